Context: an optimization exercise on an open-source flow, tuned for small area, a short achievable clock period and few clock cycles. The choices shown serve that exercise and are no tape-out recipe.
RTL that was checked went through simulation tests only; none was proved equivalent to the original.
The runs stand in the order in which they began. Some may have run side by side, so a run need not build on the results above it, and the first need not be the original design.
The series may have gaps, and a smaller design here may also do less where the tests do not look.
Function not checked in runs 2 to 7: the RTL went through the layout flow alone.
Power is estimated from default activity; no workload was simulated.

==> design/flow/design.v <==
module rv_core (
    input         clk,
    input         rst,
    output [31:0] imem_addr,
    input  [31:0] imem_rdata,
    output [31:0] dmem_addr,
    output [31:0] dmem_wdata,
    output        dmem_we,
    input  [31:0] dmem_rdata
);
top_module core (
    .clk        (clk),
    .reset_F    (rst),
    .reset_D    (rst),
    .reset_E    (rst),
    .reset_M    (rst),
    .reset_W    (rst),
    .pc_sel     (1'b1),
    .en_F       (1'b1),
    .en_D       (1'b1),
    .instr      (imem_rdata),
    .read_data  (dmem_rdata),
    .pc_out     (imem_addr),
    .write_en   (dmem_we),
    .write_data (dmem_wdata),
    .alu_result (dmem_addr)
);
endmodule
module top_module (clk,reset_F,reset_D,reset_E,reset_M,reset_W,pc_sel
					,en_F,en_D,instr,read_data,pc_out,write_en
					,write_data,alu_result);
input clk,reset_F,reset_D,reset_E,reset_M,reset_W,pc_sel,en_F,en_D;
input [31:0] instr,read_data;
output [31:0] pc_out,write_data,alu_result;
output write_en;
wire alu_sel,reg_write,jalr_sel,bne_beq_sel,jump,branch,mem_write;
wire [1:0] result_sel,imm_sel;
wire [2:0] alu_control;
wire [31:0] instrD;
control_unit c1(.instr(instrD),
				.result_sel(result_sel),
				.mem_write(mem_write),
				.alu_sel(alu_sel),
				.imm_sel(imm_sel),
				.reg_write(reg_write),
				.alu_control(alu_control),
				.jalr_sel(jalr_sel),
				.bne_beq_sel(bne_beq_sel),
				.jump(jump),
				.branch(branch));
datapath d1(.instr(instr),
			.instrD(instrD),
			.read_data(read_data),
			.clk(clk),
			.reset_F(reset_F),
			.reset_D(reset_D),
			.reset_E(reset_E),
			.reset_M(reset_M),
			.reset_W(reset_W),
			.pc_sel(pc_sel),
			.en_F(en_F),
			.en_D(en_D),
			.reg_write(reg_write),
			.alu_sel(alu_sel),
			.alu_control(alu_control),
			.result_sel(result_sel),
			.imm_sel(imm_sel),
			.pc_out(pc_out),
			.alu_result_out(alu_result),
			.write_dataM(write_data),
			.jalr_sel(jalr_sel),
			.bne_beq_sel(bne_beq_sel),
			.jump(jump),
			.branch(branch),
			.mem_write(mem_write),
			.mem_writeM(write_en));
endmodule
module datapath (instr,instrD,read_data,clk,reset_F,reset_D,reset_E,reset_M,reset_W,pc_sel,en_F,en_D,reg_write,alu_sel,alu_control,result_sel,imm_sel,pc_out
				,alu_result_out,write_dataM,jalr_sel,bne_beq_sel,jump,branch,mem_write,mem_writeM);
input [31:0] instr;
input [31:0] read_data;
input clk,reset_F,reset_D,reset_E,reset_M,reset_W,pc_sel,en_F,en_D;
input reg_write,alu_sel,jalr_sel,bne_beq_sel,jump,branch,mem_write;
input [2:0] alu_control;
input [1:0] result_sel,imm_sel;
output mem_writeM;
output [31:0] pc_out;
output [31:0] alu_result_out;
output [31:0] write_dataM;
output [31:0] instrD;
wire [31:0] pcF;
wire [31:0] pcD,pc_plus4D,rd1,rd2,immexD;
wire [4:0] rs1D,rs2D,rdD;
assign rs1D = instrD [19:15];
assign rs2D = instrD [24:20];
assign rdD = instrD [11:7];
wire reg_writeE,alu_selE,jalr_selE,bne_beq_selE,mem_writeE,jumpE,branchE;
wire [2:0] alu_controlE;
wire [1:0] result_selE;
wire [31:0] pcE,pc_plus4E,rd1E,rd2E,immexE;
wire [4:0] rs1E,rs2E,rdE;
wire [31:0] write_dataE;
wire reg_writeM;
wire [1:0] result_selM;
wire [31:0] pc_plus4M,alu_resultM;
wire [4:0] rdM;
wire reg_writeW;
wire [1:0] result_selW;
wire [31:0] pc_plus4W,alu_resultW,read_dataW;
wire [4:0] rdW;
wire [1:0] forwardAE,forwardBE;
wire stallF,stallD,flushD,flushE;
wire [31:0] sourceB,sourceA;
wire zero,zero_flag;
wire pc_sel_real;
wire [31:0] pc_next,pc_target,pc_plus4;
wire [31:0] pc_or_reg;     
mux2 pc_mux(.mux_out (pc_next),
			.in0 (pc_plus4),
			.in1 (pc_or_reg),
			.sel (pc_sel_real));
full_adder_behave add_plus_4(.f_sum (pc_plus4),
					         .a (32'd4),
							 .b (pcF));		 
wire [31:0] result;
reg_file reg_file1(.a1 (instrD[19:15]),
				   .a2 (instrD[24:20]),
				   .a3 (rdW),
				   .wd3 (result),
				   .rd1 (rd1),
				   .rd2 (rd2),
				   .clk (clk),
				   .we3 (reg_writeW));
sign_extend extend(.in (instrD[31:7]),
				   .out (immexD),
				   .sel (imm_sel));
mux3 source_forwardingA(.mux_out (sourceA),
						.in0 (rd1E),
						.in1 (result),
						.in2 (alu_resultM),
						.sel (forwardAE));
mux3 source_forwardingB(.mux_out (write_dataE),
						.in0 (rd2E),
						.in1 (result),
						.in2 (alu_resultM),
						.sel (forwardBE));
full_adder_behave add_imm(.f_sum (pc_target),
						  .a (immexE),
					      .b (pcE));						   			   
mux2 reg_out_mux(.mux_out (sourceB),
				 .in0 (write_dataE),
				 .in1 (immexE),
				 .sel (alu_selE));
wire [31:0] alu_res;
ALU alu1(.zero (zero),
		 .ALUout (alu_res),
		 .a (sourceA),
		 .b (sourceB),
		 .ALUControl (alu_controlE));
assign zero_flag = bne_beq_selE ? zero : ~zero;
assign pc_sel_real = pc_sel ? (jumpE | (zero_flag & branchE)) : 1'b0;
mux2 jalr_mux(.mux_out (pc_or_reg),
			  .in0 (pc_target),
			  .in1 (alu_res),
			  .sel (jalr_selE));
mux3 result_mux(.mux_out (result),
				.in0 (alu_resultW),
				.in1 (read_dataW),
				.in2 (pc_plus4W),
				.sel (result_selW));
wire en_F_real = en_F ? stallF : 1'b0;
d_flip_flop #(32) featch(.in(pc_next),
						 .out(pcF),
						 .clk(clk),
						 .reset(reset_F),
						 .en(en_F_real));
wire reset_D_real = reset_D ? 1'b1 : flushD;
wire en_D_real = en_D ? stallD : 1'b0;
wire [95:0] decode_in = {instr,pcF,pc_plus4};
wire [95:0] decode_out;
assign {instrD,pcD,pc_plus4D} = decode_out;
d_flip_flop #(96) decode(.in(decode_in),
						 .out(decode_out),
						 .clk(clk),
						 .reset(reset_D_real),
						 .en(en_D_real));
wire reset_E_real = reset_E ? 1'b1 : flushE;
wire [186:0] excute_in = {reg_write,alu_sel,jalr_sel,bne_beq_sel,alu_control,result_sel,mem_write,rd1,rd2,pcD,rs1D,rs2D,rdD,immexD,pc_plus4D,jump,branch};
wire [186:0] excute_out;
assign {reg_writeE,alu_selE,jalr_selE,bne_beq_selE,alu_controlE,result_selE,mem_writeE,rd1E,rd2E,pcE,rs1E,rs2E,rdE,immexE,pc_plus4E,jumpE,branchE} = excute_out;
d_flip_flop #(187) excute(.in(excute_in),
						  .out(excute_out),
						  .clk(clk),
						  .reset(reset_E_real),
						  .en(1'b0));
wire [104:0] mem_in = {reg_writeE,result_selE,mem_writeE,alu_res,write_dataE,rdE,pc_plus4E};
wire [104:0] mem_out;
assign {reg_writeM,result_selM,mem_writeM,alu_resultM,write_dataM,rdM,pc_plus4M} = mem_out;
d_flip_flop #(105) memory(.in(mem_in),
						  .out(mem_out),
						  .clk(clk),
						  .reset(reset_M),
						  .en(1'b0));
wire [103:0] write_back_in = {reg_writeM,result_selM,alu_resultM,read_data,rdM,pc_plus4M};
wire [103:0] write_back_out;
assign {reg_writeW,result_selW,alu_resultW,read_dataW,rdW,pc_plus4W} = write_back_out;
d_flip_flop #(104) write_back(.in(write_back_in),
							  .out(write_back_out),
							  .clk(clk),
							  .reset(reset_W),
							  .en(1'b0));
hazerd_unit u0(.rs1D(rs1D),
			   .rs2D(rs2D),
			   .rdE(rdE),
			   .rs1E(rs1E),
			   .rs2E(rs2E),
			   .pc_sel(pc_sel_real),
			   .result_selE(result_selE[0]),
			   .rdM(rdM),
			   .reg_writeM(reg_writeM),
			   .rdW(rdW),
			   .reg_writeW(reg_writeW),
			   .forwardAE(forwardAE),
			   .forwardBE(forwardBE),
			   .stallF(stallF),
			   .stallD(stallD),
			   .flushD(flushD),
			   .flushE(flushE));
assign pc_out = pcF;
assign alu_result_out = alu_resultM;
endmodule
module control_unit (instr,result_sel,mem_write,alu_sel,imm_sel,reg_write,alu_control,jalr_sel,bne_beq_sel,jump,branch);
localparam lw 	  = 7'b0000011;
localparam sw 	  = 7'b0100011;
localparam R_type = 7'b0110011;
localparam I_type = 7'b0010011;
localparam jal    = 7'b1101111;
localparam beq    = 7'b1100011;
localparam jalr   = 7'b1100111;
input [31:0] instr;
output reg_write,alu_sel,mem_write,jalr_sel,branch,jump;
output reg bne_beq_sel;
output reg [2:0] alu_control;
output [1:0] result_sel,imm_sel;
wire [6:0] op_code = instr [6:0];
wire [2:0] func3 = instr [14:12];
wire func7_5 = instr [30];
wire [1:0] alu_operation;
reg [11:0] op;
assign reg_write = op [11];
assign imm_sel = op [10:9];
assign alu_sel = op [8];
assign mem_write = op [7];
assign result_sel = op [6:5];
assign branch = op [4];
assign jump = op [3];
assign alu_operation = op [2:1];
assign jalr_sel = op [0];
always@(op_code)    
begin
	case (op_code)
	lw: op = 	 {1'b1,     2'b00,    1'b1,     1'b0,      2'b01,      1'b0,   1'b0,      2'b00,		1'b0};
	sw: op = 	 {1'b0,     2'b01,    1'b1,     1'b1,      2'b00,      1'b0,   1'b0,      2'b00,	    1'b0};
	beq: op =    {1'b0,     2'b10,    1'b0,     1'b0,      2'b00,      1'b1,   1'b0,      2'b01,		1'b0};
	jal: op = 	 {1'b1,     2'b11,    1'b0,     1'b0,      2'b10,      1'b0,   1'b1,      2'b00,		1'b0};
	I_type: op = {1'b1,     2'b00,    1'b1,     1'b0,      2'b00,      1'b0,   1'b0,      2'b10,		1'b0};
	R_type: op = {1'b1,     2'b00,    1'b0,     1'b0,      2'b00,      1'b0,   1'b0,      2'b10,		1'b0};
	jalr: op =   {1'b1,     2'b00,    1'b1,     1'b0,      2'b10,      1'b0,   1'b1,      2'b00,		1'b1};
	default : op = 0;
	endcase
end
always@(*)    
begin
	if (func3 == 3'b001)
		bne_beq_sel = 1'b0;
	else 
		bne_beq_sel = 1'b1;
	if (alu_operation == 2'b0)
		alu_control = 3'b000;    
	else if (alu_operation == 2'b01)
		alu_control = 3'b001;    
	else      
	begin
		case (func3)
		3'b000: 
			begin 
				if ({op_code[5],func7_5} == 2'b11)
					alu_control = 3'b001;      
				else
					alu_control = 3'b000;      
			end
		3'b010: alu_control = 3'b101;        
		3'b110: alu_control = 3'b011;        
		3'b111: alu_control = 3'b010;        
		default : 	alu_control = 3'b000;
		endcase
	end
end
endmodule
module hazerd_unit (rs1D,rs2D,rdE,rs1E,rs2E,pc_sel,result_selE,rdM,reg_writeM,rdW
					,reg_writeW,forwardAE,forwardBE,stallF,stallD,flushD,flushE);
input pc_sel,result_selE,reg_writeM,reg_writeW;
input [4:0] rdE,rdM,rdW,rs1D,rs2D,rs1E,rs2E;
output reg stallF,stallD,flushD,flushE;
output reg [1:0] forwardAE,forwardBE;
always@(*)
begin
	if (((rs1E == rdM) & reg_writeM) & (rs1E != 0)) 
		forwardAE = 2'b10;
	else if (((rs1E == rdW) & reg_writeW) & (rs1E != 0))
		forwardAE = 2'b01;
	else 
		forwardAE = 2'b00;
	if (((rs2E == rdM) & reg_writeM) & (rs2E != 0)) 
		forwardBE = 2'b10;
	else if (((rs2E == rdW) & reg_writeW) & (rs2E != 0))
		forwardBE = 2'b01;
	else 
		forwardBE = 2'b00;
end
wire lwStall;
assign lwStall = result_selE  & ((rs1D == rdE) | (rs2D == rdE));
always@(lwStall or pc_sel)
begin
	stallF = 1'b0;
	stallD = 1'b0;
	flushE = 1'b0;
	flushD = 1'b0;
	if (lwStall == 1'b1)
		begin
			stallF = lwStall;
			stallD = lwStall;
		end	
	if ((lwStall | pc_sel)== 1'b1)
	begin
		flushD = pc_sel;
		flushE = lwStall | pc_sel;
	end
end
endmodule
module ALU (zero,ALUout,a,b,ALUControl);
	output reg zero;
	output reg signed [31:0] ALUout;
	input [2:0] ALUControl;
	input [31:0] a,b;
	always @(*) 
	begin
		case (ALUControl)
		3'b010 : ALUout = a & b;    
		3'b011 : ALUout = a | b;    
		3'b000 : ALUout = a + b;    
		3'b001 : ALUout = a - b;    
		3'b101 : ALUout = ($signed(a)<$signed(b))? 1:0;    
		default : ALUout = 0;
		endcase
		if (ALUout == 0)
			zero = 1;
		else 
			zero = 0;
	end
endmodule
module reg_file (a1,a2,a3,wd3,rd1,rd2,clk,we3);
input clk,we3;
input [4:0] a1,a2,a3;
input [31:0] wd3;
output [31:0] rd1,rd2;
reg [31:0] mem [31:1];
assign rd1 = (a1 == 5'd0) ? 32'd0 : mem [a1];
assign rd2 = (a2 == 5'd0) ? 32'd0 : mem [a2];
always@(negedge clk)
	if (we3 && (a3 != 5'd0))
		mem [a3] <= wd3;
	else
		mem [a3] <= mem [a3];
endmodule
module sign_extend (in,out,sel);
input [31:7] in;
input [1:0] sel;
output reg [31:0] out;
always@(*)
	if (sel == 2'b00)    
		out = {{20{in[31]}}, in[31:20]};
	else if (sel == 2'b01)   
		out = {{20{in[31]}}, in[31:25], in[11:7]};
	else if (sel == 2'b10)		 
		out = {{20{in[31]}}, in[7], in[30:25], in[11:8], 1'b0};
	else       
		out = {{12{in[31]}}, in[19:12], in[20], in[30:21], 1'b0};
endmodule
module mux2 (mux_out,in0,in1,sel);
	output [31:0] mux_out;
	input [31:0] in0,in1;
	input sel;
	assign mux_out = sel ? in1 : in0;
endmodule
module mux3 (mux_out,in0,in1,in2,sel);
	output reg [31:0] mux_out;
	input [31:0] in0,in1,in2;
	input [1:0] sel;
	always@(*)
		case (sel)
		2'b00:	mux_out = in0;
		2'b01:	mux_out = in1;
		2'b10:	mux_out = in2;
		2'b11:	mux_out = 32'd0;
		endcase
endmodule
module full_adder_behave (f_sum,a,b);
	output reg [31:0] f_sum;
	input [31:0] a,b;
	always @ (*)
		f_sum = a + b ;
endmodule
module d_flip_flop #(parameter n = 32)(in,out,clk,reset,en);
input [n-1:0] in;
input clk,reset,en;
output reg [n-1:0] out;
always@(posedge clk)
	if (!en)
	begin
		if (reset)
			out <= 32'd0;
		else
			out <= in;
	end
	else
		out <= out;
endmodule
==> design/flow/run.sh <==
#!/bin/bash
# synth_recipe.tcl (not shown) runs the flow's synth.tcl, then flattens the netlist and writes it again
# the make line also repeats each setting of config.mk as NAME=value (left out here)
make -C /OpenROAD-flow-scripts/flow DESIGN_CONFIG=/design/flow/config.mk WORK_HOME=/design/flow/orfs CLKGATE_MAP_FILE= SYNTH_SCRIPT=/design/flow/synth_recipe.tcl finish
==> design/flow/config.mk <==
export PLATFORM = sky130hd
export DESIGN_NAME = rv_core
export DESIGN_NICKNAME = rv_core
export VERILOG_FILES = /design/flow/design.v
export SDC_FILE = /design/flow/constraint.sdc
export NUM_CORES = 8
export LEC_CHECK = 0
export CAP_MARGIN = 20
export CORE_MARGIN = 2
export CORE_UTILIZATION = 40
export SLEW_MARGIN = 20
==> design/flow/constraint.sdc <==
create_clock -name core_clock -period 8.0 [get_ports {clk}]
set_input_delay 1.6000 -clock core_clock [delete_from_list [all_inputs] [get_ports {clk}]]
set_output_delay 1.6000 -clock core_clock [all_outputs]
set_load 0.01 [all_outputs]
==> notes.md, run 1 <==
----------------------------------------------------
[Status]
  Result of the run ... finished clean

[Layout]
  Total number of nets in the final design ... 6,125
  Area Overhead vs Synth ... 19.8%
  Fraction of final layout cells with drive strength greater than 1 ... 18.9%
  Leading cell types in the layout, fill and taps excluded ... sky130_fd_sc_hd__inv_1 (1,135), sky130_fd_sc_hd__edfxtp_1 (1,118), sky130_fd_sc_hd__mux4_2 (577)
  Most common cell after layout, fill and taps aside ... sky130_fd_sc_hd__inv_1

[Logic synthesis]
  Flip-flop cell with the highest count after synthesis ... sky130_fd_sc_hd__edfxtp_1
  Count of unique library cells instantiated by Yosys ... 89
  Syn Inst Count ... 4,837
  Number of enable-type register cells in the synthesized netlist ... 1,118
  Portion of the post-synthesis area used by sequential elements ... 57.9%
  Yosys reg bits ... 1,500
  Post-synthesis instance area ... 0.0712 mm²
  Yosys warnings ... 12
  Async SR Flop Fraction ... 0%
  Per-instance average area after synthesis ... 14.7 µm²

[Floorplanning]
  Effective utilization at floorplan ... 40.4%
  I/O Pins ... 163
  Width of the die ... 426 µm
  Floorplan row count ... 154
  Vertical die dimension ... 426 µm
  Floorplan core area ... 0.176 mm²
  Die ar. ... 0.182 mm²

[Clocking]
  Number of H-tree levels ... 4
  Clock tree from TritonCTS ... built
  Setup repair bufs after CTS ... 0
  Clk Latency, worst-skew pair ... 0.83 ns
  Buffer cell driving the clock tree root ... sky130_fd_sc_hd__clkbuf_16
  Register clock-pin slew on the reported worst setup and hold paths ... 0.06 ns
  Buffers from clock root to sink, at most ... 3
  Sinks on Clock Net ... 1,500
  Number of buffers created by CTS ... 163

[Setup path]
  Category of the most critical setup path ... register to register
  Max Fanout on Critical Path ... 147
  Data arrival, critical path ... 8.19 ns
  Required time at the worst-slack endpoint ... 8.58 ns
  Type of origin of the critical path ... register
  Crit path capture type ... register

[Pwr]
  Internal power ... 14.6 mW
  Part of the total power dissipated in combinational logic ... 9.9%
  Post-layout total power ... 20.5 mW
  Share of total power consumed by net switching ... 28.9%
  Power density relative to cell area ... 241 mW/mm²
  Clock Power Share ... 47.9%
  Total leakage power ... 32.9 nW
  Part of the power in registers ... 42.2%
  Maximum VDD drop ... 0.209 mV
  Net switching power of the design ... 5.93 mW

[STA]
  Final setup violation count ... 0
  Final TNS setup ... 0 ns
  Top achievable clock speed ... 131 MHz
  Pin slew with the least headroom to its limit ... 1.20 ns
  Slew Limit Fails ... 0
  Normalized max-slew margin ... 19.4%
  Post-route clock period utilization ... 95.2%
  Hold Vio Cnt, Final ... 0
  Shortest period the worst path allows ... 7.62 ns
  RSZ-0062 raised after global routing ... no
  Setup skew after layout ... 0.0654 ns

[Global routing]
  Total overflow reported by the global router ... 0
  Maximum number of pins on one net before global-route repair ... 186
  Global router's overall resource usage ... 25.1%
  Initial antenna violation count ... 8
  Global-route wire length before repair ... 331,000 µm
  Via count of the first global-routing pass ... 50,300

[Min path]
  Worst hold-check path type ... register to register

[Route]
  DRT Wirelength ... 228,000 µm
  Number of antenna-violating nets in the routed design ... 0
  Routed wire length per instance ... 27.1 µm
  Via density per instance ... 5.71
  Remaining routing DRC violations ... 0
  Count of vias placed by the detailed router ... 48,000
  DR pass1 iterations ... 6
  Iter 0 DRT Violations ... 4,923

[Place]
  Final HPWL from detailed placement ... 142,000 µm
  Quantity of I/O buffers inserted on ports ... 162
  Routability congestion estimate ... 0.964

[Run]
  Max_cap viols ... 0

----------------------------------------------------
## routing by layer
| metal | track usage (%) | part of all wire, % |
|---|---|---|
| met1 | 31.6 | 39 |
| met2 | 40.6 | 49 |
| met3 | 5.67 | 7.3 |
| met4 | 13.1 | 4.6 |
| met5 | 0 | 0.018 |
## power groups by stage
stage	clock (mW)	combinational [mW]	sequential, mW
after global placement	0.733	2.01	8.79
after global routing	10.8	2.16	8.66
after detailed placement	0.733	2.01	8.79
after floorplan	0.733	1.30	8.71
final	9.83	2.03	8.67
after CTS	10.1	2.02	8.67
## logic make-up after synthesis
kind of cell | count (synthesis) | synth area share [%]
multiplexers | 783 | 21.2
flip-flops | 1500 | 57.9
AO/OA/AOI/OAI | 674 | 6.04
XOR/XNOR | 98 | 1.20
adder cells (fa/ha/maj) | 133 | 2.37
buffers and inverters | 517 | 3.30
AND/OR/NAND/NOR | 1132 | 8.05
## what timing repair did
action                     in CTS  in global routing
setup endpoints to repair       0                 56
hold buffers                    0                  0
resized for setup               0                  1
## worst paths after layout
| check | startpoint | to | slack (ns) | cells past startpoint |
|---|---|---|---|---|
| worst max register to register | core.d1.write_back.out[35] | core.d1.decode.out[50] | 0.38 | 22 |
| worst max-delay path | core.d1.write_back.out[35] | core.d1.decode.out[50] | 0.38 | 22 |
| worst min-delay path | core.d1.memory.out[0] | core.d1.write_back.out[0] | 0.43 | 1 |
| worst min register to register | core.d1.memory.out[0] | core.d1.write_back.out[0] | 0.43 | 1 |
## final cells by class
type | count | area (µm²)
Antenna cell | 1 | 2.50
Clock buffer | 184 | 4300
Clock inverter | 1110 | 5100
Fill cell | 15600 | 91100
Inverter | 117 | 444
Multi-Input combinational cell | 2820 | 28100
Sequential cell | 1500 | 41200
Tap cell | 2340 | 2930
Timing Repair Buffer | 332 | 3250
## registers in the layout, summed over array words and instances (netlist names)
name                    cells
core.d1.decode.out         94
core.d1.write_back.out    104
core.d1.featch.out         32
core.d1.reg_file1.mem     992
core.d1.memory.out        105
core.d1.excute.out        173
## synthesized netlist by cell type (52+ instances only)
cell,number,area share [%]
sky130_fd_sc_hd__edfxtp_1,1118,47
sky130_fd_sc_hd__mux4_2,577,18
sky130_fd_sc_hd__dfxtp_1,382,11
sky130_fd_sc_hd__nor2_1,353,1.9
sky130_fd_sc_hd__clkbuf_1,243,1.3
sky130_fd_sc_hd__nor2b_1,205,1.8
sky130_fd_sc_hd__a21oi_1,193,1.4
sky130_fd_sc_hd__mux2i_1,181,2.5
sky130_fd_sc_hd__nand2_1,181,0.95
sky130_fd_sc_hd__o21ai_0,154,1.1
sky130_fd_sc_hd__ha_1,130,2.3
sky130_fd_sc_hd__inv_1,114,0.60
sky130_fd_sc_hd__and3_1,96,0.84
sky130_fd_sc_hd__buf_4,75,0.79
sky130_fd_sc_hd__and2_1,69,0.61
sky130_fd_sc_hd__xnor2_1,63,0.77
sky130_fd_sc_hd__nand2b_1,52,0.46
sky130_fd_sc_hd__o211ai_1,52,0.55
## per-stage QoR
stage / utilization, % / instance area [µm²] / setup WS, ns / hold slack (ns) / instances
6_report: 48.4 / 85400 / 0.384 / 0.432 / 8404
5_1_grt: 48.4 / 85400 / 0.00786 / 0.447 / 8403
4_1_cts: 48.4 / 85400 / 0.429 / 0.437 / 8402
3_5_place_dp: 43.0 / 76000 / 0.464 / 0.423 / 7109
3_3_place_gp: 43.0 / 76000 / 0.523 / 0.421 / 7109
2_1_floorplan: - / 71200 / 0.685 / 0.414 / 4837
## critical path, stage by stage (launching register included)
cell and delay, ns:
sky130_fd_sc_hd__dfxtp_1 0.50, sky130_fd_sc_hd__xnor2_1 0.16, sky130_fd_sc_hd__nand4_1 0.13, sky130_fd_sc_hd__nor4_2 0.48, sky130_fd_sc_hd__buf_4 0.29, sky130_fd_sc_hd__buf_4 0.32
sky130_fd_sc_hd__mux2i_1 0.33, sky130_fd_sc_hd__o21ai_0 0.20, sky130_fd_sc_hd__mux2_2 0.32, sky130_fd_sc_hd__ha_1 0.47, sky130_fd_sc_hd__inv_2 0.14, sky130_fd_sc_hd__or4_1 0.58
sky130_fd_sc_hd__o211ai_1 0.42, sky130_fd_sc_hd__a31oi_1 0.29, sky130_fd_sc_hd__o41ai_2 0.35, sky130_fd_sc_hd__mux2i_1 0.12, sky130_fd_sc_hd__a211o_1 0.41, sky130_fd_sc_hd__nor4_1 0.26
sky130_fd_sc_hd__nand3_1 0.17, sky130_fd_sc_hd__or4_4 0.63, sky130_fd_sc_hd__o211a_4 0.18, sky130_fd_sc_hd__buf_12 0.23, sky130_fd_sc_hd__and2_1 0.26
Testbench counts, summed over its fixed seeds: cycles 125,688.
==> run 2, diff against run 1 <==
==> design/flow/design.v (replaced) <==
module rv_core (
    input         clk,
    input         rst,
    output [31:0] imem_addr,
    input  [31:0] imem_rdata,
    output [31:0] dmem_addr,
    output [31:0] dmem_wdata,
    output        dmem_we,
    input  [31:0] dmem_rdata
);
integer k;
genvar  i;
reg  [31:2] pcF;
reg  [31:0] irD;
reg  [31:2] pcD;
reg         validD;
reg  [31:0] aE, bE, sdE;
reg         cinE;
reg         selSumE, selSltE, selOrE, selAndE, selSdE;
reg         brE, bneE, predE, jalrE, ldE, stE, wenE;
reg  [4:0]  rdE;
reg  [31:0] aluM, sdM;
reg         stM, wenM, ldM;
reg  [4:0]  rdM;
wire [31:0] resM = ldM ? dmem_rdata : aluM;
wire [31:0] rfq [0:31];
assign rfq[0] = 32'd0;
generate
    for (i = 1; i < 32; i = i + 1) begin : g_rf
        reg [31:0] q;
        always @(posedge clk)
            if (wenM && rdM == i)
                q <= resM;
        assign rfq[i] = q;
    end
endgenerate
wire [6:0] op  = irD[6:0];
wire [2:0] f3  = irD[14:12];
wire [4:0] rs1 = irD[19:15];
wire [4:0] rs2 = irD[24:20];
wire [4:0] rd  = irD[11:7];
wire isJal   = op[6] & op[3];
wire isJalr  = op[6] & ~op[3] & op[2];
wire isBr    = op[6] & ~op[2];
wire isAlu   = ~op[6] & op[4];
wire isLoad  = ~op[6] & ~op[4] & ~op[5];
wire isStore = ~op[6] & ~op[4] & op[5];
wire usesRs1 = ~isJal;
wire usesRs2 = op[5] & ~op[2];
wire writes  = ~op[5] | op[4] | op[2];
wire wenD    = writes & (rd != 5'd0);
wire [31:0] immI = {{20{irD[31]}}, irD[31:20]};
wire [31:0] immS = {{20{irD[31]}}, irD[31:25], irD[11:7]};
wire [31:0] immB = {{20{irD[31]}}, irD[7], irD[30:25], irD[11:8], 1'b0};
wire [31:0] immJ = {{12{irD[31]}}, irD[19:12], irD[20], irD[30:21], 1'b0};
wire [31:0] dec1 = 32'd1 << rs1;
wire [31:0] dec2 = 32'd1 << rs2;
reg  [31:0] rfA, rfB;
always @* begin
    rfA = 32'd0;
    rfB = 32'd0;
    for (k = 1; k < 32; k = k + 1) begin
        rfA = rfA | (rfq[k] & {32{dec1[k]}});
        rfB = rfB | (rfq[k] & {32{dec2[k]}});
    end
end
wire [31:0] aluOut;
wire bAE = wenE & (rdE == rs1);
wire bAM = wenM & (rdM == rs1);
wire bBE = wenE & (rdE == rs2);
wire bBM = wenM & (rdM == rs2);
wire [31:0] valA = bAE ? aluOut : bAM ? resM : rfA;
wire [31:0] valB = bBE ? aluOut : bBM ? resM : rfB;
wire stall = validD & ldE & ((bAE & usesRs1) | (bBE & usesRs2));
wire x1busy = (wenE & (rdE == 5'd1)) | (wenM & (rdM == 5'd1));
wire predD  = isJal | (isBr & irD[31]) | (isJalr & (rs1 == 5'd1) & ~x1busy);
wire [31:0] tbase = isJalr ? rfq[1] : {pcD, 2'b00};
wire [31:0] timm  = isJal ? immJ : isBr ? immB : immI;
wire [31:0] tgtD  = tbase + timm;
wire redirE;
wire redirD = validD & predD & ~stall;
wire goE    = validD & ~stall & ~redirE;
wire invB    = isAlu & ~f3[2] & (f3[1] | (op[5] & irD[30]));
wire useImm  = ~op[6] & ~(op[5] & op[4]) | isJalr;
wire [31:0] immIS = isStore ? immS : immI;
wire [31:0] bSel  = useImm ? immIS : valB;
wire [31:0] sum = aE + bE + {31'd0, cinE};
wire lt = (aE[31] == bE[31]) ? aE[31] : sum[31];
assign aluOut = ({32{selSumE}} & sum)
              | {31'd0, selSltE & lt}
              | ({32{selOrE}}  & (aE | bE))
              | ({32{selAndE}} & (aE & bE))
              | ({32{selSdE}}  & sdE);
wire eq    = (aE == bE);
wire taken = eq ^ bneE;
assign redirE = (brE & (taken ^ predE)) | jalrE;
wire [31:2] tgtE = brE ? sdE[31:2] : sum[31:2];
always @(posedge clk) begin
    if (rst)
        pcF <= 30'd0;
    else if (redirE)
        pcF <= tgtE;
    else if (stall)
        pcF <= pcF;
    else if (redirD)
        pcF <= tgtD[31:2];
    else
        pcF <= pcF + 30'd1;
    if (!stall) begin
        irD <= imem_rdata;
        pcD <= pcF;
    end
    validD <= ~rst & ~redirE & (stall | ~redirD);
    aE      <= valA;
    bE      <= bSel ^ {32{invB}};
    cinE    <= invB;
    sdE     <= isStore ? valB : (isBr & ~predD) ? tgtD : {pcF, 2'b00};
    selSumE <= ~op[6] & ~op[4] | isAlu & ~f3[2] & ~f3[1];
    selSltE <= isAlu & ~f3[2] & f3[1];
    selOrE  <= isAlu & f3[2] & ~f3[0];
    selAndE <= isAlu & f3[2] & f3[0];
    selSdE  <= op[6];
    bneE    <= f3[0];
    predE   <= predD;
    rdE     <= rd;
    if (rst) begin
        brE <= 1'b0; jalrE <= 1'b0; ldE <= 1'b0; stE <= 1'b0; wenE <= 1'b0;
    end else begin
        brE   <= goE & isBr;
        jalrE <= goE & isJalr & ~predD;
        ldE   <= goE & isLoad & wenD;
        stE   <= goE & isStore;
        wenE  <= goE & wenD;
    end
    aluM <= aluOut;
    sdM  <= sdE;
    rdM  <= rdE;
    ldM  <= ldE;
    if (rst) begin
        stM <= 1'b0; wenM <= 1'b0;
    end else begin
        stM  <= stE;
        wenM <= wenE;
    end
end
assign imem_addr  = {pcF, 2'b00};
assign dmem_addr  = aluM;
assign dmem_wdata = sdM;
assign dmem_we    = stM;
endmodule
==> run 2 against run 1 <==
  * Worst setup slack improved by 1.9 ns
  * Combinational power rose by about 40%
  * Synthesized area fell by 18%
  * Global-route usage rose by 12 points
  * Critical path depth fell by 6
  * Total power fell by 16%
  * Critical path type unchanged
  * Highest routed layer unchanged
==> notes.md, run 2 <==
----------------------------------------------------
[Min path]
  Worst hold-check path type ... register to register

[Status]
  Result of the run ... finished clean

[Setup path]
  Required time at the worst-slack endpoint ... 8.67 ns (+0.09 ns)
  Crit path capture type ... register
  Type of origin of the critical path ... register
  Data arrival, critical path ... 6.41 ns (-1.78 ns)
  Category of the most critical setup path ... register to register
  Max Fanout on Critical Path ... 31 (-79%)

[Clocking]
  Resized cells post-CTS ... 0 (unchanged)
  Setup repair bufs after CTS ... 0 (unchanged)
  Sinks on Clock Net ... 1,269 (-15%)
  Buffers from clock root to sink, at most ... 3 (unchanged)
  Register clock-pin slew on the reported worst setup and hold paths ... 0.06 ns (about the same)
  Hold bufs inserted after CTS ... 0 (unchanged)
  Number of H-tree levels ... 4 (unchanged)
  Clk Latency, worst-skew pair ... 0.81 ns (-0.02 ns)
  Clock tree from TritonCTS ... built
  Buffer cell driving the clock tree root ... sky130_fd_sc_hd__clkbuf_16
  Number of buffers created by CTS ... 136 (-17%)

[Floorplanning]
  I/O Pins ... 163 (unchanged)
  Effective utilization at floorplan ... 40.4% (about the same)
  Floorplan core area ... 0.144 mm² (-19%)
  Width of the die ... 385 µm (-9.6%)
  Vertical die dimension ... 385 µm (-9.6%)
  Floorplan row count ... 139 (-9.7%)
  Die ar. ... 0.148 mm² (-18%)

[Logic synthesis]
  Most common cell in the synthesized netlist ... sky130_fd_sc_hd__edfxtp_1
  Yosys warnings ... 1 (-11)
  Cell types with the highest counts after synthesis ... sky130_fd_sc_hd__edfxtp_1 (1,052), sky130_fd_sc_hd__a22oi_1 (648), sky130_fd_sc_hd__nand2_1 (436)
  Syn Inst Count ... 4,770 (-1.4%)
  Synth top area share ... 54.4% (+7.3 points)
  Yosys reg bits ... 1,269 (-15%)
  Cell accounting for the most synthesized area ... sky130_fd_sc_hd__edfxtp_1
  Portion of the post-synthesis area used by sequential elements ... 61.9% (+4.0 points)
  Ranking of synthesized cells by area ... sky130_fd_sc_hd__edfxtp_1 (54%), sky130_fd_sc_hd__a22oi_1 (8.4%), sky130_fd_sc_hd__dfxtp_1 (7.5%), sky130_fd_sc_hd__nand2_1 (2.8%), sky130_fd_sc_hd__ha_1 (2.1%)
  Per-instance average area after synthesis ... 12.2 µm² (-17%)
  Flip-flop cell with the highest count after synthesis ... sky130_fd_sc_hd__edfxtp_1
  Async SR Flop Fraction ... 0% (unchanged)
  Count of unique library cells instantiated by Yosys ... 95 (+6.7%)
  Number of enable-type register cells in the synthesized netlist ... 1,052 (-5.9%)
  Post-synthesis instance area ... 0.0581 mm² (-18%)

[Layout]
  Post-route cell area ... 0.0670 mm² (-22%)
  Fraction of final layout cells with drive strength greater than 1 ... 10.7% (-8.1 points)
  Number of cells in the finished layout apart from fillers ... 6,891 (-18%)
  Total number of nets in the final design ... 5,042 (-18%)
  Max FFs per register ... 992 (unchanged)
  Utilization after layout ... 46.6% (-1.8 points)
  Reg with most FFs ... g_rf.q
  Leading cell types in the layout, fill and taps excluded ... sky130_fd_sc_hd__edfxtp_1 (1,052), sky130_fd_sc_hd__a22oi_1 (648), sky130_fd_sc_hd__nand2_1 (436)
  Area Overhead vs Synth ... 15.3%
  Most common cell after layout, fill and taps aside ... sky130_fd_sc_hd__edfxtp_1

[STA]
  RSZ-0062 raised after global routing ... no
  Slew Limit Fails ... 0 (unchanged)
  Hold Vio Cnt, Final ... 0 (unchanged)
  Final TNS setup ... 0 ns (unchanged)
  Top achievable clock speed ... 174 MHz (+33%)
  Final setup violation count ... 0 (unchanged)
  Post-route clock period utilization ... 71.7% (-23 points)
  Pin slew with the least headroom to its limit ... 1.31 ns (+0.112 ns)
  Setup skew after layout ... 0.0395 ns (-0.0259 ns)
  Shortest period the worst path allows ... 5.74 ns (-1.88 ns)
  Normalized max-slew margin ... 12.5% (-6.8 points)
  Worst hold margin ... 0.378 ns (-0.0535 ns)

[Place]
  Routability congestion estimate ... 0.971 (+0.78%)
  Number of placed instances with taps included ... 6,641 (-6.6%)
  Final HPWL from detailed placement ... 166,000 µm (+17%)
  Quantity of I/O buffers inserted on ports ... 158 (-2.5%)
  Placed cell areas ... 0.0625 mm² (-18%)

[Run]
  Max_cap viols ... 0 (unchanged)

[Global routing]
  Global-route wire length before repair ... 383,000 µm (+16%)
  Total overflow reported by the global router ... 0 (unchanged)
  Via count of the first global-routing pass ... 46,800 (-7.1%)
  Global router's overall resource usage ... 37.6% (+12 points)
  Maximum number of pins on one net before global-route repair ... 53 (-72%)
  Initial antenna violation count ... 18 (+10)

[Pwr]
  Part of the power in registers ... 46.2% (+4.0 points)
  Share of total power consumed by net switching ... 28.7% (-0.21 points)
  Part of the total power dissipated in combinational logic ... 16.4% (+6.5 points)
  Power density relative to cell area ... 259 mW/mm² (+7.6%)
  Net switching power of the design ... 4.97 mW (-16%)
  Clock Power Share ... 37.4% (-10 points)
  Internal power ... 12.4 mW (-15%)
  Total leakage power ... 23.4 nW (-29%)
  Maximum VDD drop ... 0.214 mV (+2.6%)

[Route]
  DR pass1 iterations ... 8 (+2)
  Number of antenna-violating nets in the routed design ... 0 (unchanged)
  Routed wire length per instance ... 41.5 µm (+53%)
  Count of vias placed by the detailed router ... 50,200 (+4.5%)
  Via density per instance ... 7.28 (+27%)
  DRT Wirelength ... 286,000 µm (+25%)
  Iter 0 DRT Violations ... 10,800 (+120%)
  Remaining routing DRC violations ... 0 (unchanged)

----------------------------------------------------
==> run 2: cell count changes in the layout (fill, tap and decap cells not counted), moves of 118 or more <==
cell,delta
sky130_fd_sc_hd__a221oi_1,+127
sky130_fd_sc_hd__a22o_1,+118
sky130_fd_sc_hd__a22oi_1,+609
sky130_fd_sc_hd__dfxtp_1,-164
sky130_fd_sc_hd__inv_1,-1024
sky130_fd_sc_hd__mux2i_1,-139
sky130_fd_sc_hd__mux4_2,-577
sky130_fd_sc_hd__nand2_1,+256
sky130_fd_sc_hd__nor2_1,-172
sky130_fd_sc_hd__nor2b_1,-188
==> run 2: critical path: stages, from the launching register on <==
cell and delay, ns:
sky130_fd_sc_hd__edfxtp_1 0.80, sky130_fd_sc_hd__inv_1 0.31, sky130_fd_sc_hd__nor2_4 0.69, sky130_fd_sc_hd__nand2_1 0.19, sky130_fd_sc_hd__inv_1 0.10, sky130_fd_sc_hd__ha_1 0.24
sky130_fd_sc_hd__a211oi_1 0.87, sky130_fd_sc_hd__o211ai_1 0.29, sky130_fd_sc_hd__nand4_1 0.27, sky130_fd_sc_hd__o31ai_1 0.11, sky130_fd_sc_hd__buf_4 0.16, sky130_fd_sc_hd__a22oi_1 0.45
sky130_fd_sc_hd__a21boi_1 0.16, sky130_fd_sc_hd__o21ai_0 0.44, sky130_fd_sc_hd__nor2b_1 0.23, sky130_fd_sc_hd__mux2i_1 0.22, sky130_fd_sc_hd__nor3_1 0.08
==> run 2: final timing paths <==
path	from	end	slack [ns]	depth (start not counted)
setup / recovery	irD[6]	pcF[25]	2.26	16
setup reg to reg	irD[6]	pcF[25]	2.26	16
hold / removal	ldE	ldM	0.38	0
hold reg to reg	ldE	ldM	0.38	0
==> run 2: area by class of cell <==
type	count	area, µm²
flip-flops and latches	1269	35900
multi-input cells	3046	21000
inverters	113	425
diodes	7	17.5
repair buffers	311	2800
well taps	1903	2380
clock inverters	70	713
clock buffers	172	3760
fillers	12800	76800
==> run 2: logic make-up (layout without fill, tap and decap cells) <==
kind of cell	after synthesis	after routing	share of synthesized area, %
AOI/OAI and AO/OA	1551	1551	19.8
DFF	1269	1269	61.9
and+or+nand+nor	1197	1197	9.73
buffers and inverters	456	666	3.16
xor gates and xnor gates	111	111	1.67
adders and majority gates	99	99	2.17
muxes	86	86	1.60
other	1	9	0.00645
==> run 2: per-layer routing <==
metal  track usage, %  up-vias  share of wire (%)
met5            0.877        -               0.11
met4             25.5       25                9.3
met3             16.9     1575                 17
met2             53.6     5240                 40
met1             45.4    24100                 33
li1                 -    19200                  -
==> run 2: stage by stage <==
stage	worst slack, ns	power, mW
after floorplan	3.92	9.57
after global placement	2.27	10.8
after detailed placement	2.31	10.8
after CTS	2.29	17.2
after global routing	1.87	17.7
final	2.26	17.3
==> run 2: power groups by stage <==
stage / Sequential (mW) / Clock, mW / Combinational, mW
after floorplan: 8.08 / 0 / 1.50
after global placement: 8.15 / 0 / 2.68
after detailed placement: 8.15 / 0 / 2.70
after CTS: 8.01 / 6.45 / 2.71
after global routing: 8.03 / 6.71 / 2.95
final: 8.02 / 6.47 / 2.84
==> run 3, diff against run 2 <==
--- a/design/flow/config.mk
+++ b/design/flow/config.mk
@@ -6,6 +6,8 @@
 export NUM_CORES = 8
 export LEC_CHECK = 0
+export ABC_CLOCK_PERIOD_IN_PS = 3000
 export CAP_MARGIN = 20
 export CORE_MARGIN = 2
 export CORE_UTILIZATION = 40
+export SETUP_SLACK_MARGIN = 5
 export SLEW_MARGIN = 20
==> run 3 against run 2 <==
  * Still clean on timing, DRC and antenna
  * Register-to-register slack improved by 1.9 ns
  * Total power increased by 5.5%
  * Count of clock-buffer cells in the layout decreased by 3
  * Flip-flop and latch count unchanged
  * Utilization increased by 6.3 points
  * Synthesized area unchanged
  * Clock skew increased by 0.0048 ns
  * Maximum frequency increased by 48%
  * Global-route usage increased by 3.6 points
  * Die area unchanged
  * Critical path type unchanged
==> notes.md, run 3 <==
----------------------------------------------------
[Floorplanning]
  I/O Pins ... 163 (unchanged)
  Floorplan row count ... 139 (unchanged)
  Width of the die ... 385 µm (unchanged)
  Die ar. ... 0.148 mm² (unchanged)
  Effective utilization at floorplan ... 40.4% (unchanged)
  Vertical die dimension ... 385 µm (unchanged)
  Floorplan core area ... 0.144 mm² (unchanged)

[STA]
  Slew Limit Fails ... 0 (unchanged)
  Setup skew after layout ... 0.0443 ns (+0.00482 ns)
  Hold Vio Cnt, Final ... 0 (unchanged)
  Pin slew with the least headroom to its limit ... 1.23 ns (-0.0821 ns)
  Normalized max-slew margin ... 18.2% (+5.7 points)
  Final TNS setup ... 0 ns (unchanged)
  Worst hold margin ... 0.359 ns (-0.0194 ns)
  RSZ-0062 raised after global routing ... yes
  Post-route clock period utilization ... 48.4% (-23 points)
  Shortest period the worst path allows ... 3.87 ns (-1.86 ns)
  Final setup violation count ... 0 (unchanged)
  Top achievable clock speed ... 258 MHz (+48%)

[Global routing]
  Global router's overall resource usage ... 41.2% (+3.6 points)
  Total overflow reported by the global router ... 0 (unchanged)
  Maximum number of pins on one net before global-route repair ... 50 (-5.7%)
  Via count of the first global-routing pass ... 49,700 (+6.3%)
  Initial antenna violation count ... 17 (-1)
  Global-route wire length before repair ... 416,000 µm (+8.5%)

[Layout]
  Total number of nets in the final design ... 5,505 (+9.2%)
  Leading cell types in the layout, fill and taps excluded ... sky130_fd_sc_hd__edfxtp_1 (1,052), sky130_fd_sc_hd__a22oi_1 (601), sky130_fd_sc_hd__nand2_1 (410)
  Area Overhead vs Synth ... 31.0%
  Fraction of final layout cells with drive strength greater than 1 ... 28.7% (+18 points)
  Most common cell after layout, fill and taps aside ... sky130_fd_sc_hd__edfxtp_1
  Max FFs per register ... 992 (unchanged)
  Reg with most FFs ... g_rf.q
  Filler cells ... 11,900 (-7.4%)
  Utilization after layout ... 52.9% (+6.3 points)

[Clocking]
  Clock tree from TritonCTS ... built
  Buffers from clock root to sink, at most ... 3 (unchanged)
  Register clock-pin slew on the reported worst setup and hold paths ... 0.06 ns (about the same)
  Sinks on Clock Net ... 1,269 (unchanged)
  Number of H-tree levels ... 4 (unchanged)
  Number of buffers created by CTS ... 136 (unchanged)
  Clk Latency, worst-skew pair ... 0.83 ns (+0.02 ns)
  Buffer cell driving the clock tree root ... sky130_fd_sc_hd__clkbuf_16

[Pwr]
  Power density relative to cell area ... 240 mW/mm² (-7.1%)
  Maximum VDD drop ... 0.189 mV (-12%)
  Total leakage power ... 27.3 nW (+17%)
  Post-layout total power ... 18.3 mW (+5.5%)

[Run]
  Max_cap viols ... 0 (unchanged)

[Place]
  Final HPWL from detailed placement ... 168,000 µm (+1.6%)
  Routability congestion estimate ... 0.997 (+2.6%)
  Quantity of I/O buffers inserted on ports ... 158 (unchanged)

[Route]
  Remaining routing DRC violations ... 0 (unchanged)
  Via density per instance ... 7.40 (+1.7%)
  Iter 0 DRT Violations ... 11,600 (+7.6%)
  DRT Wirelength ... 318,000 µm (+11%)
  Count of vias placed by the detailed router ... 54,500 (+8.6%)
  Number of antenna-violating nets in the routed design ... 0 (unchanged)
  DR pass1 iterations ... 13 (+5)
  Routed wire length per instance ... 43.2 µm (+4.3%)

[Setup path]
  Cell with the largest stage delay on the worst path ... sky130_fd_sc_hd__edfxtp_1
  Required time at the worst-slack endpoint ... 8.69 ns (+0.02 ns)
  Data arrival, critical path ... 4.56 ns (-1.85 ns)
  Critical-path cell list ... buf_6 -> nand2b_4 -> nor2_4 -> mux2_4 -> ha_4 -> a211oi_4 -> o211ai_1 -> buf_4 -> nand4_1 -> o31ai_4 -> a22oi_2 -> buf_4 -> a21boi_4 -> o21ai_4 -> nor2b_4 -> mux2i_1 -> nor3_1
  Category of the most critical setup path ... register to register
  Worst reg-to-reg path cell count ... 17 (+1)
  Worst R2R Setup Slack ... 4.13 ns (+1.86 ns)
  CP most frequent cell ... sky130_fd_sc_hd__buf_4
  Top delay family on crit path ... compound AO/OA/AOI/OAI gates
  Type of origin of the critical path ... register
  Critical register-to-register path endpoint ... pcF[25]
  Number of buffers and inverters on the critical path ... 3 (unchanged)
  Crit path capture type ... register
  Maximum single-stage delay on the critical path ... 0.43 ns (-0.44 ns)
  RR Startpoint ... irD[6]
  Max Fanout on Critical Path ... 11 (-65%)

[Min path]
  Hold Crit Start ... ldE
  Hold Crit Endpoint ... ldM
  Worst hold-check path type ... register to register
  Instance count along the most critical hold path ... 0 (unchanged)

[Logic synthesis]
  Ranking of synthesized cells by area ... sky130_fd_sc_hd__edfxtp_1 (54%), sky130_fd_sc_hd__a22oi_1 (8.4%), sky130_fd_sc_hd__dfxtp_1 (7.5%), sky130_fd_sc_hd__nand2_1 (2.8%), sky130_fd_sc_hd__ha_1 (2.1%)
  Async SR Flop Fraction ... 0% (unchanged)
  Syn Inst Count ... 4,770 (unchanged)
  Count of unique library cells instantiated by Yosys ... 95 (unchanged)
  Most common cell in the synthesized netlist ... sky130_fd_sc_hd__edfxtp_1
  Flip-flop cell with the highest count after synthesis ... sky130_fd_sc_hd__edfxtp_1
  Cell accounting for the most synthesized area ... sky130_fd_sc_hd__edfxtp_1
  Number of enable-type register cells in the synthesized netlist ... 1,052 (unchanged)
  Portion of the post-synthesis area used by sequential elements ... 61.9% (unchanged)
  Yosys warnings ... 1 (unchanged)
  Yosys reg bits ... 1,269 (unchanged)
  Cell types with the highest counts after synthesis ... sky130_fd_sc_hd__edfxtp_1 (1,052), sky130_fd_sc_hd__a22oi_1 (648), sky130_fd_sc_hd__nand2_1 (436)
  Synth top area share ... 54.4% (unchanged)
  Post-synthesis instance area ... 0.0581 mm² (unchanged)
  Per-instance average area after synthesis ... 12.2 µm² (unchanged)

[Status]
  Result of the run ... finished clean

----------------------------------------------------
## run 3: cell counts after synthesis
Identical to the previous run, type by type.
## run 3: layout make-up
| cell class | instances | area, µm² | area share [%] |
|---|---|---|---|
| Clock buffer | 169 | 3760 | 4.94 |
| Clock inverter | 72 | 717 | 0.942 |
| Inverter | 113 | 437 | 0.574 |
| Sequential cell | 1269 | 36100 | 47.4 |
| Tap cell | 1903 | 2380 | 3.13 |
| Antenna cell | 12 | 30.0 | 0.0395 |
| Timing Repair Buffer | 764 | 8290 | 10.9 |
| Timing Repair inverter | 1 | 8.76 | 0.0115 |
| Multi-Input combinational cell | 3055 | 24400 | 32.0 |
## run 3: logic make-up (layout without fill, tap and decap cells)
kind of cell	Yosys count	after routing	synth area share (%)
muxes	86	86	1.60
xor gates and xnor gates	111	111	1.67
and+or+nand+nor	1197	1206	9.73
adders and majority gates	99	99	2.17
DFF	1269	1269	61.9
AOI/OAI and AO/OA	1551	1551	19.8
buffers and inverters	456	1119	3.16
other	1	14	0.00645
## run 3: worst reg2reg max path, stage by stage (launching register included)
cell and delay [ns]:
sky130_fd_sc_hd__edfxtp_1 0.43, sky130_fd_sc_hd__buf_6 0.20, sky130_fd_sc_hd__nand2b_4 0.08, sky130_fd_sc_hd__nor2_4 0.20, sky130_fd_sc_hd__mux2_4 0.37, sky130_fd_sc_hd__ha_4 0.24, sky130_fd_sc_hd__a211oi_4 0.34, sky130_fd_sc_hd__o211ai_1 0.12
sky130_fd_sc_hd__buf_4 0.19, sky130_fd_sc_hd__nand4_1 0.20, sky130_fd_sc_hd__o31ai_4 0.12, sky130_fd_sc_hd__a22oi_2 0.34, sky130_fd_sc_hd__buf_4 0.19, sky130_fd_sc_hd__a21boi_4 0.06, sky130_fd_sc_hd__o21ai_4 0.26, sky130_fd_sc_hd__nor2b_4 0.20
sky130_fd_sc_hd__mux2i_1 0.19, sky130_fd_sc_hd__nor3_1 0.06
## run 3: report_power, final
part	internal [mW]	switching, mW
Clock	3.65	2.82
Combinational	1.35	2.47
Sequential	7.82	0.188
## run 3: metrics by stage
| step | instances | setup slack, ns | cell area (µm²) |
|---|---|---|---|
| after floorplan | 4771 | 4.55 | 58300 |
| final | 7358 | 4.13 | 76100 |
| after global routing | 7347 | 4.03 | 76100 |
| after CTS | 7232 | 4.23 | 73400 |
| after global placement | 6637 | 2.78 | 62600 |
| after detailed placement | 6637 | 2.80 | 62600 |
## run 3: per-layer routing
metal  vias up  global-route usage, %  routed length, µm
met2      6153                   57.7             125000
li1      20100                      -                  -
met3      2062                   21.2              58100
met1     26100                   46.7              98600
met4        44                   33.2              35500
met5         -                   1.30                718
## run 3: how the worst max path moves through the flow
| stage | start | endpoint | cells past startpoint |
|---|---|---|---|
| global route | irD[2] | pcF[29] | 16 |
| finish | irD[6] | pcF[25] | 17 |
| detailed placement | irD[6] | pcF[22] | 17 |
| global placement | irD[6] | sdE[31] | 16 |
| floorplan | irD[3] | pcF[26] | 17 |
| CTS | irD[2] | sdE[31] | 15 |
## run 3: timing repair
action                                  in CTS  in global routing
gates resized for setup                    971                356
pin swaps                                  222                224
gates cloned                                20                  6
hold buffers                                 0                  0
setup buffers                              334                108
endpoints found under the setup margin     352                204
==> run 4, diff against run 3 <==
--- a/design/flow/config.mk
+++ b/design/flow/config.mk
@@ -6,5 +6,4 @@
 export NUM_CORES = 8
 export LEC_CHECK = 0
-export ABC_CLOCK_PERIOD_IN_PS = 3000
 export CAP_MARGIN = 20
 export CORE_MARGIN = 2
==> run 4 against run 3 <==
  * Total power unchanged
  * Still clean on timing, DRC and antenna
  * Global-route usage is the same
  * Sequential power barely moved
  * Worst setup slack is the same
  * Highest routed layer unchanged
  * Critical endpoint unchanged
  * Synthesized cell count did not move
==> notes.md, run 4 <==
----------------------------------------------------
[Status]
  Result of the run ... finished clean

[Layout]
  Filler cells ... 11,900 (unchanged)
  Max FFs per register ... 992 (unchanged)
  Total number of nets in the final design ... 5,505 (unchanged)
  Reg with most FFs ... g_rf.q
  Most common cell after layout, fill and taps aside ... sky130_fd_sc_hd__edfxtp_1
  Leading cell types in the layout, fill and taps excluded ... sky130_fd_sc_hd__edfxtp_1 (1,052), sky130_fd_sc_hd__a22oi_1 (601), sky130_fd_sc_hd__nand2_1 (410)
  Fraction of final layout cells with drive strength greater than 1 ... 28.7% (unchanged)
  Area Overhead vs Synth ... 31.0% (unchanged)

[Floorplanning]
  Floorplan core area ... 0.144 mm² (unchanged)
  Floorplan row count ... 139 (unchanged)
  Width of the die ... 385 µm (unchanged)
  Die ar. ... 0.148 mm² (unchanged)
  I/O Pins ... 163 (unchanged)
  Vertical die dimension ... 385 µm (unchanged)
  Effective utilization at floorplan ... 40.4% (unchanged)

[Pwr]
  Total leakage power ... 27.3 nW (unchanged)
  Power density relative to cell area ... 240 mW/mm² (unchanged)
  Post-layout total power ... 18.3 mW (unchanged)
  Maximum VDD drop ... 0.189 mV (unchanged)

[Setup path]
  Critical register-to-register path endpoint ... pcF[25]
  RR Startpoint ... irD[6]
  Category of the most critical setup path ... register to register
  Data arrival, critical path ... 4.56 ns (about the same)
  Max Fanout on Critical Path ... 11 (unchanged)
  Number of buffers and inverters on the critical path ... 3 (unchanged)
  Maximum single-stage delay on the critical path ... 0.43 ns (about the same)
  Type of origin of the critical path ... register
  Worst R2R Setup Slack ... 4.13 ns (about the same)
  Worst reg-to-reg path cell count ... 17 (unchanged)
  Top delay family on crit path ... compound AO/OA/AOI/OAI gates
  Critical-path cell list ... buf_6 -> nand2b_4 -> nor2_4 -> mux2_4 -> ha_4 -> a211oi_4 -> o211ai_1 -> buf_4 -> nand4_1 -> o31ai_4 -> a22oi_2 -> buf_4 -> a21boi_4 -> o21ai_4 -> nor2b_4 -> mux2i_1 -> nor3_1
  CP most frequent cell ... sky130_fd_sc_hd__buf_4
  Crit path capture type ... register
  Required time at the worst-slack endpoint ... 8.69 ns (about the same)
  Cell with the largest stage delay on the worst path ... sky130_fd_sc_hd__edfxtp_1

[Min path]
  Hold Crit Endpoint ... ldM
  Worst hold-check path type ... register to register
  Instance count along the most critical hold path ... 0 (unchanged)
  Hold Crit Start ... ldE

[Clocking]
  Buffers from clock root to sink, at most ... 3 (unchanged)
  Number of buffers created by CTS ... 136 (unchanged)
  Sinks on Clock Net ... 1,269 (unchanged)
  Buffer cell driving the clock tree root ... sky130_fd_sc_hd__clkbuf_16
  Clock tree from TritonCTS ... built
  Register clock-pin slew on the reported worst setup and hold paths ... 0.06 ns (about the same)
  Clk Latency, worst-skew pair ... 0.83 ns (about the same)
  Number of H-tree levels ... 4 (unchanged)

[Place]
  Quantity of I/O buffers inserted on ports ... 158 (unchanged)
  Final HPWL from detailed placement ... 168,000 µm (unchanged)
  Routability congestion estimate ... 0.997 (unchanged)

[STA]
  Shortest period the worst path allows ... 3.87 ns (unchanged)
  Slew Limit Fails ... 0 (unchanged)
  Normalized max-slew margin ... 18.2% (unchanged)
  Hold Vio Cnt, Final ... 0 (unchanged)
  Final TNS setup ... 0 ns (unchanged)
  RSZ-0062 raised after global routing ... yes
  Final setup violation count ... 0 (unchanged)
  Pin slew with the least headroom to its limit ... 1.23 ns (unchanged)
  Post-route clock period utilization ... 48.4% (unchanged)
  Top achievable clock speed ... 258 MHz (unchanged)
  Setup skew after layout ... 0.0443 ns (unchanged)

[Global routing]
  Maximum number of pins on one net before global-route repair ... 50 (unchanged)
  Via count of the first global-routing pass ... 49,700 (unchanged)
  Total overflow reported by the global router ... 0 (unchanged)
  Initial antenna violation count ... 17 (unchanged)
  Global-route wire length before repair ... 416,000 µm (unchanged)
  Global router's overall resource usage ... 41.2% (unchanged)

[Route]
  Remaining routing DRC violations ... 0 (unchanged)
  Count of vias placed by the detailed router ... 54,500 (unchanged)
  Number of antenna-violating nets in the routed design ... 0 (unchanged)
  Via density per instance ... 7.40 (unchanged)
  Iter 0 DRT Violations ... 11,600 (unchanged)
  DR pass1 iterations ... 13 (unchanged)
  Routed wire length per instance ... 43.2 µm (unchanged)
  DRT Wirelength ... 318,000 µm (unchanged)

[Logic synthesis]
  Per-instance average area after synthesis ... 12.2 µm² (unchanged)
  Async SR Flop Fraction ... 0% (unchanged)
  Cell accounting for the most synthesized area ... sky130_fd_sc_hd__edfxtp_1
  Number of enable-type register cells in the synthesized netlist ... 1,052 (unchanged)
  Cell types with the highest counts after synthesis ... sky130_fd_sc_hd__edfxtp_1 (1,052), sky130_fd_sc_hd__a22oi_1 (648), sky130_fd_sc_hd__nand2_1 (436)
  Syn Inst Count ... 4,770 (unchanged)
  Synth top area share ... 54.4% (unchanged)
  Portion of the post-synthesis area used by sequential elements ... 61.9% (unchanged)
  Count of unique library cells instantiated by Yosys ... 95 (unchanged)
  Ranking of synthesized cells by area ... sky130_fd_sc_hd__edfxtp_1 (54%), sky130_fd_sc_hd__a22oi_1 (8.4%), sky130_fd_sc_hd__dfxtp_1 (7.5%), sky130_fd_sc_hd__nand2_1 (2.8%), sky130_fd_sc_hd__ha_1 (2.1%)
  Yosys reg bits ... 1,269 (unchanged)
  Most common cell in the synthesized netlist ... sky130_fd_sc_hd__edfxtp_1
  Flip-flop cell with the highest count after synthesis ... sky130_fd_sc_hd__edfxtp_1
  Post-synthesis instance area ... 0.0581 mm² (unchanged)
  Yosys warnings ... 1 (unchanged)

[Run]
  Max_cap viols ... 0 (unchanged)

----------------------------------------------------
run 4: cell counts after synthesis:
No cell type changed its count.
run 4: cell families after synthesis:
family          after synthesis  share of synthesized area (%)
compound gates             1551                           19.8
xor+xnor                    111                           1.67
fa+ha+maj                    99                           2.17
buf+inv                     456                           3.16
flops                      1269                           61.9
mux                          86                           1.60
other cells                   1                        0.00645
simple gates               1197                           9.73
run 4: layer usage:
| metal | part of all wire [%] | global-route usage (%) |
|---|---|---|
| met4 | 11 | 33.2 |
| met3 | 18 | 21.2 |
| met2 | 39 | 57.7 |
| met5 | 0.23 | 1.30 |
| met1 | 31 | 46.7 |
run 4: how the worst max path moves through the flow:
stage | from | to | slack, ns | cells after the start
finish | irD[6] | pcF[25] | 4.13 | 17
detailed placement | irD[6] | pcF[22] | 2.80 | 17
floorplan | irD[3] | pcF[26] | 4.55 | 17
CTS | irD[2] | sdE[31] | 4.23 | 15
global placement | irD[6] | sdE[31] | 2.78 | 16
global route | irD[2] | pcF[29] | 4.03 | 16
run 4: repair_timing:
action,4_1_cts,5_1_grt
setup buffers,334,108
cloned,20,6
pin swaps,222,224
gates resized for setup,971,356
setup endpoints to repair,352,204
hold buffers,0,0
run 4: cell type report:
class                      instances  area (µm²)  share of cell area (%)
sequential                      1269       36100                    47.4
clock buffer                     169        3760                    4.94
clock inverter                    72         717                   0.942
timing repair inverter             1        8.76                  0.0115
inverter                         113         437                   0.574
timing repair buffer             764        8290                    10.9
multi-input combinational       3055       24400                    32.0
antenna                           12        30.0                  0.0395
tap                             1903        2380                    3.13
run 4: power breakdown:
part / internal (mW) / switching, mW
Clock: 3.65 / 2.82
Combinational: 1.35 / 2.47
Sequential: 7.82 / 0.188
run 4: through the flow:
step,instance area (µm²),utilization (%),setup slack [ns],std cells,hold WS [ns]
2_1_floorplan,58300,-,4.55,4771,0.331
3_3_place_gp,62600,43.5,2.78,6637,0.339
3_5_place_dp,62600,43.5,2.80,6637,0.337
4_1_cts,73400,51.0,4.23,7232,0.357
5_1_grt,76100,52.9,4.03,7347,0.378
6_report,76100,52.9,4.13,7358,0.359
==> run 5, diff against run 4 <==
==> design/flow/design.v (replaced) <==
module rv_core (
    input         clk,
    input         rst,
    output [31:0] imem_addr,
    input  [31:0] imem_rdata,
    output [31:0] dmem_addr,
    output [31:0] dmem_wdata,
    output        dmem_we,
    input  [31:0] dmem_rdata
);
integer k;
genvar  i;
reg  [31:2] pcF;
reg  [31:0] aX, bX, sdX;
reg         cinX;
reg         selSumX, selSltX, selOrX, selAndX, selSdX;
reg         brX, bneX, predX, jalrX, ldX, stX, wenX;
reg  [4:0]  rdX;
reg  [31:0] aluM, sdM;
reg         stM, wenM, ldM;
reg  [4:0]  rdM;
wire [31:0] resM = ldM ? dmem_rdata : aluM;
wire [31:0] rfq [0:31];
assign rfq[0] = 32'd0;
generate
    for (i = 1; i < 32; i = i + 1) begin : g_rf
        reg [31:0] q;
        always @(posedge clk)
            if (wenM && rdM == i)
                q <= resM;
        assign rfq[i] = q;
    end
endgenerate
wire [31:0] ir  = imem_rdata;
wire [6:0]  op  = ir[6:0];
wire [2:0]  f3  = ir[14:12];
wire [4:0]  rs1 = ir[19:15];
wire [4:0]  rs2 = ir[24:20];
wire [4:0]  rd  = ir[11:7];
wire isJal   = op[6] & op[3];
wire isJalr  = op[6] & ~op[3] & op[2];
wire isBr    = op[6] & ~op[2];
wire isAlu   = ~op[6] & op[4];
wire isLoad  = ~op[6] & ~op[4] & ~op[5];
wire isStore = ~op[6] & ~op[4] & op[5];
wire usesRs1 = ~isJal;
wire usesRs2 = op[5] & ~op[2];
wire writes  = ~op[5] | op[4] | op[2];
wire wenF    = writes & (rd != 5'd0);
wire [31:0] immI = {{20{ir[31]}}, ir[31:20]};
wire [31:0] immS = {{20{ir[31]}}, ir[31:25], ir[11:7]};
wire [31:2] immB = {{20{ir[31]}}, ir[7], ir[30:25], ir[11:9]};
wire [31:2] immJ = {{12{ir[31]}}, ir[19:12], ir[20], ir[30:22]};
wire [31:0] dec1 = 32'd1 << rs1;
wire [31:0] dec2 = 32'd1 << rs2;
reg  [31:0] rfA, rfB;
always @* begin
    rfA = 32'd0;
    rfB = 32'd0;
    for (k = 1; k < 32; k = k + 1) begin
        rfA = rfA | (rfq[k] & {32{dec1[k]}});
        rfB = rfB | (rfq[k] & {32{dec2[k]}});
    end
end
wire [31:0] aluOut;
wire bAX = wenX & (rdX == rs1);
wire bAM = wenM & (rdM == rs1);
wire bBX = wenX & (rdX == rs2);
wire bBM = wenM & (rdM == rs2);
wire [31:0] valA = bAX ? aluOut : bAM ? resM : rfA;
wire [31:0] valB = bBX ? aluOut : bBM ? resM : rfB;
wire stall = ldX & ((bAX & usesRs1) | (bBX & usesRs2));
wire x1busy = (wenX & (rdX == 5'd1)) | (wenM & (rdM == 5'd1));
wire isRet  = isJalr & (rs1 == 5'd1) & (ir[31:20] == 12'd0) & ~x1busy;
wire predF  = isJal | (isBr & ir[31]) | isRet;
wire [31:2] pcInc = pcF + 30'd1;
wire [31:2] tgtF  = pcF + (isJal ? immJ : immB);
wire redirX;
wire goX = ~stall & ~redirX;
wire invB    = isAlu & ~f3[2] & (f3[1] | (op[5] & ir[30]));
wire useImm  = ~op[6] & ~(op[5] & op[4]) | isJalr;
wire [31:0] immIS = isStore ? immS : immI;
wire [31:0] bSel  = useImm ? immIS : valB;
wire [31:0] sum = aX + bX + {31'd0, cinX};
wire lt = (aX[31] == bX[31]) ? aX[31] : sum[31];
assign aluOut = ({32{selSumX}} & sum)
              | {31'd0, selSltX & lt}
              | ({32{selOrX}}  & (aX | bX))
              | ({32{selAndX}} & (aX & bX))
              | ({32{selSdX}}  & sdX);
wire eq    = (aX == bX);
wire taken = eq ^ bneX;
assign redirX = (brX & (taken ^ predX)) | jalrX;
wire [31:2] tgtX = brX ? sdX[31:2] : sum[31:2];
always @(posedge clk) begin
    if (rst)
        pcF <= 30'd0;
    else if (redirX)
        pcF <= tgtX;
    else if (stall)
        pcF <= pcF;
    else if (predF)
        pcF <= isRet ? rfq[1][31:2] : tgtF;
    else
        pcF <= pcInc;
    aX      <= valA;
    bX      <= bSel ^ {32{invB}};
    cinX    <= invB;
    sdX     <= isStore ? valB : (isBr & ~predF) ? {tgtF, 2'b00} : {pcInc, 2'b00};
    selSumX <= ~op[6] & ~op[4] | isAlu & ~f3[2] & ~f3[1];
    selSltX <= isAlu & ~f3[2] & f3[1];
    selOrX  <= isAlu & f3[2] & ~f3[0];
    selAndX <= isAlu & f3[2] & f3[0];
    selSdX  <= op[6];
    bneX    <= f3[0];
    predX   <= predF;
    rdX     <= rd;
    if (rst) begin
        brX <= 1'b0; jalrX <= 1'b0; ldX <= 1'b0; stX <= 1'b0; wenX <= 1'b0;
    end else begin
        brX   <= goX & isBr;
        jalrX <= goX & isJalr & ~isRet;
        ldX   <= goX & isLoad & wenF;
        stX   <= goX & isStore;
        wenX  <= goX & wenF;
    end
    aluM <= aluOut;
    sdM  <= sdX;
    rdM  <= rdX;
    ldM  <= ldX;
    if (rst) begin
        stM <= 1'b0; wenM <= 1'b0;
    end else begin
        stM  <= stX;
        wenM <= wenX;
    end
end
assign imem_addr  = {pcF, 2'b00};
assign dmem_addr  = aluM;
assign dmem_wdata = sdM;
assign dmem_we    = stM;
endmodule
==> run 5 against run 4 <==
  * Synthesized area decreased by 2.8%
  * Utilization rose by 4.3 points
  * Largest power group unchanged
  * Die area decreased by 2.8%
  * Hold slack better by 0.018 ns
  * Wire length is 14% higher
  * Sequential power is 3.5% lower
  * Clock skew decreased by 0.0047 ns
  * Critical path depth down 2
  * Design area is 5.2% higher
  * Non-clock buffer count rose by 282
  * Critical path type is now input pin to register
==> notes.md, run 5 <==
----------------------------------------------------
[Floorplanning]
  I/O Pins ... 163 (unchanged)
  Width of the die ... 380 µm (-1.4%)
  Effective utilization at floorplan ... 40.4% (about the same)
  Floorplan row count ... 137 (-1.4%)
  Vertical die dimension ... 380 µm (-1.4%)
  Floorplan core area ... 0.140 mm² (-2.7%)
  Die ar. ... 0.144 mm² (-2.8%)

[STA]
  Top achievable clock speed ... 241 MHz (-6.8%)
  Post-route clock period utilization ... 52.0% (+3.6 points)
  Normalized max-slew margin ... 12.3% (-5.9 points)
  Pin slew with the least headroom to its limit ... 1.32 ns (+0.0891 ns)
  Final setup violation count ... 0 (unchanged)
  Setup skew after layout ... 0.0396 ns (-0.00473 ns)
  Final TNS setup ... 0 ns (unchanged)
  Hold Vio Cnt, Final ... 0 (unchanged)
  PnR worst setup slack ... 3.84 ns (-0.284 ns)
  RSZ-0062 raised after global routing ... yes
  Shortest period the worst path allows ... 4.16 ns (+0.284 ns)
  Slew Limit Fails ... 0 (unchanged)

[Route]
  Routed wire length per instance ... 47.5 µm (+9.9%)
  Count of vias placed by the detailed router ... 58,500 (+7.5%)
  DR pass1 iterations ... 22 (+9)
  Via density per instance ... 7.63 (+3.1%)
  Number of antenna-violating nets in the routed design ... 0 (unchanged)
  DRT Wirelength ... 364,000 µm (+14%)
  Iter 0 DRT Violations ... 14,300 (+23%)
  Remaining routing DRC violations ... 0 (unchanged)

[Setup path]
  Worst R2R Setup Slack ... 4.09 ns (-0.04 ns)
  Critical-path cell list ... buf_6 -> buf_6 -> and2_4 -> mux2_4 -> ha_4 -> a21o_1 -> a221o_1 -> a41oi_4 -> o21a_1 -> o211a_1 -> o31a_1 -> buf_6 -> o211ai_1 -> a41oi_4 -> mux2i_1
  Crit path capture type ... register
  Number of gates on the worst path with buffers counted ... 15 (-2)
  Category of the most critical setup path ... input pin to register
  Number of buffers and inverters on the critical path ... 3 (unchanged)
  Required time at the worst-slack endpoint ... 8.68 ns (about the same)
  Top delay family on crit path ... compound AO/OA/AOI/OAI gates
  CP most frequent cell ... sky130_fd_sc_hd__buf_6
  Type of origin of the critical path ... input pin
  Data arrival, critical path ... 4.84 ns (+0.28 ns)
  Worst reg-to-reg path cell count ... 11 (-6)
  Cell with the largest stage delay on the worst path ... sky130_fd_sc_hd__a221o_1
  Maximum single-stage delay on the critical path ... 0.41 ns (-0.02 ns)
  Max Fanout on Critical Path ... 7 (-4)

[Clocking]
  Clk Latency, worst-skew pair ... 0.81 ns (-0.02 ns)
  Sinks on Clock Net ... 1,208 (-4.8%)
  Buffer cell driving the clock tree root ... sky130_fd_sc_hd__clkbuf_16
  Buffers from clock root to sink, at most ... 3 (unchanged)
  Clock tree from TritonCTS ... built
  Number of buffers created by CTS ... 133 (-2.2%)
  Number of H-tree levels ... 4 (unchanged)
  Register clock-pin slew on the reported worst setup and hold paths ... 0.06 ns (about the same)

[Layout]
  Reg with most FFs ... g_rf.q
  Register cell area after layout ... 0.0343 mm² (-5.0%)
  Most common cell after layout, fill and taps aside ... sky130_fd_sc_hd__edfxtp_1
  Leading cell types in the layout, fill and taps excluded ... sky130_fd_sc_hd__edfxtp_1 (992), sky130_fd_sc_hd__a22oi_1 (563), sky130_fd_sc_hd__buf_4 (510)
  Area Overhead vs Synth ... 41.8%
  Filler cells ... 11,000 (-7.0%)
  Max FFs per register ... 992 (unchanged)
  Total area of multi-input combinational cells ... 0.0265 mm² (+8.7%)
  Fraction of final layout cells with drive strength greater than 1 ... 37.3% (+8.7 points)
  Total number of nets in the final design ... 5,820 (+5.7%)

[Place]
  Final HPWL from detailed placement ... 175,000 µm (+3.9%)
  Quantity of I/O buffers inserted on ports ... 158 (unchanged)
  Routability congestion estimate ... 0.984 (-1.3%)
  Pre-CTS setup slack ... 1.66 ns (-1.13 ns)

[Logic synthesis]
  Count of unique library cells instantiated by Yosys ... 91 (-4.2%)
  Async SR Flop Fraction ... 0% (unchanged)
  Flip-flop cell with the highest count after synthesis ... sky130_fd_sc_hd__edfxtp_1
  Yosys warnings ... 1 (unchanged)
  Synth top area share ... 52.7% (-1.6 points)
  Number of enable-type register cells in the synthesized netlist ... 992 (-5.7%)
  Syn Inst Count ... 4,776 (+0.13%)
  Yosys reg bits ... 1,208 (-4.8%)
  Cell accounting for the most synthesized area ... sky130_fd_sc_hd__edfxtp_1
  Ranking of synthesized cells by area ... sky130_fd_sc_hd__edfxtp_1 (53%), sky130_fd_sc_hd__a22oi_1 (10%), sky130_fd_sc_hd__dfxtp_1 (7.7%), sky130_fd_sc_hd__nand2_1 (3.1%), sky130_fd_sc_hd__ha_1 (2.1%)
  Cell types with the highest counts after synthesis ... sky130_fd_sc_hd__edfxtp_1 (992), sky130_fd_sc_hd__a22oi_1 (780), sky130_fd_sc_hd__nand2_1 (464)
  Per-instance average area after synthesis ... 11.8 µm² (-2.9%)
  Post-synthesis instance area ... 0.0565 mm² (-2.8%)
  Most common cell in the synthesized netlist ... sky130_fd_sc_hd__edfxtp_1
  Portion of the post-synthesis area used by sequential elements ... 60.4% (-1.5 points)

[Global routing]
  Via count of the first global-routing pass ... 51,500 (+3.5%)
  Total overflow reported by the global router ... 0 (unchanged)
  Global router's overall resource usage ... 47.0% (+5.8 points)
  Global-route wire length before repair ... 458,000 µm (+10%)
  Maximum number of pins on one net before global-route repair ... 52 (+4.0%)
  Initial antenna violation count ... 34 (+17)

[Pwr]
  Power density relative to cell area ... 232 mW/mm² (-3.4%)
  Total leakage power ... 29.6 nW (+8.4%)
  Maximum VDD drop ... 0.250 mV (+32%)

[Status]
  Result of the run ... finished clean

[Min path]
  Worst hold-check path type ... register to register
  Instance count along the most critical hold path ... 0 (unchanged)

[Run]
  Max_cap viols ... 0 (unchanged)

----------------------------------------------------
## run 5: power by group
part | total, mW | internal [mW] | switching, mW
clock network | 6.54 | 3.79 | 2.75
registers | 7.72 | 7.50 | 0.221
logic | 4.35 | 1.43 | 2.92
total | 18.6 | 12.7 | 5.90
## run 5: stage by stage
step | hold slack, ns | utilization, % | cell area (µm²) | power (mW) | instances
finish | 0.377 | 57.2 | 80100 | 18.6 | 7666
global route | 0.381 | 57.2 | 80000 | 18.8 | 7651
CTS | 0.374 | 54.1 | 75700 | 17.9 | 7427
detailed placement | 0.363 | 44.3 | 61900 | 11.0 | 6626
global placement | 0.362 | 44.3 | 61900 | 11.0 | 6626
floorplan | 0.332 | - | 59200 | 9.47 | 4777
## run 5: worst paths after layout
kind,from,end
max,imem_rdata[6],sdX[31]
min,sdX[1],sdM[1]
max reg2reg,aX[21],pcF[26]
min reg2reg,sdX[1],sdM[1]
## run 5: area by class of cell
class / instances / share of cell area (%)
diodes: 30 / 0.0938
clock buffers: 166 / 4.49
clock inverters: 72 / 1.12
inverters: 121 / 0.581
multi-input cells: 3146 / 33.1
flip-flops and latches: 1208 / 42.8
well taps: 1876 / 2.93
repair buffers: 1046 / 14.9
repair inverters: 1 / 0.00625
## run 5: routing by layer
metal  global-route usage, %  share of wire (%)
met5                    9.19               0.80
met4                    42.3                 13
met3                    30.2                 19
met2                    63.2                 37
met1                    49.3                 29
## run 5: logic make-up after synthesis
group,after synthesis,synth area share (%)
AND/OR/NAND/NOR,1282,10.9
multiplexers,79,1.49
XOR/XNOR,118,1.83
buffers and inverters,457,3.34
AO/OA/AOI/OAI,1534,19.9
other,1,0.00664
flip-flops,1208,60.4
adder cells (fa/ha/maj),97,2.19
## run 5: timing repair
| action | CTS | global route |
|---|---|---|
| cloned | 47 | 14 |
| resized for setup | 1136 | 472 |
| endpoints found under the setup margin | 242 | 182 |
| hold buffers | 0 | 0 |
| pin swaps | 333 | 317 |
| buffers inserted | 516 | 194 |
## run 5: worst register-to-register path: stages, from the launching register on
cell and delay [ns]:
sky130_fd_sc_hd__dfxtp_1 0.42, sky130_fd_sc_hd__inv_1 0.07, sky130_fd_sc_hd__ha_1 0.40, sky130_fd_sc_hd__nor4_1 0.30
sky130_fd_sc_hd__nand4_1 0.18, sky130_fd_sc_hd__nor2_1 0.41, sky130_fd_sc_hd__xnor2_1 0.20, sky130_fd_sc_hd__a21o_2 0.39
sky130_fd_sc_hd__buf_4 0.47, sky130_fd_sc_hd__nand2_1 0.15, sky130_fd_sc_hd__a21oi_2 0.56, sky130_fd_sc_hd__o32ai_1 0.18
==> run 6, diff against run 5 <==
--- a/design/flow/config.mk
+++ b/design/flow/config.mk
@@ -9,4 +9,4 @@
 export CORE_MARGIN = 2
 export CORE_UTILIZATION = 40
-export SETUP_SLACK_MARGIN = 5
+export SETUP_SLACK_MARGIN = 3.5
 export SLEW_MARGIN = 20
==> run 6 against run 5 <==
  * Synthesized area is the same
  * Largest power group unchanged
  * Count of clock-buffer cells in the layout is 4 lower
  * Highest routed layer unchanged
  * Via count shrank 11%
  * Sequential share of layout area grew 8.0 points
  * Cell count shrank 7.9%
  * First-iteration DRC count decreased by 15%
  * Synthesized cell count unchanged
  * Global-route usage down 6.6 points
  * Still clean on timing, DRC and antenna
  * Die area unchanged
  * Clock power fell by 3.7%
  * Critical path type unchanged
==> notes.md, run 6 <==
----------------------------------------------------
[Clocking]
  Buffers from clock root to sink, at most ... 3 (unchanged)
  Number of H-tree levels ... 4 (unchanged)
  Sinks on Clock Net ... 1,208 (unchanged)
  Clock tree from TritonCTS ... built
  Clk Latency, worst-skew pair ... 0.78 ns (-0.03 ns)
  Register clock-pin slew on the reported worst setup and hold paths ... 0.06 ns (about the same)
  Buffer cell driving the clock tree root ... sky130_fd_sc_hd__clkbuf_16
  Number of buffers created by CTS ... 131 (-1.5%)

[Min path]
  Hold Crit Start ... sdX[13]
  Hold Crit Endpoint ... sdM[13]
  Instance count along the most critical hold path ... 0 (unchanged)
  Worst hold-check path type ... register to register

[Floorplanning]
  Width of the die ... 380 µm (unchanged)
  Floorplan core area ... 0.140 mm² (unchanged)
  Floorplan row count ... 137 (unchanged)
  Vertical die dimension ... 380 µm (unchanged)
  I/O Pins ... 163 (unchanged)
  Die ar. ... 0.144 mm² (unchanged)
  Effective utilization at floorplan ... 40.4% (unchanged)

[Pwr]
  Total leakage power ... 24.1 nW (-18%)
  Power density relative to cell area ... 259 mW/mm² (+12%)
  Maximum VDD drop ... 0.220 mV (-12%)

[Route]
  DRT Wirelength ... 306,000 µm (-16%)
  Routed wire length per instance ... 43.3 µm (-8.9%)
  Remaining routing DRC violations ... 0 (unchanged)
  Number of antenna-violating nets in the routed design ... 0 (unchanged)
  Iter 0 DRT Violations ... 12,100 (-15%)
  Via density per instance ... 7.41 (-2.9%)
  Count of vias placed by the detailed router ... 52,300 (-11%)
  DR pass1 iterations ... 13 (-41%)

[Logic synthesis]
  Synth top area share ... 52.7% (unchanged)
  Flip-flop cell with the highest count after synthesis ... sky130_fd_sc_hd__edfxtp_1
  Ranking of synthesized cells by area ... sky130_fd_sc_hd__edfxtp_1 (53%), sky130_fd_sc_hd__a22oi_1 (10%), sky130_fd_sc_hd__dfxtp_1 (7.7%), sky130_fd_sc_hd__nand2_1 (3.1%), sky130_fd_sc_hd__ha_1 (2.1%)
  Count of unique library cells instantiated by Yosys ... 91 (unchanged)
  Syn Inst Count ... 4,776 (unchanged)
  Most common cell in the synthesized netlist ... sky130_fd_sc_hd__edfxtp_1
  Async SR Flop Fraction ... 0% (unchanged)
  Yosys warnings ... 1 (unchanged)
  Cell accounting for the most synthesized area ... sky130_fd_sc_hd__edfxtp_1
  Per-instance average area after synthesis ... 11.8 µm² (unchanged)
  Post-synthesis instance area ... 0.0565 mm² (unchanged)
  Portion of the post-synthesis area used by sequential elements ... 60.4% (unchanged)
  Number of enable-type register cells in the synthesized netlist ... 992 (unchanged)
  Yosys reg bits ... 1,208 (unchanged)
  Cell types with the highest counts after synthesis ... sky130_fd_sc_hd__edfxtp_1 (992), sky130_fd_sc_hd__a22oi_1 (780), sky130_fd_sc_hd__nand2_1 (464)

[Layout]
  Total number of nets in the final design ... 5,215 (-10%)
  Filler cells ... 12,500 (+13%)
  Area Overhead vs Synth ... 18.9%
  Max FFs per register ... 992 (unchanged)
  Post-route cell area ... 0.0672 mm² (-16%)
  Leading cell types in the layout, fill and taps excluded ... sky130_fd_sc_hd__edfxtp_1 (992), sky130_fd_sc_hd__a22oi_1 (780), sky130_fd_sc_hd__nand2_1 (463)
  Fraction of final layout cells with drive strength greater than 1 ... 14.6% (-23 points)
  Reg with most FFs ... g_rf.q
  Most common cell after layout, fill and taps aside ... sky130_fd_sc_hd__edfxtp_1

[Setup path]
  Worst reg-to-reg path cell count ... 12 (+1)
  Worst R2R Setup Slack ... 3.62 ns (-0.47 ns)
  Crit path capture type ... register
  Required time at the worst-slack endpoint ... 8.65 ns (-0.03 ns)
  Type of origin of the critical path ... input pin
  Category of the most critical setup path ... input pin to register
  RR Startpoint ... aX[0]
  Data arrival, critical path ... 5.37 ns (+0.53 ns)
  Critical register-to-register path endpoint ... pcF[26]
  Max Fanout on Critical Path ... 14 (+7)

[Global routing]
  Global router's overall resource usage ... 40.4% (-6.6 points)
  Initial antenna violation count ... 28 (-18%)
  Total overflow reported by the global router ... 0 (unchanged)
  Global-route wire length before repair ... 403,000 µm (-12%)
  Maximum number of pins on one net before global-route repair ... 51 (-1.9%)
  Via count of the first global-routing pass ... 47,800 (-7.2%)

[STA]
  Hold Vio Cnt, Final ... 0 (unchanged)
  Slew Limit Fails ... 0 (unchanged)
  Post-route clock period utilization ... 59.0% (+7.0 points)
  RSZ-0062 raised after global routing ... yes
  Shortest period the worst path allows ... 4.72 ns (+0.560 ns)
  Pin slew with the least headroom to its limit ... 1.44 ns (+0.121 ns)
  Top achievable clock speed ... 212 MHz (-12%)
  Normalized max-slew margin ... 3.23% (-9.1 points)
  Final TNS setup ... 0 ns (unchanged)
  Final setup violation count ... 0 (unchanged)
  Setup skew after layout ... 0.0384 ns (-0.00114 ns)

[Place]
  Final HPWL from detailed placement ... 182,000 µm (+4.0%)
  Routability congestion estimate ... 1.02 (+3.5%)
  Quantity of I/O buffers inserted on ports ... 158 (unchanged)
  Placed cell areas ... 0.0611 mm² (-1.3%)

[Status]
  Result of the run ... finished clean

[Run]
  Max_cap viols ... 0 (unchanged)

----------------------------------------------------
==> run 6: cell counts after synthesis <==
No cell type changed its count.
==> run 6: layout make-up <==
cell class | count | area (µm²) | area share, %
multi-input cells | 3119 | 21500 | 31.9
inverters | 121 | 455 | 0.678
well taps | 1876 | 2350 | 3.49
flip-flops and latches | 1208 | 34100 | 50.8
clock inverters | 78 | 815 | 1.21
diodes | 23 | 57.6 | 0.0857
clock buffers | 162 | 3550 | 5.29
repair buffers | 471 | 4370 | 6.50
==> run 6: what timing repair did <==
action / 4_1_cts / 5_1_grt
pin swaps: 20 / 26
setup buffers: 63 / 53
gates resized for setup: 69 / 68
gates cloned: 2 / 5
hold buffers: 0 / 0
endpoints found under the setup margin: 121 / 88
==> run 6: cell families after synthesis <==
kind of cell             count (synthesis)  share of synthesized area (%)
XOR/XNOR                               118                           1.83
other                                    1                        0.00664
AO/OA/AOI/OAI                         1534                           19.9
multiplexers                            79                           1.49
AND/OR/NAND/NOR                       1282                           10.9
flip-flops                            1208                           60.4
adder cells (fa/ha/maj)                 97                           2.19
buffers and inverters                  457                           3.34
==> run 6: worst max path at each step <==
stage                     cells past startpoint            from  endpoint
after floorplan                              14   imem_rdata[6]   sdX[31]
after global placement                       14   imem_rdata[6]   sdX[23]
after detailed placement                     14   imem_rdata[6]   sdX[23]
after CTS                                    14  imem_rdata[31]   sdX[23]
after global routing                         12  imem_rdata[18]    pcF[8]
final                                        13  imem_rdata[20]    bX[27]
==> run 6: per-stage QoR <==
stage                     hold WS, ns  utilization, %  setup slack (ns)  std cells  power (mW)
after global placement          0.363            43.7              1.37       6671        10.9
after detailed placement        0.368            43.7              1.43       6671        11.0
final                           0.370            48.0              3.28       7058        17.4
after floorplan                 0.332               -              3.49       4777        9.38
after CTS                       0.372            47.4              3.43       6976        17.1
after global routing            0.380            48.0              3.47       7036        17.7
==> run 6: power by group <==
| part | switching, mW | leakage [nW] | internal, mW |
|---|---|---|---|
| Clock | 2.67 | 2.13 | 3.63 |
| Combinational | 2.42 | 11.2 | 0.995 |
| Sequential | 0.233 | 10.8 | 7.48 |
==> run 6: layer usage <==
layer  share of wire [%]  up-vias  GRT usage [%]
li1                    -    19400              -
met1                  31    24800           46.0
met2                  39     5969           56.4
met3                  18     2039           19.9
met4                  12       38           34.7
met5                0.11        -          0.132
==> run 6: worst max-delay path: stages <==
cell and delay (ns):
sky130_fd_sc_hd__clkdlybuf4s50_1 0.45, sky130_fd_sc_hd__buf_4 0.23, sky130_fd_sc_hd__nor2b_4 0.46, sky130_fd_sc_hd__buf_4 0.24, sky130_fd_sc_hd__and2_4 0.42, sky130_fd_sc_hd__buf_4 0.38, sky130_fd_sc_hd__a22oi_1 0.17, sky130_fd_sc_hd__nand2_1 0.12
sky130_fd_sc_hd__nor4_1 0.05, sky130_fd_sc_hd__nand3_1 0.31, sky130_fd_sc_hd__o211ai_1 0.29, sky130_fd_sc_hd__and3_1 0.25, sky130_fd_sc_hd__a2111o_1 0.33
==> run 7, diff against run 6 <==
==> design/flow/design.v (replaced) <==
module rv_core (
    input         clk,
    input         rst,
    output [31:0] imem_addr,
    input  [31:0] imem_rdata,
    output [31:0] dmem_addr,
    output [31:0] dmem_wdata,
    output        dmem_we,
    input  [31:0] dmem_rdata
);
genvar i;
function [32:0] ks32;
    input [31:0] a;
    input [31:0] b;
    input        cin;
    reg   [31:0] g, p, gn, pn;
    integer l, j;
    begin
        g = a & b;
        p = a ^ b;
        g[0] = g[0] | (p[0] & cin);
        for (l = 0; l < 5; l = l + 1) begin
            for (j = 0; j < 32; j = j + 1) begin
                if (j >= (1 << l)) begin
                    gn[j] = g[j] | (p[j] & g[j - (1 << l)]);
                    pn[j] = p[j] & p[j - (1 << l)];
                end else begin
                    gn[j] = g[j];
                    pn[j] = p[j];
                end
            end
            g = gn;
            p = pn;
        end
        ks32 = {g[31], (a ^ b) ^ {g[30:0], cin}};
    end
endfunction
function [29:0] inc30;
    input [29:0] a;
    reg   [29:0] c, cn;
    integer l, j;
    begin
        c = a;
        for (l = 0; l < 5; l = l + 1) begin
            for (j = 0; j < 30; j = j + 1)
                cn[j] = (j >= (1 << l)) ? (c[j] & c[j - (1 << l)]) : c[j];
            c = cn;
        end
        inc30 = a ^ {c[28:0], 1'b1};
    end
endfunction
reg  [31:2] pcF;
reg  [31:0] irD;
reg  [31:2] pcD;
reg  [11:2] tLoD;        
reg         cLoD;        
reg         predTD;      
reg         predRD;      
reg         validD;
reg  [31:1] sel1D, sel2D;        
reg         bAXD, bAMD, bBXD, bBMD;   
reg  [31:0] aX, bX, sdX;
reg         cinX;
reg         selSumX, selSltX, selOrX, selAndX, selSdX;
reg         brX, bneX, predX, jmpX, ldX, stX, wenX;
reg  [4:0]  rdX;
reg  [31:0] aluM, sdM;
reg         stM, wenM, ldM;
reg  [4:0]  rdM;
wire [31:0] resM = ldM ? dmem_rdata : aluM;
wire [32*32-1:0] rfv;
assign rfv[31:0] = 32'd0;
generate
    for (i = 1; i < 32; i = i + 1) begin : g_rf
        reg [31:0] q;
        always @(posedge clk)
            if (wenM && rdM == i)
                q <= resM;
        assign rfv[32*i +: 32] = q;
    end
endgenerate
wire [31:0] x1 = rfv[63:32];
wire [6:0]  op  = irD[6:0];
wire [2:0]  f3  = irD[14:12];
wire [4:0]  rdD = irD[11:7];
wire isJal   = op[6] & op[3];
wire isJalr  = op[6] & ~op[3] & op[2];
wire isBr    = op[6] & ~op[2];
wire isAlu   = ~op[6] & op[4];
wire isLoad  = ~op[6] & ~op[4] & ~op[5];
wire isStore = ~op[6] & ~op[4] & op[5];
wire usesRs1 = ~isJal;
wire usesRs2 = op[5] & ~op[2];
wire dWrites = ~op[5] | op[4] | op[2];
wire wenD    = validD & dWrites & (rdD != 5'd0);
wire [31:0] ir = imem_rdata;
wire [4:0] rs1F = ir[19:15];
wire [4:0] rs2F = ir[24:20];
wire fJal  = ir[6] & ir[3];
wire fJalr = ir[6] & ~ir[3] & ir[2];
wire fBr   = ir[6] & ~ir[2];
wire fUse1 = ~fJal;
wire fUse2 = ir[5] & ~ir[2];
wire sgn   = ir[31];
wire [11:2] offLo = {ir[3] ? ir[20] : ir[7], ir[30:25], ir[3] ? ir[24:22] : ir[11:9]};
wire x1busy = (wenD & (rdD == 5'd1)) | (wenX & (rdX == 5'd1)) | (wenM & (rdM == 5'd1));
wire ffF    = &pcF[11:2];           
wire [31:2] pcInc = inc30(pcF);
wire [32:0] tgfSum = ks32({22'd0, pcF[11:2]}, {22'd0, offLo}, 1'b0);
wire [11:2] tLo = tgfSum[9:0];
wire        cLo = tgfSum[10];
wire [31:0] dec1F, dec2F;
dec5 u_d1 (.a(rs1F), .y(dec1F));
dec5 u_d2 (.a(rs2F), .y(dec2F));
wire [31:0] immI  = {{20{irD[31]}}, irD[31:20]};
wire [31:0] immS  = {{20{irD[31]}}, irD[31:25], irD[11:7]};
wire [31:0] immJ  = {{12{irD[31]}}, irD[19:12], irD[20], irD[30:21], 1'b0};
wire [31:2] linkD = inc30(pcD);
wire [29:0] hiInc = inc30({10'd0, pcD[31:12]});
wire [29:0] hiDec = ~inc30({10'd0, ~pcD[31:12]});
wire [31:12] pcDHiInc = hiInc[19:0];
wire [31:12] pcDHiDec = hiDec[19:0];
wire crossD = cLoD ^ irD[31];
wire fitsJD = (irD[19:12] == {8{irD[31]}});
wire longJD = isJal & ~fitsJD;
wire [31:12] tHiD = ~crossD ? pcD[31:12] : irD[31] ? pcDHiDec : pcDHiInc;
wire [31:2] tgtD = {tHiD, tLoD};
wire [31:0] rfA, rfB;
rf_read u_r1 (.q(rfv), .sel({sel1D, 1'b0}), .y(rfA));
rf_read u_r2 (.q(rfv), .sel({sel2D, 1'b0}), .y(rfB));
wire [31:0] aluOut;
wire sAld = bAMD & ldM;
wire sAal = bAMD & ~ldM;
wire sApc = ~bAMD & isJal;
wire sArf = ~bAMD & ~isJal;
wire [31:0] slowA = ({32{sAld}} & dmem_rdata) | ({32{sAal}} & aluM)
                  | ({32{sApc}} & {pcD, 2'b00}) | ({32{sArf}} & rfA);
wire [31:0] slowB = ({32{bBMD & ldM}} & dmem_rdata) | ({32{bBMD & ~ldM}} & aluM)
                  | ({32{~bBMD}} & rfB);
wire [31:0] valA, valB;
late_mux #(32) u_ba (.d(slowA), .f(aluOut), .s(bAXD), .y(valA));
late_mux #(32) u_bb (.d(slowB), .f(aluOut), .s(bBXD), .y(valB));
wire stall = validD & ldX & (bAXD | bBXD);
wire redirX;
wire redirD = validD & predTD & crossD & ~longJD & ~stall & ~redirX;
wire goX = validD & ~stall & ~redirX;
wire invB    = isAlu & ~f3[2] & (f3[1] | (op[5] & irD[30]));
wire useImm  = ~op[6] & ~(op[5] & op[4]) | op[2];
wire [31:0] immISJ = isStore ? immS : op[3] ? immJ : immI;
wire sBld = bBMD & ldM & ~useImm;
wire sBal = bBMD & ~ldM & ~useImm;
wire sBrf = ~bBMD & ~useImm;
wire [31:0] bPre  = ({32{sBld}} & dmem_rdata) | ({32{sBal}} & aluM)
                  | ({32{sBrf}} & rfB) | ({32{useImm}} & immISJ);
wire [31:0] bSlow = bPre ^ {32{invB}};
wire [31:0] bFast = aluOut ^ {32{invB}};
wire [31:0] bNext;
late_mux #(32) u_bn (.d(bSlow), .f(bFast), .s(bBXD & ~useImm), .y(bNext));
wire [32:0] aluSum = ks32(aX, bX, cinX);
wire [31:0] sum = aluSum[31:0];
wire lt = (aX[31] == bX[31]) ? aX[31] : sum[31];
wire [31:0] aluSlow = {31'd0, selSltX & lt}
                    | ({32{selOrX}}  & (aX | bX))
                    | ({32{selAndX}} & (aX & bX))
                    | ({32{selSdX}}  & sdX);
late_mux #(32) u_res (.d(aluSlow), .f(sum), .s(selSumX), .y(aluOut));
wire eq    = (aX == bX);
wire taken = eq ^ bneX;
assign redirX = (brX & (taken ^ predX)) | jmpX;
wire [31:2] tgtX = brX ? sdX[31:2] : sum[31:2];
wire        slowSel = redirX | stall | redirD;
wire [31:2] pcSlow  = redirX ? tgtX : stall ? pcF : redirD ? tgtD : pcInc;
wire        predT, isRet, retSel, takeT;
fpred u_fp (.op({ir[6], ir[3], ir[2]}), .sgn(sgn), .rs1(rs1F), .x1busy(x1busy),
            .ff(ffF), .slow(slowSel), .predT(predT), .isRet(isRet),
            .takeT(takeT), .retSel(retSel));
wire [31:2] pcRet;
late_mux #(30) u_pcr (.d(pcSlow), .f(x1[31:2]), .s(retSel), .y(pcRet));
wire [11:2] pcLo;
late_mux #(10) u_pc (.d(pcRet[11:2]), .f(tLo), .s(takeT), .y(pcLo));
wire [31:2] pcNext = {pcRet[31:12], pcLo};
wire nAX1 = wenD & (rdD == rs1F) & fUse1;
wire nAM1 = wenX & (rdX == rs1F) & fUse1;
wire nAX2 = wenD & (rdD == rs2F) & fUse2;
wire nAM2 = wenX & (rdX == rs2F) & fUse2;
always @(posedge clk) begin
    if (rst)
        pcF <= 30'd0;
    else
        pcF <= pcNext;
    if (stall) begin
        bAXD <= 1'b0;
        bBXD <= 1'b0;
        bAMD <= bAXD;
        bBMD <= bBXD;
    end else begin
        irD    <= ir;
        pcD    <= pcF;
        tLoD   <= tLo;
        cLoD   <= cLo;
        predTD <= predT;
        predRD <= isRet;
        sel1D  <= dec1F[31:1];
        sel2D  <= dec2F[31:1];
        bAXD   <= nAX1;
        bAMD   <= nAM1;
        bBXD   <= nAX2;
        bBMD   <= nAM2;
    end
    validD <= ~rst & ~redirX & ~redirD;
    aX      <= valA;
    bX      <= bNext;
    cinX    <= invB;
    sdX     <= isStore ? valB : (isBr & ~predTD) ? {tgtD, 2'b00} : {linkD, 2'b00};
    selSumX <= ~op[6] & ~op[4] | isAlu & ~f3[2] & ~f3[1];
    selSltX <= isAlu & ~f3[2] & f3[1];
    selOrX  <= isAlu & f3[2] & ~f3[0];
    selAndX <= isAlu & f3[2] & f3[0];
    selSdX  <= op[6];
    bneX    <= f3[0];
    predX   <= predTD;
    rdX     <= rdD;
    if (rst) begin
        brX <= 1'b0; jmpX <= 1'b0; ldX <= 1'b0; stX <= 1'b0; wenX <= 1'b0;
    end else begin
        brX  <= goX & isBr;
        jmpX <= goX & ((isJalr & ~(predRD & (irD[31:20] == 12'd0))) | (isJal & (~predTD | longJD)));
        ldX  <= goX & isLoad & wenD;
        stX  <= goX & isStore;
        wenX <= goX & wenD;
    end
    aluM <= aluOut;
    sdM  <= sdX;
    rdM  <= rdX;
    ldM  <= ldX;
    if (rst) begin
        stM <= 1'b0; wenM <= 1'b0;
    end else begin
        stM  <= stX;
        wenM <= wenX;
    end
end
assign imem_addr  = {pcF, 2'b00};
assign dmem_addr  = aluM;
assign dmem_wdata = sdM;
assign dmem_we    = stM;
endmodule
module dec5 (
    input  [4:0]  a,
    output [31:0] y
);
wire [3:0] lo = 4'b0001 << a[1:0];
wire [7:0] hi = 8'b00000001 << a[4:2];
genvar i;
generate
    for (i = 0; i < 32; i = i + 1) begin : g_y
        assign y[i] = lo[i % 4] & hi[i / 4];
    end
endgenerate
endmodule
module rf_read (
    input  [32*32-1:0] q,
    input  [31:0]      sel,
    output [31:0]      y
);
reg [31:0] acc;
integer k;
always @* begin
    acc = 32'd0;
    for (k = 1; k < 32; k = k + 1)
        acc = acc | (q[32*k +: 32] & {32{sel[k]}});
end
assign y = acc;
endmodule
module late_mux #(parameter N = 32) (
    input  [N-1:0] d,
    input  [N-1:0] f,
    input          s,
    output [N-1:0] y
);
assign y = s ? f : d;
endmodule
module fpred (
    input  [2:0] op,         
    input        sgn,        
    input  [4:0] rs1,
    input        x1busy,
    input        ff,
    input        slow,
    output       predT,
    output       isRet,
    output       takeT,
    output       retSel
);
assign predT  = op[2] & (op[1] | (~op[0] & sgn)) & ~ff;
assign isRet  = op[2] & ~op[1] & op[0] & (rs1 == 5'd1) & ~x1busy;
assign takeT  = predT & ~slow;
assign retSel = isRet & ~slow;
endmodule
module ks_add #(parameter N = 32) (
    input  [N-1:0] a,
    input  [N-1:0] b,
    input          cin,
    output [N-1:0] s,
    output         cout
);
localparam L = $clog2(N);
wire [N-1:0] p0 = a ^ b;
wire [N-1:0] g0 = a & b;
wire [N-1:0] gl [0:L];
wire [N-1:0] pl [0:L];
assign gl[0] = {g0[N-1:1], g0[0] | (p0[0] & cin)};
assign pl[0] = p0;
genvar l, j;
generate
    for (l = 0; l < L; l = l + 1) begin : g_lvl
        for (j = 0; j < N; j = j + 1) begin : g_bit
            if (j >= (1 << l)) begin : g_op
                assign gl[l+1][j] = gl[l][j] | (pl[l][j] & gl[l][j - (1 << l)]);
                assign pl[l+1][j] = pl[l][j] & pl[l][j - (1 << l)];
            end else begin : g_pass
                assign gl[l+1][j] = gl[l][j];
                assign pl[l+1][j] = pl[l][j];
            end
        end
    end
endgenerate
assign s    = p0 ^ {gl[L][N-2:0], cin};
assign cout = gl[L][N-1];
endmodule
module inc_pp #(parameter N = 30) (
    input  [N-1:0] a,
    output [N-1:0] s
);
localparam L = $clog2(N);
wire [N-1:0] al [0:L];
assign al[0] = a;
genvar l, j;
generate
    for (l = 0; l < L; l = l + 1) begin : g_lvl
        for (j = 0; j < N; j = j + 1) begin : g_bit
            if (j >= (1 << l)) begin : g_op
                assign al[l+1][j] = al[l][j] & al[l][j - (1 << l)];
            end else begin : g_pass
                assign al[l+1][j] = al[l][j];
            end
        end
    end
endgenerate
assign s = a ^ {al[L][N-2:0], 1'b1};
endmodule
module dec_pp #(parameter N = 12) (
    input  [N-1:0] a,
    output [N-1:0] s
);
wire [N-1:0] t;
inc_pp #(N) u (.a(~a), .s(t));
assign s = ~t;
endmodule
--- a/design/flow/config.mk
+++ b/design/flow/config.mk
@@ -9,4 +9,4 @@
 export CORE_MARGIN = 2
 export CORE_UTILIZATION = 40
-export SETUP_SLACK_MARGIN = 3.5
+export SETUP_SLACK_MARGIN = 5
 export SLEW_MARGIN = 20
==> run 7 against run 6 <==
  * Wire length shrank 1.2%
  * Clock skew rose by 0.00061 ns
  * Hold slack lost 0.0018 ns
  * Flip-flop and latch count grew 140
  * Critical path type is now register to register
==> notes.md, run 7 <==
----------------------------------------------------
[Status]
  Result of the run ... finished clean

[Clocking]
  Buffers from clock root to sink, at most ... 3 (unchanged)
  Register clock-pin slew on the reported worst setup and hold paths ... 0.06 ns (about the same)
  Number of H-tree levels ... 4 (unchanged)
  Clk Latency, worst-skew pair ... 0.81 ns (+0.03 ns)
  Clock tree from TritonCTS ... built
  Sinks on Clock Net ... 1,348 (+12%)
  Number of buffers created by CTS ... 140 (+6.9%)
  Buffer cell driving the clock tree root ... sky130_fd_sc_hd__clkbuf_16

[STA]
  Normalized max-slew margin ... 22.2% (+19 points)
  Shortest period the worst path allows ... 3.30 ns (-1.42 ns)
  Pin slew with the least headroom to its limit ... 1.16 ns (-0.274 ns)
  Worst hold margin ... 0.369 ns (-0.00184 ns)
  Hold Vio Cnt, Final ... 0 (unchanged)
  Top achievable clock speed ... 303 MHz (+43%)
  Post-route clock period utilization ... 41.2% (-18 points)
  Final setup violation count ... 0 (unchanged)
  Slew Limit Fails ... 0 (unchanged)
  RSZ-0062 raised after global routing ... yes
  Final TNS setup ... 0 ns (unchanged)
  Setup skew after layout ... 0.0390 ns (+0.000610 ns)

[Logic synthesis]
  Yosys warnings ... 2 (+1)
  Synth top area share ... 56.0% (+3.3 points)
  Yosys reg bits ... 1,348 (+12%)
  Flip-flop cell with the highest count after synthesis ... sky130_fd_sc_hd__edfxtp_1
  Post-synthesis instance area ... 0.0604 mm² (+6.9%)
  Cell types with the highest counts after synthesis ... sky130_fd_sc_hd__edfxtp_1 (1,127), sky130_fd_sc_hd__a22oi_1 (422), sky130_fd_sc_hd__clkbuf_1 (263)
  Syn Inst Count ... 4,744 (-0.67%)
  Most common cell in the synthesized netlist ... sky130_fd_sc_hd__edfxtp_1
  Per-instance average area after synthesis ... 12.7 µm² (+7.7%)
  Count of unique library cells instantiated by Yosys ... 98 (+7.7%)
  Cell accounting for the most synthesized area ... sky130_fd_sc_hd__edfxtp_1
  Portion of the post-synthesis area used by sequential elements ... 63.4% (+3.0 points)
  Ranking of synthesized cells by area ... sky130_fd_sc_hd__edfxtp_1 (56%), sky130_fd_sc_hd__dfxtp_1 (7.3%), sky130_fd_sc_hd__a22oi_1 (5.2%), sky130_fd_sc_hd__a221oi_1 (3.8%), sky130_fd_sc_hd__a22o_1 (3.7%)
  Number of enable-type register cells in the synthesized netlist ... 1,127 (+14%)
  Async SR Flop Fraction ... 0% (unchanged)

[Route]
  Count of vias placed by the detailed router ... 53,200 (+1.7%)
  Routed wire length per instance ... 41.6 µm (-3.9%)
  Remaining routing DRC violations ... 0 (unchanged)
  DR pass1 iterations ... 10 (-3)
  Via density per instance ... 7.33 (-1.1%)
  Iter 0 DRT Violations ... 11,500 (-4.9%)
  Top metal layer carrying routed signals ... met5
  Met1 WL ... 98,500 µm (+2.9%)
  Number of antenna-violating nets in the routed design ... 0 (unchanged)
  Amount of wire on met3 after detailed routing ... 51,200 µm (-4.9%)
  Routed length on met2 ... 124,000 µm (+3.5%)
  DRT Wirelength ... 302,000 µm (-1.2%)

[Setup path]
  Worst reg-to-reg path cell count ... 13 (+1)
  Critical-path cell list ... fa_2 -> inv_2 -> fa_2 -> nor2b_4 -> o2111ai_4 -> a21oi_4 -> or3_4 -> o21ai_4 -> nor3b_4 -> o31ai_2 -> buf_4 -> a211oi_1 -> a21oi_1
  Required time at the worst-slack endpoint ... 8.66 ns (about the same)
  CP Launch Point ... cinX
  Data arrival, critical path ... 3.96 ns (-1.41 ns)
  Category of the most critical setup path ... register to register
  Top delay family on crit path ... compound AO/OA/AOI/OAI gates
  Maximum single-stage delay on the critical path ... 0.47 ns (about the same)
  Number of buffers and inverters on the critical path ... 2 (-2)
  Crit path capture type ... register
  Cell with the largest stage delay on the worst path ... sky130_fd_sc_hd__or3_4
  CP most frequent cell ... sky130_fd_sc_hd__fa_2
  Critical register-to-register path endpoint ... sdX[24]
  RR Startpoint ... cinX
  Worst R2R Setup Slack ... 4.70 ns (+1.08 ns)
  Number of gates on the worst path with buffers counted ... 13 (unchanged)
  Max Fanout on Critical Path ... 4 (-10)
  Type of origin of the critical path ... register

[Pwr]
  Post-layout total power ... 19.0 mW (+9.0%)
  Maximum VDD drop ... 0.209 mV (-5.3%)
  Total leakage power ... 25.4 nW (+5.1%)
  Power density relative to cell area ... 255 mW/mm² (-1.6%)

[Layout]
  Leading cell types in the layout, fill and taps excluded ... sky130_fd_sc_hd__edfxtp_1 (1,127), sky130_fd_sc_hd__a22oi_1 (417), sky130_fd_sc_hd__buf_4 (326)
  Area Overhead vs Synth ... 23.2%
  Utilization after layout ... 49.6% (+1.6 points)
  Post-route cell area ... 0.0744 mm² (+11%)
  Reg with most FFs ... g_rf.q
  Max FFs per register ... 992 (unchanged)
  Most common cell after layout, fill and taps aside ... sky130_fd_sc_hd__edfxtp_1
  Fraction of final layout cells with drive strength greater than 1 ... 23.3% (+8.7 points)
  Total number of nets in the final design ... 5,261 (+0.88%)

[Place]
  Final HPWL from detailed placement ... 169,000 µm (-6.9%)
  Quantity of I/O buffers inserted on ports ... 158 (unchanged)
  Routability congestion estimate ... 0.968 (-5.0%)
  Placed cell areas ... 0.0648 mm² (+6.0%)

[Global routing]
  Initial antenna violation count ... 12 (-57%)
  Global router's overall resource usage ... 37.8% (-2.6 points)
  Via count of the first global-routing pass ... 49,000 (+2.7%)
  Total overflow reported by the global router ... 0 (unchanged)
  Maximum number of pins on one net before global-route repair ... 77 (+51%)
  Global-route wire length before repair ... 401,000 µm (-0.52%)

[Floorplanning]
  I/O Pins ... 163 (unchanged)
  Floorplan core area ... 0.150 mm² (+7.2%)
  Die ar. ... 0.154 mm² (+6.9%)
  Width of the die ... 393 µm (+3.4%)
  Floorplan row count ... 142 (+3.6%)
  Vertical die dimension ... 393 µm (+3.4%)
  Effective utilization at floorplan ... 40.3% (-0.098 points)

[Min path]
  Hold Crit Start ... ldX
  Instance count along the most critical hold path ... 0 (unchanged)
  Worst hold-check path type ... register to register
  Hold Crit Endpoint ... ldM

[Run]
  Max_cap viols ... 0 (unchanged)

----------------------------------------------------
## run 7: cell types whose count changed after synthesis, sizes merged, moves of 41 or more
cell,previous run,this run
a21oi,126,192
a221oi,62,264
a22o,41,258
a22oi,780,422
and3,105,25
buf,127,86
clkbuf,209,263
edfxtp,992,1127
nand2,464,204
nand4,45,156
nor3,28,106
## run 7: timing repair
action,in CTS,in global routing
gates resized for setup,715,324
hold buffers,0,0
pin swaps,84,155
gates cloned,3,1
buffers inserted,130,117
setup endpoints to repair,320,191
## run 7: cells by family after synthesis
family / Yosys count / synth area share (%)
buffers and inverters: 444 / 2.92
DFF: 1348 / 63.4
muxes: 63 / 1.12
and+or+nand+nor: 1079 / 9.02
adders and majority gates: 81 / 1.72
xor gates and xnor gates: 148 / 2.15
AOI/OAI and AO/OA: 1580 / 19.7
other: 1 / 0.00621
## run 7: layer usage
layer  vias up  track usage (%)
met5         -            0.606
met4        15             26.0
met3      1717             16.2
met2      5744             54.5
met1     25700             45.7
li1      20000                -
## run 7: area by class of cell
| type | instances | area (µm²) |
|---|---|---|
| antenna | 11 | 27.5 |
| clock buffer | 183 | 3910 |
| clock inverter | 73 | 812 |
| fill | 12900 | 75500 |
| inverter | 95 | 373 |
| multi-input combinational | 2955 | 23200 |
| sequential | 1348 | 38500 |
| tap | 2016 | 2520 |
| timing repair buffer | 574 | 5090 |
## run 7: metrics by stage
stage	setup slack, ns	cells
global placement	2.47	6737
floorplan	4.30	4745
global route	4.66	7246
detailed placement	2.44	6737
finish	4.70	7255
CTS	4.72	7126
## run 7: worst max-delay path by stage
stage | to | slack [ns]
after floorplan | cLoD | 4.30
after CTS | pcF[26] | 4.72
after detailed placement | pcF[29] | 2.44
final | sdX[24] | 4.70
after global placement | pcF[29] | 2.47
after global routing | pcF[26] | 4.66
## run 7: power breakdown
part	switching, mW	internal [mW]
clock network	2.89	3.97
logic	2.32	1.29
registers	0.268	8.24
==> run 8, diff against run 7 <==
--- a/design/flow/design.v
+++ b/design/flow/design.v
@@ -298,62 +298,2 @@
 assign retSel = isRet & ~slow;
 endmodule
-module ks_add #(parameter N = 32) (
-    input  [N-1:0] a,
-    input  [N-1:0] b,
-    input          cin,
-    output [N-1:0] s,
-    output         cout
-);
-localparam L = $clog2(N);
-wire [N-1:0] p0 = a ^ b;
-wire [N-1:0] g0 = a & b;
-wire [N-1:0] gl [0:L];
-wire [N-1:0] pl [0:L];
-assign gl[0] = {g0[N-1:1], g0[0] | (p0[0] & cin)};
-assign pl[0] = p0;
-genvar l, j;
-generate
-    for (l = 0; l < L; l = l + 1) begin : g_lvl
-        for (j = 0; j < N; j = j + 1) begin : g_bit
-            if (j >= (1 << l)) begin : g_op
-                assign gl[l+1][j] = gl[l][j] | (pl[l][j] & gl[l][j - (1 << l)]);
-                assign pl[l+1][j] = pl[l][j] & pl[l][j - (1 << l)];
-            end else begin : g_pass
-                assign gl[l+1][j] = gl[l][j];
-                assign pl[l+1][j] = pl[l][j];
-            end
-        end
-    end
-endgenerate
-assign s    = p0 ^ {gl[L][N-2:0], cin};
-assign cout = gl[L][N-1];
-endmodule
-module inc_pp #(parameter N = 30) (
-    input  [N-1:0] a,
-    output [N-1:0] s
-);
-localparam L = $clog2(N);
-wire [N-1:0] al [0:L];
-assign al[0] = a;
-genvar l, j;
-generate
-    for (l = 0; l < L; l = l + 1) begin : g_lvl
-        for (j = 0; j < N; j = j + 1) begin : g_bit
-            if (j >= (1 << l)) begin : g_op
-                assign al[l+1][j] = al[l][j] & al[l][j - (1 << l)];
-            end else begin : g_pass
-                assign al[l+1][j] = al[l][j];
-            end
-        end
-    end
-endgenerate
-assign s = a ^ {al[L][N-2:0], 1'b1};
-endmodule
-module dec_pp #(parameter N = 12) (
-    input  [N-1:0] a,
-    output [N-1:0] s
-);
-wire [N-1:0] t;
-inc_pp #(N) u (.a(~a), .s(t));
-assign s = ~t;
-endmodule
==> run 8 against run 7 <==
  * First-iteration DRC count unchanged
  * Critical path depth unchanged
  * Register-to-register slack barely moved
  * Sequential power about the same
  * Wire length unchanged
  * Non-clock buffer count is the same
  * Critical path type unchanged
==> notes.md, run 8 <==
----------------------------------------------------
[Layout]
  Fraction of final layout cells with drive strength greater than 1 ... 23.3% (unchanged)
  Area Overhead vs Synth ... 23.2% (unchanged)
  Max FFs per register ... 992 (unchanged)
  Leading cell types in the layout, fill and taps excluded ... sky130_fd_sc_hd__edfxtp_1 (1,127), sky130_fd_sc_hd__a22oi_1 (417), sky130_fd_sc_hd__buf_4 (326)
  Total number of nets in the final design ... 5,261 (unchanged)
  Reg with most FFs ... g_rf.q
  Utilization after layout ... 49.6% (unchanged)
  Post-route cell area ... 0.0744 mm² (unchanged)
  Most common cell after layout, fill and taps aside ... sky130_fd_sc_hd__edfxtp_1

[Setup path]
  Category of the most critical setup path ... register to register
  Max Fanout on Critical Path ... 4 (unchanged)
  CP most frequent cell ... sky130_fd_sc_hd__fa_2
  Cell with the largest stage delay on the worst path ... sky130_fd_sc_hd__or3_4
  Type of origin of the critical path ... register
  Required time at the worst-slack endpoint ... 8.66 ns (about the same)
  Worst R2R Setup Slack ... 4.70 ns (about the same)
  Number of buffers and inverters on the critical path ... 2 (unchanged)
  Top delay family on crit path ... compound AO/OA/AOI/OAI gates
  Worst reg-to-reg path cell count ... 13 (unchanged)
  Crit path capture type ... register
  RR Startpoint ... cinX
  Data arrival, critical path ... 3.96 ns (about the same)
  Critical register-to-register path endpoint ... sdX[24]
  Maximum single-stage delay on the critical path ... 0.47 ns (about the same)
  Critical-path cell list ... fa_2 -> inv_2 -> fa_2 -> nor2b_4 -> o2111ai_4 -> a21oi_4 -> or3_4 -> o21ai_4 -> nor3b_4 -> o31ai_2 -> buf_4 -> a211oi_1 -> a21oi_1

[Logic synthesis]
  Count of unique library cells instantiated by Yosys ... 98 (unchanged)
  Yosys reg bits ... 1,348 (unchanged)
  Number of enable-type register cells in the synthesized netlist ... 1,127 (unchanged)
  Synth top area share ... 56.0% (unchanged)
  Async SR Flop Fraction ... 0% (unchanged)
  Cell types with the highest counts after synthesis ... sky130_fd_sc_hd__edfxtp_1 (1,127), sky130_fd_sc_hd__a22oi_1 (422), sky130_fd_sc_hd__clkbuf_1 (263)
  Post-synthesis instance area ... 0.0604 mm² (unchanged)
  Per-instance average area after synthesis ... 12.7 µm² (unchanged)
  Flip-flop cell with the highest count after synthesis ... sky130_fd_sc_hd__edfxtp_1
  Yosys warnings ... 2 (unchanged)
  Syn Inst Count ... 4,744 (unchanged)
  Cell accounting for the most synthesized area ... sky130_fd_sc_hd__edfxtp_1
  Portion of the post-synthesis area used by sequential elements ... 63.4% (unchanged)
  Most common cell in the synthesized netlist ... sky130_fd_sc_hd__edfxtp_1
  Ranking of synthesized cells by area ... sky130_fd_sc_hd__edfxtp_1 (56%), sky130_fd_sc_hd__dfxtp_1 (7.3%), sky130_fd_sc_hd__a22oi_1 (5.2%), sky130_fd_sc_hd__a221oi_1 (3.8%), sky130_fd_sc_hd__a22o_1 (3.7%)

[Clocking]
  Number of buffers created by CTS ... 140 (unchanged)
  Sinks on Clock Net ... 1,348 (unchanged)
  Clock tree from TritonCTS ... built
  Clk Latency, worst-skew pair ... 0.81 ns (about the same)
  Register clock-pin slew on the reported worst setup and hold paths ... 0.06 ns (about the same)
  Number of H-tree levels ... 4 (unchanged)
  Buffers from clock root to sink, at most ... 3 (unchanged)
  Buffer cell driving the clock tree root ... sky130_fd_sc_hd__clkbuf_16

[Min path]
  Hold Crit Endpoint ... ldM
  Hold Crit Start ... ldX
  Instance count along the most critical hold path ... 0 (unchanged)
  Worst hold-check path type ... register to register

[STA]
  Normalized max-slew margin ... 22.2% (unchanged)
  Hold Vio Cnt, Final ... 0 (unchanged)
  Setup skew after layout ... 0.0390 ns (unchanged)
  Shortest period the worst path allows ... 3.30 ns (unchanged)
  Slew Limit Fails ... 0 (unchanged)
  Worst hold margin ... 0.369 ns (unchanged)
  Final TNS setup ... 0 ns (unchanged)
  Top achievable clock speed ... 303 MHz (unchanged)
  Final setup violation count ... 0 (unchanged)
  Post-route clock period utilization ... 41.2% (unchanged)
  RSZ-0062 raised after global routing ... yes
  Pin slew with the least headroom to its limit ... 1.16 ns (unchanged)

[Global routing]
  Global router's overall resource usage ... 37.8% (unchanged)
  Total overflow reported by the global router ... 0 (unchanged)
  Global-route wire length before repair ... 401,000 µm (unchanged)
  Initial antenna violation count ... 12 (unchanged)
  Maximum number of pins on one net before global-route repair ... 77 (unchanged)
  Met2 Use GR ... 54.5% (unchanged)
  Met3 routing resource usage after global routing ... 16.2% (unchanged)
  Busiest metal layer after global routing ... met2
  Via count of the first global-routing pass ... 49,000 (unchanged)
  Met1 track utilization from global routing ... 45.7% (unchanged)

[Route]
  Remaining routing DRC violations ... 0 (unchanged)
  Number of antenna-violating nets in the routed design ... 0 (unchanged)
  Count of vias placed by the detailed router ... 53,200 (unchanged)
  DR pass1 iterations ... 10 (unchanged)
  DRT Wirelength ... 302,000 µm (unchanged)
  Iter 0 DRT Violations ... 11,500 (unchanged)
  Via density per instance ... 7.33 (unchanged)
  Routed wire length per instance ... 41.6 µm (unchanged)

[Floorplanning]
  Floorplan row count ... 142 (unchanged)
  Die ar. ... 0.154 mm² (unchanged)
  Width of the die ... 393 µm (unchanged)
  Vertical die dimension ... 393 µm (unchanged)
  Effective utilization at floorplan ... 40.3% (unchanged)
  Floorplan core area ... 0.150 mm² (unchanged)
  I/O Pins ... 163 (unchanged)

[Place]
  Placed cell areas ... 0.0648 mm² (unchanged)
  Quantity of I/O buffers inserted on ports ... 158 (unchanged)
  Final HPWL from detailed placement ... 169,000 µm (unchanged)
  Routability congestion estimate ... 0.968 (unchanged)

[Pwr]
  Total leakage power ... 25.4 nW (unchanged)
  Power density relative to cell area ... 255 mW/mm² (unchanged)
  Maximum VDD drop ... 0.209 mV (unchanged)
  Post-layout total power ... 19.0 mW (unchanged)

[Run]
  Max_cap viols ... 0 (unchanged)

[Status]
  Result of the run ... finished clean

----------------------------------------------------
[run 8: final cells by class]
cell class	count	area [µm²]
fillers	12900	75500
flip-flops and latches	1348	38500
multi-input cells	2955	23200
repair buffers	574	5090
clock buffers	183	3910
well taps	2016	2520
clock inverters	73	812
inverters	95	373
diodes	11	27.5
[run 8: metal layers]
metal | vias up | part of all wire [%]
li1 | 20000 | -
met1 | 25700 | 33
met2 | 5744 | 41
met3 | 1717 | 17
met4 | 15 | 9.1
met5 | - | 0.11
[run 8: worst max path at each step]
stage                    from  endpoint  slack, ns  depth (start not counted)
2_1_floorplan   imem_rdata[3]      cLoD       4.30                         13
3_3_place_gp   imem_rdata[17]   pcF[29]       2.47                         10
3_5_place_dp   imem_rdata[17]   pcF[29]       2.44                         10
4_1_cts                  cinX   pcF[26]       4.72                         13
5_1_grt                  cinX   pcF[26]       4.66                         13
6_report                 cinX   sdX[24]       4.70                         13
[run 8: repair_timing]
item | in CTS | in global routing
hold buffers | 0 | 0
gates cloned | 3 | 1
resized for setup | 715 | 324
endpoints found under the hold margin | 0 | 0
pin swaps | 84 | 155
buffers inserted | 130 | 117
setup endpoints to repair | 320 | 191
[run 8: where the power goes]
group          switching, mW  total (mW)  internal (mW)
clock                   2.89        6.86           3.97
sequential             0.268        8.51           8.24
combinational           2.32        3.62           1.29
total                   5.48        19.0           13.5
[run 8: kinds of logic after synthesis]
kind of cell | count (synthesis) | synth area share [%]
AOI/OAI and AO/OA | 1580 | 19.7
DFF | 1348 | 63.4
and+or+nand+nor | 1079 | 9.02
buffers and inverters | 444 | 2.92
xor gates and xnor gates | 148 | 2.15
adders and majority gates | 81 | 1.72
muxes | 63 | 1.12
other | 1 | 0.00621
[run 8: per-stage QoR]
| step | setup slack (ns) | std cells |
|---|---|---|
| global placement | 2.47 | 6737 |
| floorplan | 4.30 | 4745 |
| CTS | 4.72 | 7126 |
| global route | 4.66 | 7246 |
| detailed placement | 2.44 | 6737 |
| finish | 4.70 | 7255 |
Testbench counts for the RTL of run 8, summed over its fixed seeds: cycles 104,436.
==> run 9, diff against run 8 <==
--- a/design/flow/design.v
+++ b/design/flow/design.v
@@ -103,11 +103,11 @@
 wire fUse2 = ir[5] & ~ir[2];
 wire sgn   = ir[31];
-wire [11:2] offLo = {ir[3] ? ir[20] : ir[7], ir[30:25], ir[3] ? ir[24:22] : ir[11:9]};
 wire x1busy = (wenD & (rdD == 5'd1)) | (wenX & (rdX == 5'd1)) | (wenM & (rdM == 5'd1));
 wire ffF    = &pcF[11:2];           
 wire [31:2] pcInc = inc30(pcF);
-wire [32:0] tgfSum = ks32({22'd0, pcF[11:2]}, {22'd0, offLo}, 1'b0);
-wire [11:2] tLo = tgfSum[9:0];
-wire        cLo = tgfSum[10];
+wire [32:0] tgfJ = ks32({22'd0, pcF[11:2]}, {22'd0, ir[20], ir[30:25], ir[24:22]}, 1'b0);
+wire [32:0] tgfB = ks32({22'd0, pcF[11:2]}, {22'd0, ir[7],  ir[30:25], ir[11:9]},  1'b0);
+wire [11:2] tLo = ir[3] ? tgfJ[9:0] : tgfB[9:0];
+wire        cLo = ir[3] ? tgfJ[10]  : tgfB[10];
 wire [31:0] dec1F, dec2F;
 dec5 u_d1 (.a(rs1F), .y(dec1F));
==> design/flow/flow/run.sh (new file) <==
#!/bin/bash
# Layout flow: the standard layout (standard.sh), with one change: the
# buffers that buffer_ports puts on every input and output port are
# sky130_fd_sc_hd__buf_4 instead of the cell OpenROAD picks by default (a
# clock-delay buffer, clkdlybuf4s50_1, which adds about 0.4 ns to every path
# from an input or to an output).  make's full output goes to flow.log.
set -euo pipefail
bash standard.sh "BUFFER_PORTS_ARGS=-buffer_cell sky130_fd_sc_hd__buf_4" finish > flow.log 2>&1
==> design/flow/standard.sh (new file) <==
#!/bin/bash
# synth_recipe.tcl (not shown) runs the flow's synth.tcl, then flattens the netlist and writes it again
# the make line also repeats each setting of config.mk as NAME=value (left out here)
make -C /OpenROAD-flow-scripts/flow DESIGN_CONFIG=/design/flow/config.mk WORK_HOME=/design/flow/orfs CLKGATE_MAP_FILE= SYNTH_SCRIPT=/design/flow/synth_recipe.tcl "${@:-finish}"
--- a/design/flow/config.mk
+++ b/design/flow/config.mk
@@ -6,4 +6,5 @@
 export NUM_CORES = 8
 export LEC_CHECK = 0
+export ABC_AREA = 1
 export CAP_MARGIN = 20
 export CORE_MARGIN = 2
removed: design/flow/run.sh
==> run 9 against run 8 <==
  * Cell count up 27%
  * Sequential share of layout area about the same
  * Register-to-register slack better by 0.18 ns
  * Clock power up 2%
  * Flip-flop and latch count unchanged
  * Still clean on timing, DRC and antenna
  * Count of clock-buffer cells in the layout down 2
  * Critical path depth down 4
  * Non-clock buffer count down 166
  * Via count up 11%
  * Total power down 3.7%
  * Design area down 0.15%
  * Largest power group unchanged
==> notes.md, run 9 <==
----------------------------------------------------
[Status]
  Result of the run ... finished clean

[Logic synthesis]
  Adder-cell share of the synthesized area ... 1.73% (+0.012 points)
  Post-synthesis instance area ... 0.0640 mm² (+6.0%)
  Flip-flop cell with the highest count after synthesis ... sky130_fd_sc_hd__edfxtp_1
  Portion of the post-synthesis area used by sequential elements ... 59.8% (-3.6 points)
  Syn Inst Count ... 6,751 (+42%)
  Yosys reg bits ... 1,348 (unchanged)
  Post-synthesis compound-gate area fraction ... 9.38% (-10 points)
  Yosys warnings ... 2 (unchanged)
  Number of enable-type register cells in the synthesized netlist ... 1,127 (unchanged)
  Per-instance average area after synthesis ... 9.49 µm² (-25%)
  Dominant combinational cell family by area after synthesis ... simple AND/OR/NAND/NOR gates
  Count of unique library cells instantiated by Yosys ... 67 (-32%)
  Multiplexer fraction of the synthesized cell area ... 0.0156% (-1.1 points)
  Most common cell in the synthesized netlist ... sky130_fd_sc_hd__nand2_1
  Synth top area share ... 52.8% (-3.2 points)
  Async SR Flop Fraction ... 0% (unchanged)
  Ranking of synthesized cells by area ... sky130_fd_sc_hd__edfxtp_1 (53%), sky130_fd_sc_hd__nand2_1 (14%), sky130_fd_sc_hd__dfxtp_1 (6.9%), sky130_fd_sc_hd__nand4_1 (3.0%), sky130_fd_sc_hd__nand3_1 (2.7%)
  Xor and xnor area share after synthesis ... 1.37% (-0.78 points)
  Simple logic cell fraction of the synthesized area ... 23.4% (+14 points)
  Cell types with the highest counts after synthesis ... sky130_fd_sc_hd__nand2_1 (2,417), sky130_fd_sc_hd__edfxtp_1 (1,127), sky130_fd_sc_hd__inv_1 (382)
  Cell accounting for the most synthesized area ... sky130_fd_sc_hd__edfxtp_1

[STA]
  Shortest period the worst path allows ... 3.12 ns (-0.177 ns)
  RSZ-0062 raised after global routing ... yes
  Slew Limit Fails ... 0 (unchanged)
  Normalized max-slew margin ... 22.8% (+0.56 points)
  Setup skew after layout ... 0.0351 ns (-0.00391 ns)
  Final setup violation count ... 0 (unchanged)
  Worst hold margin ... 0.350 ns (-0.0181 ns)
  PnR worst setup slack ... 4.88 ns (+0.177 ns)
  Pin slew with the least headroom to its limit ... 1.15 ns (-0.0163 ns)
  Hold Vio Cnt, Final ... 0 (unchanged)
  Top achievable clock speed ... 320 MHz (+5.7%)
  Final TNS setup ... 0 ns (unchanged)
  Post-route clock period utilization ... 39.0% (-2.2 points)

[Setup path]
  Critical-path cell list ... buf_6 -> nand2_1 -> nand4_1 -> nor4_1 -> nand4_1 -> nand2_1 -> o2111ai_1 -> nand3_1 -> nand2_1
  Required time at the worst-slack endpoint ... 8.70 ns (+0.04 ns)
  Max Fanout on Critical Path ... 26 (+22)
  Type of origin of the critical path ... register
  Crit path capture type ... register
  Category of the most critical setup path ... register to register
  Maximum single-stage delay on the critical path ... 0.71 ns (+0.24 ns)
  Data arrival, critical path ... 3.82 ns (-0.14 ns)
  CP most frequent cell ... sky130_fd_sc_hd__nand2_1
  Number of buffers and inverters on the critical path ... 1 (-1)
  Cell with the largest stage delay on the worst path ... sky130_fd_sc_hd__edfxtp_1
  Top delay family on crit path ... simple AND/OR/NAND/NOR gates

[Layout]
  Max FFs per register ... 992 (unchanged)
  Leading cell types in the layout, fill and taps excluded ... sky130_fd_sc_hd__nand2_1 (2,390), sky130_fd_sc_hd__edfxtp_1 (1,127), sky130_fd_sc_hd__buf_4 (389)
  Number of cells in the finished layout apart from fillers ... 9,194 (+27%)
  Reg with most FFs ... g_rf.q
  Area Overhead vs Synth ... 16.0%
  Total number of nets in the final design ... 7,142 (+36%)
  Most common cell after layout, fill and taps aside ... sky130_fd_sc_hd__nand2_1
  Fraction of final layout cells with drive strength greater than 1 ... 11.9% (-11 points)

[Floorplanning]
  Floorplan row count ... 146 (+2.8%)
  Die ar. ... 0.163 mm² (+6.0%)
  Width of the die ... 404 µm (+2.9%)
  Floorplan core area ... 0.159 mm² (+5.9%)
  Vertical die dimension ... 404 µm (+2.9%)
  I/O Pins ... 163 (unchanged)
  Effective utilization at floorplan ... 40.3% (+0.062 points)

[Clocking]
  Number of H-tree levels ... 4 (unchanged)
  Clk Latency, worst-skew pair ... 0.83 ns (+0.02 ns)
  Hold bufs inserted after CTS ... 0 (unchanged)
  Number of buffers created by CTS ... 147 (+5.0%)
  Register clock-pin slew on the reported worst setup and hold paths ... 0.06 ns (about the same)
  Buffer cell driving the clock tree root ... sky130_fd_sc_hd__clkbuf_16
  Buffers from clock root to sink, at most ... 3 (unchanged)
  Clock tree from TritonCTS ... built
  Sinks on Clock Net ... 1,348 (unchanged)

[Place]
  Quantity of I/O buffers inserted on ports ... 158 (unchanged)
  Number of placed instances with taps included ... 8,842 (+31%)
  Pre-CTS setup slack ... 3.67 ns (+1.24 ns)
  Routability congestion estimate ... 1.04 (+7.7%)
  Final HPWL from detailed placement ... 196,000 µm (+16%)

[Min path]
  Worst hold-check path type ... register to register

[Route]
  Number of antenna-violating nets in the routed design ... 0 (unchanged)
  DRT Wirelength ... 322,000 µm (+6.7%)
  Remaining routing DRC violations ... 0 (unchanged)
  Iter 0 DRT Violations ... 9,744 (-16%)
  Count of vias placed by the detailed router ... 58,800 (+11%)
  Routed wire length per instance ... 35.0 µm (-16%)
  Via density per instance ... 6.40 (-13%)
  DR pass1 iterations ... 11 (+1)

[Global routing]
  Total overflow reported by the global router ... 0 (unchanged)
  Maximum number of pins on one net before global-route repair ... 78 (+1.3%)
  Global router's overall resource usage ... 38.5% (+0.66 points)
  Initial antenna violation count ... 22 (+10)
  Global-route wire length before repair ... 433,000 µm (+8.0%)
  Via count of the first global-routing pass ... 54,700 (+12%)

[Pwr]
  Total leakage power ... 28.0 nW (+10%)
  Power density relative to cell area ... 246 mW/mm² (-3.6%)
  Maximum VDD drop ... 0.214 mV (+2.8%)

[Run]
  Max_cap viols ... 0 (unchanged)

----------------------------------------------------
run 9: changes by cell type after synthesis, sizes merged, moves of 43 or more:
cell,change
a221oi,-151
nand2,+2218
xnor2,-43
a22o,-180
a222oi,-50
nor3,-51
o21ai,+69
nand3,+209
inv,+297
a21oi,+108
a22oi,-398
nand4,+155
nor2,+94
run 9: metrics by stage:
stage / power [mW] / instance area, µm² / utilization [%]
after floorplan: 9.85 / 64200 / -
after global placement: 11.2 / 68300 / 43.0
after detailed placement: 11.2 / 68300 / 43.0
after CTS: 18.1 / 73900 / 46.5
after global routing: 18.7 / 74300 / 46.8
final: 18.3 / 74300 / 46.8
run 9: final timing paths:
check / from / end / slack [ns] / cells after the start
worst min-delay path: sdX[20] / sdM[20] / 0.35 / 0
worst min register to register: sdX[20] / sdM[20] / 0.35 / 0
worst max register to register: sel2D[18] / bX[27] / 4.88 / 9
worst max-delay path: sel2D[18] / bX[27] / 4.88 / 9
run 9: what timing repair did:
item / in CTS / in global routing
pin swaps: 8 / 10
setup buffers: 50 / 17
setup endpoints to repair: 214 / 79
resized for setup: 124 / 67
cloned: 4 / 0
run 9: final cells by class:
cell class / instances / area, µm²
multi-input cells: 4691 / 23700
clock buffers: 181 / 3930
flip-flops and latches: 1348 / 38400
inverters: 394 / 1530
clock inverters: 88 / 877
repair buffers: 408 / 3240
diodes: 12 / 30.0
fillers: 14800 / 84400
well taps: 2072 / 2590
run 9: cells by family after synthesis:
kind of cell,after synthesis
xor gates and xnor gates,99
AOI/OAI and AO/OA,940
muxes,1
DFF,1348
other,1
adders and majority gates,86
and+or+nand+nor,3559
buffers and inverters,717
run 9: per-layer routing:
metal  vias to the layer above  global-route usage, %  wire, µm
li1                      24100                      -         -
met1                     28000                   44.5    107000
met2                      5120                   57.9    137000
met3                      1572                   14.1     46400
met4                        22                   29.9     31800
met5                         -                 0.0595       157
run 9: power breakdown:
| group | total [mW] | internal (mW) | switching [mW] | leakage [nW] |
|---|---|---|---|---|
| Clock | 6.97 | 3.96 | 3.01 | 2.34 |
| Sequential | 8.40 | 8.14 | 0.256 | 12.5 |
| Combinational | 2.92 | 0.768 | 2.15 | 13.2 |
| Total | 18.3 | 12.9 | 5.41 | 28.0 |
Testbench counts for the RTL of run 9, summed over its fixed seeds: cycles 104,436.
==> run 10, diff against run 9 <==
--- a/design/flow/config.mk
+++ b/design/flow/config.mk
@@ -10,4 +10,6 @@
 export CORE_MARGIN = 2
 export CORE_UTILIZATION = 40
+export CTS_CLUSTER_DIAMETER = 100
+export CTS_CLUSTER_SIZE = 20
 export SETUP_SLACK_MARGIN = 5
 export SLEW_MARGIN = 20
==> run 10 against run 9 <==
  * Clock power fell by 37%
  * Cell count is 1.8% lower
  * Hold slack improved by 0.0052 ns
  * Count of clock-buffer cells in the layout decreased by 68
  * Synthesized cell count is the same
  * Critical endpoint is now bX[2]
  * Global-route usage fell by 0.53 points
  * Largest power group unchanged
  * Utilization decreased by 1.7 points
==> notes.md, run 10 <==
----------------------------------------------------
[Logic synthesis]
  Per-instance average area after synthesis ... 9.49 µm² (unchanged)
  Async SR Flop Fraction ... 0% (unchanged)
  Portion of the post-synthesis area used by sequential elements ... 59.8% (unchanged)
  Number of enable-type register cells in the synthesized netlist ... 1,127 (unchanged)
  Cell accounting for the most synthesized area ... sky130_fd_sc_hd__edfxtp_1
  Yosys reg bits ... 1,348 (unchanged)
  Cell types with the highest counts after synthesis ... sky130_fd_sc_hd__nand2_1 (2,417), sky130_fd_sc_hd__edfxtp_1 (1,127), sky130_fd_sc_hd__inv_1 (382)
  Ranking of synthesized cells by area ... sky130_fd_sc_hd__edfxtp_1 (53%), sky130_fd_sc_hd__nand2_1 (14%), sky130_fd_sc_hd__dfxtp_1 (6.9%), sky130_fd_sc_hd__nand4_1 (3.0%), sky130_fd_sc_hd__nand3_1 (2.7%)
  Synth top area share ... 52.8% (unchanged)
  Flip-flop cell with the highest count after synthesis ... sky130_fd_sc_hd__edfxtp_1
  Count of unique library cells instantiated by Yosys ... 67 (unchanged)
  Most common cell in the synthesized netlist ... sky130_fd_sc_hd__nand2_1
  Post-synthesis instance area ... 0.0640 mm² (unchanged)
  Syn Inst Count ... 6,751 (unchanged)
  Yosys warnings ... 2 (unchanged)

[STA]
  Slew Limit Fails ... 0 (unchanged)
  Shortest period the worst path allows ... 3.05 ns (-0.0711 ns)
  Top achievable clock speed ... 328 MHz (+2.3%)
  RSZ-0062 raised after global routing ... yes
  Hold Vio Cnt, Final ... 0 (unchanged)
  Pin slew with the least headroom to its limit ... 1.14 ns (-0.0101 ns)
  Final TNS setup ... 0 ns (unchanged)
  Post-route clock period utilization ... 38.1% (-0.89 points)
  Final setup violation count ... 0 (unchanged)
  Normalized max-slew margin ... 24.0% (+1.2 points)
  PnR worst setup slack ... 4.95 ns (+0.0711 ns)
  Worst hold margin ... 0.356 ns (+0.00519 ns)
  Setup skew after layout ... 0.0459 ns (+0.0108 ns)

[Route]
  DRT Wirelength ... 319,000 µm (-1.1%)
  Amount of wire on met3 after detailed routing ... 45,000 µm (-3.1%)
  Routed wire length per instance ... 35.3 µm (+0.69%)
  Met1 WL ... 106,000 µm (-0.57%)
  Top metal layer carrying routed signals ... met5
  Iter 0 DRT Violations ... 9,859 (+1.2%)
  Count of vias placed by the detailed router ... 58,100 (-1.2%)
  Remaining routing DRC violations ... 0 (unchanged)
  Routed length on met2 ... 136,000 µm (-0.88%)
  Number of antenna-violating nets in the routed design ... 0 (unchanged)
  DR pass1 iterations ... 8 (-3)
  Via density per instance ... 6.43 (+0.54%)

[Run]
  Max_cap viols ... 0 (unchanged)

[Setup path]
  Worst reg-to-reg path cell count ... 10 (+1)
  CP most frequent cell ... sky130_fd_sc_hd__buf_4
  Worst R2R Setup Slack ... 4.95 ns (+0.07 ns)
  Required time at the worst-slack endpoint ... 8.60 ns (-0.10 ns)
  Number of gates on the worst path with buffers counted ... 10 (+1)
  Maximum single-stage delay on the critical path ... 0.58 ns (-0.13 ns)
  Max Fanout on Critical Path ... 39 (+50%)
  Number of buffers and inverters on the critical path ... 5 (+4)
  Critical register-to-register path endpoint ... bX[2]
  Data arrival, critical path ... 3.65 ns (-0.17 ns)
  Crit path capture type ... register
  Critical-path cell list ... nor2_1 -> inv_1 -> nor2_4 -> buf_8 -> clkinvlp_4 -> buf_4 -> buf_4 -> o211ai_1 -> nand2_1 -> xor2_1
  RR Startpoint ... irD[6]
  Category of the most critical setup path ... register to register
  Cell with the largest stage delay on the worst path ... sky130_fd_sc_hd__o211ai_1
  Top delay family on crit path ... buffers and inverters
  Type of origin of the critical path ... register

[Min path]
  Instance count along the most critical hold path ... 0 (unchanged)
  Worst hold-check path type ... register to register
  Hold Crit Endpoint ... sdM[20]
  Hold Crit Start ... sdX[20]

[Global routing]
  Initial antenna violation count ... 26 (+18%)
  Via count of the first global-routing pass ... 53,800 (-1.7%)
  Total overflow reported by the global router ... 0 (unchanged)
  Maximum number of pins on one net before global-route repair ... 78 (unchanged)
  Global router's overall resource usage ... 38.0% (-0.53 points)
  Global-route wire length before repair ... 428,000 µm (-1.3%)

[Place]
  Quantity of I/O buffers inserted on ports ... 158 (unchanged)
  Pre-CTS setup slack ... 3.67 ns (unchanged)
  Routability congestion estimate ... 1.04 (unchanged)
  Final HPWL from detailed placement ... 196,000 µm (unchanged)

[Clocking]
  Sinks on Clock Net ... 1,348 (unchanged)
  Hold bufs inserted after CTS ... 0 (unchanged)
  Buffer cell driving the clock tree root ... sky130_fd_sc_hd__clkbuf_16
  Number of H-tree levels ... 3 (-1)
  Clk Latency, worst-skew pair ... 0.74 ns (-0.09 ns)
  Clock tree from TritonCTS ... built
  Register clock-pin slew on the reported worst setup and hold paths ... 0.10 ns (+0.04 ns)
  Buffers from clock root to sink, at most ... 3 (unchanged)
  Number of buffers created by CTS ... 79 (-46%)

[Pwr]
  Power density relative to cell area ... 219 mW/mm² (-11%)
  Total leakage power ... 26.6 nW (-4.8%)
  Maximum VDD drop ... 0.150 mV (-30%)

[Floorplanning]
  Width of the die ... 404 µm (unchanged)
  Floorplan row count ... 146 (unchanged)
  I/O Pins ... 163 (unchanged)
  Floorplan core area ... 0.159 mm² (unchanged)
  Die ar. ... 0.163 mm² (unchanged)
  Vertical die dimension ... 404 µm (unchanged)
  Effective utilization at floorplan ... 40.3% (unchanged)

[Layout]
  Max FFs per register ... 992 (unchanged)
  Leading cell types in the layout, fill and taps excluded ... sky130_fd_sc_hd__nand2_1 (2,389), sky130_fd_sc_hd__edfxtp_1 (1,127), sky130_fd_sc_hd__inv_1 (374)
  Area Overhead vs Synth ... 11.8%
  Utilization after layout ... 45.1% (-1.7 points)
  Total number of nets in the final design ... 7,058 (-1.2%)
  Fraction of final layout cells with drive strength greater than 1 ... 10.3% (-1.6 points)
  Reg with most FFs ... g_rf.q
  Most common cell after layout, fill and taps aside ... sky130_fd_sc_hd__nand2_1

[Status]
  Result of the run ... finished clean

----------------------------------------------------
[run 10: cell counts after synthesis]
No cell type changed its count.
[run 10: layer usage]
| metal | vias up | global-route usage [%] |
|---|---|---|
| met5 | - | 0.119 |
| met4 | 20 | 29.3 |
| met3 | 1473 | 12.5 |
| met2 | 4929 | 57.6 |
| met1 | 27800 | 44.5 |
| li1 | 23900 | - |
[run 10: where the power goes]
group	internal (mW)	total, mW	switching [mW]
sequential	8.13	8.41	0.283
clock	1.91	4.38	2.47
combinational	0.762	2.86	2.10
[run 10: worst max path at each step]
| stage | from | end | slack (ns) |
|---|---|---|---|
| after floorplan | bAXD | pcF[18] | 4.45 |
| after global placement | imem_rdata[16] | pcF[20] | 3.71 |
| after detailed placement | imem_rdata[16] | pcF[20] | 3.67 |
| after CTS | pcD[2] | sdX[30] | 5.00 |
| after global routing | aX[12] | pcF[20] | 4.95 |
| final | irD[6] | bX[2] | 4.95 |
[run 10: what timing repair did]
action                                  CTS  global route
cloned                                    4             0
endpoints found under the hold margin     0             0
pin swaps                                 7            12
gates resized for setup                 105            77
endpoints found under the setup margin  217            82
setup buffers                            33            18
[run 10: cell type report]
cell class,instances,area (µm²)
Fill cell,15100,87100
Sequential cell,1348,38300
Multi-Input combinational cell,4691,23700
Timing Repair Buffer,392,3130
Tap cell,2072,2590
Clock buffer,113,2170
Inverter,394,1520
Clock inverter,10,97.6
Antenna cell,11,27.5
[run 10: cell families (layout without fill, tap and decap cells)]
| kind of cell | count (synthesis) | in the layout | synth area share (%) |
|---|---|---|---|
| other | 1 | 13 | 0.00586 |
| flip-flops | 1348 | 1348 | 59.8 |
| multiplexers | 1 | 1 | 0.0156 |
| XOR/XNOR | 99 | 99 | 1.37 |
| AND/OR/NAND/NOR | 3559 | 3563 | 23.4 |
| adder cells (fa/ha/maj) | 86 | 86 | 1.73 |
| buffers and inverters | 717 | 909 | 4.35 |
| AO/OA/AOI/OAI | 940 | 940 | 9.38 |
[run 10: stage by stage]
step / power (mW) / std cells / cell area (µm²)
after floorplan: 9.85 / 6752 / 64200
after global placement: 11.2 / 8840 / 68300
after detailed placement: 11.2 / 8842 / 68300
after CTS: 15.4 / 9002 / 71200
after global routing: 16.0 / 9020 / 71600
final: 15.7 / 9031 / 71600
[run 10: worst register-to-register path, cell delays in order (launching register included)]
cell and delay, ns:
sky130_fd_sc_hd__edfxtp_1 0.49, sky130_fd_sc_hd__nor2_1 0.14, sky130_fd_sc_hd__inv_1 0.11, sky130_fd_sc_hd__nor2_4 0.11, sky130_fd_sc_hd__buf_8 0.39, sky130_fd_sc_hd__clkinvlp_4 0.23, sky130_fd_sc_hd__buf_4 0.21, sky130_fd_sc_hd__buf_4 0.28
sky130_fd_sc_hd__o211ai_1 0.67, sky130_fd_sc_hd__nand2_1 0.14, sky130_fd_sc_hd__xor2_1 0.16
==> run 11, diff against run 10 <==
--- a/design/flow/design.v
+++ b/design/flow/design.v
@@ -63,5 +63,5 @@
 reg         cinX;
 reg         selSumX, selSltX, selOrX, selAndX, selSdX;
-reg         brX, bneX, predX, jmpX, ldX, stX, wenX;
+reg         brX, bneX, predX, jmpX, ldX, stX, wenX, off8X;
 reg  [4:0]  rdX;
 reg  [31:0] aluM, sdM;
@@ -103,5 +103,4 @@
 wire fUse2 = ir[5] & ~ir[2];
 wire sgn   = ir[31];
-wire x1busy = (wenD & (rdD == 5'd1)) | (wenX & (rdX == 5'd1)) | (wenM & (rdM == 5'd1));
 wire ffF    = &pcF[11:2];           
 wire [31:2] pcInc = inc30(pcF);
@@ -142,7 +141,7 @@
 late_mux #(32) u_bb (.d(slowB), .f(aluOut), .s(bBXD), .y(valB));
 wire stall = validD & ldX & (bAXD | bBXD);
-wire redirX;
+wire redirX, skipX;
 wire redirD = validD & predTD & crossD & ~longJD & ~stall & ~redirX;
-wire goX = validD & ~stall & ~redirX;
+wire goX = validD & ~stall & ~redirX & ~skipX;
 wire invB    = isAlu & ~f3[2] & (f3[1] | (op[5] & irD[30]));
 wire useImm  = ~op[6] & ~(op[5] & op[4]) | op[2];
@@ -167,6 +166,12 @@
 wire eq    = (aX == bX);
 wire taken = eq ^ bneX;
-assign redirX = (brX & (taken ^ predX)) | jmpX;
+assign skipX  = brX & ~predX & taken & off8X & validD & ~op[6];
+assign redirX = (brX & (taken ^ predX) & ~skipX) | jmpX;
 wire [31:2] tgtX = brX ? sdX[31:2] : sum[31:2];
+wire dX1 = wenD & (rdD == 5'd1);
+wire xX1 = wenX & (rdX == 5'd1);
+wire mX1 = wenM & (rdM == 5'd1);
+wire x1busy = dX1 ? ~(op[6] & op[2]) : xX1 ? ~selSdX : (mX1 & ldM);
+wire [31:2] x1p = dX1 ? linkD : xX1 ? sdX[31:2] : mX1 ? aluM[31:2] : x1[31:2];
 wire        slowSel = redirX | stall | redirD;
 wire [31:2] pcSlow  = redirX ? tgtX : stall ? pcF : redirD ? tgtD : pcInc;
@@ -176,11 +181,11 @@
             .takeT(takeT), .retSel(retSel));
 wire [31:2] pcRet;
-late_mux #(30) u_pcr (.d(pcSlow), .f(x1[31:2]), .s(retSel), .y(pcRet));
+late_mux #(30) u_pcr (.d(pcSlow), .f(x1p), .s(retSel), .y(pcRet));
 wire [11:2] pcLo;
 late_mux #(10) u_pc (.d(pcRet[11:2]), .f(tLo), .s(takeT), .y(pcLo));
 wire [31:2] pcNext = {pcRet[31:12], pcLo};
-wire nAX1 = wenD & (rdD == rs1F) & fUse1;
+wire nAX1 = wenD & ~skipX & (rdD == rs1F) & fUse1;
 wire nAM1 = wenX & (rdX == rs1F) & fUse1;
-wire nAX2 = wenD & (rdD == rs2F) & fUse2;
+wire nAX2 = wenD & ~skipX & (rdD == rs2F) & fUse2;
 wire nAM2 = wenX & (rdX == rs2F) & fUse2;
 always @(posedge clk) begin
@@ -220,4 +225,5 @@
     bneX    <= f3[0];
     predX   <= predTD;
+    off8X   <= (irD[31:25] == 7'd0) & (irD[11:7] == 5'b01000);
     rdX     <= rdD;
     if (rst) begin
==> run 11 against run 10 <==
  * Still clean on timing, DRC and antenna
  * Cell count rose by 0.78%
  * Hold slack worse by 0.011 ns
  * Clock power decreased by 2%
  * First-iteration DRC count rose by 1.3%
  * Largest power group unchanged
  * Highest routed layer unchanged
==> notes.md, run 11 <==
----------------------------------------------------
[Status]
  Result of the run ... finished clean

[Place]
  Final HPWL from detailed placement ... 195,000 µm (-0.52%)
  Routability congestion estimate ... 1.07 (+3.0%)
  Quantity of I/O buffers inserted on ports ... 158 (unchanged)

[STA]
  Shortest period the worst path allows ... 3.06 ns (+0.0124 ns)
  Pin slew with the least headroom to its limit ... 1.12 ns (-0.0189 ns)
  RSZ-0062 raised after global routing ... yes
  Slew Limit Fails ... 0 (unchanged)
  Hold Vio Cnt, Final ... 0 (unchanged)
  Setup skew after layout ... 0.0407 ns (-0.00527 ns)
  Post-route clock period utilization ... 38.3% (+0.16 points)
  Top achievable clock speed ... 327 MHz (-0.41%)
  Normalized max-slew margin ... 24.7% (+0.76 points)
  Final TNS setup ... 0 ns (unchanged)
  Final setup violation count ... 0 (unchanged)

[Logic synthesis]
  Async SR Flop Fraction ... 0% (unchanged)
  Most common cell in the synthesized netlist ... sky130_fd_sc_hd__nand2_1
  Post-synthesis instance area ... 0.0644 mm² (+0.58%)
  Post-synthesis compound-gate area fraction ... 10.8% (+1.4 points)
  Ranking of synthesized cells by area ... sky130_fd_sc_hd__edfxtp_1 (53%), sky130_fd_sc_hd__nand2_1 (13%), sky130_fd_sc_hd__dfxtp_1 (6.9%), sky130_fd_sc_hd__nand4_1 (2.9%), sky130_fd_sc_hd__o21ai_0 (2.7%)
  Yosys warnings ... 2 (unchanged)
  Dominant combinational cell family by area after synthesis ... simple AND/OR/NAND/NOR gates
  Per-instance average area after synthesis ... 9.58 µm² (+1.0%)
  Cell types with the highest counts after synthesis ... sky130_fd_sc_hd__nand2_1 (2,233), sky130_fd_sc_hd__edfxtp_1 (1,127), sky130_fd_sc_hd__nor2_1 (374)
  Synth top area share ... 52.5% (-0.30 points)
  Syn Inst Count ... 6,723 (-0.41%)
  Simple logic cell fraction of the synthesized area ... 21.8% (-1.6 points)
  Cell accounting for the most synthesized area ... sky130_fd_sc_hd__edfxtp_1
  Flip-flop cell with the highest count after synthesis ... sky130_fd_sc_hd__edfxtp_1
  Portion of the post-synthesis area used by sequential elements ... 59.4% (-0.31 points)
  Number of enable-type register cells in the synthesized netlist ... 1,127 (unchanged)
  Yosys reg bits ... 1,349 (+0.074%)
  Multiplexer fraction of the synthesized cell area ... 0.0622% (+0.047 points)
  Adder-cell share of the synthesized area ... 1.72% (-0.0099 points)
  Count of unique library cells instantiated by Yosys ... 70 (+4.5%)
  Xor and xnor area share after synthesis ... 1.86% (+0.49 points)

[Layout]
  Reg with most FFs ... g_rf.q
  Register cell area after layout ... 0.0384 mm² (about the same)
  Filler cells ... 15,100 (+0.38%)
  Total area of multi-input combinational cells ... 0.0247 mm² (+4.2%)
  Total number of nets in the final design ... 7,054 (-0.057%)
  Leading cell types in the layout, fill and taps excluded ... sky130_fd_sc_hd__nand2_1 (2,211), sky130_fd_sc_hd__edfxtp_1 (1,127), sky130_fd_sc_hd__buf_4 (393)
  Most common cell after layout, fill and taps aside ... sky130_fd_sc_hd__nand2_1
  Max FFs per register ... 992 (unchanged)
  Area Overhead vs Synth ... 13.4%
  Fraction of final layout cells with drive strength greater than 1 ... 12.0% (+1.7 points)

[Floorplanning]
  Vertical die dimension ... 405 µm (+0.28%)
  I/O Pins ... 163 (unchanged)
  Floorplan core area ... 0.160 mm² (+0.92%)
  Floorplan row count ... 147 (+0.68%)
  Width of the die ... 405 µm (+0.28%)
  Die ar. ... 0.164 mm² (+0.57%)
  Effective utilization at floorplan ... 40.2% (-0.14 points)

[Clocking]
  Sinks on Clock Net ... 1,349 (+0.074%)
  Number of buffers created by CTS ... 78 (-1.3%)
  Number of H-tree levels ... 3 (unchanged)
  Register clock-pin slew on the reported worst setup and hold paths ... 0.09 ns (about the same)
  Buffers from clock root to sink, at most ... 3 (unchanged)
  Clock tree from TritonCTS ... built
  Hold bufs inserted after CTS ... 0 (unchanged)
  Clk Latency, worst-skew pair ... 0.75 ns (about the same)
  Buffer cell driving the clock tree root ... sky130_fd_sc_hd__clkbuf_16

[Global routing]
  Via count of the first global-routing pass ... 55,200 (+2.7%)
  Global router's overall resource usage ... 37.8% (-0.21 points)
  Initial antenna violation count ... 13 (-50%)
  Global-route wire length before repair ... 430,000 µm (+0.64%)
  Maximum number of pins on one net before global-route repair ... 83 (+6.4%)
  Total overflow reported by the global router ... 0 (unchanged)

[Pwr]
  Power density relative to cell area ... 215 mW/mm² (-1.8%)
  Maximum VDD drop ... 0.176 mV (+17%)
  Post-layout total power ... 15.7 mW (+0.24%)
  Total leakage power ... 26.7 nW (+0.32%)

[Setup path]
  Required time at the worst-slack endpoint ... 8.58 ns (-0.02 ns)
  Type of origin of the critical path ... register
  Max Fanout on Critical Path ... 19 (-51%)
  Category of the most critical setup path ... register to register
  Crit path capture type ... register
  Data arrival, critical path ... 3.65 ns (about the same)

[Route]
  Top metal layer carrying routed signals ... met5
  Remaining routing DRC violations ... 0 (unchanged)
  Routed wire length per instance ... 35.1 µm (-0.60%)
  Iter 0 DRT Violations ... 9,983 (+1.3%)
  Amount of wire on met3 after detailed routing ... 48,800 µm (+8.5%)
  Count of vias placed by the detailed router ... 59,300 (+2.1%)
  Via density per instance ... 6.52 (+1.4%)
  DRT Wirelength ... 319,000 µm (+0.17%)
  Number of antenna-violating nets in the routed design ... 0 (unchanged)
  Routed length on met2 ... 134,000 µm (-1.6%)
  Met1 WL ... 105,000 µm (-1.2%)
  DR pass1 iterations ... 9 (+1)

[Run]
  Max_cap viols ... 0 (unchanged)

[Min path]
  Worst hold-check path type ... register to register

----------------------------------------------------
==> run 11: cell types whose count changed in the layout (fill, tap and decap cells not counted), sizes merged, moves of 12 or more <==
cell    delta
a31oi     +15
o22ai     +12
a21oi     -30
o21ai    +124
xor2      +23
nor3      -14
o41ai     +14
a221oi    -14
nor2      +33
nand2    -183
o211ai    +34
nand3     -81
buf       +37
==> run 11: worst paths after layout <==
| path | cells after the start | from | to | slack (ns) |
|---|---|---|---|---|
| max reg2reg | 10 | sel2D[9] | bX[15] | 4.94 |
| max | 10 | sel2D[9] | bX[15] | 4.94 |
| min | 0 | ldX | ldM | 0.34 |
| min reg2reg | 0 | ldX | ldM | 0.34 |
==> run 11: layout make-up <==
| class | instances | area share [%] |
|---|---|---|
| Timing Repair Buffer | 430 | 4.87 |
| Tap cell | 2160 | 3.70 |
| Clock inverter | 7 | 0.106 |
| Inverter | 388 | 2.09 |
| Timing Repair inverter | 1 | 0.0120 |
| Sequential cell | 1349 | 52.5 |
| Antenna cell | 6 | 0.0206 |
| Multi-Input combinational cell | 4654 | 33.8 |
| Clock buffer | 106 | 2.87 |
==> run 11: what timing repair did <==
| action | 4_1_cts | 5_1_grt |
|---|---|---|
| buffers inserted | 40 | 22 |
| cloned | 6 | 2 |
| gates resized for setup | 141 | 156 |
| pin swaps | 16 | 18 |
| setup endpoints to repair | 138 | 88 |
==> run 11: cell families after synthesis <==
logic type,after synthesis
other cells,1
xor+xnor,134
fa+ha+maj,86
buf+inv,727
compound gates,1098
simple gates,3324
flops,1349
mux,4
==> run 11: power by group <==
group          internal [mW]  switching, mW  total, mW  leakage, nW
registers               8.13          0.306       8.43         12.5
logic                  0.878           2.10       2.98         13.2
clock network           1.85           2.43       4.28         1.05
==> run 11: worst max-delay path, stage by stage, from the launching register on <==
cell	delay (ns)
sky130_fd_sc_hd__edfxtp_1	0.72
sky130_fd_sc_hd__buf_4	0.32
sky130_fd_sc_hd__buf_4	0.48
sky130_fd_sc_hd__nand2_1	0.17
sky130_fd_sc_hd__nand3_1	0.12
sky130_fd_sc_hd__nor4_1	0.05
sky130_fd_sc_hd__nand2_1	0.22
sky130_fd_sc_hd__o21ai_0	0.22
sky130_fd_sc_hd__o211ai_1	0.29
sky130_fd_sc_hd__o21ai_0	0.15
sky130_fd_sc_hd__xor2_1	0.16
==> run 11: per-layer routing <==
layer  up-vias  global-route usage [%]
met5         -                       0
met4         8                    29.5
met3      1669                    12.4
met2      5461                    56.2
met1     28300                    45.0
li1      23900                       -
==> run 11: stage by stage <==
stage               cells  utilization [%]  instance area (µm²)  hold slack [ns]  worst slack (ns)
finish               9101             45.6                73100            0.345              4.94
global route         9096             45.6                73000            0.358              4.91
CTS                  9070             45.0                72100            0.345              4.95
detailed placement   8911             43.1                69000            0.332              3.20
global placement     8909             43.0                68900            0.333              3.20
floorplan            6724                -                64600            0.331              4.82
Testbench counts for the RTL of run 11, summed over its fixed seeds: cycles 102,727.
==> run 12, diff against run 11 <==
--- a/design/flow/design.v
+++ b/design/flow/design.v
@@ -57,4 +57,5 @@
 reg         predTD;      
 reg         predRD;      
+reg         predLD;      
 reg         validD;
 reg  [31:1] sel1D, sel2D;        
@@ -174,4 +175,8 @@
 wire x1busy = dX1 ? ~(op[6] & op[2]) : xX1 ? ~selSdX : (mX1 & ldM);
 wire [31:2] x1p = dX1 ? linkD : xX1 ? sdX[31:2] : mX1 ? aluM[31:2] : x1[31:2];
+wire liD   = wenD & isAlu & ~op[5] & (f3 == 3'b000) & (irD[19:15] == 5'd0);
+wire liHit = fJalr & liD & (rs1F == rdD) & ~skipX;
+wire [12:0] liSum = {irD[31], irD[31:20]} + {ir[31], ir[31:20]};
+wire [31:2] tgtL  = {{19{liSum[12]}}, liSum[12:2]};
 wire        slowSel = redirX | stall | redirD;
 wire [31:2] pcSlow  = redirX ? tgtX : stall ? pcF : redirD ? tgtD : pcInc;
@@ -181,5 +186,5 @@
             .takeT(takeT), .retSel(retSel));
 wire [31:2] pcRet;
-late_mux #(30) u_pcr (.d(pcSlow), .f(x1p), .s(retSel), .y(pcRet));
+late_mux #(30) u_pcr (.d(pcSlow), .f(liHit ? tgtL : x1p), .s(retSel | (liHit & ~slowSel)), .y(pcRet));
 wire [11:2] pcLo;
 late_mux #(10) u_pc (.d(pcRet[11:2]), .f(tLo), .s(takeT), .y(pcLo));
@@ -206,4 +211,5 @@
         predTD <= predT;
         predRD <= isRet;
+        predLD <= liHit;
         sel1D  <= dec1F[31:1];
         sel2D  <= dec2F[31:1];
@@ -231,5 +237,5 @@
     end else begin
         brX  <= goX & isBr;
-        jmpX <= goX & ((isJalr & ~(predRD & (irD[31:20] == 12'd0))) | (isJal & (~predTD | longJD)));
+        jmpX <= goX & ((isJalr & ~(predRD & (irD[31:20] == 12'd0)) & ~predLD) | (isJal & (~predTD | longJD)));
         ldX  <= goX & isLoad & wenD;
         stX  <= goX & isStore;
==> run 12 against run 11 <==
  * Still clean on timing, DRC and antenna
  * Design area up 1.2%
  * Flip-flop and latch count grew 1
  * Synthesized area increased by 0.84%
  * Sequential share of layout area decreased by 0.56 points
  * Critical path type unchanged
  * Largest power group unchanged
  * Highest routed layer unchanged
==> notes.md, run 12 <==
----------------------------------------------------
[Status]
  Result of the run ... finished clean

[Logic synthesis]
  Cell accounting for the most synthesized area ... sky130_fd_sc_hd__edfxtp_1
  Async SR Flop Fraction ... 0% (unchanged)
  Flip-flop cell with the highest count after synthesis ... sky130_fd_sc_hd__edfxtp_1
  Ranking of synthesized cells by area ... sky130_fd_sc_hd__edfxtp_1 (52%), sky130_fd_sc_hd__nand2_1 (13%), sky130_fd_sc_hd__dfxtp_1 (6.8%), sky130_fd_sc_hd__nand4_1 (2.7%), sky130_fd_sc_hd__nand3_1 (2.6%)
  Syn Inst Count ... 6,780 (+0.85%)
  Synth top area share ... 52.1% (-0.39 points)
  Count of unique library cells instantiated by Yosys ... 73 (+4.3%)
  Most common cell in the synthesized netlist ... sky130_fd_sc_hd__nand2_1
  Yosys reg bits ... 1,350 (+0.074%)
  Number of enable-type register cells in the synthesized netlist ... 1,128 (+0.089%)
  Yosys warnings ... 2 (unchanged)
  Post-synthesis instance area ... 0.0650 mm² (+0.84%)
  Cell types with the highest counts after synthesis ... sky130_fd_sc_hd__nand2_1 (2,271), sky130_fd_sc_hd__edfxtp_1 (1,128), sky130_fd_sc_hd__inv_1 (370)
  Portion of the post-synthesis area used by sequential elements ... 59.0% (-0.45 points)
  Per-instance average area after synthesis ... 9.58 µm² (about the same)

[Layout]
  Most common cell after layout, fill and taps aside ... sky130_fd_sc_hd__nand2_1
  Total area of multi-input combinational cells ... 0.0254 mm² (+2.9%)
  Leading cell types in the layout, fill and taps excluded ... sky130_fd_sc_hd__nand2_1 (2,241), sky130_fd_sc_hd__edfxtp_1 (1,128), sky130_fd_sc_hd__buf_4 (409)
  Filler cells ... 15,200 (+0.58%)
  Register cell area after layout ... 0.0384 mm² (+0.13%)
  Total number of nets in the final design ... 7,153 (+1.4%)
  Number of cells in the finished layout apart from fillers ... 9,203 (+1.1%)
  Area Overhead vs Synth ... 13.8%
  Utilization after layout ... 45.9% (+0.34 points)
  Fraction of final layout cells with drive strength greater than 1 ... 12.8% (+0.78 points)
  Reg with most FFs ... g_rf.q
  Max FFs per register ... 992 (unchanged)
  Post-route cell area ... 0.0739 mm² (+1.2%)

[Floorplanning]
  Effective utilization at floorplan ... 40.4% (+0.15 points)
  Die ar. ... 0.166 mm² (+0.83%)
  Width of the die ... 407 µm (+0.42%)
  Floorplan row count ... 147 (unchanged)
  Vertical die dimension ... 407 µm (+0.42%)
  Floorplan core area ... 0.161 mm² (+0.46%)
  I/O Pins ... 163 (unchanged)

[Place]
  Routability congestion estimate ... 1.02 (-4.8%)
  Number of placed instances with taps included ... 8,979 (+0.76%)
  Pre-CTS setup slack ... 3.79 ns (+0.588 ns)
  Quantity of I/O buffers inserted on ports ... 158 (unchanged)
  Final HPWL from detailed placement ... 204,000 µm (+4.2%)
  Placed cell areas ... 0.0696 mm² (+0.87%)

[Clocking]
  Clk Latency, worst-skew pair ... 0.76 ns (about the same)
  Number of H-tree levels ... 3 (unchanged)
  Buffers from clock root to sink, at most ... 3 (unchanged)
  Register clock-pin slew on the reported worst setup and hold paths ... 0.09 ns (about the same)
  Buffer cell driving the clock tree root ... sky130_fd_sc_hd__clkbuf_16
  Hold bufs inserted after CTS ... 0 (unchanged)
  Sinks on Clock Net ... 1,350 (+0.074%)
  Clock tree from TritonCTS ... built
  Number of buffers created by CTS ... 78 (unchanged)

[Global routing]
  Total overflow reported by the global router ... 0 (unchanged)
  Maximum number of pins on one net before global-route repair ... 76 (-8.4%)
  Global router's overall resource usage ... 37.7% (about the same)
  Via count of the first global-routing pass ... 54,900 (-0.51%)
  Initial antenna violation count ... 15 (+2)
  Global-route wire length before repair ... 431,000 µm (about the same)

[Setup path]
  Maximum single-stage delay on the critical path ... 0.52 ns (-0.20 ns)
  Required time at the worst-slack endpoint ... 8.68 ns (+0.10 ns)
  Crit path capture type ... register
  Category of the most critical setup path ... register to register
  Type of origin of the critical path ... register
  Max Fanout on Critical Path ... 23 (+4)
  Cell with the largest stage delay on the worst path ... sky130_fd_sc_hd__dfxtp_1
  Data arrival, critical path ... 3.76 ns (+0.11 ns)
  Critical-path cell list ... buf_4 -> inv_4 -> a21oi_2 -> buf_6 -> nor2_4 -> buf_12 -> inv_2 -> nand3_4 -> inv_2 -> nand2_1 -> o211ai_1 -> nand2_1 -> nand3_1 -> nand3_1 -> inv_1

[STA]
  Final setup violation count ... 0 (unchanged)
  Post-route clock period utilization ... 38.5% (+0.22 points)
  Shortest period the worst path allows ... 3.08 ns (+0.0180 ns)
  PnR worst setup slack ... 4.92 ns (-0.0180 ns)
  Hold Vio Cnt, Final ... 0 (unchanged)
  Slew Limit Fails ... 0 (unchanged)
  Worst hold margin ... 0.399 ns (+0.0547 ns)
  RSZ-0062 raised after global routing ... yes
  Final TNS setup ... 0 ns (unchanged)
  Top achievable clock speed ... 325 MHz (-0.58%)
  Pin slew with the least headroom to its limit ... 1.19 ns (+0.0727 ns)
  Normalized max-slew margin ... 20.5% (-4.2 points)
  Setup skew after layout ... 0.0683 ns (+0.0277 ns)

[Pwr]
  Maximum VDD drop ... 0.182 mV (+3.5%)
  Power density relative to cell area ... 214 mW/mm² (-0.35%)
  Total leakage power ... 27.3 nW (+2.2%)
  Post-layout total power ... 15.8 mW (+0.85%)

[Route]
  Iter 0 DRT Violations ... 10,400 (+4.3%)
  Routed wire length per instance ... 34.9 µm (-0.40%)
  Remaining routing DRC violations ... 0 (unchanged)
  DR pass1 iterations ... 9 (unchanged)
  Count of vias placed by the detailed router ... 60,000 (+1.1%)
  Number of antenna-violating nets in the routed design ... 0 (unchanged)
  DRT Wirelength ... 322,000 µm (+0.72%)
  Via density per instance ... 6.52 (about the same)

[Min path]
  Worst hold-check path type ... register to register

[Run]
  Max_cap viols ... 0 (unchanged)

----------------------------------------------------
## run 12: changes by cell type in the layout (fill, tap and decap cells not counted), moves of 19 or more
cell,change
sky130_fd_sc_hd__nand3_1,+81
sky130_fd_sc_hd__nor2_1,-47
sky130_fd_sc_hd__nand2_1,+30
sky130_fd_sc_hd__a22o_1,+20
sky130_fd_sc_hd__nand4_1,-19
sky130_fd_sc_hd__nor4_1,-19
## run 12: final cells by class
class | instances | area share, %
antenna | 16 | 0.0542
clock buffer | 107 | 2.79
clock inverter | 10 | 0.252
inverter | 386 | 2.07
multi-input combinational | 4727 | 34.4
sequential | 1350 | 52.0
tap | 2160 | 3.66
timing repair buffer | 444 | 4.78
timing repair inverter | 3 | 0.0372
## run 12: worst paths after layout
path                            start  endpoint  slack (ns)  cells after the start
worst min register to register    ldX       ldM        0.40                      0
worst max-delay path             bBXD   pcF[15]        4.92                     15
worst min-delay path              ldX       ldM        0.40                      0
worst max register to register   bBXD   pcF[15]        4.92                     15
## run 12: what timing repair did
action	CTS	global route
pin swaps	18	48
gates resized for setup	188	174
cloned	6	4
hold endpoints to repair	0	0
endpoints found under the setup margin	362	112
buffers inserted	42	38
## run 12: metal layers
metal	global-route usage [%]	routed length (µm)	up-vias
li1	-	-	24200
met5	0.595	228	-
met4	24.4	25600	16
met3	13.5	52500	1173
met2	51.3	126000	5460
met1	50.3	117000	29100
## run 12: cells by family after synthesis
logic type / after synthesis / share of synthesized area, %
other cells: 1 / 0.00577
buf+inv: 711 / 4.24
mux: 4 / 0.0616
xor+xnor: 143 / 1.95
simple gates: 3379 / 22.0
flops: 1350 / 59.0
compound gates: 1095 / 10.9
fa+ha+maj: 97 / 1.91
## run 12: power breakdown
group | internal, mW | switching (mW)
Clock | 1.89 | 2.51
Combinational | 0.873 | 2.06
Sequential | 8.16 | 0.334
Total | 10.9 | 4.91
## run 12: critical path: cells and delay by family, from the launching register on
kind / cells / cell delay, ns
buffers and inverters: 7 / 1.56
and+or+nand+nor: 6 / 0.63
AOI/OAI and AO/OA: 2 / 0.28
DFF: 1 / 0.52
Testbench counts for the RTL of run 12, summed over its fixed seeds: cycles 99,749.
==> run 13, diff against run 12 <==
--- a/design/flow/design.v
+++ b/design/flow/design.v
@@ -182,5 +182,5 @@
 wire [31:2] pcSlow  = redirX ? tgtX : stall ? pcF : redirD ? tgtD : pcInc;
 wire        predT, isRet, retSel, takeT;
-fpred u_fp (.op({ir[6], ir[3], ir[2]}), .sgn(sgn), .rs1(rs1F), .x1busy(x1busy),
+fpred u_fp (.op({ir[6], ir[3], ir[2]}), .sgn(sgn), .f30(ir[12]), .rs1(rs1F), .rs2(rs2F), .x1busy(x1busy),
             .ff(ffF), .slow(slowSel), .predT(predT), .isRet(isRet),
             .takeT(takeT), .retSel(retSel));
@@ -296,5 +296,7 @@
     input  [2:0] op,         
     input        sgn,        
+    input        f30,        
     input  [4:0] rs1,
+    input  [4:0] rs2,
     input        x1busy,
     input        ff,
@@ -305,5 +307,5 @@
     output       retSel
 );
-assign predT  = op[2] & (op[1] | (~op[0] & sgn)) & ~ff;
+assign predT  = op[2] & (op[1] | (~op[0] & ((rs1 == rs2) ? ~f30 : sgn))) & ~ff;
 assign isRet  = op[2] & ~op[1] & op[0] & (rs1 == 5'd1) & ~x1busy;
 assign takeT  = predT & ~slow;
==> run 13 against run 12 <==
  * Still clean on timing, DRC and antenna
  * Hold slack worse by 0.037 ns
  * Non-clock buffer count is 47 higher
  * Flip-flop and latch count stayed put
  * Global-route usage is 1.4 points higher
  * Maximum frequency is 0.15% lower
  * Sequential power hardly changed
  * Wire length is 5.2% higher
  * Synthesized cell count is 1.6% higher
  * Sequential share of layout area is 0.66 points lower
  * Critical path depth stayed put
  * Cell count is 1.6% higher
  * Critical path type unchanged
  * Largest cell class unchanged
  * Largest power group unchanged
  * Highest routed layer unchanged
==> notes.md, run 13 <==
----------------------------------------------------
[Layout]
  Total number of nets in the final design ... 7,297 (+2.0%)
  Fraction of final layout cells with drive strength greater than 1 ... 13.3% (+0.56 points)
  Max FFs per register ... 992 (unchanged)
  Most common cell after layout, fill and taps aside ... sky130_fd_sc_hd__nand2_1
  Leading cell types in the layout, fill and taps excluded ... sky130_fd_sc_hd__nand2_1 (2,283), sky130_fd_sc_hd__edfxtp_1 (1,128), sky130_fd_sc_hd__buf_4 (448)
  Area Overhead vs Synth ... 14.8%
  Number of cells in the finished layout apart from fillers ... 9,346 (+1.6%)
  Utilization after layout ... 46.1% (+0.21 points)
  Reg with most FFs ... g_rf.q

[Logic synthesis]
  Simple logic cell fraction of the synthesized area ... 22.2% (+0.27 points)
  Yosys warnings ... 2 (unchanged)
  Most common cell in the synthesized netlist ... sky130_fd_sc_hd__nand2_1
  Count of unique library cells instantiated by Yosys ... 68 (-6.8%)
  Portion of the post-synthesis area used by sequential elements ... 58.7% (-0.30 points)
  Adder-cell share of the synthesized area ... 1.90% (-0.0099 points)
  Ranking of synthesized cells by area ... sky130_fd_sc_hd__edfxtp_1 (52%), sky130_fd_sc_hd__nand2_1 (13%), sky130_fd_sc_hd__dfxtp_1 (6.8%), sky130_fd_sc_hd__nand4_1 (2.9%), sky130_fd_sc_hd__nand3_1 (2.7%)
  Xor and xnor area share after synthesis ... 1.89% (-0.066 points)
  Number of enable-type register cells in the synthesized netlist ... 1,128 (unchanged)
  Multiplexer fraction of the synthesized cell area ... 0.0460% (-0.016 points)
  Cell types with the highest counts after synthesis ... sky130_fd_sc_hd__nand2_1 (2,307), sky130_fd_sc_hd__edfxtp_1 (1,128), sky130_fd_sc_hd__inv_1 (388)
  Syn Inst Count ... 6,887 (+1.6%)
  Yosys reg bits ... 1,350 (unchanged)
  Async SR Flop Fraction ... 0% (unchanged)
  Per-instance average area after synthesis ... 9.48 µm² (-1.0%)
  Dominant combinational cell family by area after synthesis ... simple AND/OR/NAND/NOR gates
  Cell accounting for the most synthesized area ... sky130_fd_sc_hd__edfxtp_1
  Post-synthesis compound-gate area fraction ... 10.8% (-0.031 points)
  Synth top area share ... 51.9% (-0.27 points)
  Flip-flop cell with the highest count after synthesis ... sky130_fd_sc_hd__edfxtp_1
  Post-synthesis instance area ... 0.0653 mm² (+0.52%)

[STA]
  Setup skew after layout ... 0.0426 ns (-0.0257 ns)
  Final setup violation count ... 0 (unchanged)
  Final TNS setup ... 0 ns (unchanged)
  RSZ-0062 raised after global routing ... yes
  Post-route clock period utilization ... 38.6% (+0.059 points)
  Slew Limit Fails ... 0 (unchanged)
  Normalized max-slew margin ... 17.2% (-3.3 points)
  Top achievable clock speed ... 324 MHz (-0.15%)
  Worst hold margin ... 0.362 ns (-0.0374 ns)
  Pin slew with the least headroom to its limit ... 1.24 ns (+0.0487 ns)
  Hold Vio Cnt, Final ... 0 (unchanged)
  Shortest period the worst path allows ... 3.08 ns (+0.00476 ns)

[Min path]
  Instance count along the most critical hold path ... 0 (unchanged)
  Hold Crit Endpoint ... sdM[28]
  Hold Crit Start ... sdX[28]
  Worst hold-check path type ... register to register

[Setup path]
  Required time at the worst-slack endpoint ... 8.64 ns (-0.04 ns)
  Maximum single-stage delay on the critical path ... 0.40 ns (-0.12 ns)
  Worst R2R Setup Slack ... 4.92 ns (about the same)
  Data arrival, critical path ... 3.72 ns (-0.04 ns)
  Category of the most critical setup path ... register to register
  Type of origin of the critical path ... register
  Crit path capture type ... register
  Top delay family on crit path ... simple AND/OR/NAND/NOR gates
  Critical register-to-register path endpoint ... pcF[25]
  Max Fanout on Critical Path ... 6 (-74%)
  Cell with the largest stage delay on the worst path ... sky130_fd_sc_hd__o211ai_1
  Critical-path cell list ... inv_1 -> ha_1 -> nor2_1 -> nand2_1 -> nor2_2 -> nand2_4 -> nor2_4 -> xnor3_2 -> nand2_8 -> nand2_8 -> buf_4 -> o211ai_1 -> nand3_1 -> nand2_1 -> a21oi_1
  RR Startpoint ... aX[0]
  Worst reg-to-reg path cell count ... 15 (unchanged)
  Number of buffers and inverters on the critical path ... 2 (-5)

[Global routing]
  Initial antenna violation count ... 19 (+4)
  Global router's overall resource usage ... 39.2% (+1.4 points)
  Via count of the first global-routing pass ... 56,000 (+2.0%)
  Maximum number of pins on one net before global-route repair ... 61 (-20%)
  Global-route wire length before repair ... 453,000 µm (+5.1%)
  Total overflow reported by the global router ... 0 (unchanged)

[Floorplanning]
  Vertical die dimension ... 408 µm (+0.26%)
  Width of the die ... 408 µm (+0.26%)
  Die ar. ... 0.166 mm² (+0.51%)
  I/O Pins ... 163 (unchanged)
  Floorplan row count ... 148 (+0.68%)
  Effective utilization at floorplan ... 40.2% (-0.16 points)
  Floorplan core area ... 0.162 mm² (+0.91%)

[Pwr]
  Maximum VDD drop ... 0.171 mV (-5.7%)
  Power density relative to cell area ... 216 mW/mm² (+0.89%)
  Total leakage power ... 27.6 nW (+1.1%)
  Post-layout total power ... 16.2 mW (+2.3%)

[Route]
  Remaining routing DRC violations ... 0 (unchanged)
  Routed length on met2 ... 141,000 µm (+12%)
  Met1 WL ... 114,000 µm (-3.0%)
  Top metal layer carrying routed signals ... met5
  Number of antenna-violating nets in the routed design ... 0 (unchanged)
  DRT Wirelength ... 338,000 µm (+5.2%)
  Count of vias placed by the detailed router ... 60,800 (+1.3%)
  Routed wire length per instance ... 36.2 µm (+3.6%)
  Iter 0 DRT Violations ... 10,600 (+1.3%)
  Via density per instance ... 6.50 (-0.25%)
  DR pass1 iterations ... 6 (-3)
  Amount of wire on met3 after detailed routing ... 49,700 µm (-5.3%)

[Clocking]
  Clk Latency, worst-skew pair ... 0.78 ns (+0.02 ns)
  Register clock-pin slew on the reported worst setup and hold paths ... 0.09 ns (about the same)
  Sinks on Clock Net ... 1,350 (unchanged)
  Buffer cell driving the clock tree root ... sky130_fd_sc_hd__clkbuf_16
  Clock tree from TritonCTS ... built
  Number of buffers created by CTS ... 81 (+3.8%)
  Hold bufs inserted after CTS ... 0 (unchanged)
  Buffers from clock root to sink, at most ... 3 (unchanged)
  Number of H-tree levels ... 3 (unchanged)

[Place]
  Final HPWL from detailed placement ... 209,000 µm (+2.7%)
  Quantity of I/O buffers inserted on ports ... 158 (unchanged)
  Number of placed instances with taps included ... 9,090 (+1.2%)
  Routability congestion estimate ... 1.05 (+3.2%)

[Run]
  Max_cap viols ... 0 (unchanged)

[Status]
  Result of the run ... finished clean

----------------------------------------------------
[run 13: cell types whose count changed in the layout (fill, tap and decap cells not counted), sizes merged, moves of 11 or more]
cell	previous run	this run
buf	444	488
nand2	2279	2317
inv	378	396
a21oi	259	279
a221oi	111	122
a22o	105	90
nand4	282	303
[run 13: through the flow]
step | worst slack, ns | instance area (µm²)
6_report | 4.92 | 74900
5_1_grt | 4.81 | 74900
4_1_cts | 4.97 | 73700
3_5_place_dp | 2.77 | 69900
3_3_place_gp | 2.81 | 69900
2_1_floorplan | 4.01 | 65400
[run 13: how the worst max path moves through the flow]
stage / startpoint / to / slack, ns / depth (start not counted)
6_report: aX[0] / pcF[25] / 4.92 / 15
4_1_cts: aX[7] / pcF[20] / 4.97 / 13
2_1_floorplan: bAXD / pcF[20] / 4.01 / 10
5_1_grt: aX[0] / pcF[25] / 4.81 / 15
3_3_place_gp: imem_rdata[3] / pcF[8] / 2.81 / 12
3_5_place_dp: imem_rdata[3] / pcF[8] / 2.77 / 12
[run 13: cells by family (layout without fill, tap and decap cells)]
group,Yosys count,after routing
xor+xnor,139,139
simple gates,3451,3459
compound gates,1106,1106
mux,3,3
fa+ha+maj,97,97
buf+inv,740,1009
other cells,1,8
flops,1350,1350
[run 13: area by class of cell]
class | instances | area (µm²)
antenna | 6 | 15.0
clock buffer | 98 | 2150
clock inverter | 16 | 205
fill | 15400 | 87500
inverter | 401 | 1580
multi-input combinational | 4806 | 25800
sequential | 1350 | 38400
tap | 2175 | 2720
timing repair buffer | 491 | 4060
timing repair inverter | 3 | 21.3
[run 13: report_power, final]
| part | switching, mW | internal, mW |
|---|---|---|
| Sequential | 0.327 | 8.14 |
| Combinational | 2.26 | 0.923 |
| Clock | 2.57 | 1.97 |
| Total | 5.16 | 11.0 |
[run 13: layer usage]
| layer | up-vias | GRT usage, % |
|---|---|---|
| li1 | 24700 | - |
| met1 | 29000 | 47.0 |
| met2 | 5483 | 57.4 |
| met3 | 1630 | 13.3 |
| met4 | 22 | 31.1 |
| met5 | - | 0 |
[run 13: timing repair]
action	CTS	global route
setup endpoints to repair	256	94
pin swaps	26	31
buffers inserted	77	46
resized for setup	214	182
cloned	9	4
[run 13: worst reg2reg max path: cells and delay by family (launching register included)]
kind	cells	cell delay (ns)
flops	1	0.39
fa+ha+maj	1	0.31
simple gates	9	1.20
compound gates	2	0.46
xor+xnor	1	0.30
buf+inv	2	0.29
Testbench counts for the RTL of run 13, summed over its fixed seeds: cycles 98,793.
==> run 14, diff against run 13 <==
--- a/design/flow/design.v
+++ b/design/flow/design.v
@@ -180,5 +180,5 @@
 wire [31:2] tgtL  = {{19{liSum[12]}}, liSum[12:2]};
 wire        slowSel = redirX | stall | redirD;
-wire [31:2] pcSlow  = redirX ? tgtX : stall ? pcF : redirD ? tgtD : pcInc;
+wire [31:2] pcSlow  = redirX ? tgtX : stall ? pcD : redirD ? tgtD : pcInc;
 wire        predT, isRet, retSel, takeT;
 fpred u_fp (.op({ir[6], ir[3], ir[2]}), .sgn(sgn), .f30(ir[12]), .rs1(rs1F), .rs2(rs2F), .x1busy(x1busy),
@@ -199,10 +199,5 @@
     else
         pcF <= pcNext;
-    if (stall) begin
-        bAXD <= 1'b0;
-        bBXD <= 1'b0;
-        bAMD <= bAXD;
-        bBMD <= bBXD;
-    end else begin
+    begin
         irD    <= ir;
         pcD    <= pcF;
@@ -219,5 +214,5 @@
         bBMD   <= nAM2;
     end
-    validD <= ~rst & ~redirX & ~redirD;
+    validD <= ~rst & ~redirX & ~redirD & ~stall;
     aX      <= valA;
     bX      <= bNext;
==> run 14 against run 13 <==
  * Still clean
  * Clock skew down 0.0031 ns
  * Sequential share of layout area down 0.45 points
  * Cell count down 1.2%
==> notes.md, run 14 <==
----------------------------------------------------
[Status]
  Result of the run ... finished clean

[Logic synthesis]
  Post-synthesis compound-gate area fraction ... 11.0% (+0.15 points)
  Ranking of synthesized cells by area ... sky130_fd_sc_hd__edfxtp_1 (47%), sky130_fd_sc_hd__nand2_1 (14%), sky130_fd_sc_hd__dfxtp_1 (11%), sky130_fd_sc_hd__nand4_1 (2.9%), sky130_fd_sc_hd__nand3_1 (2.7%)
  Cell types with the highest counts after synthesis ... sky130_fd_sc_hd__nand2_1 (2,350), sky130_fd_sc_hd__edfxtp_1 (992), sky130_fd_sc_hd__inv_1 (397)
  Dominant combinational cell family by area after synthesis ... simple AND/OR/NAND/NOR gates
  Synth top area share ... 46.6% (-5.3 points)
  Post-synthesis instance area ... 0.0640 mm² (-2.0%)
  Number of enable-type register cells in the synthesized netlist ... 992 (-12%)
  Multiplexer fraction of the synthesized cell area ... 0.0469% (+0.00094 points)
  Most common cell in the synthesized netlist ... sky130_fd_sc_hd__nand2_1
  Yosys warnings ... 2 (unchanged)
  Adder-cell share of the synthesized area ... 1.94% (+0.039 points)
  Flip-flop cell with the highest count after synthesis ... sky130_fd_sc_hd__edfxtp_1
  Xor and xnor area share after synthesis ... 1.83% (-0.055 points)
  Per-instance average area after synthesis ... 9.23 µm² (-2.7%)
  Portion of the post-synthesis area used by sequential elements ... 57.8% (-0.93 points)
  Count of unique library cells instantiated by Yosys ... 68 (unchanged)
  Async SR Flop Fraction ... 0% (unchanged)
  Syn Inst Count ... 6,935 (+0.70%)
  Simple logic cell fraction of the synthesized area ... 22.8% (+0.55 points)
  Yosys reg bits ... 1,350 (unchanged)
  Cell accounting for the most synthesized area ... sky130_fd_sc_hd__edfxtp_1

[Route]
  Via density per instance ... 6.47 (-0.48%)
  Number of antenna-violating nets in the routed design ... 0 (unchanged)
  DR pass1 iterations ... 7 (+1)
  Routed wire length per instance ... 35.4 µm (-2.1%)
  Count of vias placed by the detailed router ... 59,700 (-1.7%)
  Iter 0 DRT Violations ... 9,034 (-14%)
  Remaining routing DRC violations ... 0 (unchanged)
  DRT Wirelength ... 327,000 µm (-3.3%)

[Run]
  Max_cap viols ... 0 (unchanged)

[STA]
  Shortest period the worst path allows ... 3.15 ns (+0.0606 ns)
  Pin slew with the least headroom to its limit ... 1.25 ns (+0.0113 ns)
  Final setup violation count ... 0 (unchanged)
  Hold Vio Cnt, Final ... 0 (unchanged)
  Normalized max-slew margin ... 15.6% (-1.6 points)
  Final TNS setup ... 0 ns (unchanged)
  Slew Limit Fails ... 0 (unchanged)
  Setup skew after layout ... 0.0395 ns (-0.00311 ns)
  RSZ-0062 raised after global routing ... yes
  Post-route clock period utilization ... 39.3% (+0.76 points)
  Top achievable clock speed ... 318 MHz (-1.9%)

[Global routing]
  Global-route wire length before repair ... 441,000 µm (-2.5%)
  Total overflow reported by the global router ... 0 (unchanged)
  Maximum number of pins on one net before global-route repair ... 52 (-15%)
  Initial antenna violation count ... 25 (+6)
  Global router's overall resource usage ... 39.1% (-0.099 points)
  Via count of the first global-routing pass ... 55,400 (-1.0%)

[Setup path]
  Type of origin of the critical path ... register
  RR Startpoint ... sel2D[8]
  Critical register-to-register path endpoint ... bX[22]
  Endpoint of the most critical setup path ... bX[22]
  Required time at the worst-slack endpoint ... 8.59 ns (-0.05 ns)
  Category of the most critical setup path ... register to register
  Crit path capture type ... register
  Data arrival, critical path ... 3.74 ns (+0.02 ns)
  Max Fanout on Critical Path ... 17 (+11)
  Worst R2R Setup Slack ... 4.85 ns (-0.06 ns)
  Worst reg-to-reg path cell count ... 10 (-5)
  CP Launch Point ... sel2D[8]

[Clocking]
  Number of buffers created by CTS ... 79 (-2.5%)
  Buffers from clock root to sink, at most ... 3 (unchanged)
  Sinks on Clock Net ... 1,350 (unchanged)
  Buffer cell driving the clock tree root ... sky130_fd_sc_hd__clkbuf_16
  Number of H-tree levels ... 3 (unchanged)
  Clk Latency, worst-skew pair ... 0.74 ns (-0.04 ns)
  Clock tree from TritonCTS ... built
  Register clock-pin slew on the reported worst setup and hold paths ... 0.09 ns (about the same)

[Layout]
  Area Overhead vs Synth ... 14.2%
  Leading cell types in the layout, fill and taps excluded ... sky130_fd_sc_hd__nand2_1 (2,312), sky130_fd_sc_hd__edfxtp_1 (992), sky130_fd_sc_hd__buf_4 (385)
  Total number of nets in the final design ... 7,264 (-0.45%)
  Reg with most FFs ... g_rf.q
  Most common cell after layout, fill and taps aside ... sky130_fd_sc_hd__nand2_1
  Fraction of final layout cells with drive strength greater than 1 ... 13.6% (+0.30 points)
  Utilization after layout ... 46.1% (-0.067 points)
  Max FFs per register ... 992 (unchanged)

[Place]
  Routability congestion estimate ... 1.08 (+2.1%)
  Final HPWL from detailed placement ... 203,000 µm (-2.8%)
  Quantity of I/O buffers inserted on ports ... 158 (unchanged)

[Pwr]
  Total leakage power ... 26.9 nW (-2.4%)
  Maximum VDD drop ... 0.156 mV (-8.7%)
  Power density relative to cell area ... 219 mW/mm² (+1.4%)

[Floorplanning]
  Die ar. ... 0.163 mm² (-2.0%)
  Vertical die dimension ... 404 µm (-1.0%)
  Width of the die ... 404 µm (-1.0%)
  Floorplan core area ... 0.159 mm² (-2.4%)
  I/O Pins ... 163 (unchanged)
  Floorplan row count ... 146 (-1.4%)
  Effective utilization at floorplan ... 40.4% (+0.15 points)

[Min path]
  Instance count along the most critical hold path ... 0 (unchanged)
  Worst hold-check path type ... register to register

----------------------------------------------------
[run 14: cell count changes in the layout (fill, tap and decap cells not counted), moves of 13 or more]
| cell | change |
|---|---|
| sky130_fd_sc_hd__a21oi_1 | +21 |
| sky130_fd_sc_hd__clkbuf_1 | +13 |
| sky130_fd_sc_hd__nand3_1 | -14 |
| sky130_fd_sc_hd__edfxtp_1 | -136 |
| sky130_fd_sc_hd__dfxtp_1 | +73 |
| sky130_fd_sc_hd__buf_4 | -63 |
| sky130_fd_sc_hd__or2_2 | -14 |
| sky130_fd_sc_hd__dfxtp_2 | +67 |
| sky130_fd_sc_hd__nand2_1 | +29 |
[run 14: cells by family after synthesis]
group / after synthesis
simple gates: 3484
flops: 1350
compound gates: 1105
buf+inv: 763
xor+xnor: 132
fa+ha+maj: 97
mux: 3
other cells: 1
[run 14: worst max-delay path: stages, from the launching register on]
cell and delay, ns:
sky130_fd_sc_hd__dfxtp_2 0.92, sky130_fd_sc_hd__buf_4 0.57, sky130_fd_sc_hd__a22o_1 0.21, sky130_fd_sc_hd__inv_1 0.06, sky130_fd_sc_hd__nand4_1 0.11, sky130_fd_sc_hd__nor2_1 0.05
sky130_fd_sc_hd__a31oi_1 0.61, sky130_fd_sc_hd__nand2_1 0.10, sky130_fd_sc_hd__nand2_1 0.08, sky130_fd_sc_hd__o21ai_0 0.10, sky130_fd_sc_hd__xor2_1 0.17
[run 14: per-stage QoR]
stage | hold WS [ns] | setup slack, ns | total power [mW] | cells | instance area, µm²
4_1_cts | 0.349 | 4.95 | 15.7 | 9178 | 72000
5_1_grt | 0.359 | 4.88 | 16.3 | 9213 | 73000
3_3_place_gp | 0.333 | 3.22 | 11.3 | 8998 | 68400
3_5_place_dp | 0.334 | 3.26 | 11.3 | 8998 | 68400
6_report | 0.352 | 4.85 | 16.0 | 9231 | 73100
2_1_floorplan | 0.331 | 4.82 | 9.80 | 6936 | 64200
[run 14: power breakdown]
part	internal (mW)	switching, mW	leakage, nW
logic	0.940	2.28	13.8
clock network	1.90	2.47	1.10
registers	8.04	0.376	12.0
[run 14: repair_timing]
| item | in CTS | in global routing |
|---|---|---|
| setup endpoints to repair | 168 | 81 |
| setup buffers | 49 | 31 |
| resized for setup | 206 | 181 |
| pin swaps | 35 | 56 |
| gates cloned | 10 | 2 |
| hold buffers | 0 | 0 |
| hold endpoints to repair | 0 | 0 |
[run 14: metal layers]
metal | vias to the layer above | share of wire [%] | GRT usage (%)
met5 | - | 0.047 | 0
met4 | 14 | 11 | 32.2
met3 | 1644 | 13 | 13.5
met2 | 5182 | 43 | 59.2
met1 | 28400 | 33 | 44.6
li1 | 24500 | - | -
[run 14: how the worst min path moves through the flow]
stage	slack, ns	endpoint	startpoint
floorplan	0.33	sdM[27]	sdX[27]
global placement	0.33	ldM	ldX
detailed placement	0.33	ldM	ldX
CTS	0.35	ldM	ldX
global route	0.36	ldM	ldX
finish	0.35	ldM	ldX
[run 14: layout make-up]
cell class / count / area [µm²]
antenna: 18 / 45.0
clock buffer: 110 / 2160
clock inverter: 11 / 98.8
fill: 15000 / 85500
inverter: 415 / 1600
multi-input combinational: 4830 / 25900
sequential: 1350 / 37100
tap: 2072 / 2590
timing repair buffer: 424 / 3490
timing repair inverter: 1 / 7.51
Testbench counts for the RTL of run 14, summed over its fixed seeds: cycles 100,129.
==> run 15, diff against run 14 <==
--- a/design/flow/design.v
+++ b/design/flow/design.v
@@ -180,5 +180,5 @@
 wire [31:2] tgtL  = {{19{liSum[12]}}, liSum[12:2]};
 wire        slowSel = redirX | stall | redirD;
-wire [31:2] pcSlow  = redirX ? tgtX : stall ? pcD : redirD ? tgtD : pcInc;
+wire [31:2] pcSlow  = redirX ? tgtX : stall ? pcF : redirD ? tgtD : pcInc;
 wire        predT, isRet, retSel, takeT;
 fpred u_fp (.op({ir[6], ir[3], ir[2]}), .sgn(sgn), .f30(ir[12]), .rs1(rs1F), .rs2(rs2F), .x1busy(x1busy),
@@ -199,5 +199,10 @@
     else
         pcF <= pcNext;
-    begin
+    if (stall) begin
+        bAXD <= 1'b0;
+        bBXD <= 1'b0;
+        bAMD <= bAXD;
+        bBMD <= bBXD;
+    end else begin
         irD    <= ir;
         pcD    <= pcF;
@@ -214,5 +219,5 @@
         bBMD   <= nAM2;
     end
-    validD <= ~rst & ~redirX & ~redirD & ~stall;
+    validD <= ~rst & ~redirX & ~redirD;
     aX      <= valA;
     bX      <= bNext;
==> design/flow/flow/run.sh (replaced) <==
#!/bin/bash
# Layout flow: the standard layout (standard.sh), with two changes:
#  - the buffers that buffer_ports puts on every input and output port are
#    sky130_fd_sc_hd__buf_4 instead of the cell OpenROAD picks by default
#    (clkdlybuf4s50_1, a clock-delay buffer);
#  - synthesis does not map adders to the library's full/half-adder cells
#    (ADDER_MAP_FILE empty), so ABC maps the carry logic itself.  This changes
#    only combinational logic; the registers are those of the standard
#    synthesis.
# make's full output goes to flow.log.
set -euo pipefail
bash standard.sh "ADDER_MAP_FILE=" "BUFFER_PORTS_ARGS=-buffer_cell sky130_fd_sc_hd__buf_4" finish > flow.log 2>&1
==> run 15 against run 14 <==
  * Critical endpoint is now bX[10]
  * Die area up 0.73%
  * Synthesized cell count decreased by 1.5%
  * Via count about the same
  * Largest cell class unchanged
  * Hold slack improved by 0.0042 ns
  * Utilization is essentially flat
  * Register-to-register slack got worse by 0.03 ns
  * Clock skew fell by 0.0081 ns
  * First-iteration DRC count is 16% higher
  * Sequential power grew 1%
  * Global-route usage is 0.73 points lower
  * Combinational power shrank 12%
  * Sequential share of layout area is 1.2 points higher
==> notes.md, run 15 <==
----------------------------------------------------
[Logic synthesis]
  Per-instance average area after synthesis ... 9.44 µm² (+2.3%)
  Async SR Flop Fraction ... 0% (unchanged)
  Yosys reg bits ... 1,350 (unchanged)
  Flip-flop cell with the highest count after synthesis ... sky130_fd_sc_hd__edfxtp_1
  Count of unique library cells instantiated by Yosys ... 66 (-2.9%)
  Portion of the post-synthesis area used by sequential elements ... 59.4% (+1.7 points)
  Post-synthesis instance area ... 0.0645 mm² (+0.73%)
  Cell accounting for the most synthesized area ... sky130_fd_sc_hd__edfxtp_1
  Cell types with the highest counts after synthesis ... sky130_fd_sc_hd__nand2_1 (2,216), sky130_fd_sc_hd__edfxtp_1 (1,128), sky130_fd_sc_hd__nor2_1 (430)
  Yosys warnings ... 2 (unchanged)
  Ranking of synthesized cells by area ... sky130_fd_sc_hd__edfxtp_1 (53%), sky130_fd_sc_hd__nand2_1 (13%), sky130_fd_sc_hd__dfxtp_1 (6.9%), sky130_fd_sc_hd__o21ai_0 (2.8%), sky130_fd_sc_hd__nand3_1 (2.8%)
  Most common cell in the synthesized netlist ... sky130_fd_sc_hd__nand2_1
  Synth top area share ... 52.6% (+6.0 points)
  Number of enable-type register cells in the synthesized netlist ... 1,128 (+14%)
  Syn Inst Count ... 6,830 (-1.5%)

[STA]
  Hold Vio Cnt, Final ... 0 (unchanged)
  Normalized max-slew margin ... 20.3% (+4.7 points)
  Final TNS setup ... 0 ns (unchanged)
  Slew Limit Fails ... 0 (unchanged)
  RSZ-0062 raised after global routing ... yes
  Top achievable clock speed ... 315 MHz (-0.94%)
  Post-route clock period utilization ... 39.7% (+0.37 points)
  Shortest period the worst path allows ... 3.18 ns (+0.0298 ns)
  Final setup violation count ... 0 (unchanged)
  Setup skew after layout ... 0.0314 ns (-0.00810 ns)
  PnR worst setup slack ... 4.82 ns (-0.0298 ns)
  Pin slew with the least headroom to its limit ... 1.19 ns (-0.0571 ns)

[Route]
  Via density per instance ... 6.45 (-0.35%)
  Number of antenna-violating nets in the routed design ... 0 (unchanged)
  Routed wire length per instance ... 35.1 µm (-1.0%)
  Count of vias placed by the detailed router ... 59,700 (-0.035%)
  DR pass1 iterations ... 8 (+1)
  DRT Wirelength ... 325,000 µm (-0.69%)
  Remaining routing DRC violations ... 0 (unchanged)
  Iter 0 DRT Violations ... 10,500 (+16%)

[Layout]
  Area Overhead vs Synth ... 14.6%
  Total number of nets in the final design ... 7,119 (-2.0%)
  Max FFs per register ... 992 (unchanged)
  Reg with most FFs ... g_rf.q
  Leading cell types in the layout, fill and taps excluded ... sky130_fd_sc_hd__nand2_1 (2,175), sky130_fd_sc_hd__edfxtp_1 (1,128), sky130_fd_sc_hd__buf_4 (424)
  Fraction of final layout cells with drive strength greater than 1 ... 13.2% (-0.44 points)
  Most common cell after layout, fill and taps aside ... sky130_fd_sc_hd__nand2_1

[Setup path]
  Worst R2R Setup Slack ... 4.82 ns (-0.03 ns)
  Worst reg-to-reg path cell count ... 9 (-1)
  Category of the most critical setup path ... register to register
  Type of origin of the critical path ... register
  RR Startpoint ... sel2D[4]
  Number of gates on the worst path with buffers counted ... 9 (-1)
  Required time at the worst-slack endpoint ... 8.69 ns (+0.10 ns)
  Data arrival, critical path ... 3.86 ns (+0.12 ns)
  Critical-path cell list ... buf_12 -> nand2_1 -> nand2_1 -> a2111oi_4 -> nand4_1 -> nand2_1 -> a21oi_1 -> o21ai_0 -> xor2_1
  Cell with the largest stage delay on the worst path ... sky130_fd_sc_hd__nand4_1
  Crit path capture type ... register
  Maximum single-stage delay on the critical path ... 0.78 ns (-0.14 ns)
  Max Fanout on Critical Path ... 27 (+10)
  CP most frequent cell ... sky130_fd_sc_hd__nand2_1
  Number of buffers and inverters on the critical path ... 1 (-1)
  Top delay family on crit path ... simple AND/OR/NAND/NOR gates
  Critical register-to-register path endpoint ... bX[10]

[Floorplanning]
  Floorplan core area ... 0.160 mm² (+1.0%)
  Die ar. ... 0.164 mm² (+0.73%)
  Floorplan row count ... 147 (+0.68%)
  Width of the die ... 405 µm (+0.36%)
  Effective utilization at floorplan ... 40.2% (-0.12 points)
  Vertical die dimension ... 405 µm (+0.36%)
  I/O Pins ... 163 (unchanged)

[Run]
  Max_cap viols ... 0 (unchanged)

[Global routing]
  Global-route wire length before repair ... 435,000 µm (-1.4%)
  Global router's overall resource usage ... 38.3% (-0.73 points)
  Initial antenna violation count ... 23 (-8.0%)
  Via count of the first global-routing pass ... 54,300 (-2.1%)
  Maximum number of pins on one net before global-route repair ... 84 (+62%)
  Total overflow reported by the global router ... 0 (unchanged)

[Place]
  Quantity of I/O buffers inserted on ports ... 158 (unchanged)
  Routability congestion estimate ... 1.03 (-4.0%)
  Pre-CTS setup slack ... 3.21 ns (-0.0449 ns)
  Final HPWL from detailed placement ... 207,000 µm (+1.8%)

[Min path]
  Hold Crit Start ... ldX
  Hold Crit Endpoint ... ldM
  Instance count along the most critical hold path ... 0 (unchanged)
  Worst hold-check path type ... register to register

[Clocking]
  Buffers from clock root to sink, at most ... 3 (unchanged)
  Sinks on Clock Net ... 1,350 (unchanged)
  Number of H-tree levels ... 3 (unchanged)
  Number of buffers created by CTS ... 81 (+2.5%)
  Register clock-pin slew on the reported worst setup and hold paths ... 0.10 ns (about the same)
  Buffer cell driving the clock tree root ... sky130_fd_sc_hd__clkbuf_16
  Hold bufs inserted after CTS ... 0 (unchanged)
  Clock tree from TritonCTS ... built
  Clk Latency, worst-skew pair ... 0.75 ns (about the same)

[Pwr]
  Maximum VDD drop ... 0.171 mV (+9.5%)
  Total leakage power ... 27.2 nW (+1.0%)
  Post-layout total power ... 15.8 mW (-1.0%)
  Power density relative to cell area ... 214 mW/mm² (-2.1%)

[Status]
  Result of the run ... finished clean

----------------------------------------------------
[run 15: cell families (layout without fill, tap and decap cells)]
kind of cell              after synthesis  after routing  synth area share, %
and+or+nand+nor                      3373           3375                 21.8
DFF                                  1350           1350                 59.4
AOI/OAI and AO/OA                    1240           1240                 12.4
buffers and inverters                 720            984                 4.29
xor gates and xnor gates              146            146                 2.01
other                                   1              5              0.00582
[run 15: area by class of cell]
cell class / instances / area, µm²
flip-flops and latches: 1350 / 38400
clock buffers: 112 / 2210
inverters: 382 / 1520
diodes: 3 / 7.51
repair inverters: 1 / 6.26
repair buffers: 474 / 3990
fillers: 15100 / 86300
well taps: 2160 / 2700
clock inverters: 15 / 175
multi-input cells: 4763 / 24800
[run 15: layer usage]
layer  vias up  track usage, %  part of all wire [%]
li1      24500               -                     -
met1     28700            48.9                    35
met2      5179            55.4                    41
met3      1296            12.6                    15
met4        30            25.4                   8.6
met5         -               0                 0.063
[run 15: how the worst max path moves through the flow]
stage | slack [ns] | start | to
final | 4.82 | sel2D[4] | bX[10]
after global routing | 4.88 | imem_rdata[29] | pcF[26]
after CTS | 4.97 | wenM | g_rf[12].q[22]
after detailed placement | 3.21 | irD[31] | pcF[21]
after global placement | 3.29 | irD[31] | pcF[25]
after floorplan | 4.75 | imem_rdata[21] | pcF[15]
[run 15: per-stage QoR]
stage	instances	hold WS, ns	area [µm²]	util (%)
4_1_cts	9196	0.356	72600	45.3
3_3_place_gp	9006	0.332	69100	43.1
3_5_place_dp	9009	0.342	69100	43.2
2_1_floorplan	6831	0.331	64800	-
5_1_grt	9257	0.367	73900	46.1
6_report	9260	0.356	73900	46.1
[run 15: where the power goes]
part | total [mW] | internal (mW) | switching, mW
Clock | 4.50 | 1.97 | 2.54
Sequential | 8.50 | 8.15 | 0.350
Combinational | 2.83 | 0.758 | 2.07
Total | 15.8 | 10.9 | 4.96
[run 15: worst reg2reg max path: cells and delay by family, from the launching register on]
kind                   cells  cell delay, ns
AND/OR/NAND/NOR            4            1.35
AO/OA/AOI/OAI              3            0.73
flip-flops                 1            0.59
buffers and inverters      1            0.28
XOR/XNOR                   1            0.16
[run 15: repair_timing]
action / in CTS / in global routing
setup endpoints to repair: 153 / 484
setup buffers: 56 / 59
resized for setup: 187 / 176
hold endpoints to repair: 0 / 0
cloned: 4 / 2
pin swaps: 16 / 39
Testbench counts for the RTL of run 15, summed over its fixed seeds: cycles 98,793.
==> run 16, diff against run 15 <==
--- a/design/flow/design.v
+++ b/design/flow/design.v
@@ -170,15 +170,16 @@
 assign redirX = (brX & (taken ^ predX) & ~skipX) | jmpX;
 wire [31:2] tgtX = brX ? sdX[31:2] : sum[31:2];
-wire dX1 = wenD & (rdD == 5'd1);
+wire dX1 = wenD & ~stall & (rdD == 5'd1);
 wire xX1 = wenX & (rdX == 5'd1);
 wire mX1 = wenM & (rdM == 5'd1);
 wire x1busy = dX1 ? ~(op[6] & op[2]) : xX1 ? ~selSdX : (mX1 & ldM);
 wire [31:2] x1p = dX1 ? linkD : xX1 ? sdX[31:2] : mX1 ? aluM[31:2] : x1[31:2];
-wire liD   = wenD & isAlu & ~op[5] & (f3 == 3'b000) & (irD[19:15] == 5'd0);
+wire liD   = wenD & ~stall & isAlu & ~op[5] & (f3 == 3'b000) & (irD[19:15] == 5'd0);
 wire liHit = fJalr & liD & (rs1F == rdD) & ~skipX;
 wire [12:0] liSum = {irD[31], irD[31:20]} + {ir[31], ir[31:20]};
 wire [31:2] tgtL  = {{19{liSum[12]}}, liSum[12:2]};
-wire        slowSel = redirX | stall | redirD;
-wire [31:2] pcSlow  = redirX ? tgtX : stall ? pcF : redirD ? tgtD : pcInc;
+wire        nStall  = isLoad & goX & (nAX1 | nAX2);
+wire        slowSel = redirX | nStall | redirD;
+wire [31:2] pcSlow  = redirX ? tgtX : nStall ? pcF : redirD ? tgtD : pcInc;
 wire        predT, isRet, retSel, takeT;
 fpred u_fp (.op({ir[6], ir[3], ir[2]}), .sgn(sgn), .f30(ir[12]), .rs1(rs1F), .rs2(rs2F), .x1busy(x1busy),
@@ -190,7 +191,7 @@
 late_mux #(10) u_pc (.d(pcRet[11:2]), .f(tLo), .s(takeT), .y(pcLo));
 wire [31:2] pcNext = {pcRet[31:12], pcLo};
-wire nAX1 = wenD & ~skipX & (rdD == rs1F) & fUse1;
+wire nAX1 = wenD & ~stall & ~skipX & (rdD == rs1F) & fUse1;
 wire nAM1 = wenX & (rdX == rs1F) & fUse1;
-wire nAX2 = wenD & ~skipX & (rdD == rs2F) & fUse2;
+wire nAX2 = wenD & ~stall & ~skipX & (rdD == rs2F) & fUse2;
 wire nAM2 = wenX & (rdX == rs2F) & fUse2;
 always @(posedge clk) begin
@@ -199,10 +200,5 @@
     else
         pcF <= pcNext;
-    if (stall) begin
-        bAXD <= 1'b0;
-        bBXD <= 1'b0;
-        bAMD <= bAXD;
-        bBMD <= bBXD;
-    end else begin
+    begin
         irD    <= ir;
         pcD    <= pcF;
==> design/flow/flow/run.sh (replaced) <==
#!/bin/bash
# Layout flow: the standard layout (standard.sh), with one change: the
# buffers that buffer_ports puts on every input and output port are
# sky130_fd_sc_hd__buf_4 instead of the cell OpenROAD picks by default (a
# clock-delay buffer, clkdlybuf4s50_1, which adds about 0.4 ns to every path
# from an input or to an output).  make's full output goes to flow.log.
set -euo pipefail
bash standard.sh "BUFFER_PORTS_ARGS=-buffer_cell sky130_fd_sc_hd__buf_4" finish > flow.log 2>&1
==> run 16 against run 15 <==
  * Still clean on timing, DRC and antenna
  * Synthesized area decreased by 0.77%
  * Critical path depth increased by 3
  * Wire length down 1.5%
  * Non-clock buffer count fell by 44
  * Total power is 1.3% higher
  * Utilization decreased by 0.060 points
  * Critical path type unchanged
  * Critical endpoint is now bX[18]
==> notes.md, run 16 <==
----------------------------------------------------
[Floorplanning]
  Vertical die dimension ... 404 µm (-0.38%)
  Die ar. ... 0.163 mm² (-0.76%)
  Effective utilization at floorplan ... 40.3% (+0.10 points)
  Width of the die ... 404 µm (-0.38%)
  I/O Pins ... 163 (unchanged)
  Floorplan core area ... 0.159 mm² (-1.0%)
  Floorplan row count ... 146 (-0.68%)

[STA]
  Shortest period the worst path allows ... 3.04 ns (-0.139 ns)
  Pin slew with the least headroom to its limit ... 1.21 ns (+0.0122 ns)
  Setup skew after layout ... 0.0703 ns (+0.0389 ns)
  Slew Limit Fails ... 0 (unchanged)
  Final TNS setup ... 0 ns (unchanged)
  Final setup violation count ... 0 (unchanged)
  Post-route clock period utilization ... 38.0% (-1.7 points)
  Hold Vio Cnt, Final ... 0 (unchanged)
  Top achievable clock speed ... 329 MHz (+4.6%)
  RSZ-0062 raised after global routing ... yes
  Worst hold margin ... 0.354 ns (-0.00165 ns)
  Normalized max-slew margin ... 18.6% (-1.7 points)

[Route]
  DRT Wirelength ... 320,000 µm (-1.5%)
  Count of vias placed by the detailed router ... 59,100 (-1.1%)
  Iter 0 DRT Violations ... 9,412 (-9.9%)
  DR pass1 iterations ... 7 (-1)
  Routed wire length per instance ... 34.9 µm (-0.41%)
  Remaining routing DRC violations ... 0 (unchanged)
  Number of antenna-violating nets in the routed design ... 0 (unchanged)
  Via density per instance ... 6.45 (about the same)

[Min path]
  Worst hold-check path type ... register to register

[Place]
  Placed cell areas ... 0.0684 mm² (-1.1%)
  Final HPWL from detailed placement ... 209,000 µm (+0.89%)
  Quantity of I/O buffers inserted on ports ... 158 (unchanged)
  Routability congestion estimate ... 1.01 (-2.1%)

[Logic synthesis]
  Cell types with the highest counts after synthesis ... sky130_fd_sc_hd__nand2_1 (2,243), sky130_fd_sc_hd__edfxtp_1 (992), sky130_fd_sc_hd__inv_1 (399)
  Portion of the post-synthesis area used by sequential elements ... 57.8% (-1.7 points)
  Yosys reg bits ... 1,350 (unchanged)
  Per-instance average area after synthesis ... 9.31 µm² (-1.3%)
  Syn Inst Count ... 6,867 (+0.54%)
  Ranking of synthesized cells by area ... sky130_fd_sc_hd__edfxtp_1 (47%), sky130_fd_sc_hd__nand2_1 (13%), sky130_fd_sc_hd__dfxtp_1 (11%), sky130_fd_sc_hd__nand4_1 (2.7%), sky130_fd_sc_hd__nand3_1 (2.7%)
  Async SR Flop Fraction ... 0% (unchanged)
  Yosys warnings ... 2 (unchanged)
  Count of unique library cells instantiated by Yosys ... 71 (+7.6%)
  Cell accounting for the most synthesized area ... sky130_fd_sc_hd__edfxtp_1
  Flip-flop cell with the highest count after synthesis ... sky130_fd_sc_hd__edfxtp_1
  Post-synthesis instance area ... 0.0640 mm² (-0.77%)
  Most common cell in the synthesized netlist ... sky130_fd_sc_hd__nand2_1
  Number of enable-type register cells in the synthesized netlist ... 992 (-12%)
  Synth top area share ... 46.6% (-6.0 points)

[Setup path]
  Type of origin of the critical path ... register
  Required time at the worst-slack endpoint ... 8.63 ns (-0.06 ns)
  Worst R2R Setup Slack ... 4.96 ns (+0.14 ns)
  Crit path capture type ... register
  Category of the most critical setup path ... register to register
  Max Fanout on Critical Path ... 17 (-37%)
  Data arrival, critical path ... 3.67 ns (-0.19 ns)

[Global routing]
  Maximum number of pins on one net before global-route repair ... 47 (-44%)
  Via count of the first global-routing pass ... 54,600 (+0.58%)
  Met2 Use GR ... 57.1% (+1.7 points)
  Busiest metal layer after global routing ... met2
  Met1 track utilization from global routing ... 46.5% (-2.4 points)
  Global router's overall resource usage ... 38.1% (-0.25 points)
  Global-route wire length before repair ... 432,000 µm (-0.62%)
  Total overflow reported by the global router ... 0 (unchanged)
  Initial antenna violation count ... 17 (-26%)
  Met3 routing resource usage after global routing ... 11.8% (-0.81 points)

[Layout]
  Max FFs per register ... 992 (unchanged)
  Total number of nets in the final design ... 7,209 (+1.3%)
  Area Overhead vs Synth ... 14.2%
  Leading cell types in the layout, fill and taps excluded ... sky130_fd_sc_hd__nand2_1 (2,211), sky130_fd_sc_hd__edfxtp_1 (992), sky130_fd_sc_hd__buf_4 (404)
  Reg with most FFs ... g_rf.q
  Most common cell after layout, fill and taps aside ... sky130_fd_sc_hd__nand2_1
  Post-route cell area ... 0.0730 mm² (-1.1%)
  Fraction of final layout cells with drive strength greater than 1 ... 13.9% (+0.75 points)

[Run]
  Max_cap viols ... 0 (unchanged)

[Clocking]
  Clock tree from TritonCTS ... built
  Hold bufs inserted after CTS ... 0 (unchanged)
  Number of buffers created by CTS ... 79 (-2.5%)
  Buffers from clock root to sink, at most ... 3 (unchanged)
  Register clock-pin slew on the reported worst setup and hold paths ... 0.10 ns (about the same)
  Clk Latency, worst-skew pair ... 0.78 ns (+0.03 ns)
  Number of H-tree levels ... 3 (unchanged)
  Buffer cell driving the clock tree root ... sky130_fd_sc_hd__clkbuf_16
  Sinks on Clock Net ... 1,350 (unchanged)

[Pwr]
  Post-layout total power ... 16.0 mW (+1.3%)
  Total leakage power ... 27.0 nW (-0.77%)
  Power density relative to cell area ... 220 mW/mm² (+2.5%)
  Share of total power consumed by net switching ... 31.9% (+0.55 points)
  Clock Power Share ... 27.6% (-0.8 points)
  Net switching power of the design ... 5.11 mW (+3.1%)
  Part of the total power dissipated in combinational logic ... 19.8% (+1.9 points)
  Part of the power in registers ... 52.7% (-1.0 points)
  Maximum VDD drop ... 0.167 mV (-2.5%)
  Internal power ... 10.9 mW (+0.47%)

[Status]
  Result of the run ... finished clean

----------------------------------------------------
run 16: kinds of logic (layout without fill, tap and decap cells):
logic type / count (synthesis) / count (layout) / synth area share [%]
AOI/OAI and AO/OA: 1143 / 1143 / 11.7
xor gates and xnor gates: 128 / 128 / 1.77
buffers and inverters: 752 / 964 / 4.52
adders and majority gates: 97 / 97 / 1.94
and+or+nand+nor: 3393 / 3395 / 22.3
DFF: 1350 / 1350 / 57.8
other: 1 / 8 / 0.00586
muxes: 3 / 3 / 0.0470
run 16: stage by stage:
stage / utilization, % / cells / setup WS, ns
4_1_cts: 45.3 / 9109 / 4.94
2_1_floorplan: - / 6868 / 4.67
3_3_place_gp: 43.1 / 8959 / 3.43
5_1_grt: 46.0 / 9155 / 4.94
6_report: 46.1 / 9160 / 4.96
3_5_place_dp: 43.1 / 8960 / 3.41
run 16: final timing paths:
| path | endpoint | cells past startpoint | start |
|---|---|---|---|
| setup / recovery | bX[18] | 12 | sel2D[10] |
| hold / removal | ldM | 0 | ldX |
| setup reg to reg | bX[18] | 12 | sel2D[10] |
| hold reg to reg | ldM | 0 | ldX |
run 16: power by group through the flow:
stage / Sequential [mW] / Clock [mW] / Combinational, mW
floorplan: 8.39 / 0 / 1.43
global route: 8.44 / 4.65 / 3.31
finish: 8.45 / 4.42 / 3.17
detailed placement: 8.56 / 0 / 2.73
CTS: 8.42 / 4.40 / 2.87
global placement: 8.56 / 0 / 2.72
run 16: layout make-up:
type | instances | area (µm²)
repair buffers | 430 | 3470
diodes | 6 | 15.0
fillers | 15200 | 85500
clock inverters | 13 | 234
well taps | 2072 | 2590
repair inverters | 2 | 15.0
clock buffers | 104 | 2100
flip-flops and latches | 1350 | 37200
multi-input cells | 4768 | 25800
inverters | 415 | 1670
run 16: critical path: stages, from the launching register on:
cell	delay, ns
sky130_fd_sc_hd__dfxtp_4	0.51
sky130_fd_sc_hd__buf_4	0.35
sky130_fd_sc_hd__nand2_1	0.11
sky130_fd_sc_hd__nand2_1	0.06
sky130_fd_sc_hd__a211oi_1	0.22
sky130_fd_sc_hd__nand2_1	0.11
sky130_fd_sc_hd__nor2_1	0.28
sky130_fd_sc_hd__nand3_2	0.26
sky130_fd_sc_hd__nor2_1	0.30
sky130_fd_sc_hd__o21ai_1	0.21
sky130_fd_sc_hd__a22o_1	0.28
sky130_fd_sc_hd__nand3_1	0.07
sky130_fd_sc_hd__nand2_1	0.12
run 16: timing repair:
action                                  4_1_cts  5_1_grt
buffers inserted                             27       41
pin swaps                                    24       58
endpoints found under the setup margin      127       93
cloned                                        5        3
gates resized for setup                     247      187
run 16: layer usage:
layer | wire, µm | vias to the layer above
met5 | 93 | -
met4 | 28600 | 14
met3 | 43100 | 1309
met2 | 137000 | 4717
met1 | 112000 | 28700
li1 | - | 24300
Testbench counts for the RTL of run 16, summed over its fixed seeds: cycles 98,793.
==> run 17, diff against run 16 <==
==> design/flow/flow/run.sh (replaced) <==
#!/bin/bash
# Layout flow: the standard layout (standard.sh), with one change: the
# buffers that buffer_ports puts on every input and output port are
# sky130_fd_sc_hd__buf_2 instead of the cell OpenROAD picks by default (a
# clock-delay buffer, clkdlybuf4s50_1, which adds about 0.4 ns to every path
# from an input or to an output).  make's full output goes to flow.log.
set -euo pipefail
bash standard.sh "BUFFER_PORTS_ARGS=-buffer_cell sky130_fd_sc_hd__buf_2" finish > flow.log 2>&1
==> run 17 against run 16 <==
  * Utilization decreased by 0.25 points
  * Clock skew grew 0.0025 ns
  * Design area shrank 0.53%
  * Count of clock-buffer cells in the layout down 4
  * First-iteration DRC count fell by 0.39%
  * Flip-flop and latch count stayed put
  * Critical path type unchanged
  * Largest cell class unchanged
  * Largest power group unchanged
==> notes.md, run 17 <==
----------------------------------------------------
[Status]
  Result of the run ... finished clean

[Route]
  Count of vias placed by the detailed router ... 59,200 (+0.22%)
  DRT Wirelength ... 323,000 µm (+0.89%)
  Number of antenna-violating nets in the routed design ... 0 (unchanged)
  Iter 0 DRT Violations ... 9,375 (-0.39%)
  Remaining routing DRC violations ... 0 (unchanged)
  Routed wire length per instance ... 35.3 µm (+0.96%)
  Via density per instance ... 6.46 (+0.28%)
  DR pass1 iterations ... 8 (+1)

[Clocking]
  Buffers from clock root to sink, at most ... 3 (unchanged)
  Sinks on Clock Net ... 1,350 (unchanged)
  Clk Latency, worst-skew pair ... 0.76 ns (-0.02 ns)
  Number of H-tree levels ... 3 (unchanged)
  Register clock-pin slew on the reported worst setup and hold paths ... 0.10 ns (about the same)
  Clock tree from TritonCTS ... built
  Hold bufs inserted after CTS ... 0 (unchanged)
  Number of buffers created by CTS ... 79 (unchanged)
  Buffer cell driving the clock tree root ... sky130_fd_sc_hd__clkbuf_16

[Logic synthesis]
  Post-synthesis compound-gate area fraction ... 11.7% (unchanged)
  Syn Inst Count ... 6,867 (unchanged)
  Flip-flop cell with the highest count after synthesis ... sky130_fd_sc_hd__edfxtp_1
  Multiplexer fraction of the synthesized cell area ... 0.0470% (unchanged)
  Synth top area share ... 46.6% (unchanged)
  Portion of the post-synthesis area used by sequential elements ... 57.8% (unchanged)
  Post-synthesis instance area ... 0.0640 mm² (unchanged)
  Dominant combinational cell family by area after synthesis ... simple AND/OR/NAND/NOR gates
  Adder-cell share of the synthesized area ... 1.94% (unchanged)
  Cell types with the highest counts after synthesis ... sky130_fd_sc_hd__nand2_1 (2,243), sky130_fd_sc_hd__edfxtp_1 (992), sky130_fd_sc_hd__inv_1 (399)
  Cell accounting for the most synthesized area ... sky130_fd_sc_hd__edfxtp_1
  Simple logic cell fraction of the synthesized area ... 22.3% (unchanged)
  Number of enable-type register cells in the synthesized netlist ... 992 (unchanged)
  Per-instance average area after synthesis ... 9.31 µm² (unchanged)
  Most common cell in the synthesized netlist ... sky130_fd_sc_hd__nand2_1
  Ranking of synthesized cells by area ... sky130_fd_sc_hd__edfxtp_1 (47%), sky130_fd_sc_hd__nand2_1 (13%), sky130_fd_sc_hd__dfxtp_1 (11%), sky130_fd_sc_hd__nand4_1 (2.7%), sky130_fd_sc_hd__nand3_1 (2.7%)
  Async SR Flop Fraction ... 0% (unchanged)
  Xor and xnor area share after synthesis ... 1.77% (unchanged)
  Yosys reg bits ... 1,350 (unchanged)
  Count of unique library cells instantiated by Yosys ... 71 (unchanged)
  Yosys warnings ... 2 (unchanged)

[Floorplanning]
  Die ar. ... 0.163 mm² (unchanged)
  Floorplan core area ... 0.159 mm² (unchanged)
  I/O Pins ... 163 (unchanged)
  Vertical die dimension ... 404 µm (unchanged)
  Width of the die ... 404 µm (unchanged)
  Floorplan row count ... 146 (unchanged)
  Effective utilization at floorplan ... 40.3% (unchanged)

[Pwr]
  Maximum VDD drop ... 0.206 mV (+23%)
  Total leakage power ... 26.9 nW (-0.35%)
  Power density relative to cell area ... 220 mW/mm² (+0.26%)

[Place]
  Number of placed instances with taps included ... 8,946 (-0.16%)
  Routability congestion estimate ... 1.04 (+2.3%)
  Quantity of I/O buffers inserted on ports ... 158 (unchanged)
  Final HPWL from detailed placement ... 205,000 µm (-1.9%)

[Layout]
  Filler cells ... 15,200 (-0.32%)
  Max FFs per register ... 992 (unchanged)
  Total area of multi-input combinational cells ... 0.0257 mm² (-0.11%)
  Leading cell types in the layout, fill and taps excluded ... sky130_fd_sc_hd__nand2_1 (2,211), sky130_fd_sc_hd__edfxtp_1 (992), sky130_fd_sc_hd__inv_1 (376)
  Most common cell after layout, fill and taps aside ... sky130_fd_sc_hd__nand2_1
  Total number of nets in the final design ... 7,203 (-0.083%)
  Fraction of final layout cells with drive strength greater than 1 ... 13.9% (-0.019 points)
  Reg with most FFs ... g_rf.q
  Register cell area after layout ... 0.0372 mm² (about the same)
  Number of cells in the finished layout apart from fillers ... 9,154 (-0.066%)
  Area Overhead vs Synth ... 13.6%
  Utilization after layout ... 45.8% (-0.25 points)

[STA]
  Shortest period the worst path allows ... 3.16 ns (+0.127 ns)
  Hold Vio Cnt, Final ... 0 (unchanged)
  Worst hold margin ... 0.354 ns (-0.000502 ns)
  Setup skew after layout ... 0.0728 ns (+0.00245 ns)
  Pin slew with the least headroom to its limit ... 1.15 ns (-0.0520 ns)
  Final TNS setup ... 0 ns (unchanged)
  Normalized max-slew margin ... 22.8% (+4.2 points)
  RSZ-0062 raised after global routing ... yes
  Top achievable clock speed ... 316 MHz (-4.0%)
  Final setup violation count ... 0 (unchanged)
  Slew Limit Fails ... 0 (unchanged)
  Post-route clock period utilization ... 39.5% (+1.6 points)

[Global routing]
  Global router's overall resource usage ... 38.4% (+0.32 points)
  Maximum number of pins on one net before global-route repair ... 47 (unchanged)
  Initial antenna violation count ... 12 (-5)
  Global-route wire length before repair ... 435,000 µm (+0.52%)
  Via count of the first global-routing pass ... 54,200 (-0.74%)
  Total overflow reported by the global router ... 0 (unchanged)

[Setup path]
  Category of the most critical setup path ... register to register
  Worst reg-to-reg path cell count ... 9 (-3)
  Number of buffers and inverters on the critical path ... 1 (unchanged)
  Data arrival, critical path ... 3.79 ns (+0.12 ns)
  Crit path capture type ... register
  Critical-path cell list ... buf_4 -> nand2_1 -> nand4_1 -> a221oi_1 -> nand4_1 -> nand2_1 -> a21oi_1 -> o21ai_0 -> o21ai_0
  Number of gates on the worst path with buffers counted ... 9 (-3)
  Required time at the worst-slack endpoint ... 8.62 ns (about the same)
  Cell with the largest stage delay on the worst path ... sky130_fd_sc_hd__nand4_1
  Type of origin of the critical path ... register
  Maximum single-stage delay on the critical path ... 0.72 ns (+0.21 ns)
  Top delay family on crit path ... simple AND/OR/NAND/NOR gates
  Max Fanout on Critical Path ... 17 (unchanged)

[Run]
  Max_cap viols ... 0 (unchanged)

[Min path]
  Worst hold-check path type ... register to register
  Instance count along the most critical hold path ... 0 (unchanged)

----------------------------------------------------
run 17: cell counts after synthesis:
Identical to the previous run, type by type.
run 17: layout make-up:
type	instances	area share, %
Multi-Input combinational cell	4768	35.4
Tap cell	2072	3.57
Timing Repair Buffer	425	4.29
Sequential cell	1350	51.2
Clock buffer	100	2.90
Inverter	415	2.30
Clock inverter	11	0.276
Antenna cell	12	0.0413
Timing Repair inverter	1	0.0121
run 17: what timing repair did:
item / in CTS / in global routing
setup buffers: 30 / 46
gates resized for setup: 250 / 188
endpoints found under the hold margin: 0 / 0
gates cloned: 7 / 2
pin swaps: 25 / 68
setup endpoints to repair: 125 / 94
run 17: per-layer routing:
layer | up-vias | part of all wire [%] | GRT usage [%]
met1 | 28400 | 35 | 47.5
met4 | 10 | 9.4 | 27.3
li1 | 24400 | - | -
met5 | - | 0.023 | 0
met3 | 1456 | 13 | 11.1
met2 | 4988 | 42 | 57.5
run 17: final timing paths:
path                            startpoint       to  slack [ns]
worst max register to register   sel2D[30]  sdX[29]        4.84
worst min register to register         ldX      ldM        0.35
worst min-delay path                   ldX      ldM        0.35
worst max-delay path             sel2D[30]  sdX[29]        4.84
run 17: where the power goes:
group          switching (mW)  internal (mW)  leakage, nW
registers               0.378           8.07         12.1
logic                    2.28          0.899         13.7
clock network            2.47           1.91         1.11
run 17: kinds of logic after synthesis:
| logic type | after synthesis |
|---|---|
| AND/OR/NAND/NOR | 3393 |
| flip-flops | 1350 |
| AO/OA/AOI/OAI | 1143 |
| buffers and inverters | 752 |
| XOR/XNOR | 128 |
| adder cells (fa/ha/maj) | 97 |
| multiplexers | 3 |
| other | 1 |
run 17: metrics by stage:
stage	setup slack [ns]	power (mW)	instance area (µm²)
after global placement	3.19	11.2	67900
after global routing	4.87	16.3	72600
after floorplan	4.67	9.82	64200
final	4.84	16.0	72600
after CTS	4.92	15.6	71500
after detailed placement	3.19	11.2	67900
==> run 18, diff against run 17 <==
--- a/design/flow/design.v
+++ b/design/flow/design.v
@@ -64,5 +64,7 @@
 reg         cinX;
 reg         selSumX, selSltX, selOrX, selAndX, selSdX;
-reg         brX, bneX, predX, jmpX, ldX, stX, wenX, off8X;
+reg         brX, bneX, predX, jmpX, ldX, stX, wenX, off8X, rs2zX;
+reg         lxValid;
+reg  [13:2] lxTag;
 reg  [4:0]  rdX;
 reg  [31:0] aluM, sdM;
@@ -183,5 +185,6 @@
 wire [31:2] pcSlow  = redirX ? tgtX : nStall ? pcF : redirD ? tgtD : pcInc;
 wire        predT, isRet, retSel, takeT;
-fpred u_fp (.op({ir[6], ir[3], ir[2]}), .sgn(sgn), .f30(ir[12]), .rs1(rs1F), .rs2(rs2F), .x1busy(x1busy),
+wire exitHit = lxValid & (pcInc[13:2] == lxTag);
+fpred u_fp (.op({ir[6], ir[3], ir[2]}), .sgn(sgn), .f30(ir[12]), .rs1(rs1F), .rs2(rs2F), .x1busy(x1busy), .nx(exitHit),
             .ff(ffF), .slow(slowSel), .predT(predT), .isRet(isRet),
             .takeT(takeT), .retSel(retSel));
@@ -228,4 +231,5 @@
     predX   <= predTD;
     off8X   <= (irD[31:25] == 7'd0) & (irD[11:7] == 5'b01000);
+    rs2zX   <= (irD[24:20] == 5'd0);
     rdX     <= rdD;
     if (rst) begin
@@ -238,4 +242,11 @@
         wenX <= goX & wenD;
     end
+    if (rst)
+        lxValid <= 1'b0;
+    else if (brX & bneX & rs2zX & predX & (aX == 32'd1)) begin
+        lxValid <= 1'b1;
+        lxTag   <= sdX[13:2];
+    end else if (brX & ((~predX & bneX & rs2zX) | redirX))
+        lxValid <= 1'b0;
     aluM <= aluOut;
     sdM  <= sdX;
@@ -295,4 +306,5 @@
     input  [4:0] rs1,
     input  [4:0] rs2,
+    input        nx,         
     input        x1busy,
     input        ff,
@@ -303,5 +315,5 @@
     output       retSel
 );
-assign predT  = op[2] & (op[1] | (~op[0] & ((rs1 == rs2) ? ~f30 : sgn))) & ~ff;
+assign predT  = op[2] & (op[1] | (~op[0] & ((rs1 == rs2) ? ~f30 : (sgn & ~nx)))) & ~ff;
 assign isRet  = op[2] & ~op[1] & op[0] & (rs1 == 5'd1) & ~x1busy;
 assign takeT  = predT & ~slow;
==> design/flow/flow/run.sh (replaced) <==
#!/bin/bash
# Layout flow: the standard layout (standard.sh), with one change: the
# buffers that buffer_ports puts on every input and output port are
# sky130_fd_sc_hd__buf_4 instead of the cell OpenROAD picks by default (a
# clock-delay buffer, clkdlybuf4s50_1, which adds about 0.4 ns to every path
# from an input or to an output).  make's full output goes to flow.log.
set -euo pipefail
bash standard.sh "BUFFER_PORTS_ARGS=-buffer_cell sky130_fd_sc_hd__buf_4" finish > flow.log 2>&1
==> run 18 against run 17 <==
  * Still clean
  * Global-route usage grew 2.2 points
  * Maximum frequency rose by 2.0%
  * Critical path depth is the same
  * Clock skew up 0.033 ns
  * Non-clock buffer count rose by 67
  * Hold slack improved by 0.020 ns
  * Count of clock-buffer cells in the layout grew 6
  * Wire length up 6.5%
  * Sequential share of layout area fell by 1.3 points
  * Combinational power grew 11%
  * Highest routed layer unchanged
==> notes.md, run 18 <==
----------------------------------------------------
[Status]
  Result of the run ... finished clean

[Global routing]
  Initial antenna violation count ... 25 (+13)
  Total overflow reported by the global router ... 0 (unchanged)
  Global-route wire length before repair ... 458,000 µm (+5.4%)
  Maximum number of pins on one net before global-route repair ... 45 (-4.3%)
  Via count of the first global-routing pass ... 56,000 (+3.3%)
  Global router's overall resource usage ... 40.6% (+2.2 points)

[Logic synthesis]
  Most common cell in the synthesized netlist ... sky130_fd_sc_hd__nand2_1
  Syn Inst Count ... 7,010 (+2.1%)
  Post-synthesis instance area ... 0.0648 mm² (+1.3%)
  Synth top area share ... 46.5% (about the same)
  Yosys reg bits ... 1,364 (+1.0%)
  Cell accounting for the most synthesized area ... sky130_fd_sc_hd__edfxtp_1
  Portion of the post-synthesis area used by sequential elements ... 57.7% (-0.13 points)
  Number of enable-type register cells in the synthesized netlist ... 1,004 (+1.2%)
  Ranking of synthesized cells by area ... sky130_fd_sc_hd__edfxtp_1 (47%), sky130_fd_sc_hd__nand2_1 (13%), sky130_fd_sc_hd__dfxtp_1 (11%), sky130_fd_sc_hd__nand3_1 (2.7%), sky130_fd_sc_hd__nand4_1 (2.6%)
  Per-instance average area after synthesis ... 9.24 µm² (-0.76%)
  Yosys warnings ... 2 (unchanged)
  Count of unique library cells instantiated by Yosys ... 75 (+5.6%)
  Cell types with the highest counts after synthesis ... sky130_fd_sc_hd__nand2_1 (2,319), sky130_fd_sc_hd__edfxtp_1 (1,004), sky130_fd_sc_hd__inv_1 (432)
  Flip-flop cell with the highest count after synthesis ... sky130_fd_sc_hd__edfxtp_1
  Async SR Flop Fraction ... 0% (unchanged)

[Floorplanning]
  Width of the die ... 406 µm (+0.65%)
  Floorplan row count ... 147 (+0.68%)
  Floorplan core area ... 0.161 mm² (+1.4%)
  Effective utilization at floorplan ... 40.3% (about the same)
  Die ar. ... 0.165 mm² (+1.3%)
  I/O Pins ... 163 (unchanged)
  Vertical die dimension ... 406 µm (+0.65%)

[Layout]
  Reg with most FFs ... g_rf.q
  Fraction of final layout cells with drive strength greater than 1 ... 16.2% (+2.3 points)
  Filler cells ... 15,400 (+1.3%)
  Max FFs per register ... 992 (unchanged)
  Area Overhead vs Synth ... 16.6%
  Leading cell types in the layout, fill and taps excluded ... sky130_fd_sc_hd__nand2_1 (2,273), sky130_fd_sc_hd__edfxtp_1 (1,004), sky130_fd_sc_hd__buf_4 (437)
  Total number of nets in the final design ... 7,423 (+3.1%)
  Most common cell after layout, fill and taps aside ... sky130_fd_sc_hd__nand2_1
  Post-route cell area ... 0.0755 mm² (+4.0%)
  Number of cells in the finished layout apart from fillers ... 9,472 (+3.5%)
  Register cell area after layout ... 0.0377 mm² (+1.3%)
  Total area of multi-input combinational cells ... 0.0267 mm² (+3.9%)

[STA]
  Slew Limit Fails ... 0 (unchanged)
  Shortest period the worst path allows ... 3.10 ns (-0.0611 ns)
  Final setup violation count ... 0 (unchanged)
  RSZ-0062 raised after global routing ... yes
  Top achievable clock speed ... 322 MHz (+2.0%)
  Final TNS setup ... 0 ns (unchanged)
  Pin slew with the least headroom to its limit ... 1.21 ns (+0.0593 ns)
  Setup skew after layout ... 0.106 ns (+0.0331 ns)
  Post-route clock period utilization ... 38.8% (-0.76 points)
  Normalized max-slew margin ... 18.3% (-4.5 points)
  PnR worst setup slack ... 4.90 ns (+0.0611 ns)
  Hold Vio Cnt, Final ... 0 (unchanged)

[Pwr]
  Net switching power of the design ... 5.49 mW (+7.1%)
  Maximum VDD drop ... 0.190 mV (-7.4%)
  Part of the power in registers ... 51.4% (-1.4 points)
  Clock Power Share ... 27.5% (+0.2 points)
  Internal power ... 11.2 mW (+2.8%)
  Total leakage power ... 27.8 nW (+3.2%)
  Power density relative to cell area ... 221 mW/mm² (+0.15%)
  Part of the total power dissipated in combinational logic ... 21.2% (+1.3 points)
  Share of total power consumed by net switching ... 32.9% (+0.90 points)

[Place]
  Number of placed instances with taps included ... 9,177 (+2.6%)
  Quantity of I/O buffers inserted on ports ... 158 (unchanged)
  Placed cell areas ... 0.0693 mm² (+2.0%)
  Routability congestion estimate ... 1.10 (+6.4%)
  Final HPWL from detailed placement ... 221,000 µm (+8.2%)
  Pre-CTS setup slack ... 3.35 ns (+0.165 ns)

[Min path]
  Instance count along the most critical hold path ... 0 (unchanged)
  Worst hold-check path type ... register to register
  Hold Crit Endpoint ... sdM[18]
  Hold Crit Start ... sdX[18]

[Route]
  Iter 0 DRT Violations ... 9,589 (+2.3%)
  Count of vias placed by the detailed router ... 60,900 (+2.9%)
  Routed wire length per instance ... 36.3 µm (+2.9%)
  Number of antenna-violating nets in the routed design ... 0 (unchanged)
  Remaining routing DRC violations ... 0 (unchanged)
  DR pass1 iterations ... 10 (+2)
  DRT Wirelength ... 344,000 µm (+6.5%)
  Via density per instance ... 6.43 (-0.59%)

[Setup path]
  Critical register-to-register path endpoint ... sdX[11]
  Max Fanout on Critical Path ... 16 (-1)
  Worst reg-to-reg path cell count ... 9 (unchanged)
  Required time at the worst-slack endpoint ... 8.68 ns (+0.06 ns)
  Crit path capture type ... register
  Worst R2R Setup Slack ... 4.90 ns (+0.06 ns)
  Data arrival, critical path ... 3.78 ns (about the same)
  Type of origin of the critical path ... register
  RR Startpoint ... sel2D[24]
  Category of the most critical setup path ... register to register

[Clocking]
  Sinks on Clock Net ... 1,364 (+1.0%)
  Buffer cell driving the clock tree root ... sky130_fd_sc_hd__clkbuf_16
  Clock tree from TritonCTS ... built
  Number of buffers created by CTS ... 81 (+2.5%)
  Number of H-tree levels ... 3 (unchanged)
  Clk Latency, worst-skew pair ... 0.80 ns (+0.04 ns)
  Register clock-pin slew on the reported worst setup and hold paths ... 0.10 ns (about the same)
  Buffers from clock root to sink, at most ... 3 (unchanged)

[Run]
  Max_cap viols ... 0 (unchanged)

----------------------------------------------------
-- run 18: cell count changes after synthesis, moves of 10 or more --
cell | before | now
sky130_fd_sc_hd__nand2_1 | 2243 | 2319
sky130_fd_sc_hd__a22o_1 | 111 | 77
sky130_fd_sc_hd__inv_1 | 399 | 432
sky130_fd_sc_hd__nor4_1 | 36 | 52
sky130_fd_sc_hd__o2111ai_1 | 18 | 34
sky130_fd_sc_hd__a211oi_1 | 54 | 39
sky130_fd_sc_hd__a21oi_2 | 13 | 1
sky130_fd_sc_hd__edfxtp_1 | 992 | 1004
sky130_fd_sc_hd__a31oi_1 | 20 | 30
sky130_fd_sc_hd__nor3_1 | 57 | 67
-- run 18: worst max path at each step --
stage,cells after the start,from,endpoint
global placement,14,imem_rdata[15],pcF[4]
finish,9,sel2D[24],sdX[11]
detailed placement,12,imem_rdata[15],pcF[29]
floorplan,12,imem_rdata[16],pcF[10]
CTS,22,aX[0],pcF[13]
global route,19,bX[30],pcF[4]
-- run 18: critical path, stage by stage (launching register included) --
cell and delay [ns]:
sky130_fd_sc_hd__dfxtp_2 0.32, sky130_fd_sc_hd__buf_4 0.26, sky130_fd_sc_hd__buf_6 0.28, sky130_fd_sc_hd__a22o_1 0.24
sky130_fd_sc_hd__a21oi_1 0.12, sky130_fd_sc_hd__nand3_1 0.16, sky130_fd_sc_hd__nor4_1 0.47, sky130_fd_sc_hd__nand4_1 0.56
sky130_fd_sc_hd__o21bai_1 0.47, sky130_fd_sc_hd__a31oi_1 0.12
-- run 18: power groups by stage --
stage	logic (mW)	registers (mW)	clock network [mW]
floorplan	1.43	8.45	0
global route	3.63	8.54	4.80
global placement	2.83	8.67	0
finish	3.53	8.56	4.58
CTS	3.12	8.51	4.56
detailed placement	2.84	8.67	0
-- run 18: area by class of cell --
class / instances / share of cell area [%]
antenna: 15 / 0.0497
timing repair inverter: 2 / 0.0182
multi-input combinational: 4865 / 35.4
clock buffer: 106 / 2.88
timing repair buffer: 492 / 5.50
inverter: 454 / 2.38
clock inverter: 14 / 0.351
sequential: 1364 / 49.9
tap: 2160 / 3.58
-- run 18: kinds of logic after synthesis --
family,share of synthesized area [%]
other cells,0.00579
mux,0.0463
flops,57.7
fa+ha+maj,1.92
xor+xnor,1.67
simple gates,22.8
buf+inv,4.66
compound gates,11.2
-- run 18: metal layers --
layer | track usage, % | wire [µm] | vias to the layer above
met3 | 14.6 | 47200 | 1594
met2 | 59.8 | 143000 | 5113
met4 | 31.5 | 35000 | 16
met5 | 0 | 113 | -
li1 | - | - | 24900
met1 | 48.2 | 118000 | 29200
-- run 18: metrics by stage --
stage	hold slack (ns)	power [mW]	util (%)
floorplan	0.331	9.89	-
global placement	0.359	11.5	43.1
detailed placement	0.357	11.5	43.1
CTS	0.367	16.2	45.8
global route	0.374	17.0	47.0
finish	0.374	16.7	47.0
-- run 18: timing repair --
| item | 4_1_cts | 5_1_grt |
|---|---|---|
| endpoints found under the setup margin | 217 | 115 |
| pin swaps | 43 | 88 |
| hold buffers | 0 | 0 |
| buffers inserted | 73 | 72 |
| cloned | 6 | 5 |
| resized for setup | 366 | 284 |
Testbench counts for the RTL of run 18, summed over its fixed seeds: cycles 96,923.

## what the ideal ports hide
No port has a modelled driver above. Below, the same layouts with a new extraction and two added sets of constraints. Step 1, drivers: a clkbuf_16 drives clk and a buf_2 each remaining input, both assumed. Step 2 moves the port delays by t, midway between the first and last clock arrival at a register: inputs arrive t later, outputs are due t later. That takes back most of the time a late clock gives input paths. Three values: ideal, step 1, step 2; two values: the first two.
run | shift t [ns] | slack for setup (ns) | cell pins on the clock port's net
run 2 | 0.869 | 2.262 / 2.262 / 2.262 | 1
run 3 | 0.881 | 4.126 / 4.126 / 3.901 | 1
run 4 | 0.881 | 4.126 / 4.126 / 3.901 | 1
run 5 | 0.875 | 3.842 / 3.876 / 3.000 | 1
run 6 | 0.839 | 3.282 / 3.322 / 2.483 | 1
run 7 | 0.884 | 4.702 / 4.702 / 3.957 | 1
run 8 | 0.884 | 4.702 / 4.702 / 3.957 | 1
run 9 | 0.892 | 4.879 / 4.879 / 4.369 | 1
run 10 | 0.798 | 4.950 / 4.930 / 4.395 | 1
run 11 | 0.817 | 4.938 / 4.893 / 4.340 | 1
run 12 | 0.804 | 4.920 / 4.890 / 4.234 | 1
run 13 | 0.847 | 4.915 / 4.893 / 4.277 | 1
run 14 | 0.798 | 4.855 / 4.855 / 4.268 | 1
run 15 | 0.826 | 4.825 / 4.825 / 4.249 | 1
run 16 | 0.825 | 4.964 / 4.906 / 4.287 | 1
run 17 | 0.814 | 4.837 / 4.837 / 4.288 | 1
run 18 | 0.829 | 4.898 / 4.898 / 4.183 | 1
After both steps setup and hold are still met in every run listed. The setup slack of run 5, which loses most, moves by +0.034 ns with the drivers and by -0.842 ns with both steps.
